Background: an optimization exercise with open tools, aiming at small area. Do not read the settings as production practice.
Function was checked by simulation only, so behaviour that the tests miss may differ from the original.
Runs are listed by start time; runs that overlapped did not see each other's results, and the first one shown may already differ from the original design.
The series may have gaps, and a smaller design here may also do less where the tests do not look.
No driver is modelled on the clock port, so clock power and skew are understated where the tree is cut down; a real chip needs a root buffer or a tree.
No activity file was given, so power comes from the tool's default toggle rates.

## flow/design.v

```verilog
module clutchcamassy(clk, rst, clch_latch, power, cont_angle, clch_angle, rc1, rc2, rc3, rc4, rc5, rc6, rc7, rc8, rc9, rc12, rl1, rl2, rl3, rl10, sccb);
input logic clk;
input logic rst;
input logic clch_latch;
input logic power;
output int cont_angle;
output int clch_angle;
output logic rc1;
output logic rc2;
output logic rc3;
output logic rc4;
output logic rc5;
output logic rc6;
output logic rc7;
output logic rc8;
output logic rc9;
output logic rc12;
output logic rl1;
output logic rl2;
output logic rl3;
output logic rl10;
output logic sccb;
logic latched;
always @(posedge clk) begin
   if (rst) begin
      cont_angle <= 0;
      clch_angle <= 315;  
      latched = 0;
   end else begin
      if ((clch_angle == 315) && (
         cont_angle == 75 ||     
         cont_angle == 195 ||    
         cont_angle == 315)
      ) begin
            latched = clch_latch;
      end
      if (power) begin
         cont_angle <= (cont_angle + 1) % 360;
         if (latched)
            clch_angle <= (clch_angle + 1) % 360;
      end
   end
end
assign rc1 =
   (((cont_angle >= 8) && (cont_angle < 93))    ||
    ((cont_angle >= 128) && (cont_angle < 213)) ||
    ((cont_angle >= 248) && (cont_angle < 333)))
    ? 1'b1 : 1'b0;
assign rc2 =
    ((cont_angle >= 340) || (cont_angle < 65)   ||
    ((cont_angle >= 100) && (cont_angle < 195)) ||
    ((cont_angle >= 220) && (cont_angle < 306)))
    ? 1'b1 : 1'b0;
assign rc3 =
    ((cont_angle >= 342) || (cont_angle < 27)   ||
    ((cont_angle >= 102) && (cont_angle < 147)) ||
    ((cont_angle >= 222) && (cont_angle < 267)))
    ? 1'b1 : 1'b0;
assign rc4 =
   (((cont_angle >= 22) && (cont_angle < 107))  ||
    ((cont_angle >= 142) && (cont_angle < 227)) ||
    ((cont_angle >= 262) && (cont_angle < 347)))
    ? 1'b1 : 1'b0;
assign rc5 =
    ((cont_angle >= 272) && (cont_angle < 342))
    ? 1'b1 : 1'b0;
assign rc6 =
   (((cont_angle >= 32) && (cont_angle < 102))  ||
    ((cont_angle >= 152) && (cont_angle < 222)) ||
    ((cont_angle >= 272) && (cont_angle < 342)))
    ? 1'b1 : 1'b0;
assign rc7 =
    ((cont_angle >= 347) || (cont_angle < 22)   ||
    ((cont_angle >= 107) && (cont_angle < 142)) ||
    ((cont_angle >= 227) && (cont_angle < 262)))
    ? 1'b1 : 1'b0;
assign rc8 =
   (((cont_angle >= 32) && (cont_angle < 117))  ||
    ((cont_angle >= 152) && (cont_angle < 237)) ||
    ((cont_angle >= 272) && (cont_angle < 357)))
    ? 1'b1 : 1'b0;
assign rc9 =
    ((cont_angle >= 305) || (cont_angle < 15)   ||
    ((cont_angle >= 65) && (cont_angle < 135))  ||
    ((cont_angle >= 185) && (cont_angle < 265)))
    ? 1'b1 : 1'b0;
assign rc12 =
    ((cont_angle >= 331) || (cont_angle < 6)    ||
    ((cont_angle >= 91) && (cont_angle < 126))  ||
    ((cont_angle >= 211) && (cont_angle < 246)))
    ? 1'b1 : 1'b0;
assign rl1 =
   (((clch_angle >= 155) && (clch_angle < 185)) ||
    ((clch_angle >= 242) && (clch_angle < 307)))
    ? 1'b1 : 1'b0;
assign rl2 =
     (clch_angle >= 325) || (clch_angle < 155)
    ? 1'b1 : 1'b0;
assign rl3 =
    ((clch_angle >= 155) && (clch_angle < 277))
    ? 1'b1 : 1'b0;
assign rl10 =
    ((clch_angle >= 272) && (clch_angle < 342))
    ? 1'b1 : 1'b0;
assign sccb =
   (((clch_angle >= 12) && (clch_angle < 14)  ) ||
    ((clch_angle >= 30) && (clch_angle < 32))   ||
    ((clch_angle >= 48) && (clch_angle < 50))   ||
    ((clch_angle >= 66) && (clch_angle < 68))   ||
    ((clch_angle >= 84) && (clch_angle < 86))   ||
    ((clch_angle >= 102) && (clch_angle < 104)) ||
    ((clch_angle >= 120) && (clch_angle < 122)) ||
    ((clch_angle >= 138) && (clch_angle < 140)) ||
    ((clch_angle >= 156) && (clch_angle < 158)) ||
    ((clch_angle >= 174) && (clch_angle < 176)) ||
    ((clch_angle >= 192) && (clch_angle < 194)) ||
    ((clch_angle >= 210) && (clch_angle < 212)))
    ? 1'b1 : 1'b0;
endmodule
```

## flow/run.sh

```bash
#!/bin/bash
# synth_recipe.tcl (not shown) runs the flow's synth.tcl, then flattens the netlist and writes it again
# the make line also repeats each setting of config.mk as NAME=value (left out here)
make -C /OpenROAD-flow-scripts/flow DESIGN_CONFIG=/design/flow/config.mk WORK_HOME=/design/flow/orfs CLKGATE_MAP_FILE= SYNTH_SCRIPT=/design/flow/synth_recipe.tcl finish
```

## flow/config.mk

```make
export PLATFORM = sky130hd
export DESIGN_NAME = clutchcamassy
export DESIGN_NICKNAME = clutchcamassy
export VERILOG_FILES = /design/flow/design.v
export SDC_FILE = /design/flow/constraint.sdc
export NUM_CORES = 4
export LEC_CHECK = 0
export CAP_MARGIN = 20
export CORE_MARGIN = 2
export CORE_UTILIZATION = 40
export SLEW_MARGIN = 20
```

## flow/constraint.sdc

```tcl
create_clock -name core_clock -period 35.0 [get_ports {clk}]
set_input_delay 7.0000 -clock core_clock [delete_from_list [all_inputs] [get_ports {clk}]]
set_output_delay 7.0000 -clock core_clock [all_outputs]
set_load 0.01 [all_outputs]
```

==> results by group, run 1 <==
STA
  • Slew @ Worst Pin: about 1100 ps
  • Worst rel slew slack: 0.291
  • RSZ-0062 raised after global routing: no
  • Endpoints failing setup: 0
  • Period Utilization, post-route: 0.767
  • Hold Vio Cnt, Final: 0
  • Clock skew: 22.4 ps
  • Fmax: between 30 and 40 MHz
  • Final Max Tran Viols: 0
  • Fin Setup TNS: 0 ps
  • Period minus WS final: around 27000 ps

Worst setup path
  • CP arrival: approximately 27000 ps
  • Startpoint Class: flop
  • Largest delay share family, worst path: compound AO/OA/AOI/OAI gates
  • Data required time of the worst path: roughly 35000 ps
  • Worst Path Buf+Inv: 0
  • Critical Path Most Common Cell: a21oi_2
  • CP Max Fanout: 22
  • Max incr delay on CP: 890 ps
  • Kind of end point of the critical path: flop
  • Crit Path Category: flop to flop
  • Slowest stage cell, crit path: o2111ai_1

Synthesis
  • Synthesized cell area: roughly 0.024 mm²
  • Post-synth EDFFs: 0
  • Seq/Total Area, Yosys: 0.0534
  • Syn nets: approximately 3400
  • Cells after synthesis: ~3400
  • Ys flop type: dfxtp_1
  • Synth unique cells: roughly 180
  • Post-synth ARST share: 0
  • Yosys reg bits: 65
  • Warnings from Yosys: 1
  • Synth Area per Inst: between 7 and 8 µm²

Final layout
  • Layout cells sized above 1: 0.141
  • Most frequent cells in the layout: nor2_1 (364), nand2_1 (327), xnor2_1 (222)
  • Most common cell after layout, fill and taps aside: nor2_1
  • Net count, final: roughly 3400
  • # diodes: 0
  • Synth-to-layout area growth: 3.78%

Placement
  • Placer Congestion: around 0.94
  • Final HPWL DP: approximately 60 mm
  • Port buffer count: about 80

Job
  • Max Cap Viol: 0

Detailed routing
  • DRC errors left: 0
  • WL final: 78.6 mm
  • Routed len/inst: approximately 19 µm
  • Routed vias: between 20000 and 30000
  • TritonRoute pass-1 iters: 6
  • Via/cell ratio: 6.39
  • ANT nets after route: 0
  • Iteration-0 DRC Markers: around 2500

Clock tree
  • CTS Root Cell: clkbuf_16
  • CTS tree: done
  • Clock Sinks: 65
  • H-tree depth: 3
  • Worst skew pair latency: 380 ps
  • Setup Fix Bufs, Post-CTS: 0
  • Hold-fix buffers, CTS: 0
  • PostCTS Resize Cnt: 0
  • Longest Clk Path Bufs: 2
  • Clock transition at path regs: roughly 80 ps
  • TritonCTS buffer count: 9

Global routing
  • Initial antenna violation count: 0
  • First-pass GRT wire length: ~130 mm
  • Vias in the first global route: 23400
  • GRT Util Overall: 0.237
  • GR Overflow Total: 0
  • Largest net degree at the start of global routing: 40

Min path
  • Worst min path class: flop to flop

Floorplan
  • Ports: 83
  • Core area: 0.0602 mm²
  • # rows: 90
  • Initial core utilization: 0.404
  • Area of the die: 0.0629 mm²
  • Die height: ~250 µm
  • Die W: 251 µm

Status
  • Status: no timing/DRC/antenna violations
final timing paths:
kind                 start  cells after the start             end  slack (ps)
max reg2reg  clch_angle[1]                     72  clch_angle[20]        8170
max          clch_angle[1]                     72  clch_angle[20]        8170
min reg2reg        latched                      2         latched         550
min                latched                      2         latched         550
logic make-up after synthesis:
family / count (synthesis) / share of synthesized area
AO/OA/AOI/OAI: 1112 / 0.349
AND/OR/NAND/NOR: 1482 / 0.318
buffers and inverters: 262 / 0.0772
XOR/XNOR: 327 / 0.125
flip-flops: 65 / 0.0534
multiplexers: 140 / 0.0653
adder cells (fa/ha/maj): 28 / 0.0127
cells in the mapped netlist (all sizes together) (13+ instances only):
cell	n	area [µm²]
a2111oi	26	385
a211o	23	208
a211oi	56	495
a21boi	16	120
a21o	44	363
a21oi	218	1170
a221oi	13	150
a22oi	24	190
a31o	15	131
a31oi	56	393
and2	56	380
and3	52	352
and4	26	250
buf	82	676
clkbuf	125	981
dfxtp	65	1300
inv	51	191
maj3	18	184
mux2	38	462
mux2i	98	1030
nand2	351	1380
nand2b	25	164
nand3	145	763
nand4	68	465
nor2	374	1460
nor2b	18	113
nor3	148	807
nor4	64	449
o2111ai	20	181
o211ai	56	439
o21a	44	340
o21ai	201	1100
o221ai	21	208
o22ai	44	315
o31a	13	114
o31ai	43	379
o32ai	13	129
or2	33	209
or3	56	368
or4	18	155
xnor2	238	2190
xor2	89	840
metal layers:
layer,vias to the layer above,wire [µm],share of wire,GRT usage
met4,0,1550,0.020,0.0558
met2,927,34900,0.44,0.376
met5,-,0,0,0
met1,12500,37400,0.48,0.344
li1,12900,-,-,-
met3,95,4760,0.061,0.0213
worst register-to-register path, delay by kind of cell (launching register included):
family	cells	cell delay (ps)
xor+xnor	7	2630
flops	1	770
compound gates	46	17590
simple gates	15	4120
mux	3	1050
fa+ha+maj	1	550
per-stage QoR:
stage | hold slack, ps | util | instance area, µm² | instances | setup WS, ps
2_1_floorplan | 460 | - | 24400 | 3416 | 14900
3_3_place_gp | 534 | 0.414 | 25000 | 4131 | 8870
3_5_place_dp | 538 | 0.414 | 25000 | 4131 | 8240
4_1_cts | 552 | 0.419 | 25300 | 4147 | 8180
5_1_grt | 572 | 0.419 | 25300 | 4147 | 5950
6_report | 554 | 0.419 | 25300 | 4147 | 8170
area by class of cell:
| type | instances | area (µm²) |
|---|---|---|
| multi-input cells | 3089 | 21200 |
| clock buffers | 10 | 239 |
| inverters | 52 | 195 |
| fillers | 6260 | 35000 |
| flip-flops and latches | 65 | 1300 |
| well taps | 782 | 978 |
| repair buffers | 143 | 1280 |
| clock inverters | 6 | 65.1 |
Power of run 1 is not shown: the default activity estimate is doubtful for this run.
==> run 2, diff against run 1 <==
==> flow/design.v (replaced) <==
module clutchcamassy(clk, rst, clch_latch, power, cont_angle, clch_angle, rc1, rc2, rc3, rc4, rc5, rc6, rc7, rc8, rc9, rc12, rl1, rl2, rl3, rl10, sccb);
input wire clk;
input wire rst;
input wire clch_latch;
input wire power;
output wire signed [31:0] cont_angle;
output wire signed [31:0] clch_angle;
output wire rc1, rc2, rc3, rc4, rc5, rc6, rc7, rc8, rc9, rc12;
output wire rl1, rl2, rl3, rl10, sccb;
  wire _0000_;
  wire _0001_;
  wire _0002_;
  wire _0003_;
  wire _0004_;
  wire _0005_;
  wire _0006_;
  wire _0007_;
  wire _0008_;
  wire _0009_;
  wire _0010_;
  wire _0011_;
  wire _0012_;
  wire _0013_;
  wire _0014_;
  wire _0015_;
  wire _0016_;
  wire _0017_;
  wire _0018_;
  wire _0019_;
  wire _0020_;
  wire _0021_;
  wire _0022_;
  wire _0023_;
  wire _0024_;
  wire _0025_;
  wire _0026_;
  wire _0027_;
  wire _0028_;
  wire _0029_;
  wire _0030_;
  wire _0031_;
  wire _0032_;
  wire _0033_;
  wire _0034_;
  wire _0035_;
  wire _0036_;
  wire _0037_;
  wire _0038_;
  wire _0039_;
  wire _0040_;
  wire _0041_;
  wire _0042_;
  wire _0043_;
  wire _0044_;
  wire _0045_;
  wire _0046_;
  wire _0047_;
  wire _0048_;
  wire _0049_;
  wire _0050_;
  wire _0051_;
  wire _0052_;
  wire _0053_;
  wire _0054_;
  wire _0055_;
  wire _0056_;
  wire _0057_;
  wire _0058_;
  wire _0059_;
  wire _0060_;
  wire _0061_;
  wire _0062_;
  wire _0063_;
  wire _0064_;
  wire _0065_;
  wire _0066_;
  wire _0067_;
  wire _0068_;
  wire _0069_;
  wire _0070_;
  wire _0071_;
  wire _0072_;
  wire _0073_;
  wire _0074_;
  wire _0075_;
  wire _0076_;
  wire _0077_;
  wire _0078_;
  wire _0079_;
  wire _0080_;
  wire _0081_;
  wire _0082_;
  wire _0083_;
  wire _0084_;
  wire _0085_;
  wire _0086_;
  wire _0087_;
  wire _0088_;
  wire _0089_;
  wire _0090_;
  wire _0091_;
  wire _0092_;
  wire _0093_;
  wire _0094_;
  wire _0095_;
  wire _0096_;
  wire _0097_;
  wire _0098_;
  wire _0099_;
  wire _0100_;
  wire _0101_;
  wire _0102_;
  wire _0103_;
  wire _0104_;
  wire _0105_;
  wire _0106_;
  wire _0107_;
  wire _0108_;
  wire _0109_;
  wire _0110_;
  wire _0111_;
  wire _0112_;
  wire _0113_;
  wire _0114_;
  wire _0115_;
  wire _0116_;
  wire _0117_;
  wire _0118_;
  wire _0119_;
  wire _0120_;
  wire _0121_;
  wire _0122_;
  wire _0123_;
  wire _0124_;
  wire _0125_;
  wire _0126_;
  wire _0127_;
  wire _0128_;
  wire _0129_;
  wire _0130_;
  wire _0131_;
  wire _0132_;
  wire _0133_;
  wire _0134_;
  wire _0135_;
  wire _0136_;
  wire _0137_;
  wire _0138_;
  wire _0139_;
  wire _0140_;
  wire _0141_;
  wire _0142_;
  wire _0143_;
  wire _0144_;
  wire _0145_;
  wire _0146_;
  wire _0147_;
  wire _0148_;
  wire _0149_;
  wire _0150_;
  wire _0151_;
  wire _0152_;
  wire _0153_;
  wire _0154_;
  wire _0155_;
  wire _0156_;
  wire _0157_;
  wire _0158_;
  wire _0159_;
  wire _0160_;
  wire _0161_;
  wire _0162_;
  wire _0163_;
  wire _0164_;
  wire _0165_;
  wire _0166_;
  wire _0167_;
  wire _0168_;
  wire _0169_;
  wire _0170_;
  wire _0171_;
  wire _0172_;
  wire _0173_;
  wire _0174_;
  wire _0175_;
  wire _0176_;
  wire _0177_;
  wire _0178_;
  wire _0179_;
  wire _0180_;
  wire _0181_;
  wire _0182_;
  wire _0183_;
  wire _0184_;
  wire _0185_;
  wire _0186_;
  wire _0187_;
  wire _0188_;
  wire _0189_;
  wire _0190_;
  wire _0191_;
  wire _0192_;
  wire _0193_;
  wire _0194_;
  wire _0195_;
  wire _0196_;
  wire _0197_;
  wire _0198_;
  wire _0199_;
  wire _0200_;
  wire _0201_;
  wire _0202_;
  wire _0203_;
  wire _0204_;
  wire _0205_;
  wire _0206_;
  wire _0207_;
  wire _0208_;
  wire _0209_;
  wire _0210_;
  wire _0211_;
  wire _0212_;
  wire _0213_;
  wire _0214_;
  wire _0215_;
  wire _0216_;
  wire _0217_;
  wire _0218_;
  wire _0219_;
  wire _0220_;
  wire _0221_;
  wire _0222_;
  wire _0223_;
  wire _0224_;
  wire _0225_;
  wire _0226_;
  wire _0227_;
  wire _0228_;
  wire _0229_;
  wire _0230_;
  wire _0231_;
  wire _0232_;
  wire _0233_;
  wire _0234_;
  wire _0235_;
  wire _0236_;
  wire _0237_;
  wire _0238_;
  wire _0239_;
  wire _0240_;
  wire _0241_;
  wire _0242_;
  wire _0243_;
  wire _0244_;
  wire _0245_;
  wire _0246_;
  wire _0247_;
  wire _0248_;
  wire _0249_;
  wire _0250_;
  wire _0251_;
  wire _0252_;
  wire _0253_;
  wire _0254_;
  wire _0255_;
  wire _0256_;
  wire _0257_;
  wire _0258_;
  wire _0259_;
  wire _0260_;
  wire _0261_;
  wire _0262_;
  wire _0263_;
  wire _0264_;
  wire _0265_;
  wire _0266_;
  wire _0267_;
  wire _0268_;
  wire _0269_;
  wire _0270_;
  wire _0271_;
  wire _0272_;
  wire _0273_;
  wire _0274_;
  wire _0275_;
  wire _0276_;
  wire _0277_;
  wire _0278_;
  wire _0279_;
  wire _0280_;
  wire _0281_;
  wire _0282_;
  wire _0283_;
  wire _0284_;
  wire _0285_;
  wire _0286_;
  wire _0287_;
  wire _0288_;
  wire _0289_;
  wire _0290_;
  wire _0291_;
  wire _0292_;
  wire _0293_;
  wire _0294_;
  wire _0295_;
  wire _0296_;
  wire _0297_;
  wire _0298_;
  wire _0299_;
  wire _0300_;
  wire _0301_;
  wire _0302_;
  wire _0303_;
  wire _0304_;
  wire _0305_;
  wire _0306_;
  wire _0307_;
  wire _0308_;
  wire _0309_;
  wire _0310_;
  wire _0311_;
  wire _0312_;
  wire _0313_;
  wire _0314_;
  wire _0315_;
  wire _0316_;
  wire _0317_;
  wire _0318_;
  wire _0319_;
  wire _0320_;
  wire _0321_;
  wire _0322_;
  wire _0323_;
  wire _0324_;
  wire _0325_;
  wire _0326_;
  wire _0327_;
  wire _0328_;
  wire _0329_;
  wire _0330_;
  wire _0331_;
  wire _0332_;
  wire _0333_;
  wire _0334_;
  wire _0335_;
  wire _0336_;
  wire _0337_;
  wire _0338_;
  wire _0339_;
  wire _0340_;
  wire _0341_;
  wire _0342_;
  wire _0343_;
  wire _0344_;
  wire _0345_;
  wire _0346_;
  wire _0347_;
  wire _0348_;
  wire _0349_;
  wire _0350_;
  wire _0351_;
  wire _0352_;
  wire _0353_;
  wire _0354_;
  wire _0355_;
  wire _0356_;
  wire _0357_;
  wire _0358_;
  wire _0359_;
  wire _0360_;
  wire _0361_;
  wire _0362_;
  wire _0363_;
  wire _0364_;
  wire _0365_;
  wire _0366_;
  wire _0367_;
  wire _0368_;
  wire _0369_;
  wire _0370_;
  wire _0371_;
  wire _0372_;
  wire _0373_;
  wire _0374_;
  wire _0375_;
  wire _0376_;
  wire _0377_;
  wire _0378_;
  wire _0379_;
  wire _0380_;
  wire _0381_;
  wire _0382_;
  wire _0383_;
  wire _0384_;
  wire _0385_;
  wire _0386_;
  wire _0387_;
  wire _0388_;
  wire _0389_;
  wire _0390_;
  wire _0391_;
  wire _0392_;
  wire _0393_;
  wire _0394_;
  wire _0395_;
  wire _0396_;
  wire _0397_;
  wire _0398_;
  wire _0399_;
  wire _0400_;
  wire _0401_;
  wire _0402_;
  wire _0403_;
  wire _0404_;
  wire _0405_;
  wire _0406_;
  wire _0407_;
  wire _0408_;
  wire _0409_;
  wire _0410_;
  wire _0411_;
  wire _0412_;
  wire _0413_;
  wire _0414_;
  wire _0415_;
  wire _0416_;
  wire _0417_;
  wire _0418_;
  wire _0419_;
  wire _0420_;
  wire _0421_;
  wire _0422_;
  wire _0423_;
  wire _0424_;
  wire _0425_;
  wire _0426_;
  wire _0427_;
  wire _0428_;
  wire _0429_;
  wire _0430_;
  wire _0431_;
  wire _0432_;
  wire _0433_;
  wire _0434_;
  wire _0435_;
  wire _0436_;
  wire _0437_;
  wire _0438_;
  wire _0439_;
  wire _0440_;
  wire _0441_;
  wire _0442_;
  wire _0443_;
  wire _0444_;
  wire _0445_;
  wire _0446_;
  wire _0447_;
  wire _0448_;
  wire _0449_;
  wire _0450_;
  wire _0451_;
  wire _0452_;
  wire _0453_;
  wire _0454_;
  wire _0455_;
  wire _0456_;
  wire _0457_;
  wire _0458_;
  wire _0459_;
  wire _0460_;
  wire _0461_;
  wire _0462_;
  wire _0463_;
  wire _0464_;
  wire _0465_;
  wire _0466_;
  wire _0467_;
  wire _0468_;
  wire _0469_;
  wire _0470_;
  wire _0471_;
  wire _0472_;
  wire _0473_;
  wire _0474_;
  wire _0475_;
  wire _0476_;
  wire _0477_;
  wire _0478_;
  wire _0479_;
  wire _0480_;
  wire _0481_;
  wire _0482_;
  wire _0483_;
  wire _0484_;
  wire _0485_;
  wire _0486_;
  wire _0487_;
  wire _0488_;
  wire _0489_;
  wire _0490_;
  wire _0491_;
  wire _0492_;
  wire _0493_;
  wire _0494_;
  wire _0495_;
  wire _0496_;
  wire _0497_;
  wire _0498_;
  wire _0499_;
  wire _0500_;
  wire _0501_;
  wire _0502_;
  wire _0503_;
  wire _0504_;
  wire _0505_;
  wire _0506_;
  wire _0507_;
  wire _0508_;
  wire _0509_;
  wire _0510_;
  wire _0511_;
  wire _0512_;
  wire _0513_;
  wire _0514_;
  wire _0515_;
  wire _0516_;
  wire _0517_;
  wire _0518_;
  wire _0519_;
  wire _0520_;
  wire _0521_;
  wire _0522_;
  wire _0523_;
  wire _0524_;
  wire _0525_;
  wire _0526_;
  wire _0527_;
  wire _0528_;
  wire _0529_;
  wire _0530_;
  wire _0531_;
  wire _0532_;
  wire _0533_;
  wire _0534_;
  wire _0535_;
  wire _0536_;
  wire _0537_;
  wire _0538_;
  wire _0539_;
  wire _0540_;
  wire _0541_;
  wire _0542_;
  wire _0543_;
  wire _0544_;
  wire _0545_;
  wire _0546_;
  wire _0547_;
  wire _0548_;
  wire _0549_;
  wire _0550_;
  wire _0551_;
  wire _0552_;
  wire _0553_;
  wire _0554_;
  wire _0555_;
  wire _0556_;
  wire _0557_;
  wire _0558_;
  wire _0559_;
  wire _0560_;
  wire _0561_;
  wire _0562_;
  wire _0563_;
  wire _0564_;
  wire _0565_;
  wire _0566_;
  wire _0567_;
  wire _0568_;
  wire _0569_;
  wire _0570_;
  wire _0571_;
  wire _0572_;
  wire _0573_;
  wire _0574_;
  wire _0575_;
  wire _0576_;
  wire _0577_;
  wire _0578_;
  wire _0579_;
  wire _0580_;
  wire _0581_;
  wire _0582_;
  wire _0583_;
  wire _0584_;
  wire _0585_;
  wire _0586_;
  wire _0587_;
  wire _0588_;
  wire _0589_;
  wire _0590_;
  wire _0591_;
  wire _0592_;
  wire _0593_;
  wire _0594_;
  wire _0595_;
  wire _0596_;
  wire _0597_;
  wire _0598_;
  wire _0599_;
  wire _0600_;
  wire _0601_;
  wire _0602_;
  wire _0603_;
  wire _0604_;
  wire _0605_;
  wire _0606_;
  wire _0607_;
  wire _0608_;
  wire _0609_;
  wire _0610_;
  wire _0611_;
  wire _0612_;
  wire _0613_;
  wire _0614_;
  wire _0615_;
  wire _0616_;
  wire _0617_;
  wire _0618_;
  wire _0619_;
  wire _0620_;
  wire _0621_;
  wire _0622_;
  wire _0623_;
  wire _0624_;
  wire _0625_;
  wire _0626_;
  wire _0627_;
  wire _0628_;
  wire _0629_;
  wire _0630_;
  wire _0631_;
  wire _0632_;
  wire _0633_;
  wire _0634_;
  wire _0635_;
  wire _0636_;
  wire _0637_;
  wire _0638_;
  wire _0639_;
  wire _0640_;
  wire _0641_;
  wire _0642_;
  wire _0643_;
  wire _0644_;
  wire _0645_;
  wire _0646_;
  wire _0647_;
  wire _0648_;
  wire _0649_;
  wire _0650_;
  wire _0651_;
  wire _0652_;
  wire _0653_;
  wire _0654_;
  wire _0655_;
  wire _0656_;
  wire _0657_;
  wire _0658_;
  wire _0659_;
  wire _0660_;
  wire _0661_;
  wire _0662_;
  wire _0663_;
  wire _0664_;
  wire _0665_;
  wire _0666_;
  wire _0667_;
  wire _0668_;
  wire _0669_;
  wire _0670_;
  wire _0671_;
  wire _0672_;
  wire _0673_;
  wire _0674_;
  wire _0675_;
  wire _0676_;
  wire _0677_;
  wire _0678_;
  wire _0679_;
  wire _0680_;
  wire _0681_;
  wire _0682_;
  wire _0683_;
  wire _0684_;
  wire _0685_;
  wire _0686_;
  wire _0687_;
  wire _0688_;
  wire _0689_;
  wire _0690_;
  wire _0691_;
  wire _0692_;
  wire _0693_;
  wire [8:0] cx;
  reg [1:0] mode;
  reg \cx_reg[7] ;
  always @(posedge clk)
    \cx_reg[7]  <= _0108_;
  assign cx[7] = \cx_reg[7] ;
  reg \cx_reg[8] ;
  always @(posedge clk)
    \cx_reg[8]  <= _0120_;
  assign cx[8] = \cx_reg[8] ;
  reg \cx_reg[3] ;
  always @(posedge clk)
    \cx_reg[3]  <= _0105_;
  assign cx[3] = \cx_reg[3] ;
  reg \cx_reg[4] ;
  always @(posedge clk)
    \cx_reg[4]  <= _0103_;
  assign cx[4] = \cx_reg[4] ;
  reg \cx_reg[5] ;
  always @(posedge clk)
    \cx_reg[5]  <= _0101_;
  assign cx[5] = \cx_reg[5] ;
  reg \cx_reg[6] ;
  always @(posedge clk)
    \cx_reg[6]  <= _0122_;
  assign cx[6] = \cx_reg[6] ;
  reg \cont_angle_reg[0] ;
  always @(posedge clk)
    \cont_angle_reg[0]  <= _0118_;
  assign cont_angle[0] = \cont_angle_reg[0] ;
  reg \cont_angle_reg[1] ;
  always @(posedge clk)
    \cont_angle_reg[1]  <= _0116_;
  assign cont_angle[1] = \cont_angle_reg[1] ;
  reg \cont_angle_reg[2] ;
  always @(posedge clk)
    \cont_angle_reg[2]  <= _0094_;
  assign cont_angle[2] = \cont_angle_reg[2] ;
  always @(posedge clk)
    mode[0] <= _0113_;
  always @(posedge clk)
    mode[1] <= _0115_;
  assign _0001_ = ~cont_angle[1];
  assign _0000_ = _0123_ & _0124_;
  assign _0123_ = ~mode[1];
  assign _0124_ = ~mode[0];
  assign _0002_ = ~_0000_;
  assign clch_angle[1] = _0125_ | _0126_;
  assign _0125_ = ~_0001_;
  assign _0126_ = ~_0002_;
  assign _0003_ = ~cont_angle[0];
  assign clch_angle[0] = _0127_ | _0128_;
  assign _0127_ = ~_0003_;
  assign _0128_ = ~_0002_;
  assign _0004_ = ~cx[3];
  assign _0133_ = _0129_ & _0130_;
  assign _0134_ = _0131_ & _0132_;
  assign _0005_ = _0133_ | _0134_;
  assign _0129_ = ~cont_angle[0];
  assign _0130_ = ~cont_angle[2];
  assign _0131_ = ~cont_angle[1];
  assign _0132_ = ~cont_angle[2];
  assign _0006_ = _0135_ & _0136_;
  assign _0135_ = ~_0004_;
  assign _0136_ = ~_0005_;
  assign _0015_ = _0137_ & _0138_;
  assign _0137_ = ~cx[4];
  assign _0138_ = ~_0006_;
  assign _0007_ = ~cx[6];
  assign _0008_ = ~cx[5];
  assign _0009_ = _0139_ & _0140_;
  assign _0139_ = ~_0007_;
  assign _0140_ = ~_0008_;
  assign _0016_ = ~_0009_;
  assign _0010_ = _0141_ & _0142_;
  assign _0141_ = ~cx[6];
  assign _0142_ = ~cx[5];
  assign _0017_ = ~_0010_;
  assign _0013_ = ~cx[4];
  assign _0011_ = ~cont_angle[2];
  assign _0012_ = _0143_ & _0144_;
  assign _0143_ = ~_0001_;
  assign _0144_ = ~_0011_;
  assign _0014_ = _0145_ & _0146_;
  assign _0145_ = ~cx[3];
  assign _0146_ = ~_0012_;
  assign _0018_ = _0147_ & _0148_;
  assign _0147_ = ~_0013_;
  assign _0148_ = ~_0014_;
  assign _0153_ = _0149_ & _0150_;
  assign _0154_ = _0151_ & _0152_;
  assign rc7 = _0153_ | _0154_;
  assign _0149_ = ~_0017_;
  assign _0150_ = ~_0018_;
  assign _0151_ = ~_0015_;
  assign _0152_ = ~_0016_;
  assign clch_angle[2] = _0155_ & _0156_;
  assign _0155_ = ~_0011_;
  assign _0156_ = ~_0000_;
  assign _0160_ = _0157_ | _0158_;
  assign _0020_ = _0160_ | _0159_;
  assign _0157_ = ~_0004_;
  assign _0158_ = ~_0013_;
  assign _0159_ = ~cx[6];
  assign _0019_ = _0161_ & _0162_;
  assign _0161_ = ~_0009_;
  assign _0162_ = ~_0010_;
  assign _0021_ = ~_0019_;
  assign _0166_ = _0163_ & _0164_;
  assign rc6 = _0166_ | _0165_;
  assign _0163_ = ~_0012_;
  assign _0164_ = ~_0020_;
  assign _0165_ = ~_0021_;
  assign _0028_ = ~rc6;
  assign _0022_ = ~mode[0];
  assign _0025_ = ~cx[7];
  assign _0023_ = ~mode[1];
  assign _0170_ = _0167_ & _0168_;
  assign _0026_ = _0170_ & _0169_;
  assign _0167_ = ~cx[8];
  assign _0168_ = ~_0022_;
  assign _0169_ = ~_0023_;
  assign _0024_ = ~cx[8];
  assign _0175_ = _0171_ & _0172_;
  assign _0176_ = _0173_ & _0174_;
  assign _0027_ = _0175_ | _0176_;
  assign _0171_ = ~_0024_;
  assign _0172_ = ~mode[1];
  assign _0173_ = ~mode[0];
  assign _0174_ = ~mode[1];
  assign _0189_ = _0177_ & _0178_;
  assign _0190_ = _0189_ & _0179_;
  assign _0191_ = _0180_ & _0181_;
  assign _0192_ = _0191_ & _0182_;
  assign _0193_ = _0183_ & _0184_;
  assign _0194_ = _0193_ & _0185_;
  assign _0195_ = _0186_ & _0187_;
  assign _0196_ = _0195_ & _0188_;
  assign _0197_ = _0190_ | _0192_;
  assign _0198_ = _0197_ | _0194_;
  assign _0029_ = _0198_ | _0196_;
  assign _0177_ = ~_0022_;
  assign _0178_ = ~_0025_;
  assign _0179_ = ~_0027_;
  assign _0180_ = ~_0022_;
  assign _0181_ = ~_0026_;
  assign _0182_ = ~_0027_;
  assign _0183_ = ~cx[7];
  assign _0184_ = ~_0025_;
  assign _0185_ = ~_0027_;
  assign _0186_ = ~cx[7];
  assign _0187_ = ~_0026_;
  assign _0188_ = ~_0027_;
  assign _0203_ = _0199_ & _0200_;
  assign _0204_ = _0201_ & _0202_;
  assign rl10 = _0203_ | _0204_;
  assign _0199_ = ~_0002_;
  assign _0200_ = ~_0029_;
  assign _0201_ = ~_0028_;
  assign _0202_ = ~_0029_;
  assign rc5 = _0205_ & _0206_;
  assign _0205_ = ~_0024_;
  assign _0206_ = ~_0028_;
  assign _0030_ = ~_0029_;
  assign _0037_ = _0207_ | _0208_;
  assign _0207_ = ~_0002_;
  assign _0208_ = ~_0030_;
  assign _0031_ = _0209_ & _0210_;
  assign _0209_ = ~cont_angle[0];
  assign _0210_ = ~cont_angle[1];
  assign _0032_ = _0211_ & _0212_;
  assign _0211_ = ~_0011_;
  assign _0212_ = ~_0031_;
  assign _0216_ = _0213_ & _0214_;
  assign _0033_ = _0216_ & _0215_;
  assign _0213_ = ~cx[3];
  assign _0214_ = ~cx[4];
  assign _0215_ = ~_0032_;
  assign _0220_ = _0217_ & _0218_;
  assign _0038_ = _0220_ | _0219_;
  assign _0217_ = ~_0008_;
  assign _0218_ = ~_0033_;
  assign _0219_ = ~_0007_;
  assign _0224_ = _0221_ | _0222_;
  assign _0035_ = _0224_ | _0223_;
  assign _0221_ = ~_0004_;
  assign _0222_ = ~_0013_;
  assign _0223_ = ~_0005_;
  assign _0034_ = _0225_ | _0226_;
  assign _0225_ = ~_0024_;
  assign _0226_ = ~_0025_;
  assign _0239_ = _0227_ & _0228_;
  assign _0240_ = _0239_ & _0229_;
  assign _0241_ = _0230_ & _0231_;
  assign _0242_ = _0241_ & _0232_;
  assign _0243_ = _0233_ & _0234_;
  assign _0244_ = _0243_ & _0235_;
  assign _0245_ = _0236_ & _0237_;
  assign _0246_ = _0245_ & _0238_;
  assign _0247_ = _0240_ | _0242_;
  assign _0248_ = _0247_ | _0244_;
  assign _0036_ = _0248_ | _0246_;
  assign _0227_ = ~_0022_;
  assign _0228_ = ~_0023_;
  assign _0229_ = ~_0026_;
  assign _0230_ = ~_0022_;
  assign _0231_ = ~_0025_;
  assign _0232_ = ~_0026_;
  assign _0233_ = ~_0034_;
  assign _0234_ = ~_0023_;
  assign _0235_ = ~_0026_;
  assign _0236_ = ~_0034_;
  assign _0237_ = ~_0025_;
  assign _0238_ = ~_0026_;
  assign _0253_ = _0249_ & _0250_;
  assign _0254_ = _0253_ | _0251_;
  assign _0039_ = _0254_ | _0252_;
  assign _0249_ = ~cx[6];
  assign _0250_ = ~_0035_;
  assign _0251_ = ~_0036_;
  assign _0252_ = ~_0017_;
  assign _0258_ = _0255_ & _0256_;
  assign rl3 = _0258_ | _0257_;
  assign _0255_ = ~_0037_;
  assign _0256_ = ~_0038_;
  assign _0257_ = ~_0039_;
  assign _0040_ = _0259_ | _0260_;
  assign _0259_ = ~cx[3];
  assign _0260_ = ~cx[4];
  assign rc4 = _0261_ | _0262_;
  assign _0261_ = ~_0040_;
  assign _0262_ = ~rc7;
  assign _0042_ = _0263_ | _0264_;
  assign _0263_ = ~cx[4];
  assign _0264_ = ~_0006_;
  assign _0041_ = _0265_ & _0266_;
  assign _0265_ = ~cx[4];
  assign _0266_ = ~_0017_;
  assign _0043_ = _0267_ | _0268_;
  assign _0267_ = ~_0014_;
  assign _0268_ = ~_0041_;
  assign _0273_ = _0269_ & _0270_;
  assign _0274_ = _0273_ | _0271_;
  assign rc12 = _0274_ | _0272_;
  assign _0269_ = ~_0007_;
  assign _0270_ = ~_0042_;
  assign _0271_ = ~_0016_;
  assign _0272_ = ~_0043_;
  assign _0278_ = _0275_ & _0276_;
  assign _0044_ = _0278_ | _0277_;
  assign _0275_ = ~cx[5];
  assign _0276_ = ~_0042_;
  assign _0277_ = ~_0028_;
  assign rc3 = ~_0044_;
  assign _0283_ = _0279_ | _0280_;
  assign _0284_ = _0283_ | _0281_;
  assign _0045_ = _0284_ | _0282_;
  assign _0279_ = ~_0001_;
  assign _0280_ = ~_0013_;
  assign _0281_ = ~_0004_;
  assign _0282_ = ~_0011_;
  assign _0289_ = _0285_ & _0286_;
  assign _0290_ = _0287_ & _0288_;
  assign _0046_ = _0289_ | _0290_;
  assign _0285_ = ~_0024_;
  assign _0286_ = ~_0045_;
  assign _0287_ = ~cont_angle[0];
  assign _0288_ = ~_0045_;
  assign _0047_ = _0291_ | _0292_;
  assign _0291_ = ~cx[6];
  assign _0292_ = ~_0008_;
  assign _0296_ = _0293_ & _0294_;
  assign _0048_ = _0296_ & _0295_;
  assign _0293_ = ~cx[4];
  assign _0294_ = ~_0006_;
  assign _0295_ = ~_0025_;
  assign _0049_ = _0297_ | _0298_;
  assign _0297_ = ~cx[5];
  assign _0298_ = ~_0011_;
  assign _0299_ = _0046_ & _0020_;
  assign _0300_ = _0046_ & _0049_;
  assign _0301_ = _0047_ & _0020_;
  assign _0302_ = _0048_ & _0020_;
  assign _0303_ = _0047_ & _0049_;
  assign _0304_ = _0048_ & _0049_;
  assign _0305_ = _0299_ | _0300_;
  assign _0306_ = _0305_ | _0301_;
  assign _0307_ = _0306_ | _0302_;
  assign _0308_ = _0307_ | _0303_;
  assign rc2 = _0308_ | _0304_;
  assign _0050_ = ~_0036_;
  assign _0051_ = _0309_ & _0310_;
  assign _0309_ = ~_0004_;
  assign _0310_ = ~_0050_;
  assign _0315_ = _0311_ & _0312_;
  assign _0316_ = _0313_ & _0314_;
  assign _0052_ = _0315_ | _0316_;
  assign _0311_ = ~_0050_;
  assign _0312_ = ~_0051_;
  assign _0313_ = ~_0037_;
  assign _0314_ = ~_0051_;
  assign _0320_ = _0317_ & _0318_;
  assign _0053_ = _0320_ | _0319_;
  assign _0317_ = ~_0027_;
  assign _0318_ = ~_0052_;
  assign _0319_ = ~_0013_;
  assign _0055_ = _0321_ & _0322_;
  assign _0321_ = ~cx[5];
  assign _0322_ = ~_0053_;
  assign _0054_ = _0323_ & _0324_;
  assign _0323_ = ~_0051_;
  assign _0324_ = ~_0053_;
  assign _0328_ = _0325_ | _0326_;
  assign _0056_ = _0328_ | _0327_;
  assign _0325_ = ~cx[6];
  assign _0326_ = ~_0008_;
  assign _0327_ = ~_0054_;
  assign _0333_ = _0329_ & _0330_;
  assign _0334_ = _0333_ | _0331_;
  assign _0059_ = _0334_ | _0332_;
  assign _0329_ = ~cx[6];
  assign _0330_ = ~_0055_;
  assign _0331_ = ~_0002_;
  assign _0332_ = ~_0056_;
  assign _0338_ = _0335_ & _0336_;
  assign _0057_ = _0338_ | _0337_;
  assign _0335_ = ~cx[5];
  assign _0336_ = ~_0018_;
  assign _0337_ = ~_0050_;
  assign _0339_ = _0003_ & _0057_;
  assign _0340_ = _0013_ & _0057_;
  assign _0341_ = _0011_ & _0057_;
  assign _0342_ = _0029_ & _0057_;
  assign _0343_ = _0339_ | _0340_;
  assign _0344_ = _0343_ | _0341_;
  assign _0060_ = _0344_ | _0342_;
  assign _0349_ = _0345_ & _0346_;
  assign _0350_ = _0347_ & _0348_;
  assign _0058_ = _0349_ | _0350_;
  assign _0345_ = ~cont_angle[0];
  assign _0346_ = ~_0050_;
  assign _0347_ = ~cx[5];
  assign _0348_ = ~_0050_;
  assign _0354_ = _0351_ & _0352_;
  assign _0061_ = _0354_ | _0353_;
  assign _0351_ = ~_0029_;
  assign _0352_ = ~_0058_;
  assign _0353_ = ~_0039_;
  assign _0358_ = _0355_ & _0356_;
  assign rl2 = _0358_ | _0357_;
  assign _0355_ = ~_0059_;
  assign _0356_ = ~_0060_;
  assign _0357_ = ~_0061_;
  assign _0062_ = ~_0041_;
  assign _0064_ = _0359_ & _0360_;
  assign _0359_ = ~cx[3];
  assign _0360_ = ~_0062_;
  assign _0365_ = _0361_ & _0362_;
  assign _0366_ = _0363_ & _0364_;
  assign _0063_ = _0365_ | _0366_;
  assign _0361_ = ~_0017_;
  assign _0362_ = ~cont_angle[2];
  assign _0363_ = ~_0040_;
  assign _0364_ = ~cont_angle[2];
  assign _0065_ = _0367_ & _0368_;
  assign _0367_ = ~_0016_;
  assign _0368_ = ~_0063_;
  assign _0375_ = _0369_ & _0370_;
  assign _0376_ = _0375_ & _0371_;
  assign _0377_ = _0372_ & _0373_;
  assign _0378_ = _0377_ & _0374_;
  assign rc1 = _0376_ | _0378_;
  assign _0369_ = ~_0032_;
  assign _0370_ = ~_0064_;
  assign _0371_ = ~_0065_;
  assign _0372_ = ~rc12;
  assign _0373_ = ~_0064_;
  assign _0374_ = ~_0065_;
  assign _0385_ = _0379_ & _0380_;
  assign _0386_ = _0381_ & _0382_;
  assign _0387_ = _0383_ & _0384_;
  assign _0388_ = _0385_ | _0386_;
  assign clch_angle[8] = _0388_ | _0387_;
  assign _0379_ = ~_0002_;
  assign _0380_ = ~_0029_;
  assign _0381_ = ~_0030_;
  assign _0382_ = ~_0029_;
  assign _0383_ = ~_0041_;
  assign _0384_ = ~_0029_;
  assign _0393_ = _0389_ & _0390_;
  assign _0394_ = _0391_ & _0392_;
  assign clch_angle[7] = _0393_ | _0394_;
  assign _0389_ = ~_0050_;
  assign _0390_ = ~_0064_;
  assign _0391_ = ~_0037_;
  assign _0392_ = ~_0062_;
  assign clch_angle[6] = ~_0059_;
  assign _0401_ = _0395_ & _0396_;
  assign _0402_ = _0397_ & _0398_;
  assign _0403_ = _0399_ & _0400_;
  assign _0404_ = _0401_ | _0402_;
  assign rc8 = _0404_ | _0403_;
  assign _0395_ = ~cx[4];
  assign _0396_ = ~_0010_;
  assign _0397_ = ~_0009_;
  assign _0398_ = ~_0010_;
  assign _0399_ = ~_0032_;
  assign _0400_ = ~_0010_;
  assign _0066_ = _0405_ & _0406_;
  assign _0405_ = ~_0000_;
  assign _0406_ = ~_0055_;
  assign _0410_ = _0407_ & _0408_;
  assign clch_angle[5] = _0410_ | _0409_;
  assign _0407_ = ~_0008_;
  assign _0408_ = ~_0054_;
  assign _0409_ = ~_0066_;
  assign _0415_ = _0411_ & _0412_;
  assign _0416_ = _0413_ & _0414_;
  assign _0069_ = _0415_ | _0416_;
  assign _0411_ = ~cont_angle[1];
  assign _0412_ = ~cx[4];
  assign _0413_ = ~_0001_;
  assign _0414_ = ~_0013_;
  assign _0420_ = _0417_ & _0418_;
  assign _0067_ = _0420_ | _0419_;
  assign _0417_ = ~cx[5];
  assign _0418_ = ~_0011_;
  assign _0419_ = ~_0049_;
  assign _0068_ = ~_0067_;
  assign _0425_ = _0421_ & _0422_;
  assign _0426_ = _0425_ & _0423_;
  assign _0070_ = _0426_ & _0424_;
  assign _0421_ = ~cx[3];
  assign _0422_ = ~_0013_;
  assign _0423_ = ~_0021_;
  assign _0424_ = ~_0068_;
  assign _0071_ = _0427_ & _0428_;
  assign _0427_ = ~_0020_;
  assign _0428_ = ~_0067_;
  assign _0432_ = _0429_ & _0430_;
  assign _0077_ = _0432_ & _0431_;
  assign _0429_ = ~_0069_;
  assign _0430_ = ~_0070_;
  assign _0431_ = ~_0071_;
  assign _0072_ = _0433_ | _0434_;
  assign _0433_ = ~_0004_;
  assign _0434_ = ~_0011_;
  assign _0435_ = _0016_ & _0072_;
  assign _0436_ = _0435_ & _0068_;
  assign _0075_ = _0436_ | _0063_;
  assign _0073_ = _0437_ | _0438_;
  assign _0437_ = ~cx[3];
  assign _0438_ = ~cont_angle[2];
  assign _0439_ = _0017_ & _0069_;
  assign _0440_ = _0073_ & _0069_;
  assign _0074_ = _0439_ | _0440_;
  assign _0444_ = _0441_ & _0442_;
  assign _0076_ = _0444_ & _0443_;
  assign _0441_ = ~_0030_;
  assign _0442_ = ~_0074_;
  assign _0443_ = ~_0036_;
  assign _0449_ = _0445_ & _0446_;
  assign _0450_ = _0447_ & _0448_;
  assign _0078_ = _0449_ | _0450_;
  assign _0445_ = ~_0036_;
  assign _0446_ = ~_0076_;
  assign _0447_ = ~_0075_;
  assign _0448_ = ~_0076_;
  assign _0457_ = _0451_ & _0452_;
  assign _0458_ = _0457_ & _0453_;
  assign _0459_ = _0454_ & _0455_;
  assign _0460_ = _0459_ & _0456_;
  assign sccb = _0458_ | _0460_;
  assign _0451_ = ~_0007_;
  assign _0452_ = ~_0077_;
  assign _0453_ = ~_0078_;
  assign _0454_ = ~_0051_;
  assign _0455_ = ~_0077_;
  assign _0456_ = ~_0078_;
  assign _0464_ = _0461_ & _0462_;
  assign clch_angle[4] = _0464_ | _0463_;
  assign _0461_ = ~_0013_;
  assign _0462_ = ~_0052_;
  assign _0463_ = ~_0053_;
  assign _0468_ = _0465_ & _0466_;
  assign _0079_ = _0468_ | _0467_;
  assign _0465_ = ~cx[5];
  assign _0466_ = ~_0035_;
  assign _0467_ = ~cx[6];
  assign _0472_ = _0469_ & _0470_;
  assign _0080_ = _0472_ | _0471_;
  assign _0469_ = ~_0017_;
  assign _0470_ = ~_0045_;
  assign _0471_ = ~_0079_;
  assign _0081_ = _0473_ & _0474_;
  assign _0473_ = ~_0007_;
  assign _0474_ = ~_0031_;
  assign _0480_ = _0475_ & _0476_;
  assign _0481_ = _0480_ & _0477_;
  assign _0482_ = _0478_ & _0479_;
  assign rl1 = _0481_ | _0482_;
  assign _0475_ = ~_0080_;
  assign _0476_ = ~_0081_;
  assign _0477_ = ~_0039_;
  assign _0478_ = ~_0037_;
  assign _0479_ = ~_0080_;
  assign _0486_ = _0483_ & _0484_;
  assign _0082_ = _0486_ & _0485_;
  assign _0483_ = ~_0003_;
  assign _0484_ = ~_0001_;
  assign _0485_ = ~_0073_;
  assign _0490_ = _0487_ & _0488_;
  assign _0083_ = _0490_ | _0489_;
  assign _0487_ = ~cx[4];
  assign _0488_ = ~_0082_;
  assign _0489_ = ~_0024_;
  assign _0494_ = _0491_ & _0492_;
  assign _0084_ = _0494_ | _0493_;
  assign _0491_ = ~_0040_;
  assign _0492_ = ~_0031_;
  assign _0493_ = ~_0083_;
  assign _0085_ = _0495_ & _0496_;
  assign _0495_ = ~_0080_;
  assign _0496_ = ~_0081_;
  assign _0500_ = _0497_ & _0498_;
  assign rc9 = _0500_ | _0499_;
  assign _0497_ = ~_0044_;
  assign _0498_ = ~_0084_;
  assign _0499_ = ~_0085_;
  assign _0507_ = _0501_ & _0502_;
  assign _0508_ = _0503_ & _0504_;
  assign _0509_ = _0505_ & _0506_;
  assign _0510_ = _0507_ | _0508_;
  assign clch_angle[3] = _0510_ | _0509_;
  assign _0501_ = ~_0004_;
  assign _0502_ = ~_0051_;
  assign _0503_ = ~_0002_;
  assign _0504_ = ~_0051_;
  assign _0505_ = ~_0050_;
  assign _0506_ = ~_0051_;
  assign cont_angle[8] = _0511_ & _0512_;
  assign _0511_ = ~_0024_;
  assign _0512_ = ~_0041_;
  assign _0517_ = _0513_ & _0514_;
  assign _0518_ = _0515_ & _0516_;
  assign cont_angle[7] = _0517_ | _0518_;
  assign _0513_ = ~_0024_;
  assign _0514_ = ~_0062_;
  assign _0515_ = ~_0025_;
  assign _0516_ = ~_0064_;
  assign _0522_ = _0519_ & _0520_;
  assign _0086_ = _0522_ | _0521_;
  assign _0519_ = ~_0025_;
  assign _0520_ = ~_0004_;
  assign _0521_ = ~_0034_;
  assign _0087_ = ~_0086_;
  assign _0526_ = _0523_ & _0524_;
  assign _0088_ = _0526_ | _0525_;
  assign _0523_ = ~cx[8];
  assign _0524_ = ~_0087_;
  assign _0525_ = ~_0013_;
  assign _0089_ = _0527_ & _0528_;
  assign _0527_ = ~cx[4];
  assign _0528_ = ~_0086_;
  assign _0533_ = _0529_ & _0530_;
  assign _0534_ = _0531_ & _0532_;
  assign cont_angle[6] = _0533_ | _0534_;
  assign _0529_ = ~_0007_;
  assign _0530_ = ~_0089_;
  assign _0531_ = ~_0019_;
  assign _0532_ = ~_0088_;
  assign _0539_ = _0535_ & _0536_;
  assign _0540_ = _0537_ & _0538_;
  assign cont_angle[5] = _0539_ | _0540_;
  assign _0535_ = ~cx[5];
  assign _0536_ = ~_0088_;
  assign _0537_ = ~_0008_;
  assign _0538_ = ~_0089_;
  assign _0544_ = _0541_ & _0542_;
  assign cont_angle[4] = _0544_ | _0543_;
  assign _0541_ = ~_0013_;
  assign _0542_ = ~_0087_;
  assign _0543_ = ~_0088_;
  assign _0553_ = _0545_ & _0546_;
  assign _0554_ = _0547_ & _0548_;
  assign _0555_ = _0549_ & _0550_;
  assign _0556_ = _0551_ & _0552_;
  assign _0557_ = _0553_ | _0554_;
  assign _0558_ = _0557_ | _0555_;
  assign cont_angle[3] = _0558_ | _0556_;
  assign _0545_ = ~cx[7];
  assign _0546_ = ~_0025_;
  assign _0547_ = ~cx[7];
  assign _0548_ = ~_0004_;
  assign _0549_ = ~cx[3];
  assign _0550_ = ~_0025_;
  assign _0551_ = ~cx[3];
  assign _0552_ = ~_0004_;
  assign _0090_ = _0559_ | _0560_;
  assign _0559_ = ~cont_angle[0];
  assign _0560_ = ~power;
  assign _0091_ = _0561_ & _0562_;
  assign _0561_ = ~_0001_;
  assign _0562_ = ~_0090_;
  assign _0092_ = ~_0091_;
  assign _0093_ = _0563_ & _0564_;
  assign _0563_ = ~_0011_;
  assign _0564_ = ~_0092_;
  assign _0571_ = _0565_ & _0566_;
  assign _0572_ = _0571_ & _0567_;
  assign _0573_ = _0568_ & _0569_;
  assign _0574_ = _0573_ & _0570_;
  assign _0094_ = _0572_ | _0574_;
  assign _0565_ = ~_0011_;
  assign _0566_ = ~rst;
  assign _0567_ = ~_0093_;
  assign _0568_ = ~_0092_;
  assign _0569_ = ~rst;
  assign _0570_ = ~_0093_;
  assign _0095_ = _0575_ & _0576_;
  assign _0575_ = ~_0073_;
  assign _0576_ = ~_0092_;
  assign _0096_ = _0577_ | _0578_;
  assign _0577_ = ~cx[4];
  assign _0578_ = ~_0095_;
  assign _0099_ = _0579_ & _0580_;
  assign _0579_ = ~_0008_;
  assign _0580_ = ~_0096_;
  assign _0097_ = ~rst;
  assign _0584_ = _0581_ | _0582_;
  assign _0098_ = _0584_ | _0583_;
  assign _0581_ = ~cx[4];
  assign _0582_ = ~_0009_;
  assign _0583_ = ~_0093_;
  assign _0100_ = _0585_ | _0586_;
  assign _0585_ = ~_0097_;
  assign _0586_ = ~_0098_;
  assign _0593_ = _0587_ & _0588_;
  assign _0594_ = _0593_ & _0589_;
  assign _0595_ = _0590_ & _0591_;
  assign _0596_ = _0595_ & _0592_;
  assign _0101_ = _0594_ | _0596_;
  assign _0587_ = ~_0008_;
  assign _0588_ = ~_0099_;
  assign _0589_ = ~_0100_;
  assign _0590_ = ~_0096_;
  assign _0591_ = ~_0099_;
  assign _0592_ = ~_0100_;
  assign _0600_ = _0597_ & _0598_;
  assign _0102_ = _0600_ | _0599_;
  assign _0597_ = ~cx[4];
  assign _0598_ = ~_0095_;
  assign _0599_ = ~_0096_;
  assign _0103_ = _0601_ & _0602_;
  assign _0601_ = ~_0100_;
  assign _0602_ = ~_0102_;
  assign _0104_ = _0603_ & _0604_;
  assign _0603_ = ~cx[3];
  assign _0604_ = ~_0093_;
  assign _0608_ = _0605_ & _0606_;
  assign _0105_ = _0608_ & _0607_;
  assign _0605_ = ~_0100_;
  assign _0606_ = ~_0104_;
  assign _0607_ = ~_0095_;
  assign _0106_ = _0609_ & _0610_;
  assign _0609_ = ~cx[3];
  assign _0610_ = ~_0098_;
  assign _0107_ = ~_0106_;
  assign _0623_ = _0611_ & _0612_;
  assign _0624_ = _0623_ & _0613_;
  assign _0625_ = _0614_ & _0615_;
  assign _0626_ = _0625_ & _0616_;
  assign _0627_ = _0617_ & _0618_;
  assign _0628_ = _0627_ & _0619_;
  assign _0629_ = _0620_ & _0621_;
  assign _0630_ = _0629_ & _0622_;
  assign _0631_ = _0624_ | _0626_;
  assign _0632_ = _0631_ | _0628_;
  assign _0108_ = _0632_ | _0630_;
  assign _0611_ = ~_0025_;
  assign _0612_ = ~_0034_;
  assign _0613_ = ~rst;
  assign _0614_ = ~_0025_;
  assign _0615_ = ~_0106_;
  assign _0616_ = ~rst;
  assign _0617_ = ~_0107_;
  assign _0618_ = ~_0034_;
  assign _0619_ = ~rst;
  assign _0620_ = ~_0107_;
  assign _0621_ = ~_0106_;
  assign _0622_ = ~rst;
  assign _0110_ = _0633_ & _0634_;
  assign _0633_ = ~cx[8];
  assign _0634_ = ~_0025_;
  assign _0639_ = _0635_ & _0636_;
  assign _0640_ = _0639_ & _0637_;
  assign _0109_ = _0640_ & _0638_;
  assign _0635_ = ~_0004_;
  assign _0636_ = ~_0005_;
  assign _0637_ = ~cont_angle[2];
  assign _0638_ = ~_0056_;
  assign _0644_ = _0641_ | _0642_;
  assign _0111_ = _0644_ | _0643_;
  assign _0641_ = ~clch_latch;
  assign _0642_ = ~_0097_;
  assign _0643_ = ~_0109_;
  assign _0112_ = _0109_ | _0645_;
  assign _0645_ = ~_0097_;
  assign _0650_ = _0646_ & _0647_;
  assign _0651_ = _0648_ & _0649_;
  assign _0113_ = _0650_ | _0651_;
  assign _0646_ = ~_0022_;
  assign _0647_ = ~_0112_;
  assign _0648_ = ~_0110_;
  assign _0649_ = ~_0111_;
  assign _0114_ = ~cont_angle[6];
  assign _0656_ = _0652_ & _0653_;
  assign _0657_ = _0654_ & _0655_;
  assign _0115_ = _0656_ | _0657_;
  assign _0652_ = ~_0023_;
  assign _0653_ = ~_0112_;
  assign _0654_ = ~_0114_;
  assign _0655_ = ~_0111_;
  assign _0664_ = _0658_ & _0659_;
  assign _0665_ = _0664_ & _0660_;
  assign _0666_ = _0661_ & _0662_;
  assign _0667_ = _0666_ & _0663_;
  assign _0116_ = _0665_ | _0667_;
  assign _0658_ = ~_0001_;
  assign _0659_ = ~rst;
  assign _0660_ = ~_0091_;
  assign _0661_ = ~_0090_;
  assign _0662_ = ~rst;
  assign _0663_ = ~_0091_;
  assign _0671_ = _0668_ & _0669_;
  assign _0117_ = _0671_ | _0670_;
  assign _0668_ = ~cont_angle[0];
  assign _0669_ = ~power;
  assign _0670_ = ~_0097_;
  assign _0676_ = _0672_ & _0673_;
  assign _0677_ = _0674_ & _0675_;
  assign _0118_ = _0676_ | _0677_;
  assign _0672_ = ~cont_angle[0];
  assign _0673_ = ~_0117_;
  assign _0674_ = ~power;
  assign _0675_ = ~_0117_;
  assign _0119_ = _0678_ & _0679_;
  assign _0678_ = ~_0107_;
  assign _0679_ = ~_0110_;
  assign _0686_ = _0680_ & _0681_;
  assign _0687_ = _0686_ & _0682_;
  assign _0688_ = _0683_ & _0684_;
  assign _0689_ = _0688_ & _0685_;
  assign _0120_ = _0687_ | _0689_;
  assign _0680_ = ~_0024_;
  assign _0681_ = ~rst;
  assign _0682_ = ~_0119_;
  assign _0683_ = ~_0107_;
  assign _0684_ = ~rst;
  assign _0685_ = ~_0119_;
  assign _0121_ = _0690_ & _0691_;
  assign _0690_ = ~cx[6];
  assign _0691_ = ~_0099_;
  assign _0122_ = _0692_ & _0693_;
  assign _0692_ = ~_0100_;
  assign _0693_ = ~_0121_;
  assign cx[2:0] = cont_angle[2:0];
  assign clch_angle[31:9] = 23'h000000;
  assign cont_angle[31:9] = 23'h000000;
endmodule
==> flow/flow/run.sh (new file) <==
#!/bin/bash
# Own layout flow: the standard flow, with three changes that cut cell area.
#  1. After the standard synthesis, the combinational cells between the flip-flops are re-mapped
#     by Yosys/ABC for area (flow/reopt.tcl with flow/remap.abc). Every flip-flop keeps its cell
#     and its name.
#  2. Port buffers are buf_1 (BUFFER_PORTS_ARGS), not the larger cell buffer_ports picks itself.
#  3. The constant-0 outputs share one tie cell (SKIP_REPAIR_TIE_FANOUT) instead of one each.
# Each tool's full output goes to a log file in this folder.
set -euo pipefail
here=$(pwd)
res=$here/orfs/results/$FLOW_PLATFORM/clutchcamassy/base
YOSYS=${YOSYS_EXE:-$FLOW_HOME/../tools/install/yosys/bin/yosys}
[[ -x $YOSYS ]] || YOSYS=yosys

bash standard.sh synth > log_1_synth.txt 2>&1

cp $res/1_2_yosys.v $here/standard_synth.v
REOPT_IN=$here/standard_synth.v REOPT_OUT=$here/reopt.v REOPT_SCRIPT=$here/flow/remap.abc \
  $YOSYS -c $here/flow/reopt.tcl > log_2_reopt.txt 2>&1
cp $here/reopt.v $res/1_2_yosys.v
touch $res/1_2_yosys.v
rm -f $res/1_synth.odb $res/1_synth.sdc

export SKIP_REPAIR_TIE_FANOUT=1
export BUFFER_PORTS_ARGS="-buffer_cell sky130_fd_sc_hd__buf_1"
bash standard.sh > log_3_layout.txt 2>&1
==> flow/flow/remap.abc (new file) <==
strash
dch -f
amap
topo
==> flow/flow/reopt.tcl (new file) <==
# Re-map the combinational cells of the standard synthesis netlist for area. Every flip-flop
# instance is kept as it is (same cell, same name); only the logic between them is re-mapped.
yosys -import
set lib $::env(FLOW_HOME)/platforms/sky130hd/lib/sky130_fd_sc_hd__tt_025C_1v80.lib
set in $::env(REOPT_IN)
set out $::env(REOPT_OUT)
set script $::env(REOPT_SCRIPT)
read_liberty -ignore_miss_func $lib
read_verilog $in
hierarchy -top $::env(FLOW_TOP)
setattr -mod -set keep_hierarchy 1 sky130_fd_sc_hd__df* sky130_fd_sc_hd__edf* sky130_fd_sc_hd__sdf*
flatten
opt_clean -purge
# keep the nets into the flip-flops' pins, so ABC treats them as outputs of the logic
yosys cd $::env(FLOW_TOP)
setattr -set keep 1 t:sky130_fd_sc_hd__df* %x:+\[D\] t:sky130_fd_sc_hd__df* %d
yosys cd
tee -o reopt_pre_stat.txt stat -liberty $lib
abc -liberty $lib -script $script $::env(FLOW_TOP)
opt_clean -purge
hilomap -singleton -hicell sky130_fd_sc_hd__conb_1 HI -locell sky130_fd_sc_hd__conb_1 LO
splitnets
opt_clean -purge
insbuf -buf sky130_fd_sc_hd__buf_4 A X
yosys rename -hide w:*.*
opt_clean -purge
tee -o reopt_stat.txt stat -liberty $lib
read_liberty -lib -overwrite $lib
check -assert
select $::env(FLOW_TOP)
write_verilog -noattr -nohex -nodec -selected $out
==> flow/standard.sh (new file) <==
#!/bin/bash
# synth_recipe.tcl (not shown) runs the flow's synth.tcl, then flattens the netlist and writes it again
# the make line also repeats each setting of config.mk as NAME=value (left out here)
make -C /OpenROAD-flow-scripts/flow DESIGN_CONFIG=/design/flow/config.mk WORK_HOME=/design/flow/orfs CLKGATE_MAP_FILE= SYNTH_SCRIPT=/design/flow/synth_recipe.tcl "${@:-finish}"
--- a/flow/config.mk
+++ b/flow/config.mk
@@ -5,7 +5,9 @@
 export SDC_FILE = /design/flow/constraint.sdc
 export NUM_CORES = 4
 export LEC_CHECK = 0
+export ABC_AREA = 1
 export CAP_MARGIN = 20
 export CORE_MARGIN = 2
 export CORE_UTILIZATION = 40
+export CTS_BUF_LIST = sky130_fd_sc_hd__clkbuf_2 sky130_fd_sc_hd__clkbuf_4
 export SLEW_MARGIN = 20
removed: flow/run.sh
==> results by group, run 2 <==
Power
  • Net Sw Power: between 0.008 and 0.009 mW
  • Pint: 0.0186 mW
  • Gate power share: 0.159
  • Maximum ir drop on the vdd rail: roughly 0.015 mV
  • Pwr dens: 22.3 mW/mm²
  • Total power: roughly 0.027 mW
  • Leak Pwr: around 0.37 nW
  • Sw frac: 0.307
  • Register share of total power: 0.487
  • Clock share of power: 0.354

STA
  • Endpoints failing setup: 0
  • RSZ-0062 raised after global routing: no
  • Hold Vio Cnt, Final: 0
  • Fmax: between 100 and 150 MHz
  • Final Max Tran Viols: 0
  • Clock skew: a little under 5 ps
  • Period Utilization, post-route: 0.282
  • Hold slack final: 532 ps
  • Slew @ Worst Pin: around 660 ps
  • Fin Setup TNS: 0 ps
  • Period minus WS final: approximately 9900 ps
  • Worst rel slew slack: 0.553

Worst setup path
  • Max incr delay on CP: ~630 ps
  • Data required time of the worst path: between 20000 and 30000 ps
  • CP arrival: around 2900 ps
  • Crit path cell chain: clkinv_1 > a221oi_1 > clkinv_1 > nor2_1 > o21ai_0 > nor2_1 > nand3_1 > o211ai_1 > o21ai_0 > buf_1
  • Largest delay share family, worst path: compound AO/OA/AOI/OAI gates
  • Startpoint Class: flop
  • Crit Path Category: flop to primary output
  • CP Max Fanout: 9
  • Slowest stage cell, crit path: a221oi_1
  • Kind of end point of the critical path: primary output
  • Crit Reg-Reg Startpoint: cx_reg[7]
  • Worst Path Buf+Inv: 3
  • Crit path launch: cx_reg[7]
  • Reg2Reg Setup Slack: 32230 ps

Clock tree
  • TritonCTS buffer count: 3
  • Worst skew pair latency: around 270 ps
  • PostCTS Resize Cnt: 0
  • Hold-fix buffers, CTS: 0
  • Setup Fix Bufs, Post-CTS: 0
  • Clock Sinks: 11
  • Longest Clk Path Bufs: 2
  • H-tree depth: 1
  • Clock transition at path regs: about 60 ps
  • CTS tree: done
  • CTS Root Cell: clkbuf_4

Synthesis
  • Warnings from Yosys: 1
  • Syn nets: approximately 220
  • Cells after synthesis: between 200 and 250
  • Synthesized cell area: about 0.0013 mm²
  • Synth Area per Inst: 6.27 µm²

Final layout
  • Max reg flops: 6
  • Most frequent cells in the layout: nor2_1 (42), buf_1 (36), clkinv_1 (26)
  • Layout cells sized above 1: 0.0194
  • # diodes: 0
  • Synth-to-layout area growth: -10.3%
  • Most common cell after layout, fill and taps aside: nor2_1
  • Net count, final: 211

Global routing
  • Met1 Usage GRT: 0.251
  • First-pass GRT wire length: about 5.4 mm
  • Largest net degree at the start of global routing: between 40 and 50
  • GRT busiest layer: met2
  • Met3 usage: 0.0373
  • GR Overflow Total: 0
  • Vias in the first global route: 1226
  • Grt met2 use: 0.286
  • Initial antenna violation count: 0
  • GRT Util Overall: 0.188

Min path
  • Worst min path class: flop to flop
  • Hold Crit Start: mode[0]

Detailed routing
  • Routed vias: 1400
  • ANT nets after route: 0
  • Iteration-0 DRC Markers: between 100 and 150
  • TritonRoute pass-1 iters: 5
  • WL final: between 3 and 4 mm
  • Via/cell ratio: between 5 and 6
  • DRC errors left: 0
  • Routed len/inst: approximately 14 µm

Status
  • Status: no timing/DRC/antenna violations

Floorplan
  • Initial core utilization: 0.408
  • Die height: slightly above 60 µm
  • Core area: ~0.0033 mm²
  • Die W: just over 60 µm
  • Ports: 83
  • # rows: 21
  • Area of the die: around 0.0038 mm²

Job
  • Max Cap Viol: 0

Placement
  • Port buffer count: 36
  • Final HPWL DP: 2.71 mm
  • Placer Congestion: 0.921
[run 2: path summary, 6_finish.rpt]
| path | endpoint | depth (start not counted) |
|---|---|---|
| max | rl2 | 10 |
| min | mode[0] | 2 |
| max reg2reg | mode[0] | 10 |
| min reg2reg | mode[0] | 2 |
[run 2: cell type report]
class | count | area, µm²
Fill cell | 379 | 2080
Multi-Input combinational cell | 129 | 663
Sequential cell | 11 | 220
Timing Repair Buffer | 36 | 135
Inverter | 26 | 97.6
Tap cell | 46 | 57.6
Clock buffer | 4 | 30.0
[run 2: worst reg2reg max path: stages, from the launching register on]
cell	delay (ps)
dfxtp_1	400
clkinv_1	230
a221oi_1	630
clkinv_1	340
nor2_1	180
o21ai_0	140
nor2_1	160
nand3_1	110
nor2_1	240
nand3_1	130
o32ai_1	130
[run 2: layer usage]
metal,vias to the layer above,share of wire
li1,682,-
met3,11,0.099
met2,104,0.43
met4,0,0.017
met5,-,0
met1,603,0.45
[run 2: power by group through the flow]
stage          Sequential (mW)  Clock (mW)  Combinational [mW]
2_1_floorplan           0.0132           0             0.00752
4_1_cts                 0.0130     0.00973             0.00419
3_5_place_dp            0.0133           0             0.00418
5_1_grt                 0.0131      0.0104             0.00507
3_3_place_gp            0.0134           0             0.00423
6_report                0.0130     0.00951             0.00426
[run 2: stage by stage]
stage	std cells	instance area (µm²)	setup slack (ps)	utilization
after floorplan	214	1340	25920	-
after CTS	252	1200	25150	0.366
after detailed placement	248	1170	25450	0.357
final	252	1200	25120	0.366
after global routing	252	1200	24830	0.366
after global placement	248	1170	25440	0.357
==> run 3, diff against run 2 <==
--- a/flow/config.mk
+++ b/flow/config.mk
@@ -9,5 +9,5 @@
 export CAP_MARGIN = 20
 export CORE_MARGIN = 2
 export CORE_UTILIZATION = 40
-export CTS_BUF_LIST = sky130_fd_sc_hd__clkbuf_2 sky130_fd_sc_hd__clkbuf_4
+export CTS_BUF_LIST = sky130_fd_sc_hd__clkbuf_2
 export SLEW_MARGIN = 20
==> results by group, run 3 <==
Global routing
  • GRT Util Overall: 0.187
  • Vias in the first global route: roughly 1200
  • Initial antenna violation count: 0
  • Largest net degree at the start of global routing: 47
  • First-pass GRT wire length: 5.34 mm
  • GR Overflow Total: 0

Worst setup path
  • Startpoint Class: flop
  • Kind of end point of the critical path: primary output
  • Slowest stage cell, crit path: a221oi_1
  • Number of cells on the worst reg-to-reg path: 10
  • CP Max Fanout: 9
  • Max incr delay on CP: roughly 620 ps
  • Crit path cell chain: clkinv_1 > a221oi_1 > clkinv_1 > nor2_1 > o21ai_0 > nor2_1 > nand3_1 > o211ai_1 > o21ai_0 > buf_1
  • Data required time of the worst path: 28000 ps
  • Crit Path Category: flop to primary output
  • CP arrival: between 2000 and 3000 ps

Power
  • Pwr dens: 20.8 mW/mm²
  • Maximum ir drop on the vdd rail: between 0.01 and 0.015 mV
  • Leak Pwr: ~0.37 nW
  • Register share of total power: 0.527
  • Net Sw Power: 0.00833 mW
  • Sw frac: 0.336
  • Clock share of power: 0.301
  • Gate power share: 0.172
  • Pint: 0.0164 mW

Synthesis
  • Synthesized cell area: between 0.001 and 0.0015 mm²
  • Synth Area per Inst: around 6.3 µm²
  • Cells after synthesis: between 200 and 250
  • Syn nets: 218
  • Warnings from Yosys: 1

STA
  • Slew @ Worst Pin: 606 ps
  • Final Max Tran Viols: 0
  • Fmax: just over 100 MHz
  • RSZ-0062 raised after global routing: no
  • Endpoints failing setup: 0
  • Hold Vio Cnt, Final: 0
  • Clock skew: 5.72 ps
  • Fin Setup TNS: 0 ps
  • Period minus WS final: just under 10000 ps
  • Worst rel slew slack: 0.592
  • Period Utilization, post-route: 0.282

Final layout
  • Max reg flops: 6
  • Final cell count without fillers: between 200 and 300
  • Most common cell after layout, fill and taps aside: nor2_1
  • Fin area: ~0.0012 mm²
  • # diodes: 0
  • Fillers: roughly 380
  • Most frequent cells in the layout: nor2_1 (42), buf_1 (36), clkinv_1 (26)
  • Post-layout util: 0.363
  • Net count, final: about 210
  • Area of the multi-input gates: 663 µm²
  • Layout cells sized above 1: 0.0194
  • Reg area: 220 µm²
  • Synth-to-layout area growth: -11.0%

Placement
  • Cells after DPL: between 200 and 250
  • Placer Congestion: 0.921
  • Port buffer count: 36
  • Final HPWL DP: between 2 and 3 mm
  • Post-DP Area: 0.00117 mm²

Detailed routing
  • Via/cell ratio: roughly 5.5
  • Routed vias: 1387
  • Routed len/inst: 13.6 µm
  • TritonRoute pass-1 iters: 4
  • Iteration-0 DRC Markers: about 120
  • WL final: between 3 and 4 mm
  • DRC errors left: 0
  • ANT nets after route: 0

Clock tree
  • Clock transition at path regs: about 100 ps
  • PostCTS Resize Cnt: 0
  • Clock Sinks: 11
  • Longest Clk Path Bufs: 2
  • H-tree depth: 1
  • CTS tree: done
  • TritonCTS buffer count: 3
  • Hold-fix buffers, CTS: 0
  • CTS Root Cell: clkbuf_2
  • Setup Fix Bufs, Post-CTS: 0
  • Worst skew pair latency: ~270 ps

Floorplan
  • Initial core utilization: 0.408
  • # rows: 21
  • Die W: around 62 µm
  • Ports: 83
  • Core area: approximately 0.0033 mm²
  • Die height: roughly 62 µm
  • Area of the die: roughly 0.0038 mm²

Min path
  • Worst min path class: flop to flop
  • Hold path depth: 2

Status
  • Status: no timing/DRC/antenna violations

Job
  • Max Cap Viol: 0
-- run 3: cell count changes in the layout (fill, tap and decap cells not counted) --
cell,previous run,this run
clkbuf_2,0,4
clkbuf_4,4,0
-- run 3: final cells by class --
cell class              instances  area share
well taps                      46      0.0482
flip-flops and latches         11       0.184
repair buffers                 36       0.113
clock buffers                   4      0.0168
inverters                      26      0.0818
multi-input cells             129       0.556
-- run 3: final timing paths --
kind | start | endpoint | slack, ps
hold / removal | mode[1] | mode[1] | 530
setup / recovery | cx_reg[7] | rl2 | 25130
setup reg to reg | cx_reg[7] | mode[0] | 32240
hold reg to reg | mode[1] | mode[1] | 530
-- run 3: power groups by stage --
stage          Combinational, mW  Sequential, mW  Clock [mW]
3_5_place_dp             0.00418          0.0133           0
6_report                 0.00426          0.0131     0.00746
4_1_cts                  0.00419          0.0131     0.00757
5_1_grt                  0.00507          0.0131     0.00823
2_1_floorplan            0.00752          0.0132           0
3_3_place_gp             0.00423          0.0134           0
-- run 3: stage by stage --
step                setup WS, ps  power (mW)  hold slack, ps
floorplan                  25920      0.0208             483
detailed placement         25450      0.0175             526
CTS                        25140      0.0248             542
global placement           25440      0.0176             518
global route               24810      0.0264             563
finish                     25130      0.0248             535
-- run 3: worst max-delay path, delay by kind of cell (launching register included) --
family,cells,cell delay (ps)
and+or+nand+nor,3,450
AOI/OAI and AO/OA,4,1030
DFF,1,410
buffers and inverters,3,700
-- run 3: layer usage --
layer  track usage  vias to the layer above  wire length [µm]
met5             0                        -                 0
met4        0.0973                        0                70
met3        0.0373                       10               314
met2         0.286                       97              1490
met1         0.249                      594              1550
li1              -                      686                 -
==> run 4, diff against run 3 <==
--- a/flow/config.mk
+++ b/flow/config.mk
@@ -9,5 +9,7 @@
 export CAP_MARGIN = 20
 export CORE_MARGIN = 2
 export CORE_UTILIZATION = 40
-export CTS_BUF_LIST = sky130_fd_sc_hd__clkbuf_2
+export CTS_BUF_LIST = sky130_fd_sc_hd__clkbuf_4
+export CTS_CLUSTER_DIAMETER = 200
+export CTS_CLUSTER_SIZE = 20
 export SLEW_MARGIN = 20
==> results by group, run 4 <==
STA
  • Fin Setup TNS: 0 ps
  • Hold Vio Cnt, Final: 0
  • Period Utilization, post-route: 0.282
  • Clock skew: between 4 and 5 ps
  • Worst rel slew slack: 0.553
  • Final Max Tran Viols: 0
  • Fmax: about 100 MHz
  • RSZ-0062 raised after global routing: no
  • Endpoints failing setup: 0
  • Slew @ Worst Pin: about 660 ps
  • Period minus WS final: 9880 ps

Final layout
  • Layout cells sized above 1: 0.0194
  • Max reg flops: 6
  • Most frequent cells in the layout: nor2_1 (42), buf_1 (36), clkinv_1 (26)
  • Most common cell after layout, fill and taps aside: nor2_1
  • Synth-to-layout area growth: -10.3%
  • # diodes: 0
  • Net count, final: 211

Power
  • Leak Pwr: 0.373 nW
  • Total power: 0.0268 mW
  • Maximum ir drop on the vdd rail: ~0.015 mV
  • Pwr dens: 22.3 mW/mm²

Synthesis
  • Synth Area per Inst: 6.27 µm²
  • Cells after synthesis: between 200 and 250
  • Warnings from Yosys: 1
  • Syn nets: between 200 and 250
  • Synthesized cell area: between 0.001 and 0.0015 mm²

Worst setup path
  • CP arrival: 2880 ps
  • Kind of end point of the critical path: primary output
  • CP Max Fanout: 9
  • Slowest stage cell, crit path: a221oi_1
  • Max incr delay on CP: approximately 630 ps
  • Number of cells on the worst reg-to-reg path: 10
  • Crit Path Category: flop to primary output
  • Crit path cell chain: clkinv_1 > a221oi_1 > clkinv_1 > nor2_1 > o21ai_0 > nor2_1 > nand3_1 > o211ai_1 > o21ai_0 > buf_1
  • Data required time of the worst path: ~28000 ps
  • Startpoint Class: flop

Floorplan
  • Area of the die: approximately 0.0038 mm²
  • Core area: between 0.003 and 0.004 mm²
  • Ports: 83
  • Die W: 61.9 µm
  • Initial core utilization: 0.408
  • # rows: 21
  • Die height: 61.9 µm

Global routing
  • Largest net degree at the start of global routing: 47
  • First-pass GRT wire length: 5.35 mm
  • GR Overflow Total: 0
  • GRT Util Overall: 0.188
  • Initial antenna violation count: 0
  • Vias in the first global route: 1226

Min path
  • Hold path depth: 2
  • Worst min path class: flop to flop

Placement
  • Placer Congestion: roughly 0.92
  • Port buffer count: 36
  • Final HPWL DP: 2.71 mm

Job
  • Max Cap Viol: 0

Detailed routing
  • Iteration-0 DRC Markers: 106
  • WL final: around 3.4 mm
  • TritonRoute pass-1 iters: 5
  • Routed vias: between 1000 and 1500
  • Via/cell ratio: approximately 5.6
  • DRC errors left: 0
  • ANT nets after route: 0
  • Routed len/inst: 13.6 µm

Clock tree
  • Hold-fix buffers, CTS: 0
  • Setup Fix Bufs, Post-CTS: 0
  • Clock Sinks: 11
  • CTS Root Cell: clkbuf_4
  • CTS tree: done
  • Longest Clk Path Bufs: 2
  • TritonCTS buffer count: 3
  • PostCTS Resize Cnt: 0
  • Clock transition at path regs: about 60 ps
  • Worst skew pair latency: about 270 ps
  • H-tree depth: 1

Status
  • Status: no timing/DRC/antenna violations
[run 4: final cells by class]
type,count,area [µm²]
timing repair buffer,36,135
inverter,26,97.6
sequential,11,220
clock buffer,4,30.0
multi-input combinational,129,663
fill,379,2080
tap,46,57.6
[run 4: final timing paths]
check                                from       to  slack, ps
worst max-delay path            cx_reg[7]      rl2      25120
worst min-delay path              mode[0]  mode[0]        530
worst min register to register    mode[0]  mode[0]        530
worst max register to register  cx_reg[7]  mode[0]      32230
[run 4: per-layer routing]
layer	GRT usage	routed length, µm
met5	0	0
met4	0.0973	59
met3	0.0373	341
met2	0.286	1490
met1	0.251	1550
[run 4: per-stage QoR]
stage          utilization  hold slack (ps)  worst slack, ps  area, µm²  instances
3_3_place_gp         0.357              518            25440       1170        248
5_1_grt              0.366              557            24830       1200        252
6_report             0.366              532            25120       1200        252
3_5_place_dp         0.357              526            25450       1170        248
4_1_cts              0.366              536            25150       1200        252
2_1_floorplan            -              483            25920       1340        214
[run 4: report_power, final]
group          leakage, nW  internal [mW]  total [mW]  switching (mW)
combinational        0.265       0.000696     0.00426         0.00357
sequential          0.0890         0.0127      0.0130        0.000347
clock               0.0184        0.00519     0.00951         0.00431
[run 4: critical path: cells and delay by family, from the launching register on]
family                 cells  cell delay, ps
buffers and inverters      3             710
AND/OR/NAND/NOR            3             450
AO/OA/AOI/OAI              4            1050
flip-flops                 1             400
==> run 5, diff against run 4 <==
--- a/flow/config.mk
+++ b/flow/config.mk
@@ -9,7 +9,7 @@
 export CAP_MARGIN = 20
 export CORE_MARGIN = 2
 export CORE_UTILIZATION = 40
-export CTS_BUF_LIST = sky130_fd_sc_hd__clkbuf_4
+export CTS_BUF_LIST = sky130_fd_sc_hd__clkbuf_2
 export CTS_CLUSTER_DIAMETER = 200
 export CTS_CLUSTER_SIZE = 20
 export SLEW_MARGIN = 20
==> results by group, run 5 <==
Status
  • Status: no timing/DRC/antenna violations

Placement
  • Final HPWL DP: roughly 2.7 mm
  • Post-DP Area: between 0.001 and 0.0015 mm²
  • Placer Congestion: between 0.9 and 1
  • Port buffer count: 36

Floorplan
  • Ports: 83
  • Initial core utilization: 0.408
  • # rows: 21
  • Die W: 61.9 µm
  • Core area: roughly 0.0033 mm²
  • Area of the die: roughly 0.0038 mm²
  • Die height: 61.9 µm

Final layout
  • Max reg flops: 6
  • Synth-to-layout area growth: -11.0%
  • Most frequent cells in the layout: nor2_1 (42), buf_1 (36), clkinv_1 (26)
  • Layout cells sized above 1: 0.0194
  • Net count, final: 211
  • Most common cell after layout, fill and taps aside: nor2_1
  • Fin area: between 0.001 and 0.0015 mm²
  • # diodes: 0

Worst setup path
  • Worst Path Buf+Inv: 3
  • Number of cells on the worst reg-to-reg path: 10
  • Crit path cell chain: clkinv_1 > a221oi_1 > clkinv_1 > nor2_1 > o21ai_0 > nor2_1 > nand3_1 > o211ai_1 > o21ai_0 > buf_1
  • Data required time of the worst path: around 28000 ps
  • Startpoint Class: flop
  • Kind of end point of the critical path: primary output
  • CP Max Fanout: 9
  • Crit Path Category: flop to primary output
  • CP Depth: 10
  • Crit Reg-Reg Startpoint: cx_reg[7]
  • Largest delay share family, worst path: compound AO/OA/AOI/OAI gates
  • Slowest stage cell, crit path: a221oi_1
  • Max incr delay on CP: 620 ps
  • CP arrival: 2870 ps
  • Crit path launch: cx_reg[7]

STA
  • Hold Vio Cnt, Final: 0
  • RSZ-0062 raised after global routing: no
  • Worst rel slew slack: 0.592
  • Slew @ Worst Pin: around 610 ps
  • Hold slack final: around 530 ps
  • Period Utilization, post-route: 0.282
  • Endpoints failing setup: 0
  • Period minus WS final: between 9000 and 10000 ps
  • Clock skew: 5.72 ps
  • Fin Setup TNS: 0 ps
  • Fmax: between 100 and 150 MHz
  • Final Max Tran Viols: 0

Detailed routing
  • TritonRoute pass-1 iters: 4
  • Routed len/inst: 13.6 µm
  • Via/cell ratio: about 5.5
  • Routed vias: between 1000 and 1500
  • DRC errors left: 0
  • ANT nets after route: 0
  • Iteration-0 DRC Markers: approximately 120
  • WL final: ~3.4 mm

Clock tree
  • Worst skew pair latency: 270 ps
  • CTS Root Cell: clkbuf_2
  • Hold-fix buffers, CTS: 0
  • CTS tree: done
  • Clock transition at path regs: 100 ps
  • Setup Fix Bufs, Post-CTS: 0
  • PostCTS Resize Cnt: 0
  • H-tree depth: 1
  • Clock Sinks: 11
  • TritonCTS buffer count: 3
  • Longest Clk Path Bufs: 2

Synthesis
  • Syn nets: 218
  • Warnings from Yosys: 1
  • Cells after synthesis: approximately 210
  • Synthesized cell area: 0.00134 mm²
  • Synth Area per Inst: around 6.3 µm²

Global routing
  • Vias in the first global route: between 1000 and 1500
  • GR Overflow Total: 0
  • Initial antenna violation count: 0
  • GRT Util Overall: 0.187
  • First-pass GRT wire length: 5.34 mm
  • Largest net degree at the start of global routing: 47

Power
  • Register share of total power: 0.527
  • Leak Pwr: 0.371 nW
  • Gate power share: 0.172
  • Maximum ir drop on the vdd rail: 0.0128 mV
  • Total power: around 0.025 mW
  • Pint: ~0.016 mW
  • Pwr dens: a little over 20 mW/mm²
  • Net Sw Power: roughly 0.0083 mW
  • Sw frac: 0.336
  • Clock share of power: 0.301

Min path
  • Hold path depth: 2
  • Hold Crit Start: mode[1]
  • Worst min path class: flop to flop

Job
  • Max Cap Viol: 0
[run 5: final cells by class]
class / count / area [µm²]
well taps: 46 / 57.6
flip-flops and latches: 11 / 220
multi-input cells: 129 / 663
repair buffers: 36 / 135
clock buffers: 4 / 20.0
inverters: 26 / 97.6
fillers: 378 / 2090
[run 5: metal layers]
| metal | wire, µm | part of all wire | up-vias | track usage |
|---|---|---|---|---|
| met5 | 0 | 0 | - | 0 |
| met4 | 70 | 0.020 | 0 | 0.0973 |
| met3 | 314 | 0.092 | 10 | 0.0373 |
| met2 | 1490 | 0.43 | 97 | 0.286 |
| met1 | 1550 | 0.45 | 594 | 0.249 |
| li1 | - | - | 686 | - |
[run 5: final timing paths]
path                                 to  slack, ps
worst min-delay path            mode[1]        530
worst min register to register  mode[1]        530
worst max-delay path                rl2      25130
worst max register to register  mode[0]      32240
[run 5: worst min-delay path: cells and delay by family, from the launching register on]
family / cells / cell delay [ps]
DFF: 1 / 340
AOI/OAI and AO/OA: 1 / 80
buffers and inverters: 1 / 70
[run 5: power by group through the flow]
stage	registers [mW]	logic (mW)	clock network (mW)
2_1_floorplan	0.0132	0.00752	0
3_3_place_gp	0.0134	0.00423	0
3_5_place_dp	0.0133	0.00418	0
4_1_cts	0.0131	0.00419	0.00757
5_1_grt	0.0131	0.00507	0.00823
6_report	0.0131	0.00426	0.00746
[run 5: through the flow]
stage          utilization  instances  setup WS (ps)
2_1_floorplan            -        214          25920
3_3_place_gp         0.357        248          25440
3_5_place_dp         0.357        248          25450
4_1_cts              0.363        252          25140
5_1_grt              0.363        252          24810
6_report             0.363        252          25130
==> run 6, diff against run 5 <==
--- a/flow/flow/run.sh
+++ b/flow/flow/run.sh
@@ -23,4 +23,5 @@
 
 export SKIP_REPAIR_TIE_FANOUT=1
 export BUFFER_PORTS_ARGS="-buffer_cell sky130_fd_sc_hd__buf_1"
+export CTS_ARGS="-repair_clock_nets -buf_list sky130_fd_sc_hd__clkbuf_2 -dont_use_dummy_load"
 bash standard.sh > log_3_layout.txt 2>&1
--- a/flow/config.mk
+++ b/flow/config.mk
@@ -9,7 +9,5 @@
 export CAP_MARGIN = 20
 export CORE_MARGIN = 2
 export CORE_UTILIZATION = 40
-export CTS_BUF_LIST = sky130_fd_sc_hd__clkbuf_2
-export CTS_CLUSTER_DIAMETER = 200
-export CTS_CLUSTER_SIZE = 20
+export CTS_BUF_LIST = sky130_fd_sc_hd__clkbuf_2 sky130_fd_sc_hd__clkbuf_4
 export SLEW_MARGIN = 20
==> results by group, run 6 <==
Status
  • Status: no timing/DRC/antenna violations

Floorplan
  • Die height: 61.9 µm
  • Initial core utilization: 0.408
  • Ports: 83
  • Core area: around 0.0033 mm²
  • Die W: 61.9 µm
  • # rows: 21
  • Area of the die: 0.00383 mm²

Final layout
  • # diodes: 0
  • Max reg flops: 6
  • Synth-to-layout area growth: -11.4%
  • Most common cell after layout, fill and taps aside: nor2_1
  • Layout cells sized above 1: 0.0146
  • Most frequent cells in the layout: nor2_1 (42), buf_1 (36), clkinv_1 (26)
  • Final cell count without fillers: 251
  • Net count, final: 211

STA
  • Final Max Tran Viols: 0
  • Hold Vio Cnt, Final: 0
  • Period minus WS final: just under 10000 ps
  • Period Utilization, post-route: 0.283
  • RSZ-0062 raised after global routing: no
  • Fmax: approximately 100 MHz
  • Worst rel slew slack: 0.576
  • Clock skew: about 13 ps
  • Slew @ Worst Pin: between 600 and 700 ps
  • Fin Setup TNS: 0 ps
  • Endpoints failing setup: 0

Global routing
  • First-pass GRT wire length: 5.35 mm
  • Met1 Usage GRT: 0.252
  • Initial antenna violation count: 0
  • GRT busiest layer: met2
  • GR Overflow Total: 0
  • Grt met2 use: 0.286
  • GRT Util Overall: 0.187
  • Largest net degree at the start of global routing: 47
  • Vias in the first global route: 1210
  • Met3 usage: 0.0352

Worst setup path
  • Crit Path Category: flop to primary output
  • CP arrival: a little under 3000 ps
  • Startpoint Class: flop
  • Kind of end point of the critical path: primary output
  • Data required time of the worst path: 28000 ps
  • CP Max Fanout: 9

Placement
  • Port buffer count: 36
  • Final HPWL DP: ~2.7 mm
  • Cells after DPL: approximately 250
  • Placer Congestion: 0.921

Clock tree
  • Clock Sinks: 11
  • Worst skew pair latency: between 200 and 300 ps
  • Longest Clk Path Bufs: 2
  • CTS tree: done
  • Hold-fix buffers, CTS: 0
  • H-tree depth: 1
  • Clock transition at path regs: roughly 90 ps
  • TritonCTS buffer count: 3
  • Setup Fix Bufs, Post-CTS: 0
  • PostCTS Resize Cnt: 0
  • CTS Root Cell: clkbuf_2

Detailed routing
  • Via/cell ratio: ~5.6
  • Routed len/inst: ~14 µm
  • Iteration-0 DRC Markers: roughly 110
  • Routed vias: around 1400
  • DRC errors left: 0
  • WL final: 3.42 mm
  • TritonRoute pass-1 iters: 4
  • ANT nets after route: 0

Power
  • Clock share of power: 0.273
  • Net Sw Power: 0.00808 mW
  • Pint: 0.0157 mW
  • Pwr dens: between 20 and 25 mW/mm²
  • Leak Pwr: 0.367 nW
  • Gate power share: 0.179
  • Sw frac: 0.339
  • Register share of total power: 0.548
  • Maximum ir drop on the vdd rail: around 0.012 mV

Synthesis
  • Synthesized cell area: between 0.001 and 0.0015 mm²
  • Syn nets: approximately 220
  • Cells after synthesis: between 200 and 250
  • Synth Area per Inst: 6.27 µm²
  • Warnings from Yosys: 1

Job
  • Max Cap Viol: 0

Min path
  • Worst min path class: flop to flop
[run 6: routing by layer]
layer	wire (µm)	vias to the layer above	part of all wire
met1	1480	604	0.43
li1	-	681	-
met2	1530	104	0.45
met4	42	0	0.012
met3	373	6	0.11
met5	0	-	0
[run 6: worst max-delay path, stage by stage, from the launching register on]
cell and delay (ps):
dfxtp_1 410, clkinv_1 240, a221oi_1 640, clkinv_1 340, nor2_1 180, o21ai_0 140, nor2_1 160, nand3_1 110
o211ai_1 150, o21ai_0 120, buf_1 140
[run 6: cell type report]
cell class / count / area, µm²
tap: 46 / 57.6
multi-input combinational: 129 / 663
clock buffer: 3 / 15.0
fill: 380 / 2100
inverter: 26 / 97.6
sequential: 11 / 220
timing repair buffer: 36 / 135
[run 6: power by group through the flow]
stage | Clock, mW | Combinational [mW] | Sequential (mW)
2_1_floorplan | 0 | 0.00752 | 0.0132
3_3_place_gp | 0 | 0.00423 | 0.0134
3_5_place_dp | 0 | 0.00418 | 0.0133
4_1_cts | 0.00661 | 0.00419 | 0.0131
5_1_grt | 0.00728 | 0.00507 | 0.0131
6_report | 0.00651 | 0.00426 | 0.0131
[run 6: through the flow]
step | setup slack [ps] | cell area, µm² | hold WS (ps) | util | power [mW]
after floorplan | 25920 | 1340 | 483 | - | 0.0208
after global placement | 25440 | 1170 | 518 | 0.357 | 0.0176
after detailed placement | 25450 | 1170 | 526 | 0.357 | 0.0175
after CTS | 25140 | 1190 | 540 | 0.362 | 0.0238
after global routing | 24820 | 1190 | 561 | 0.362 | 0.0255
final | 25110 | 1190 | 535 | 0.362 | 0.0238
[run 6: worst paths after layout]
kind / cells after the start / endpoint / from / slack (ps)
worst max-delay path: 10 / rl2 / cx_reg[7] / 25110
worst min-delay path: 2 / mode[0] / mode[0] / 530
worst min register to register: 2 / mode[0] / mode[0] / 530
worst max register to register: 10 / mode[0] / cx_reg[7] / 32210
==> run 7, diff against run 6 <==
--- a/flow/flow/run.sh
+++ b/flow/flow/run.sh
@@ -23,5 +23,5 @@
 
 export SKIP_REPAIR_TIE_FANOUT=1
 export BUFFER_PORTS_ARGS="-buffer_cell sky130_fd_sc_hd__buf_1"
-export CTS_ARGS="-repair_clock_nets -buf_list sky130_fd_sc_hd__clkbuf_2 -dont_use_dummy_load"
+export CTS_ARGS="-repair_clock_nets -buf_list sky130_fd_sc_hd__clkbuf_4 -dont_use_dummy_load"
 bash standard.sh > log_3_layout.txt 2>&1
==> results by group, run 7 <==
Status
  • Status: no timing/DRC/antenna violations

Worst setup path
  • Worst Path Buf+Inv: 3
  • Largest delay share family, worst path: compound AO/OA/AOI/OAI gates
  • Startpoint Class: flop
  • CP arrival: approximately 2900 ps
  • Crit Reg-Reg Startpoint: cx_reg[7]
  • Data required time of the worst path: approximately 28000 ps
  • Max incr delay on CP: between 600 and 700 ps
  • Crit Path Category: flop to primary output
  • Crit path cell chain: clkinv_1 > a221oi_1 > clkinv_1 > nor2_1 > o21ai_0 > nor2_1 > nand3_1 > o211ai_1 > o21ai_0 > buf_1
  • Crit path launch: cx_reg[7]
  • Reg2Reg Setup Slack: 32250 ps
  • Slowest stage cell, crit path: a221oi_1
  • CP Max Fanout: 9
  • Kind of end point of the critical path: primary output

STA
  • Worst rel slew slack: 0.586
  • Endpoints failing setup: 0
  • Clock skew: 11.6 ps
  • Period minus WS final: between 9000 and 10000 ps
  • Final Max Tran Viols: 0
  • RSZ-0062 raised after global routing: no
  • Fmax: 102 MHz
  • Slew @ Worst Pin: ~600 ps
  • Period Utilization, post-route: 0.281
  • Hold Vio Cnt, Final: 0
  • Fin Setup TNS: 0 ps

Detailed routing
  • Routed len/inst: about 13 µm
  • Via/cell ratio: 5.54
  • Iteration-0 DRC Markers: between 80 and 90
  • Routed vias: around 1400
  • DRC errors left: 0
  • ANT nets after route: 0
  • TritonRoute pass-1 iters: 4
  • WL final: around 3.4 mm

Clock tree
  • Longest Clk Path Bufs: 2
  • H-tree depth: 1
  • Worst skew pair latency: ~270 ps
  • PostCTS Resize Cnt: 0
  • Setup Fix Bufs, Post-CTS: 0
  • Hold-fix buffers, CTS: 0
  • CTS Root Cell: clkbuf_4
  • TritonCTS buffer count: 3
  • CTS tree: done
  • Clock transition at path regs: around 60 ps
  • Clock Sinks: 11

Power
  • Maximum ir drop on the vdd rail: 0.0124 mV
  • Pwr dens: 21.2 mW/mm²
  • Pint: 0.0174 mW
  • Sw frac: 0.316
  • Net Sw Power: around 0.0080 mW
  • Clock share of power: 0.319
  • Leak Pwr: around 0.37 nW
  • Gate power share: 0.168
  • Register share of total power: 0.514

Final layout
  • Max reg flops: 6
  • Fillers: around 380
  • # diodes: 0
  • Reg area: around 220 µm²
  • Final cell count without fillers: between 200 and 300
  • Most common cell after layout, fill and taps aside: nor2_1
  • Synth-to-layout area growth: -10.8%
  • Area of the multi-input gates: about 660 µm²
  • Net count, final: roughly 210
  • Most frequent cells in the layout: nor2_1 (42), buf_1 (36), clkinv_1 (26)
  • Layout cells sized above 1: 0.0146

Global routing
  • GR Overflow Total: 0
  • Initial antenna violation count: 0
  • GRT Util Overall: 0.189
  • Vias in the first global route: ~1200
  • First-pass GRT wire length: roughly 5.4 mm
  • Largest net degree at the start of global routing: 47

Placement
  • Cells after DPL: about 250
  • Port buffer count: 36
  • Placer Congestion: just over 0.9
  • Final HPWL DP: 2.71 mm

Min path
  • Hold Crit Start: mode[1]
  • Worst min path class: flop to flop

Synthesis
  • Synth Area per Inst: approximately 6.3 µm²
  • Synthesized cell area: roughly 0.0013 mm²
  • Syn nets: between 200 and 250
  • Warnings from Yosys: 1
  • Cells after synthesis: ~210

Job
  • Max Cap Viol: 0

Floorplan
  • Ports: a little over 80
  • Core area: approximately 0.0033 mm²
  • Initial core utilization: 0.408
  • Area of the die: ~0.0038 mm²
  • Die W: approximately 62 µm
  • # rows: 21
  • Die height: slightly above 60 µm
-- run 7: area by class of cell --
cell class,count,area share
Sequential cell,11,0.184
Timing Repair Buffer,36,0.113
Tap cell,46,0.0481
Clock buffer,3,0.0188
Multi-Input combinational cell,129,0.554
Inverter,26,0.0816
-- run 7: power by group through the flow --
stage	Clock [mW]	Combinational (mW)	Sequential (mW)
after floorplan	0	0.00752	0.0132
after global placement	0	0.00423	0.0134
after detailed placement	0	0.00418	0.0133
after CTS	0.00836	0.00419	0.0130
after global routing	0.00911	0.00507	0.0131
final	0.00809	0.00426	0.0130
-- run 7: stage by stage --
stage	setup WS (ps)	total power, mW	util	instance area, µm²	hold slack [ps]
2_1_floorplan	25920	0.0208	-	1340	483
4_1_cts	25150	0.0256	0.364	1200	535
3_3_place_gp	25440	0.0176	0.357	1170	518
3_5_place_dp	25450	0.0175	0.357	1170	526
6_report	25150	0.0254	0.364	1200	529
5_1_grt	24830	0.0273	0.364	1200	556
-- run 7: path summary, 6_finish.rpt --
path,endpoint,cells past startpoint
setup reg to reg,mode[0],10
hold reg to reg,mode[1],2
setup / recovery,rl2,10
hold / removal,mode[1],2
-- run 7: worst reg2reg max path, delay by kind of cell (launching register included) --
family                 cells  cell delay (ps)
AND/OR/NAND/NOR            5              820
buffers and inverters      2              560
AO/OA/AOI/OAI              3              890
flip-flops                 1              390
-- run 7: layer usage --
metal | vias to the layer above | part of all wire | wire length, µm | GRT usage
met5 | - | 0 | 0 | 0
met4 | 0 | 0.021 | 71 | 0.100
met3 | 10 | 0.076 | 258 | 0.0352
met2 | 92 | 0.44 | 1490 | 0.287
met1 | 604 | 0.46 | 1550 | 0.253
li1 | 684 | - | - | -
==> run 8, diff against run 7 <==
--- a/flow/flow/run.sh
+++ b/flow/flow/run.sh
@@ -23,5 +23,5 @@
 
 export SKIP_REPAIR_TIE_FANOUT=1
 export BUFFER_PORTS_ARGS="-buffer_cell sky130_fd_sc_hd__buf_1"
-export CTS_ARGS="-repair_clock_nets -buf_list sky130_fd_sc_hd__clkbuf_4 -dont_use_dummy_load"
+export CTS_ARGS="-sink_clustering_enable -sink_clustering_size 12 -sink_clustering_max_diameter 500 -sink_buffer_max_cap_derate 1.0 -repair_clock_nets -buf_list sky130_fd_sc_hd__clkbuf_2 -dont_use_dummy_load"
 bash standard.sh > log_3_layout.txt 2>&1
==> results by group, run 8 <==
Status
  • Status: no timing/DRC/antenna violations

Clock tree
  • Longest Clk Path Bufs: 2
  • TritonCTS buffer count: 3
  • Setup Fix Bufs, Post-CTS: 0
  • CTS tree: done
  • PostCTS Resize Cnt: 0
  • Clock transition at path regs: roughly 90 ps
  • Clock Sinks: 11
  • Worst skew pair latency: about 270 ps
  • Hold-fix buffers, CTS: 0
  • CTS Root Cell: clkbuf_2
  • H-tree depth: 1

Worst setup path
  • CP Max Fanout: 9
  • Crit Path Category: flop to primary output
  • Crit path launch: cx_reg[7]
  • Worst r2r dst: mode[0]
  • Data required time of the worst path: between 20000 and 30000 ps
  • Reg2Reg Setup Slack: ~32000 ps
  • Kind of end point of the critical path: primary output
  • CP endpoint: rl2
  • Number of cells on the worst reg-to-reg path: 10
  • Startpoint Class: flop
  • CP arrival: between 2000 and 3000 ps
  • Crit Reg-Reg Startpoint: cx_reg[7]

STA
  • Clock skew: about 13 ps
  • Worst rel slew slack: 0.576
  • Slew @ Worst Pin: roughly 640 ps
  • Hold Vio Cnt, Final: 0
  • Fmax: about 100 MHz
  • RSZ-0062 raised after global routing: no
  • Hold slack final: between 500 and 600 ps
  • PnR worst setup slack: between 20000 and 30000 ps
  • Endpoints failing setup: 0
  • Fin Setup TNS: 0 ps
  • Period Utilization, post-route: 0.283
  • Period minus WS final: about 9900 ps
  • Final Max Tran Viols: 0

Floorplan
  • Core area: between 0.003 and 0.004 mm²
  • # rows: 21
  • Die height: around 62 µm
  • Area of the die: roughly 0.0038 mm²
  • Initial core utilization: 0.408
  • Ports: 83
  • Die W: 61.9 µm

Final layout
  • Fillers: 380
  • Most common cell after layout, fill and taps aside: nor2_1
  • Final cell count without fillers: roughly 250
  • Net count, final: 211
  • # diodes: 0
  • Area of the multi-input gates: 663 µm²
  • Fin area: 0.00119 mm²
  • Post-layout util: 0.362
  • Synth-to-layout area growth: -11.4%
  • Max reg flops: 6
  • Most frequent cells in the layout: nor2_1 (42), buf_1 (36), clkinv_1 (26)
  • Layout cells sized above 1: 0.0146
  • Reg area: roughly 220 µm²

Min path
  • Hold path depth: 2
  • Worst min path class: flop to flop

Global routing
  • GRT Util Overall: 0.187
  • GR Overflow Total: 0
  • Vias in the first global route: 1210
  • Initial antenna violation count: 0
  • First-pass GRT wire length: between 5 and 6 mm
  • Largest net degree at the start of global routing: 47

Detailed routing
  • Routed len/inst: between 10 and 15 µm
  • Iteration-0 DRC Markers: 114
  • TritonRoute pass-1 iters: 4
  • Via/cell ratio: between 5 and 6
  • ANT nets after route: 0
  • DRC errors left: 0
  • Routed vias: 1395
  • WL final: 3.42 mm

Placement
  • Post-DP Area: about 0.0012 mm²
  • Post-place setup slack: ~25000 ps
  • Final HPWL DP: 2.71 mm
  • Placer Congestion: 0.921
  • Cells after DPL: between 200 and 250
  • Port buffer count: 36

Synthesis
  • Synthesized cell area: between 0.001 and 0.0015 mm²
  • Syn nets: between 200 and 250
  • Synth Area per Inst: approximately 6.3 µm²
  • Warnings from Yosys: 1
  • Cells after synthesis: 214

Power
  • Pwr dens: 20.0 mW/mm²
  • Total power: 0.0238 mW
  • Maximum ir drop on the vdd rail: 0.0123 mV
  • Leak Pwr: about 0.37 nW

Job
  • Max Cap Viol: 0
run 8: cell count changes in the layout (fill, tap and decap cells not counted):
cell / previous run / this run
clkbuf_2: 0 / 3
clkbuf_4: 3 / 0
run 8: power breakdown:
group,switching [mW],total [mW],internal [mW],leakage [nW]
Combinational,0.00356,0.00426,0.000696,0.265
Clock,0.00417,0.00651,0.00234,0.0125
Sequential,0.000351,0.0131,0.0127,0.0890
Total,0.00808,0.0238,0.0157,0.367
run 8: cell type report:
cell class / count / area share
inverters: 26 / 0.0821
multi-input cells: 129 / 0.558
clock buffers: 3 / 0.0126
flip-flops and latches: 11 / 0.185
repair buffers: 36 / 0.114
well taps: 46 / 0.0484
run 8: worst max-delay path: stages, from the launching register on:
cell and delay (ps):
dfxtp_1 410, clkinv_1 240, a221oi_1 640, clkinv_1 340, nor2_1 180, o21ai_0 140, nor2_1 160, nand3_1 110
o211ai_1 150, o21ai_0 120, buf_1 140
run 8: how the worst min path moves through the flow:
| stage | to | slack (ps) | from |
|---|---|---|---|
| finish | mode[0] | 530 | mode[0] |
| global route | mode[1] | 560 | mode[1] |
| CTS | mode[1] | 540 | mode[1] |
| detailed placement | mode[1] | 530 | mode[1] |
| global placement | mode[1] | 520 | mode[1] |
| floorplan | cx_reg[8] | 480 | cx_reg[7] |
run 8: routing by layer:
metal,vias up,track usage,share of wire
li1,681,-,-
met1,604,0.252,0.43
met2,104,0.286,0.45
met5,-,0,0
met3,6,0.0352,0.11
met4,0,0.0942,0.012
==> run 9, diff against run 8 <==
--- a/flow/flow/run.sh
+++ b/flow/flow/run.sh
@@ -23,5 +23,5 @@
 
 export SKIP_REPAIR_TIE_FANOUT=1
 export BUFFER_PORTS_ARGS="-buffer_cell sky130_fd_sc_hd__buf_1"
-export CTS_ARGS="-sink_clustering_enable -sink_clustering_size 12 -sink_clustering_max_diameter 500 -sink_buffer_max_cap_derate 1.0 -repair_clock_nets -buf_list sky130_fd_sc_hd__clkbuf_2 -dont_use_dummy_load"
+export CTS_ARGS="-sink_clustering_enable -sink_clustering_size 12 -sink_clustering_max_diameter 500 -sink_buffer_max_cap_derate 1.0 -repair_clock_nets -buf_list sky130_fd_sc_hd__clkbuf_4 -dont_use_dummy_load"
 bash standard.sh > log_3_layout.txt 2>&1
==> results by group, run 9 <==
Final layout
  • Post-layout util: 0.364
  • Synth-to-layout area growth: -10.8%
  • Layout cells sized above 1: 0.0146
  • Final cell count without fillers: ~250
  • Max reg flops: 6
  • Net count, final: ~210
  • # diodes: 0
  • Most frequent cells in the layout: nor2_1 (42), buf_1 (36), clkinv_1 (26)
  • Most common cell after layout, fill and taps aside: nor2_1

Clock tree
  • Clock Sinks: 11
  • Longest Clk Path Bufs: 2
  • Worst skew pair latency: 270 ps
  • Setup Fix Bufs, Post-CTS: 0
  • Clock transition at path regs: 60 ps
  • CTS tree: done
  • H-tree depth: 1
  • TritonCTS buffer count: 3
  • Hold-fix buffers, CTS: 0
  • PostCTS Resize Cnt: 0
  • CTS Root Cell: clkbuf_4

Global routing
  • First-pass GRT wire length: approximately 5.4 mm
  • Initial antenna violation count: 0
  • Largest net degree at the start of global routing: 47
  • GRT Util Overall: 0.189
  • GR Overflow Total: 0
  • Vias in the first global route: 1216

Detailed routing
  • Metal-1 WL: around 1.6 mm
  • DRC errors left: 0
  • Uppermost routed layer: met4
  • Via/cell ratio: ~5.5
  • Met3 wire len: about 260 µm
  • WL final: between 3 and 4 mm
  • Routed vias: between 1000 and 1500
  • Iteration-0 DRC Markers: 85
  • WL met2: roughly 1.5 mm
  • ANT nets after route: 0
  • TritonRoute pass-1 iters: 4
  • Routed len/inst: about 13 µm

Power
  • Gate power share: 0.168
  • Leak Pwr: 0.368 nW
  • Pwr dens: 21.2 mW/mm²
  • Clock share of power: 0.319
  • Sw frac: 0.316
  • Net Sw Power: 0.00802 mW
  • Register share of total power: 0.514
  • Maximum ir drop on the vdd rail: approximately 0.012 mV
  • Pint: around 0.017 mW

Worst setup path
  • Crit Reg-Reg Startpoint: cx_reg[7]
  • CP arrival: approximately 2900 ps
  • Worst r2r dst: mode[0]
  • Kind of end point of the critical path: primary output
  • CP endpoint: rl2
  • Data required time of the worst path: roughly 28000 ps
  • Crit Path Category: flop to primary output
  • Startpoint Class: flop
  • Crit path launch: cx_reg[7]
  • CP Max Fanout: 9
  • Number of cells on the worst reg-to-reg path: 10
  • Reg2Reg Setup Slack: about 32000 ps

STA
  • Endpoints failing setup: 0
  • Final Max Tran Viols: 0
  • Slew @ Worst Pin: 614 ps
  • Hold slack final: approximately 530 ps
  • RSZ-0062 raised after global routing: no
  • Clock skew: about 12 ps
  • Period minus WS final: 9850 ps
  • Fin Setup TNS: 0 ps
  • Hold Vio Cnt, Final: 0
  • Worst rel slew slack: 0.586
  • Period Utilization, post-route: 0.281
  • Fmax: roughly 100 MHz

Synthesis
  • Synthesized cell area: 0.00134 mm²
  • Warnings from Yosys: 1
  • Syn nets: ~220
  • Cells after synthesis: about 210
  • Synth Area per Inst: ~6.3 µm²

Placement
  • Final HPWL DP: around 2.7 mm
  • Port buffer count: 36
  • Cells after DPL: 248
  • Placer Congestion: roughly 0.9

Job
  • Max Cap Viol: 0

Floorplan
  • Core area: between 0.003 and 0.004 mm²
  • Initial core utilization: 0.408
  • Die height: 61.9 µm
  • Area of the die: about 0.0038 mm²
  • # rows: 21
  • Die W: 61.9 µm
  • Ports: 83

Status
  • Status: no timing/DRC/antenna violations

Min path
  • Worst min path class: flop to flop
[run 9: worst min-delay path by stage]
| stage | startpoint | endpoint | slack, ps | depth (start not counted) |
|---|---|---|---|---|
| 2_1_floorplan | cx_reg[7] | cx_reg[8] | 480 | 2 |
| 5_1_grt | mode[1] | mode[1] | 560 | 2 |
| 3_3_place_gp | mode[1] | mode[1] | 520 | 2 |
| 3_5_place_dp | mode[1] | mode[1] | 530 | 2 |
| 4_1_cts | mode[1] | mode[1] | 540 | 2 |
| 6_report | mode[1] | mode[1] | 530 | 2 |
[run 9: critical path: stages (launching register included)]
cell and delay, ps:
dfxtp_1 390, clkinv_1 230, a221oi_1 620, clkinv_1 330
nor2_1 180, o21ai_0 140, nor2_1 160, nand3_1 110
o211ai_1 150, o21ai_0 120, buf_1 140
[run 9: power by group through the flow]
stage / combinational [mW] / clock [mW] / sequential (mW)
CTS: 0.00419 / 0.00836 / 0.0130
floorplan: 0.00752 / 0 / 0.0132
detailed placement: 0.00418 / 0 / 0.0133
global placement: 0.00423 / 0 / 0.0134
finish: 0.00426 / 0.00809 / 0.0130
global route: 0.00507 / 0.00911 / 0.0131
[run 9: layout make-up]
class	instances	area [µm²]
fillers	379	2090
inverters	26	97.6
flip-flops and latches	11	220
clock buffers	3	22.5
repair buffers	36	135
multi-input cells	129	663
well taps	46	57.6
[run 9: metal layers]
layer	vias up	GRT usage
met4	0	0.100
met1	604	0.253
li1	684	-
met5	-	0
met2	92	0.287
met3	10	0.0352
[run 9: stage by stage]
stage / power, mW / worst slack (ps) / area [µm²]
after global placement: 0.0176 / 25440 / 1170
after global routing: 0.0273 / 24830 / 1200
final: 0.0254 / 25150 / 1200
after CTS: 0.0256 / 25150 / 1200
after floorplan: 0.0208 / 25920 / 1340
after detailed placement: 0.0175 / 25450 / 1170
==> run 10, diff against run 9 <==
==> flow/design.v (replaced) <==
module clutchcamassy(clk, rst, clch_latch, power, cont_angle, clch_angle, rc1, rc2, rc3, rc4, rc5, rc6, rc7, rc8, rc9, rc12, rl1, rl2, rl3, rl10, sccb);
input wire clk;
input wire rst;
input wire clch_latch;
input wire power;
output wire signed [31:0] cont_angle;
output wire signed [31:0] clch_angle;
output wire rc1, rc2, rc3, rc4, rc5, rc6, rc7, rc8, rc9, rc12;
output wire rl1, rl2, rl3, rl10, sccb;
  wire _0113_;
  wire _0114_;
  wire _0115_;
  wire _0116_;
  wire _0117_;
  wire _0118_;
  wire _0119_;
  wire _0120_;
  wire _0121_;
  wire _0122_;
  wire _0123_;
  wire _0124_;
  wire _0125_;
  wire _0126_;
  wire _0127_;
  wire _0128_;
  wire _0129_;
  wire _0130_;
  wire _0131_;
  wire _0132_;
  wire _0133_;
  wire _0134_;
  wire _0135_;
  wire _0136_;
  wire _0137_;
  wire _0138_;
  wire _0139_;
  wire _0140_;
  wire _0141_;
  wire _0142_;
  wire _0143_;
  wire _0144_;
  wire _0145_;
  wire _0146_;
  wire _0147_;
  wire _0148_;
  wire _0149_;
  wire _0150_;
  wire _0151_;
  wire _0152_;
  wire _0153_;
  wire _0154_;
  wire _0155_;
  wire _0156_;
  wire _0157_;
  wire _0158_;
  wire _0159_;
  wire _0160_;
  wire _0161_;
  wire _0162_;
  wire _0163_;
  wire _0164_;
  wire _0165_;
  wire _0166_;
  wire _0167_;
  wire _0168_;
  wire _0169_;
  wire _0170_;
  wire _0171_;
  wire _0172_;
  wire _0173_;
  wire _0174_;
  wire _0175_;
  wire _0176_;
  wire _0177_;
  wire _0178_;
  wire _0179_;
  wire _0180_;
  wire _0181_;
  wire _0182_;
  wire _0183_;
  wire _0184_;
  wire _0185_;
  wire _0186_;
  wire _0187_;
  wire _0188_;
  wire _0189_;
  wire _0190_;
  wire _0191_;
  wire _0192_;
  wire _0193_;
  wire _0194_;
  wire _0195_;
  wire _0196_;
  wire _0197_;
  wire _0198_;
  wire _0199_;
  wire _0200_;
  wire _0201_;
  wire _0202_;
  wire _0203_;
  wire _0204_;
  wire _0205_;
  wire _0206_;
  wire _0207_;
  wire _0208_;
  wire _0209_;
  wire _0210_;
  wire _0211_;
  wire _0212_;
  wire _0213_;
  wire _0214_;
  wire _0215_;
  wire _0216_;
  wire _0217_;
  wire _0218_;
  wire _0219_;
  wire _0220_;
  wire _0221_;
  wire _0222_;
  wire _0223_;
  wire _0224_;
  wire _0225_;
  wire _0226_;
  wire _0227_;
  wire _0228_;
  wire _0229_;
  wire _0230_;
  wire _0231_;
  wire _0232_;
  wire _0233_;
  wire _0234_;
  wire _0235_;
  wire _0236_;
  wire _0237_;
  wire _0238_;
  wire _0239_;
  wire _0240_;
  wire _0241_;
  wire _0242_;
  wire _0243_;
  wire _0244_;
  wire _0245_;
  wire _0246_;
  wire _0247_;
  wire _0248_;
  wire _0249_;
  wire _0250_;
  wire _0251_;
  wire _0252_;
  wire _0253_;
  wire _0254_;
  wire _0255_;
  wire _0256_;
  wire _0257_;
  wire _0258_;
  wire _0259_;
  wire _0260_;
  wire _0261_;
  wire _0262_;
  wire _0263_;
  wire _0264_;
  wire _0265_;
  wire _0266_;
  wire _0267_;
  wire _0268_;
  wire _0269_;
  wire _0270_;
  wire _0271_;
  wire _0272_;
  wire _0273_;
  wire _0274_;
  wire _0275_;
  wire _0276_;
  wire _0277_;
  wire _0278_;
  wire _0279_;
  wire _0280_;
  wire _0281_;
  wire _0282_;
  wire _0283_;
  wire _0284_;
  wire _0285_;
  wire _0286_;
  wire _0287_;
  wire _0288_;
  wire _0289_;
  wire _0290_;
  wire _0291_;
  wire _0292_;
  wire _0293_;
  wire _0294_;
  wire _0295_;
  wire _0296_;
  wire _0297_;
  wire _0298_;
  wire _0299_;
  wire _0300_;
  wire _0301_;
  wire _0302_;
  wire _0303_;
  wire _0304_;
  wire _0305_;
  wire _0306_;
  wire _0307_;
  wire _0308_;
  wire _0309_;
  wire _0310_;
  wire _0311_;
  wire _0312_;
  wire _0313_;
  wire _0314_;
  wire _0315_;
  wire _0316_;
  wire _0317_;
  wire _0318_;
  wire _0319_;
  wire _0320_;
  wire _0321_;
  wire _0322_;
  wire _0323_;
  wire _0324_;
  wire _0325_;
  wire _0326_;
  wire _0327_;
  wire _0328_;
  wire _0329_;
  wire _0330_;
  wire _0331_;
  wire _0332_;
  wire _0333_;
  wire _0334_;
  wire _0335_;
  wire _0336_;
  wire _0337_;
  wire _0338_;
  wire _0339_;
  wire _0340_;
  wire _0341_;
  wire _0342_;
  wire _0343_;
  wire _0344_;
  wire _0345_;
  wire _0346_;
  wire _0347_;
  wire _0348_;
  wire _0349_;
  wire _0350_;
  wire _0351_;
  wire _0352_;
  wire _0353_;
  wire _0354_;
  wire _0355_;
  wire _0356_;
  wire _0357_;
  wire _0358_;
  wire _0359_;
  wire _0360_;
  wire _0361_;
  wire _0362_;
  wire _0363_;
  wire _0364_;
  wire _0365_;
  wire _0366_;
  wire _0367_;
  wire _0368_;
  wire _0369_;
  wire _0370_;
  wire _0371_;
  wire _0372_;
  wire _0373_;
  wire _0374_;
  wire _0375_;
  wire _0376_;
  wire _0377_;
  wire _0378_;
  wire _0379_;
  wire _0380_;
  wire _0381_;
  wire _0382_;
  wire _0383_;
  wire _0384_;
  wire _0385_;
  wire _0386_;
  wire _0387_;
  wire _0388_;
  wire _0389_;
  wire _0390_;
  wire _0391_;
  wire _0392_;
  wire _0393_;
  wire _0394_;
  wire _0395_;
  wire _0396_;
  wire _0397_;
  wire _0398_;
  wire _0399_;
  wire _0400_;
  wire _0401_;
  wire _0402_;
  wire _0403_;
  wire _0404_;
  wire _0405_;
  wire _0406_;
  wire _0407_;
  wire _0408_;
  wire _0409_;
  wire _0410_;
  wire _0411_;
  wire _0412_;
  wire _0413_;
  wire _0414_;
  wire _0415_;
  wire _0416_;
  wire _0417_;
  wire _0418_;
  wire _0419_;
  wire _0420_;
  wire _0421_;
  wire _0422_;
  wire _0423_;
  wire _0424_;
  wire _0425_;
  wire _0426_;
  wire _0427_;
  wire _0428_;
  wire _0429_;
  wire _0430_;
  wire _0431_;
  wire _0432_;
  wire _0433_;
  wire _0434_;
  wire _0435_;
  wire _0436_;
  wire _0437_;
  wire _0438_;
  wire _0439_;
  wire _0440_;
  wire _0441_;
  wire _0442_;
  wire _0443_;
  wire _0444_;
  wire _0445_;
  wire _0446_;
  wire _0447_;
  wire _0448_;
  wire _0449_;
  wire _0450_;
  wire _0451_;
  wire _0452_;
  wire _0453_;
  wire _0454_;
  wire _0455_;
  wire _0456_;
  wire _0457_;
  wire _0458_;
  wire _0459_;
  wire _0460_;
  wire _0461_;
  wire _0462_;
  wire _0463_;
  wire _0464_;
  wire _0465_;
  wire _0466_;
  wire _0467_;
  wire _0468_;
  wire _0469_;
  wire _0470_;
  wire _0471_;
  wire _0472_;
  wire _0473_;
  wire _0474_;
  wire _0475_;
  wire _0476_;
  wire _0477_;
  wire _0478_;
  wire _0479_;
  wire _0480_;
  wire _0481_;
  wire _0482_;
  wire _0483_;
  wire _0484_;
  wire _0485_;
  wire _0486_;
  wire _0487_;
  wire _0488_;
  wire _0489_;
  wire _0490_;
  wire _0491_;
  wire _0492_;
  wire _0493_;
  wire _0494_;
  wire _0495_;
  wire _0496_;
  wire _0497_;
  wire _0498_;
  wire _0499_;
  wire _0500_;
  wire _0501_;
  wire _0502_;
  wire _0503_;
  wire _0504_;
  wire _0505_;
  wire _0506_;
  wire _0507_;
  wire _0508_;
  wire _0509_;
  wire _0510_;
  wire _0511_;
  wire _0512_;
  wire _0513_;
  wire _0514_;
  wire _0515_;
  wire _0516_;
  wire _0517_;
  wire _0518_;
  wire _0519_;
  wire _0520_;
  wire _0521_;
  wire _0522_;
  wire _0523_;
  wire _0524_;
  wire _0525_;
  wire _0526_;
  wire _0527_;
  wire _0528_;
  wire _0529_;
  wire _0530_;
  wire _0531_;
  wire _0532_;
  wire _0533_;
  wire _0534_;
  wire _0535_;
  wire _0536_;
  wire _0537_;
  wire _0538_;
  wire _0539_;
  wire _0540_;
  wire _0541_;
  wire _0542_;
  wire _0543_;
  wire _0544_;
  wire _0545_;
  wire _0546_;
  wire _0547_;
  wire _0548_;
  wire _0549_;
  wire _0550_;
  wire _0551_;
  wire _0552_;
  wire _0553_;
  wire _0554_;
  wire _0555_;
  wire _0556_;
  wire _0557_;
  wire _0558_;
  wire _0559_;
  wire _0560_;
  wire _0561_;
  wire _0562_;
  wire _0563_;
  wire _0564_;
  wire _0565_;
  wire _0566_;
  wire _0567_;
  wire _0568_;
  wire _0569_;
  wire _0570_;
  wire _0571_;
  wire _0572_;
  wire _0573_;
  wire _0574_;
  wire _0575_;
  wire _0576_;
  wire _0577_;
  wire _0578_;
  wire _0579_;
  wire _0580_;
  wire _0581_;
  wire _0582_;
  wire _0583_;
  wire _0584_;
  wire _0585_;
  wire _0586_;
  wire _0587_;
  wire _0588_;
  wire _0589_;
  wire _0590_;
  wire _0591_;
  wire _0592_;
  wire _0593_;
  wire _0594_;
  wire _0595_;
  wire _0596_;
  wire _0597_;
  wire _0598_;
  wire _0599_;
  wire _0600_;
  wire _0601_;
  wire _0602_;
  wire _0603_;
  wire _0604_;
  wire _0605_;
  wire _0606_;
  wire _0607_;
  wire _0608_;
  wire _0609_;
  wire _0610_;
  wire _0611_;
  wire _0612_;
  wire _0613_;
  wire _0614_;
  wire _0615_;
  wire _0616_;
  wire _0617_;
  wire _0618_;
  wire _0619_;
  wire _0620_;
  wire _0621_;
  wire _0622_;
  wire _0623_;
  wire _0624_;
  wire _0625_;
  wire _0626_;
  wire _0627_;
  wire _0628_;
  wire _0629_;
  wire _0630_;
  wire _0631_;
  wire _0632_;
  wire _0633_;
  wire _0634_;
  wire _0635_;
  wire _0636_;
  wire _0637_;
  wire _0638_;
  wire _0639_;
  wire _0640_;
  wire _0641_;
  wire _0642_;
  wire _0643_;
  wire _0644_;
  wire _0645_;
  wire _0646_;
  wire _0647_;
  wire _0648_;
  wire _0649_;
  wire _0650_;
  wire _0651_;
  wire _0652_;
  wire _0653_;
  wire _0654_;
  wire _0655_;
  wire _0656_;
  wire _0657_;
  wire _0658_;
  wire _0659_;
  wire _0660_;
  wire _0661_;
  wire _0662_;
  wire _0663_;
  wire _0664_;
  wire _0665_;
  wire _0666_;
  wire _0667_;
  wire _0668_;
  wire _0669_;
  wire _0670_;
  wire _0671_;
  wire _0672_;
  wire _0673_;
  wire _0674_;
  wire _0675_;
  wire _0676_;
  wire _0677_;
  wire _0678_;
  wire _0679_;
  wire _0680_;
  wire _0681_;
  wire _0682_;
  wire _0683_;
  wire _0684_;
  wire _0685_;
  wire _0686_;
  wire _0687_;
  wire _0688_;
  wire _0689_;
  wire _0690_;
  wire _0691_;
  wire _0692_;
  wire _0693_;
  wire _0694_;
  wire _0695_;
  wire _0696_;
  wire _0697_;
  wire _0698_;
  wire _0699_;
  wire _0700_;
  wire _0701_;
  wire _0702_;
  wire _0703_;
  wire _0704_;
  wire _0705_;
  wire _0706_;
  wire _0707_;
  wire _0708_;
  wire _0709_;
  wire _0710_;
  wire _0711_;
  wire _0712_;
  wire _0713_;
  wire _0714_;
  wire _0715_;
  wire _0716_;
  wire _0717_;
  wire _0718_;
  wire _0719_;
  wire _0720_;
  wire _0721_;
  wire _0722_;
  wire _0723_;
  wire _0724_;
  wire _0725_;
  wire _0726_;
  wire _0727_;
  wire _0728_;
  wire _0729_;
  wire _0730_;
  wire _0731_;
  wire _0732_;
  wire _0733_;
  wire _0734_;
  wire _0735_;
  wire _0736_;
  wire _0737_;
  wire _0738_;
  wire _0739_;
  wire _0740_;
  wire _0741_;
  wire _0742_;
  wire _0743_;
  wire _0744_;
  wire _0745_;
  wire _0746_;
  wire _0747_;
  wire _0748_;
  wire _0749_;
  wire _0750_;
  wire _0751_;
  wire _0752_;
  wire _0753_;
  wire _0754_;
  wire _0755_;
  wire _0756_;
  wire _0757_;
  wire _0758_;
  wire _0759_;
  wire _0760_;
  wire _0761_;
  wire _0762_;
  wire _0763_;
  wire _0086_;
  wire _0089_;
  wire _0094_;
  wire _0097_;
  wire _0101_;
  wire _0105_;
  wire _0106_;
  wire _0107_;
  wire _0109_;
  wire _0110_;
  wire _0112_;
  reg cont_angle_reg_0 ;
  reg cont_angle_reg_1 ;
  reg cont_angle_reg_2 ;
  reg cx_reg_3 ;
  reg cx_reg_4 ;
  reg cx_reg_5 ;
  reg cx_reg_6 ;
  reg cx_reg_7 ;
  reg cx_reg_8 ;
  reg [1:0] mode;
  always @(posedge clk)
    mode[1] <= _0107_;
  always @(posedge clk)
    mode[0] <= _0094_;
  always @(posedge clk)
    cx_reg_8  <= _0106_;
  always @(posedge clk)
    cx_reg_7  <= _0101_;
  always @(posedge clk)
    cx_reg_6  <= _0105_;
  always @(posedge clk)
    cx_reg_5  <= _0109_;
  always @(posedge clk)
    cx_reg_4  <= _0110_;
  always @(posedge clk)
    cx_reg_3  <= _0112_;
  always @(posedge clk)
    cont_angle_reg_2  <= _0097_;
  always @(posedge clk)
    cont_angle_reg_1  <= _0086_;
  always @(posedge clk)
    cont_angle_reg_0  <= _0089_;
  assign _0138_ = ~mode[1];
  assign _0116_ = ~cont_angle_reg_2 ;
  assign _0113_ = ~cont_angle_reg_0 ;
  assign _0114_ = ~cont_angle_reg_1 ;
  assign _0115_ = _0216_ & _0217_;
  assign _0216_ = ~_0113_;
  assign _0217_ = ~_0114_;
  assign _0117_ = ~_0115_;
  assign _0118_ = ~cx_reg_3 ;
  assign _0222_ = _0218_ & _0219_;
  assign _0223_ = _0220_ & _0221_;
  assign _0135_ = _0222_ | _0223_;
  assign _0218_ = ~_0116_;
  assign _0219_ = ~_0118_;
  assign _0220_ = ~_0117_;
  assign _0221_ = ~_0118_;
  assign _0120_ = ~mode[0];
  assign _0121_ = _0224_ | _0225_;
  assign _0224_ = ~mode[1];
  assign _0225_ = ~cx_reg_7 ;
  assign _0119_ = ~cx_reg_7 ;
  assign _0229_ = _0226_ & _0227_;
  assign _0122_ = _0229_ | _0228_;
  assign _0226_ = ~cx_reg_8 ;
  assign _0227_ = ~_0119_;
  assign _0228_ = ~_0120_;
  assign _0235_ = _0230_ & _0231_;
  assign _0236_ = _0232_ & _0233_;
  assign _0237_ = _0235_ | _0236_;
  assign _0129_ = _0237_ | _0234_;
  assign _0230_ = ~mode[1];
  assign _0231_ = ~cx_reg_8 ;
  assign _0232_ = ~_0120_;
  assign _0233_ = ~_0121_;
  assign _0234_ = ~_0122_;
  assign _0123_ = _0238_ & _0239_;
  assign _0238_ = ~mode[1];
  assign _0239_ = ~mode[0];
  assign _0128_ = ~_0123_;
  assign _0124_ = ~cx_reg_8 ;
  assign _0243_ = _0240_ & _0241_;
  assign _0125_ = _0243_ | _0242_;
  assign _0240_ = ~mode[1];
  assign _0241_ = ~cx_reg_7 ;
  assign _0242_ = ~_0121_;
  assign _0247_ = _0244_ | _0245_;
  assign _0126_ = _0247_ | _0246_;
  assign _0244_ = ~mode[0];
  assign _0245_ = ~_0124_;
  assign _0246_ = ~_0125_;
  assign _0251_ = _0248_ & _0249_;
  assign _0127_ = _0251_ | _0250_;
  assign _0248_ = ~_0121_;
  assign _0249_ = ~_0122_;
  assign _0250_ = ~_0126_;
  assign _0130_ = ~_0127_;
  assign _0255_ = _0252_ | _0253_;
  assign _0131_ = _0255_ | _0254_;
  assign _0252_ = ~_0128_;
  assign _0253_ = ~_0129_;
  assign _0254_ = ~_0130_;
  assign _0259_ = _0256_ & _0257_;
  assign _0132_ = _0259_ | _0258_;
  assign _0256_ = ~_0118_;
  assign _0257_ = ~_0129_;
  assign _0258_ = ~_0131_;
  assign _0133_ = _0260_ & _0261_;
  assign _0260_ = ~cx_reg_4 ;
  assign _0261_ = ~_0132_;
  assign _0134_ = ~_0133_;
  assign _0136_ = _0262_ & _0263_;
  assign _0262_ = ~cx_reg_5 ;
  assign _0263_ = ~_0134_;
  assign _0268_ = _0264_ | _0265_;
  assign _0269_ = _0268_ | _0266_;
  assign _0137_ = _0269_ | _0267_;
  assign _0264_ = ~_0116_;
  assign _0265_ = ~cx_reg_6 ;
  assign _0266_ = ~_0135_;
  assign _0267_ = ~_0136_;
  assign _0139_ = rst | _0270_;
  assign _0270_ = ~_0137_;
  assign _0272_ = rst | _0137_;
  assign _0140_ = _0272_ | _0271_;
  assign _0271_ = ~clch_latch;
  assign _0277_ = _0273_ & _0274_;
  assign _0278_ = _0275_ & _0276_;
  assign _0107_ = _0277_ | _0278_;
  assign _0273_ = ~_0119_;
  assign _0274_ = ~_0140_;
  assign _0275_ = ~_0138_;
  assign _0276_ = ~_0139_;
  assign _0145_ = ~cx_reg_5 ;
  assign _0141_ = ~cx_reg_4 ;
  assign _0282_ = _0279_ & _0280_;
  assign _0142_ = _0282_ | _0281_;
  assign _0279_ = ~cx_reg_3 ;
  assign _0280_ = ~_0124_;
  assign _0281_ = ~cx_reg_7 ;
  assign _0143_ = _0283_ | _0284_;
  assign _0283_ = ~_0141_;
  assign _0284_ = ~_0142_;
  assign _0144_ = _0285_ & _0286_;
  assign _0285_ = ~_0118_;
  assign _0286_ = ~_0124_;
  assign _0146_ = _0287_ & _0288_;
  assign _0287_ = ~_0143_;
  assign _0288_ = ~_0144_;
  assign _0147_ = ~cx_reg_6 ;
  assign _0292_ = _0289_ | _0290_;
  assign _0148_ = _0292_ | _0291_;
  assign _0289_ = ~_0141_;
  assign _0290_ = ~_0142_;
  assign _0291_ = ~_0145_;
  assign _0305_ = _0293_ & _0294_;
  assign _0306_ = _0295_ & _0296_;
  assign _0307_ = _0297_ & _0298_;
  assign _0308_ = _0299_ & _0300_;
  assign _0309_ = _0301_ & _0302_;
  assign _0310_ = _0303_ & _0304_;
  assign _0311_ = _0305_ | _0306_;
  assign _0312_ = _0311_ | _0307_;
  assign _0313_ = _0312_ | _0308_;
  assign _0314_ = _0313_ | _0309_;
  assign cont_angle[6] = _0314_ | _0310_;
  assign _0293_ = ~_0145_;
  assign _0294_ = ~_0147_;
  assign _0295_ = ~_0145_;
  assign _0296_ = ~_0148_;
  assign _0297_ = ~cx_reg_6 ;
  assign _0298_ = ~_0147_;
  assign _0299_ = ~_0146_;
  assign _0300_ = ~_0147_;
  assign _0301_ = ~cx_reg_6 ;
  assign _0302_ = ~_0148_;
  assign _0303_ = ~_0146_;
  assign _0304_ = ~_0148_;
  assign _0319_ = _0315_ & _0316_;
  assign _0320_ = _0317_ & _0318_;
  assign _0152_ = _0319_ | _0320_;
  assign _0315_ = ~cont_angle_reg_2 ;
  assign _0316_ = ~cx_reg_3 ;
  assign _0317_ = ~cont_angle_reg_1 ;
  assign _0318_ = ~cx_reg_3 ;
  assign _0149_ = _0321_ & _0322_;
  assign _0321_ = ~cx_reg_5 ;
  assign _0322_ = ~cx_reg_6 ;
  assign _0150_ = ~_0149_;
  assign _0326_ = _0323_ & _0324_;
  assign _0151_ = _0326_ | _0325_;
  assign _0323_ = ~_0145_;
  assign _0324_ = ~_0147_;
  assign _0325_ = ~_0150_;
  assign _0153_ = ~_0151_;
  assign _0333_ = _0327_ & _0328_;
  assign _0334_ = _0329_ & _0330_;
  assign _0335_ = _0331_ & _0332_;
  assign _0336_ = _0333_ | _0334_;
  assign _0154_ = _0336_ | _0335_;
  assign _0327_ = ~_0141_;
  assign _0328_ = ~_0153_;
  assign _0329_ = ~cx_reg_6 ;
  assign _0330_ = ~_0153_;
  assign _0331_ = ~_0152_;
  assign _0332_ = ~_0153_;
  assign rc6 = ~_0154_;
  assign _0340_ = _0337_ & _0338_;
  assign _0155_ = _0340_ & _0339_;
  assign _0337_ = ~_0118_;
  assign _0338_ = ~_0116_;
  assign _0339_ = ~_0117_;
  assign _0156_ = _0341_ | _0342_;
  assign _0341_ = ~power;
  assign _0342_ = ~_0155_;
  assign _0157_ = _0343_ & _0344_;
  assign _0343_ = ~_0141_;
  assign _0344_ = ~_0156_;
  assign _0166_ = _0345_ | _0346_;
  assign _0345_ = ~cx_reg_5 ;
  assign _0346_ = ~_0157_;
  assign _0158_ = ~power;
  assign _0159_ = _0347_ & _0348_;
  assign _0347_ = ~_0113_;
  assign _0348_ = ~_0158_;
  assign _0160_ = _0349_ | _0350_;
  assign _0349_ = ~cont_angle_reg_1 ;
  assign _0350_ = ~_0159_;
  assign _0163_ = ~_0160_;
  assign _0161_ = _0351_ | _0352_;
  assign _0351_ = ~_0113_;
  assign _0352_ = ~_0114_;
  assign _0356_ = _0353_ | _0354_;
  assign _0162_ = _0356_ | _0355_;
  assign _0353_ = ~cont_angle_reg_2 ;
  assign _0354_ = ~_0161_;
  assign _0355_ = ~cx_reg_4 ;
  assign _0360_ = _0357_ & _0358_;
  assign _0164_ = _0360_ & _0359_;
  assign _0357_ = ~_0145_;
  assign _0358_ = ~_0147_;
  assign _0359_ = ~_0162_;
  assign _0165_ = _0361_ | _0362_;
  assign _0361_ = ~_0163_;
  assign _0362_ = ~_0164_;
  assign _0167_ = rst | _0363_;
  assign _0363_ = ~_0165_;
  assign _0368_ = _0364_ & _0365_;
  assign _0369_ = _0366_ & _0367_;
  assign _0105_ = _0368_ | _0369_;
  assign _0364_ = ~_0147_;
  assign _0365_ = ~_0167_;
  assign _0366_ = ~rst;
  assign _0367_ = ~_0166_;
  assign _0168_ = _0370_ & _0371_;
  assign _0370_ = ~_0116_;
  assign _0371_ = ~_0160_;
  assign _0378_ = _0372_ & _0373_;
  assign _0379_ = _0378_ & _0374_;
  assign _0380_ = _0375_ & _0376_;
  assign _0381_ = _0380_ & _0377_;
  assign _0097_ = _0379_ | _0381_;
  assign _0372_ = ~_0116_;
  assign _0373_ = ~rst;
  assign _0374_ = ~_0168_;
  assign _0375_ = ~_0160_;
  assign _0376_ = ~rst;
  assign _0377_ = ~_0168_;
  assign _0386_ = _0382_ & _0383_;
  assign _0387_ = _0384_ & _0385_;
  assign _0171_ = _0386_ | _0387_;
  assign _0382_ = ~_0116_;
  assign _0383_ = ~_0145_;
  assign _0384_ = ~_0117_;
  assign _0385_ = ~_0145_;
  assign _0169_ = _0388_ & _0389_;
  assign _0388_ = ~cx_reg_3 ;
  assign _0389_ = ~cx_reg_4 ;
  assign _0170_ = _0390_ | _0391_;
  assign _0390_ = ~cont_angle_reg_2 ;
  assign _0391_ = ~_0161_;
  assign _0398_ = _0392_ & _0393_;
  assign _0399_ = _0394_ & _0395_;
  assign _0400_ = _0396_ & _0397_;
  assign _0401_ = _0398_ | _0399_;
  assign _0172_ = _0401_ | _0400_;
  assign _0392_ = ~_0147_;
  assign _0393_ = ~_0149_;
  assign _0394_ = ~_0169_;
  assign _0395_ = ~_0149_;
  assign _0396_ = ~_0170_;
  assign _0397_ = ~_0149_;
  assign _0173_ = _0402_ & _0403_;
  assign _0402_ = ~_0171_;
  assign _0403_ = ~_0172_;
  assign _0408_ = _0404_ & _0405_;
  assign _0409_ = _0406_ & _0407_;
  assign rl3 = _0408_ | _0409_;
  assign _0404_ = ~_0130_;
  assign _0405_ = ~_0172_;
  assign _0406_ = ~_0129_;
  assign _0407_ = ~_0173_;
  assign _0174_ = _0410_ & _0411_;
  assign _0410_ = ~_0118_;
  assign _0411_ = ~_0141_;
  assign _0175_ = ~_0174_;
  assign _0415_ = _0412_ | _0413_;
  assign _0176_ = _0415_ | _0414_;
  assign _0412_ = ~_0145_;
  assign _0413_ = ~_0175_;
  assign _0414_ = ~_0162_;
  assign _0177_ = _0416_ | _0417_;
  assign _0416_ = ~cx_reg_6 ;
  assign _0417_ = ~_0176_;
  assign _0178_ = _0418_ & _0419_;
  assign _0418_ = ~_0129_;
  assign _0419_ = ~_0173_;
  assign _0426_ = _0420_ & _0421_;
  assign _0427_ = _0426_ & _0422_;
  assign _0428_ = _0423_ & _0424_;
  assign _0429_ = _0428_ & _0425_;
  assign rl2 = _0427_ | _0429_;
  assign _0420_ = ~_0127_;
  assign _0421_ = ~_0123_;
  assign _0422_ = ~_0178_;
  assign _0423_ = ~_0177_;
  assign _0424_ = ~_0123_;
  assign _0425_ = ~_0178_;
  assign _0433_ = _0430_ | _0431_;
  assign _0179_ = _0433_ | _0432_;
  assign _0430_ = ~_0145_;
  assign _0431_ = ~_0116_;
  assign _0432_ = ~_0169_;
  assign _0180_ = _0434_ & _0435_;
  assign _0434_ = ~cont_angle_reg_1 ;
  assign _0435_ = ~_0179_;
  assign _0181_ = _0436_ & _0437_;
  assign _0436_ = ~_0145_;
  assign _0437_ = ~_0116_;
  assign _0441_ = _0438_ & _0439_;
  assign _0182_ = _0441_ | _0440_;
  assign _0438_ = ~_0161_;
  assign _0439_ = ~_0179_;
  assign _0440_ = ~cx_reg_6 ;
  assign _0448_ = _0442_ & _0443_;
  assign _0449_ = _0448_ & _0444_;
  assign _0450_ = _0445_ & _0446_;
  assign _0451_ = _0450_ & _0447_;
  assign _0184_ = _0449_ | _0451_;
  assign _0442_ = ~_0119_;
  assign _0443_ = ~_0181_;
  assign _0444_ = ~_0182_;
  assign _0445_ = ~_0180_;
  assign _0446_ = ~_0181_;
  assign _0447_ = ~_0182_;
  assign _0183_ = _0452_ & _0453_;
  assign _0452_ = ~cx_reg_5 ;
  assign _0453_ = ~_0135_;
  assign _0460_ = _0454_ & _0455_;
  assign _0461_ = _0456_ & _0457_;
  assign _0462_ = _0458_ & _0459_;
  assign _0463_ = _0460_ | _0461_;
  assign rc3 = _0463_ | _0462_;
  assign _0454_ = ~cx_reg_4 ;
  assign _0455_ = ~rc6;
  assign _0456_ = ~_0147_;
  assign _0457_ = ~rc6;
  assign _0458_ = ~_0135_;
  assign _0459_ = ~rc6;
  assign _0470_ = _0464_ & _0465_;
  assign _0471_ = _0466_ & _0467_;
  assign _0472_ = _0468_ & _0469_;
  assign _0473_ = _0470_ | _0471_;
  assign _0185_ = _0473_ | _0472_;
  assign _0464_ = ~cx_reg_8 ;
  assign _0465_ = ~rc3;
  assign _0466_ = ~_0141_;
  assign _0467_ = ~rc3;
  assign _0468_ = ~_0183_;
  assign _0469_ = ~rc3;
  assign rc2 = _0474_ | _0475_;
  assign _0474_ = ~_0184_;
  assign _0475_ = ~_0185_;
  assign _0186_ = _0476_ & _0477_;
  assign _0476_ = ~cont_angle_reg_1 ;
  assign _0477_ = ~_0159_;
  assign _0481_ = _0478_ & _0479_;
  assign _0086_ = _0481_ & _0480_;
  assign _0478_ = ~rst;
  assign _0479_ = ~_0186_;
  assign _0480_ = ~_0163_;
  assign _0187_ = _0482_ | _0483_;
  assign _0482_ = ~_0178_;
  assign _0483_ = ~_0182_;
  assign _0484_ = _0147_ & cx_reg_6 ;
  assign _0485_ = _0147_ & _0180_;
  assign _0486_ = _0179_ & cx_reg_6 ;
  assign _0487_ = _0115_ & cx_reg_6 ;
  assign _0488_ = _0179_ & _0180_;
  assign _0489_ = _0115_ & _0180_;
  assign _0490_ = _0484_ | _0485_;
  assign _0491_ = _0490_ | _0486_;
  assign _0492_ = _0491_ | _0487_;
  assign _0493_ = _0492_ | _0488_;
  assign _0188_ = _0493_ | _0489_;
  assign _0498_ = _0494_ & _0495_;
  assign _0499_ = _0496_ & _0497_;
  assign rl1 = _0498_ | _0499_;
  assign _0494_ = ~_0130_;
  assign _0495_ = ~_0188_;
  assign _0496_ = ~_0187_;
  assign _0497_ = ~_0188_;
  assign _0504_ = _0500_ & _0501_;
  assign _0505_ = _0502_ & _0503_;
  assign cont_angle[3] = _0504_ | _0505_;
  assign _0500_ = ~_0118_;
  assign _0501_ = ~_0144_;
  assign _0502_ = ~_0124_;
  assign _0503_ = ~_0144_;
  assign _0509_ = _0506_ & _0507_;
  assign cont_angle[4] = _0509_ | _0508_;
  assign _0506_ = ~_0141_;
  assign _0507_ = ~_0142_;
  assign _0508_ = ~_0143_;
  assign _0514_ = _0510_ & _0511_;
  assign _0515_ = _0512_ & _0513_;
  assign _0189_ = _0514_ | _0515_;
  assign _0510_ = ~_0145_;
  assign _0511_ = ~_0181_;
  assign _0512_ = ~_0116_;
  assign _0513_ = ~_0181_;
  assign _0190_ = _0516_ & _0517_;
  assign _0516_ = ~_0131_;
  assign _0517_ = ~_0151_;
  assign _0521_ = _0518_ | _0519_;
  assign _0199_ = _0521_ | _0520_;
  assign _0518_ = ~cx_reg_4 ;
  assign _0519_ = ~_0189_;
  assign _0520_ = ~_0190_;
  assign _0191_ = _0522_ | _0523_;
  assign _0522_ = ~_0141_;
  assign _0523_ = ~cx_reg_6 ;
  assign _0192_ = _0524_ | _0525_;
  assign _0524_ = ~cx_reg_4 ;
  assign _0525_ = ~_0147_;
  assign _0526_ = _0131_ & _0129_;
  assign _0527_ = _0191_ & _0129_;
  assign _0528_ = _0131_ & _0192_;
  assign _0529_ = _0191_ & _0192_;
  assign _0530_ = _0526_ | _0527_;
  assign _0531_ = _0530_ | _0528_;
  assign _0193_ = _0531_ | _0529_;
  assign _0535_ = _0532_ & _0533_;
  assign _0195_ = _0535_ | _0534_;
  assign _0532_ = ~_0193_;
  assign _0533_ = ~_0189_;
  assign _0534_ = ~_0175_;
  assign _0539_ = _0536_ & _0537_;
  assign _0194_ = _0539_ & _0538_;
  assign _0536_ = ~cx_reg_6 ;
  assign _0537_ = ~_0189_;
  assign _0538_ = ~_0129_;
  assign _0544_ = _0540_ & _0541_;
  assign _0545_ = _0542_ & _0543_;
  assign _0196_ = _0544_ | _0545_;
  assign _0540_ = ~_0145_;
  assign _0541_ = ~_0194_;
  assign _0542_ = ~cx_reg_3 ;
  assign _0543_ = ~_0194_;
  assign _0200_ = _0195_ | _0196_;
  assign _0549_ = _0546_ & _0547_;
  assign _0197_ = _0549_ & _0548_;
  assign _0546_ = ~cont_angle_reg_2 ;
  assign _0547_ = ~_0147_;
  assign _0548_ = ~_0129_;
  assign _0553_ = _0550_ & _0551_;
  assign _0198_ = _0553_ & _0552_;
  assign _0550_ = ~_0116_;
  assign _0551_ = ~_0150_;
  assign _0552_ = ~_0131_;
  assign _0559_ = _0554_ & _0555_;
  assign _0560_ = _0559_ & _0556_;
  assign _0561_ = _0557_ & _0558_;
  assign _0201_ = _0560_ | _0561_;
  assign _0554_ = ~_0118_;
  assign _0555_ = ~_0197_;
  assign _0556_ = ~_0198_;
  assign _0557_ = ~_0114_;
  assign _0558_ = ~_0195_;
  assign _0568_ = _0562_ & _0563_;
  assign _0569_ = _0564_ & _0565_;
  assign _0570_ = _0566_ & _0567_;
  assign _0571_ = _0568_ | _0569_;
  assign sccb = _0571_ | _0570_;
  assign _0562_ = ~_0114_;
  assign _0563_ = ~_0201_;
  assign _0564_ = ~_0199_;
  assign _0565_ = ~_0201_;
  assign _0566_ = ~_0200_;
  assign _0567_ = ~_0201_;
  assign _0202_ = _0572_ & _0573_;
  assign _0572_ = ~cx_reg_4 ;
  assign _0573_ = ~_0150_;
  assign _0203_ = ~_0202_;
  assign _0204_ = _0574_ & _0575_;
  assign _0574_ = ~cx_reg_3 ;
  assign _0575_ = ~_0203_;
  assign _0580_ = _0576_ & _0577_;
  assign _0581_ = _0578_ & _0579_;
  assign cont_angle[7] = _0580_ | _0581_;
  assign _0576_ = ~cx_reg_7 ;
  assign _0577_ = ~_0203_;
  assign _0578_ = ~_0124_;
  assign _0579_ = ~_0204_;
  assign _0585_ = _0582_ & _0583_;
  assign clch_angle[8] = _0585_ | _0584_;
  assign _0582_ = ~_0130_;
  assign _0583_ = ~_0202_;
  assign _0584_ = ~_0128_;
  assign clch_angle[0] = _0586_ | _0587_;
  assign _0586_ = ~_0113_;
  assign _0587_ = ~_0128_;
  assign _0588_ = _0135_ & _0152_;
  assign _0589_ = _0588_ & _0151_;
  assign _0590_ = _0191_ & _0152_;
  assign _0591_ = _0590_ & _0151_;
  assign _0592_ = _0135_ & _0192_;
  assign _0593_ = _0592_ & _0151_;
  assign _0594_ = _0191_ & _0192_;
  assign _0595_ = _0594_ & _0151_;
  assign _0596_ = _0589_ | _0591_;
  assign _0597_ = _0596_ | _0593_;
  assign rc7 = _0597_ | _0595_;
  assign _0604_ = _0598_ & _0599_;
  assign _0605_ = _0604_ & _0600_;
  assign _0606_ = _0601_ & _0602_;
  assign _0607_ = _0606_ & _0603_;
  assign _0089_ = _0605_ | _0607_;
  assign _0598_ = ~_0113_;
  assign _0599_ = ~rst;
  assign _0600_ = ~_0159_;
  assign _0601_ = ~_0158_;
  assign _0602_ = ~rst;
  assign _0603_ = ~_0159_;
  assign clch_angle[1] = _0608_ | _0609_;
  assign _0608_ = ~_0114_;
  assign _0609_ = ~_0128_;
  assign _0205_ = _0610_ | _0611_;
  assign _0610_ = ~_0202_;
  assign _0611_ = ~_0152_;
  assign _0615_ = _0612_ & _0613_;
  assign rc12 = _0615_ | _0614_;
  assign _0612_ = ~_0177_;
  assign _0613_ = ~_0183_;
  assign _0614_ = ~_0205_;
  assign rc4 = _0616_ | _0617_;
  assign _0616_ = ~_0175_;
  assign _0617_ = ~rc7;
  assign rc5 = _0618_ & _0619_;
  assign _0618_ = ~cx_reg_7 ;
  assign _0619_ = ~_0154_;
  assign _0626_ = _0620_ & _0621_;
  assign _0627_ = _0626_ & _0622_;
  assign _0628_ = _0623_ & _0624_;
  assign _0629_ = _0628_ & _0625_;
  assign _0110_ = _0627_ | _0629_;
  assign _0620_ = ~_0141_;
  assign _0621_ = ~_0167_;
  assign _0622_ = ~_0157_;
  assign _0623_ = ~_0156_;
  assign _0624_ = ~_0167_;
  assign _0625_ = ~_0157_;
  assign _0633_ = _0630_ & _0631_;
  assign cont_angle[5] = _0633_ | _0632_;
  assign _0630_ = ~_0145_;
  assign _0631_ = ~_0146_;
  assign _0632_ = ~_0148_;
  assign _0206_ = rst | _0165_;
  assign _0634_ = cx_reg_7  & _0124_;
  assign _0635_ = _0167_ & _0124_;
  assign _0636_ = cx_reg_7  & _0206_;
  assign _0637_ = _0167_ & _0206_;
  assign _0638_ = _0634_ | _0635_;
  assign _0639_ = _0638_ | _0636_;
  assign _0101_ = _0639_ | _0637_;
  assign _0207_ = _0640_ & _0641_;
  assign _0640_ = ~_0118_;
  assign _0641_ = ~_0129_;
  assign _0648_ = _0642_ & _0643_;
  assign _0649_ = _0644_ & _0645_;
  assign _0650_ = _0646_ & _0647_;
  assign _0651_ = _0648_ | _0649_;
  assign clch_angle[3] = _0651_ | _0650_;
  assign _0642_ = ~_0128_;
  assign _0643_ = ~_0207_;
  assign _0644_ = ~_0129_;
  assign _0645_ = ~_0207_;
  assign _0646_ = ~_0118_;
  assign _0647_ = ~_0207_;
  assign _0208_ = _0652_ & _0653_;
  assign _0652_ = ~_0123_;
  assign _0653_ = ~_0132_;
  assign _0657_ = _0654_ & _0655_;
  assign clch_angle[4] = _0657_ | _0656_;
  assign _0654_ = ~_0141_;
  assign _0655_ = ~_0208_;
  assign _0656_ = ~_0134_;
  assign _0663_ = _0658_ & _0659_;
  assign _0664_ = _0663_ & _0660_;
  assign _0665_ = _0661_ & _0662_;
  assign _0106_ = _0664_ | _0665_;
  assign _0658_ = ~cx_reg_8 ;
  assign _0659_ = ~_0119_;
  assign _0660_ = ~_0206_;
  assign _0661_ = ~_0124_;
  assign _0662_ = ~_0167_;
  assign _0669_ = _0666_ & _0667_;
  assign _0209_ = _0669_ | _0668_;
  assign _0666_ = ~cx_reg_3 ;
  assign _0667_ = ~_0168_;
  assign _0668_ = ~_0156_;
  assign _0112_ = _0670_ & _0671_;
  assign _0670_ = ~_0167_;
  assign _0671_ = ~_0209_;
  assign _0210_ = _0672_ | _0673_;
  assign _0672_ = ~_0174_;
  assign _0673_ = ~_0161_;
  assign _0686_ = _0674_ & _0675_;
  assign _0687_ = _0686_ & _0676_;
  assign _0688_ = _0677_ & _0678_;
  assign _0689_ = _0688_ & _0679_;
  assign _0690_ = _0680_ & _0681_;
  assign _0691_ = _0690_ & _0682_;
  assign _0692_ = _0683_ & _0684_;
  assign _0693_ = _0692_ & _0685_;
  assign _0694_ = _0687_ | _0689_;
  assign _0695_ = _0694_ | _0691_;
  assign _0211_ = _0695_ | _0693_;
  assign _0674_ = ~_0116_;
  assign _0675_ = ~_0145_;
  assign _0676_ = ~_0147_;
  assign _0677_ = ~_0116_;
  assign _0678_ = ~_0210_;
  assign _0679_ = ~_0147_;
  assign _0680_ = ~_0174_;
  assign _0681_ = ~_0145_;
  assign _0682_ = ~_0147_;
  assign _0683_ = ~_0174_;
  assign _0684_ = ~_0210_;
  assign _0685_ = ~_0147_;
  assign rc1 = _0696_ & _0697_;
  assign _0696_ = ~_0204_;
  assign _0697_ = ~_0211_;
  assign _0701_ = _0698_ & _0699_;
  assign _0212_ = _0701_ | _0700_;
  assign _0698_ = ~cx_reg_5 ;
  assign _0699_ = ~_0157_;
  assign _0700_ = ~_0166_;
  assign _0109_ = _0702_ & _0703_;
  assign _0702_ = ~_0167_;
  assign _0703_ = ~_0212_;
  assign clch_angle[2] = _0704_ & _0705_;
  assign _0704_ = ~_0116_;
  assign _0705_ = ~_0123_;
  assign _0709_ = _0706_ & _0707_;
  assign rl10 = _0709_ | _0708_;
  assign _0706_ = ~_0130_;
  assign _0707_ = ~_0154_;
  assign _0708_ = ~_0128_;
  assign cont_angle[8] = _0710_ & _0711_;
  assign _0710_ = ~cx_reg_7 ;
  assign _0711_ = ~_0202_;
  assign rc8 = _0712_ & _0713_;
  assign _0712_ = ~_0149_;
  assign _0713_ = ~_0164_;
  assign _0718_ = _0714_ & _0715_;
  assign _0719_ = _0716_ & _0717_;
  assign _0094_ = _0718_ | _0719_;
  assign _0714_ = ~cx_reg_8 ;
  assign _0715_ = ~_0140_;
  assign _0716_ = ~_0120_;
  assign _0717_ = ~_0139_;
  assign _0732_ = _0720_ & _0721_;
  assign _0733_ = _0732_ & _0722_;
  assign _0734_ = _0723_ & _0724_;
  assign _0735_ = _0734_ & _0725_;
  assign _0736_ = _0726_ & _0727_;
  assign _0737_ = _0736_ & _0728_;
  assign _0738_ = _0729_ & _0730_;
  assign _0739_ = _0738_ & _0731_;
  assign _0740_ = _0733_ | _0735_;
  assign _0741_ = _0740_ | _0737_;
  assign clch_angle[6] = _0741_ | _0739_;
  assign _0720_ = ~_0133_;
  assign _0721_ = ~_0147_;
  assign _0722_ = ~_0123_;
  assign _0723_ = ~_0133_;
  assign _0724_ = ~_0134_;
  assign _0725_ = ~_0123_;
  assign _0726_ = ~_0153_;
  assign _0727_ = ~_0147_;
  assign _0728_ = ~_0123_;
  assign _0729_ = ~_0153_;
  assign _0730_ = ~_0134_;
  assign _0731_ = ~_0123_;
  assign _0213_ = _0742_ & _0743_;
  assign _0742_ = ~_0123_;
  assign _0743_ = ~_0136_;
  assign _0747_ = _0744_ & _0745_;
  assign clch_angle[5] = _0747_ | _0746_;
  assign _0744_ = ~_0145_;
  assign _0745_ = ~_0133_;
  assign _0746_ = ~_0213_;
  assign _0751_ = _0748_ & _0749_;
  assign _0214_ = _0751_ | _0750_;
  assign _0748_ = ~cx_reg_4 ;
  assign _0749_ = ~_0155_;
  assign _0750_ = ~cx_reg_7 ;
  assign _0755_ = _0752_ | _0753_;
  assign _0215_ = _0755_ | _0754_;
  assign _0752_ = ~rc3;
  assign _0753_ = ~_0210_;
  assign _0754_ = ~_0214_;
  assign rc9 = _0756_ | _0757_;
  assign _0756_ = ~_0182_;
  assign _0757_ = ~_0215_;
  assign _0762_ = _0758_ & _0759_;
  assign _0763_ = _0760_ & _0761_;
  assign clch_angle[7] = _0762_ | _0763_;
  assign _0758_ = ~_0130_;
  assign _0759_ = ~_0203_;
  assign _0760_ = ~_0129_;
  assign _0761_ = ~_0204_;
  assign clch_angle[31:9] = 23'h000000;
  assign { cont_angle[31:9], cont_angle[2:0] } = { 23'h000000, cont_angle_reg_2 , cont_angle_reg_1 , cont_angle_reg_0  };
endmodule
==> flow/flow/run.sh (replaced) <==
#!/bin/bash
# Own layout flow: the standard flow, with four changes that cut cell area.
#  1. After the standard synthesis, the combinational cells between the flip-flops are re-mapped
#     by Yosys/ABC for area (flow/reopt.tcl tries flow/remap_*.abc and keeps the smallest).
#     Every flip-flop keeps its cell and its name.
#  2. Port buffers are buf_1 (BUFFER_PORTS_ARGS), not the larger cell buffer_ports picks itself.
#  3. The constant-0 outputs share one tie cell (SKIP_REPAIR_TIE_FANOUT) instead of one each.
#  4. Clock tree: clkbuf_2 buffers only, without sink clustering or dummy loads (CTS_ARGS).
# Each tool's full output goes to a log file in this folder.
set -euo pipefail
here=$(pwd)
res=$here/orfs/results/$FLOW_PLATFORM/clutchcamassy/base
YOSYS=${YOSYS_EXE:-$FLOW_HOME/../tools/install/yosys/bin/yosys}
[[ -x $YOSYS ]] || YOSYS=yosys

bash standard.sh synth > log_1_synth.txt 2>&1

cp $res/1_2_yosys.v $here/standard_synth.v
REOPT_IN=$here/standard_synth.v REOPT_OUT=$here/reopt.v REOPT_DIR=$here/flow \
  $YOSYS -c $here/flow/reopt.tcl > log_2_reopt.txt 2>&1
cp $here/reopt.v $res/1_2_yosys.v
touch $res/1_2_yosys.v
rm -f $res/1_synth.odb $res/1_synth.sdc

export SKIP_REPAIR_TIE_FANOUT=1
export BUFFER_PORTS_ARGS="-buffer_cell sky130_fd_sc_hd__buf_1"
export CTS_ARGS="-repair_clock_nets -buf_list sky130_fd_sc_hd__clkbuf_2 -dont_use_dummy_load"
bash standard.sh > log_3_layout.txt 2>&1
==> flow/flow/remap_1.abc (new file) <==
strash
dch -f
amap
topo
==> flow/flow/remap_2.abc (new file) <==
strash
dch -f
amap
strash
dch -f
amap
topo
==> flow/flow/remap_3.abc (new file) <==
strash
dch -f
amap
strash
dch -f
amap
strash
dch -f
amap
topo
==> flow/flow/remap_4.abc (new file) <==
strash
dch -f
amap
strash
dch -f
amap
strash
dch -f
amap
strash
dch -f
amap
topo
==> flow/flow/remap_5.abc (new file) <==
strash
dch -f
amap
strash
dch -f
amap
strash
dch -f
amap
strash
dch -f
amap
strash
dch -f
amap
topo
==> flow/flow/remap_6.abc (new file) <==
strash
dch -f
amap
strash
dch -f
amap
strash
dch -f
amap
strash
dch -f
amap
strash
dch -f
amap
strash
dch -f
amap
topo
==> flow/flow/reopt.tcl (replaced) <==
# Re-map the combinational cells of the standard synthesis netlist for area. Every flip-flop
# instance is kept as it is (same cell, same name); only the logic between them is re-mapped.
# Several ABC scripts (flow/remap_*.abc) are tried and the smallest result is kept.
yosys -import
set lib $::env(FLOW_HOME)/platforms/sky130hd/lib/sky130_fd_sc_hd__tt_025C_1v80.lib
set in $::env(REOPT_IN)
set out $::env(REOPT_OUT)
set top $::env(FLOW_TOP)
read_liberty -ignore_miss_func $lib
read_verilog $in
hierarchy -top $top
setattr -mod -set keep_hierarchy 1 sky130_fd_sc_hd__df* sky130_fd_sc_hd__edf* sky130_fd_sc_hd__sdf*
flatten
opt_clean -purge
# keep the nets into the flip-flops' pins, so ABC treats them as outputs of the logic
yosys cd $top
setattr -set keep 1 t:sky130_fd_sc_hd__df* %x:+\[D\] t:sky130_fd_sc_hd__df* %d
yosys cd
design -save base

# the platform's don't-use cells (DONT_USE_CELLS in its config.mk) must not be mapped to
set dont_use {}
set f [open $::env(FLOW_HOME)/platforms/sky130hd/config.mk r]
set cfg [read $f]
close $f
if {[regexp {DONT_USE_CELLS \+= \\(.*?)\n\s*\n} $cfg -> block]} {
  foreach c [regexp -all -inline {sky130_fd_sc_hd__\w+} $block] { lappend dont_use -dont_use $c }
}
if {[llength $dont_use] < 20} { error "could not read the platform's don't-use cells" }
puts "REOPT dont_use: [expr {[llength $dont_use] / 2}] cells"

proc area_of {lib top} {
  set s [tee -q -s result.string stat -liberty $lib $top]
  if {[regexp {Chip area for module '\\[^']+': ([0-9.]+)} $s -> a]} { return $a }
  return 1e9
}

set best 1e9
set best_script ""
foreach script [lsort [glob $::env(REOPT_DIR)/remap_*.abc]] {
  design -load base
  abc -liberty $lib {*}$dont_use -script $script $top
  opt_clean -purge
  set a [area_of $lib $top]
  puts "REOPT [file tail $script]: $a"
  if {$a < $best} {
    set best $a
    set best_script $script
    design -save best
  }
}
puts "REOPT best: [file tail $best_script] $best"
design -load best
hilomap -singleton -hicell sky130_fd_sc_hd__conb_1 HI -locell sky130_fd_sc_hd__conb_1 LO
splitnets
opt_clean -purge
insbuf -buf sky130_fd_sc_hd__buf_4 A X
yosys rename -hide w:*.*
opt_clean -purge
tee -o reopt_stat.txt stat -liberty $lib
read_liberty -lib -overwrite $lib
check -assert
select $top
write_verilog -noattr -nohex -nodec -selected $out
--- a/flow/config.mk
+++ b/flow/config.mk
@@ -9,5 +9,4 @@
 export CAP_MARGIN = 20
 export CORE_MARGIN = 2
 export CORE_UTILIZATION = 40
-export CTS_BUF_LIST = sky130_fd_sc_hd__clkbuf_2 sky130_fd_sc_hd__clkbuf_4
 export SLEW_MARGIN = 20
removed: flow/flow/remap.abc
==> results by group, run 10 <==
Floorplan
  • Die W: slightly above 60 µm
  • Die height: about 61 µm
  • # rows: 20
  • Area of the die: between 0.003 and 0.004 mm²
  • Core area: approximately 0.0031 mm²
  • Ports: 83
  • Initial core utilization: 0.422

Global routing
  • Largest net degree at the start of global routing: 47
  • GRT Util Overall: 0.181
  • GR Overflow Total: 0
  • First-pass GRT wire length: 5.08 mm
  • Initial antenna violation count: 0
  • Vias in the first global route: around 1100

Placement
  • Placer Congestion: ~0.97
  • Post-place setup slack: 25530 ps
  • Final HPWL DP: 2.51 mm
  • Post-DP Area: 0.00112 mm²
  • Port buffer count: 36
  • Cells after DPL: 230

Min path
  • Hold path depth: 2
  • Hold Path End: mode[0]
  • Worst min path class: flop to flop
  • Hold Crit Start: mode[0]

Clock tree
  • Clock Sinks: 11
  • TritonCTS buffer count: 3
  • Clock transition at path regs: 100 ps
  • Longest Clk Path Bufs: 2
  • PostCTS Resize Cnt: 0
  • Setup Fix Bufs, Post-CTS: 0
  • H-tree depth: 1
  • Worst skew pair latency: about 260 ps
  • CTS tree: done
  • CTS Root Cell: clkbuf_2
  • Hold-fix buffers, CTS: 0

STA
  • Hold Vio Cnt, Final: 0
  • PnR worst setup slack: roughly 25000 ps
  • RSZ-0062 raised after global routing: no
  • Worst rel slew slack: 0.606
  • Fmax: roughly 100 MHz
  • Endpoints failing setup: 0
  • Period Utilization, post-route: 0.281
  • Clock skew: 9.64 ps
  • Final Max Tran Viols: 0
  • Fin Setup TNS: 0 ps
  • Period minus WS final: about 9800 ps
  • Slew @ Worst Pin: 591 ps
  • Hold slack final: about 530 ps

Detailed routing
  • DRC errors left: 0
  • Iteration-0 DRC Markers: about 180
  • ANT nets after route: 0
  • Via/cell ratio: about 5.7
  • TritonRoute pass-1 iters: 4
  • Routed len/inst: 14.4 µm
  • WL final: around 3.4 mm
  • Routed vias: between 1000 and 1500

Final layout
  • Synth-to-layout area growth: -12.0%
  • Most common cell after layout, fill and taps aside: buf_1
  • Post-layout util: 0.371
  • Final cell count without fillers: 233
  • Net count, final: 195
  • Max reg flops: 2
  • Fin area: about 0.0011 mm²
  • Most frequent cells in the layout: buf_1 (36), nor2_1 (27), clkinv_1 (22)
  • Fillers: 354
  • # diodes: 0
  • Layout cells sized above 1: 0.0159

Power
  • Total power: roughly 0.023 mW
  • Pwr dens: between 20 and 25 mW/mm²
  • Leak Pwr: between 0.3 and 0.4 nW
  • Maximum ir drop on the vdd rail: roughly 0.012 mV

Status
  • Status: no timing/DRC/antenna violations

Synthesis
  • Warnings from Yosys: 1
  • Cells after synthesis: ~200
  • Synth Area per Inst: between 6 and 7 µm²
  • Syn nets: about 200
  • Synthesized cell area: around 0.0013 mm²

Job
  • Max Cap Viol: 0

Worst setup path
  • Startpoint Class: flop
  • Data required time of the worst path: between 20000 and 30000 ps
  • CP arrival: 2830 ps
  • Crit Path Category: flop to primary output
  • Reg2Reg Setup Slack: around 32000 ps
  • Kind of end point of the critical path: primary output
  • Worst r2r dst: mode[0]
  • CP Max Fanout: 9
  • Number of cells on the worst reg-to-reg path: 9
  • Crit Reg-Reg Startpoint: cx_reg_8
[run 10: area by class of cell]
cell class / count / area (µm²) / share of cell area
well taps: 44 / 55.1 / 0.0486
flip-flops and latches: 11 / 220 / 0.194
multi-input cells: 117 / 626 / 0.552
repair buffers: 36 / 135 / 0.119
clock buffers: 3 / 15.0 / 0.0132
inverters: 22 / 82.6 / 0.0728
[run 10: worst max-delay path by stage]
stage                               end      from  slack [ps]
final                     clch_angle[6]  cx_reg_8       25170
after global routing      clch_angle[6]  cx_reg_8       24970
after CTS                 clch_angle[6]  cx_reg_8       25240
after detailed placement  clch_angle[6]  cx_reg_8       25530
after global placement    clch_angle[6]  cx_reg_8       25490
after floorplan                    sccb  cx_reg_8       25960
[run 10: metal layers]
metal,vias up,global-route usage,share of wire
li1,636,-,-
met1,574,0.282,0.44
met2,108,0.241,0.41
met3,7,0.0341,0.14
met4,0,0.0683,0.011
met5,-,0,0
[run 10: power by group]
part | switching [mW] | internal (mW)
Clock | 0.00421 | 0.00234
Combinational | 0.00334 | 0.000587
Sequential | 0.000284 | 0.0127
Total | 0.00783 | 0.0156
[run 10: critical path, cell delays in order, from the launching register on]
cell and delay [ps]:
dfxtp_1 410, clkinv_1 250, a221oi_1 610, clkinv_1 340
o21ai_0 350, nor2_1 90, nand2_1 150, o21ai_0 100
a21oi_1 120, buf_1 160
==> run 11, diff against run 10 <==
==> flow/design.v (replaced) <==
module clutchcamassy(clk, rst, clch_latch, power, cont_angle, clch_angle, rc1, rc2, rc3, rc4, rc5, rc6, rc7, rc8, rc9, rc12, rl1, rl2, rl3, rl10, sccb);
input wire clk;
input wire rst;
input wire clch_latch;
input wire power;
output wire signed [31:0] cont_angle;
output wire signed [31:0] clch_angle;
output wire rc1, rc2, rc3, rc4, rc5, rc6, rc7, rc8, rc9, rc12;
output wire rl1, rl2, rl3, rl10, sccb;
  wire _0189_;
  wire _0190_;
  wire _0191_;
  wire _0192_;
  wire _0193_;
  wire _0194_;
  wire _0195_;
  wire _0196_;
  wire _0197_;
  wire _0198_;
  wire _0199_;
  wire _0200_;
  wire _0201_;
  wire _0202_;
  wire _0203_;
  wire _0204_;
  wire _0205_;
  wire _0206_;
  wire _0207_;
  wire _0208_;
  wire _0209_;
  wire _0210_;
  wire _0211_;
  wire _0212_;
  wire _0213_;
  wire _0214_;
  wire _0215_;
  wire _0216_;
  wire _0217_;
  wire _0218_;
  wire _0219_;
  wire _0220_;
  wire _0221_;
  wire _0222_;
  wire _0223_;
  wire _0224_;
  wire _0225_;
  wire _0226_;
  wire _0227_;
  wire _0228_;
  wire _0229_;
  wire _0230_;
  wire _0231_;
  wire _0232_;
  wire _0233_;
  wire _0234_;
  wire _0235_;
  wire _0236_;
  wire _0237_;
  wire _0238_;
  wire _0239_;
  wire _0240_;
  wire _0241_;
  wire _0242_;
  wire _0243_;
  wire _0244_;
  wire _0245_;
  wire _0246_;
  wire _0247_;
  wire _0248_;
  wire _0249_;
  wire _0250_;
  wire _0251_;
  wire _0252_;
  wire _0253_;
  wire _0254_;
  wire _0255_;
  wire _0256_;
  wire _0257_;
  wire _0258_;
  wire _0259_;
  wire _0260_;
  wire _0261_;
  wire _0262_;
  wire _0263_;
  wire _0264_;
  wire _0265_;
  wire _0266_;
  wire _0267_;
  wire _0268_;
  wire _0269_;
  wire _0270_;
  wire _0271_;
  wire _0272_;
  wire _0273_;
  wire _0274_;
  wire _0275_;
  wire _0276_;
  wire _0277_;
  wire _0278_;
  wire _0279_;
  wire _0280_;
  wire _0281_;
  wire _0282_;
  wire _0283_;
  wire _0284_;
  wire _0285_;
  wire _0286_;
  wire _0287_;
  wire _0288_;
  wire _0289_;
  wire _0290_;
  wire _0291_;
  wire _0292_;
  wire _0293_;
  wire _0294_;
  wire _0295_;
  wire _0296_;
  wire _0297_;
  wire _0298_;
  wire _0299_;
  wire _0300_;
  wire _0301_;
  wire _0302_;
  wire _0303_;
  wire _0304_;
  wire _0305_;
  wire _0306_;
  wire _0307_;
  wire _0308_;
  wire _0309_;
  wire _0310_;
  wire _0311_;
  wire _0312_;
  wire _0313_;
  wire _0314_;
  wire _0315_;
  wire _0316_;
  wire _0317_;
  wire _0318_;
  wire _0319_;
  wire _0320_;
  wire _0321_;
  wire _0322_;
  wire _0323_;
  wire _0324_;
  wire _0325_;
  wire _0326_;
  wire _0327_;
  wire _0328_;
  wire _0329_;
  wire _0330_;
  wire _0331_;
  wire _0332_;
  wire _0333_;
  wire _0334_;
  wire _0335_;
  wire _0336_;
  wire _0337_;
  wire _0338_;
  wire _0339_;
  wire _0340_;
  wire _0341_;
  wire _0342_;
  wire _0343_;
  wire _0344_;
  wire _0345_;
  wire _0346_;
  wire _0347_;
  wire _0348_;
  wire _0349_;
  wire _0350_;
  wire _0351_;
  wire _0352_;
  wire _0353_;
  wire _0354_;
  wire _0355_;
  wire _0356_;
  wire _0357_;
  wire _0358_;
  wire _0359_;
  wire _0360_;
  wire _0361_;
  wire _0362_;
  wire _0363_;
  wire _0364_;
  wire _0365_;
  wire _0366_;
  wire _0367_;
  wire _0368_;
  wire _0369_;
  wire _0370_;
  wire _0371_;
  wire _0372_;
  wire _0373_;
  wire _0374_;
  wire _0375_;
  wire _0376_;
  wire _0377_;
  wire _0378_;
  wire _0379_;
  wire _0380_;
  wire _0381_;
  wire _0382_;
  wire _0383_;
  wire _0384_;
  wire _0385_;
  wire _0386_;
  wire _0387_;
  wire _0388_;
  wire _0389_;
  wire _0390_;
  wire _0391_;
  wire _0392_;
  wire _0393_;
  wire _0394_;
  wire _0395_;
  wire _0396_;
  wire _0397_;
  wire _0398_;
  wire _0399_;
  wire _0400_;
  wire _0401_;
  wire _0402_;
  wire _0403_;
  wire _0404_;
  wire _0405_;
  wire _0406_;
  wire _0407_;
  wire _0408_;
  wire _0409_;
  wire _0410_;
  wire _0411_;
  wire _0412_;
  wire _0413_;
  wire _0414_;
  wire _0415_;
  wire _0416_;
  wire _0417_;
  wire _0418_;
  wire _0419_;
  wire _0420_;
  wire _0421_;
  wire _0422_;
  wire _0423_;
  wire _0424_;
  wire _0425_;
  wire _0426_;
  wire _0427_;
  wire _0428_;
  wire _0429_;
  wire _0430_;
  wire _0431_;
  wire _0432_;
  wire _0433_;
  wire _0434_;
  wire _0435_;
  wire _0436_;
  wire _0437_;
  wire _0438_;
  wire _0439_;
  wire _0440_;
  wire _0441_;
  wire _0442_;
  wire _0443_;
  wire _0444_;
  wire _0445_;
  wire _0446_;
  wire _0447_;
  wire _0448_;
  wire _0449_;
  wire _0450_;
  wire _0451_;
  wire _0452_;
  wire _0453_;
  wire _0454_;
  wire _0455_;
  wire _0456_;
  wire _0457_;
  wire _0458_;
  wire _0459_;
  wire _0460_;
  wire _0461_;
  wire _0462_;
  wire _0463_;
  wire _0464_;
  wire _0465_;
  wire _0466_;
  wire _0467_;
  wire _0468_;
  wire _0469_;
  wire _0470_;
  wire _0471_;
  wire _0472_;
  wire _0473_;
  wire _0474_;
  wire _0475_;
  wire _0476_;
  wire _0477_;
  wire _0478_;
  wire _0479_;
  wire _0480_;
  wire _0481_;
  wire _0482_;
  wire _0483_;
  wire _0484_;
  wire _0485_;
  wire _0486_;
  wire _0487_;
  wire _0488_;
  wire _0489_;
  wire _0490_;
  wire _0491_;
  wire _0492_;
  wire _0493_;
  wire _0494_;
  wire _0495_;
  wire _0496_;
  wire _0497_;
  wire _0498_;
  wire _0499_;
  wire _0500_;
  wire _0501_;
  wire _0502_;
  wire _0503_;
  wire _0504_;
  wire _0505_;
  wire _0506_;
  wire _0507_;
  wire _0508_;
  wire _0509_;
  wire _0510_;
  wire _0511_;
  wire _0512_;
  wire _0513_;
  wire _0514_;
  wire _0515_;
  wire _0516_;
  wire _0517_;
  wire _0518_;
  wire _0519_;
  wire _0520_;
  wire _0521_;
  wire _0522_;
  wire _0523_;
  wire _0524_;
  wire _0525_;
  wire _0526_;
  wire _0527_;
  wire _0528_;
  wire _0529_;
  wire _0530_;
  wire _0531_;
  wire _0532_;
  wire _0533_;
  wire _0534_;
  wire _0535_;
  wire _0536_;
  wire _0537_;
  wire _0538_;
  wire _0539_;
  wire _0540_;
  wire _0541_;
  wire _0542_;
  wire _0543_;
  wire _0544_;
  wire _0545_;
  wire _0546_;
  wire _0547_;
  wire _0548_;
  wire _0549_;
  wire _0550_;
  wire _0551_;
  wire _0552_;
  wire _0553_;
  wire _0554_;
  wire _0555_;
  wire _0556_;
  wire _0557_;
  wire _0558_;
  wire _0559_;
  wire _0560_;
  wire _0561_;
  wire _0562_;
  wire _0563_;
  wire _0564_;
  wire _0565_;
  wire _0566_;
  wire _0567_;
  wire _0568_;
  wire _0569_;
  wire _0570_;
  wire _0571_;
  wire _0572_;
  wire _0573_;
  wire _0574_;
  wire _0575_;
  wire _0576_;
  wire _0577_;
  wire _0578_;
  wire _0579_;
  wire _0580_;
  wire _0581_;
  wire _0582_;
  wire _0583_;
  wire _0584_;
  wire _0585_;
  wire _0586_;
  wire _0587_;
  wire _0588_;
  wire _0589_;
  wire _0590_;
  wire _0591_;
  wire _0592_;
  wire _0593_;
  wire _0594_;
  wire _0595_;
  wire _0596_;
  wire _0597_;
  wire _0598_;
  wire _0599_;
  wire _0600_;
  wire _0601_;
  wire _0602_;
  wire _0603_;
  wire _0604_;
  wire _0605_;
  wire _0606_;
  wire _0607_;
  wire _0608_;
  wire _0609_;
  wire _0610_;
  wire _0611_;
  wire _0612_;
  wire _0613_;
  wire _0614_;
  wire _0615_;
  wire _0616_;
  wire _0617_;
  wire _0618_;
  wire _0619_;
  wire _0620_;
  wire _0621_;
  wire _0622_;
  wire _0623_;
  wire _0624_;
  wire _0625_;
  wire _0626_;
  wire _0627_;
  wire _0628_;
  wire _0629_;
  wire _0630_;
  wire _0631_;
  wire _0632_;
  wire _0633_;
  wire _0634_;
  wire _0635_;
  wire _0636_;
  wire _0637_;
  wire _0638_;
  wire _0639_;
  wire _0640_;
  wire _0641_;
  wire _0642_;
  wire _0643_;
  wire _0644_;
  wire _0645_;
  wire _0646_;
  wire _0647_;
  wire _0648_;
  wire _0649_;
  wire _0650_;
  wire _0651_;
  wire _0652_;
  wire _0653_;
  wire _0654_;
  wire _0655_;
  wire _0656_;
  wire _0657_;
  wire _0658_;
  wire _0659_;
  wire _0660_;
  wire _0661_;
  wire _0662_;
  wire _0663_;
  wire _0664_;
  wire _0665_;
  wire _0666_;
  wire _0667_;
  wire _0668_;
  wire _0669_;
  wire _0670_;
  wire _0671_;
  wire _0672_;
  wire _0673_;
  wire _0674_;
  wire _0675_;
  wire _0676_;
  wire _0677_;
  wire _0678_;
  wire _0679_;
  wire _0680_;
  wire _0681_;
  wire _0682_;
  wire _0683_;
  wire _0684_;
  wire _0685_;
  wire _0686_;
  wire _0687_;
  wire _0688_;
  wire _0689_;
  wire _0690_;
  wire _0691_;
  wire _0692_;
  wire _0693_;
  wire _0694_;
  wire _0695_;
  wire _0696_;
  wire _0697_;
  wire _0698_;
  wire _0699_;
  wire _0700_;
  wire _0701_;
  wire _0702_;
  wire _0703_;
  wire _0704_;
  wire _0705_;
  wire _0706_;
  wire _0707_;
  wire _0708_;
  wire _0709_;
  wire _0710_;
  wire _0711_;
  wire _0712_;
  wire _0713_;
  wire _0714_;
  wire _0715_;
  wire _0716_;
  wire _0717_;
  wire _0718_;
  wire _0719_;
  wire _0720_;
  wire _0721_;
  wire _0722_;
  wire _0723_;
  wire _0724_;
  wire _0725_;
  wire _0726_;
  wire _0727_;
  wire _0728_;
  wire _0729_;
  wire _0730_;
  wire _0731_;
  wire _0732_;
  wire _0733_;
  wire _0734_;
  wire _0735_;
  wire _0736_;
  wire _0737_;
  wire _0738_;
  wire _0739_;
  wire _0740_;
  wire _0741_;
  wire _0742_;
  wire _0743_;
  wire _0744_;
  wire _0745_;
  wire _0746_;
  wire _0747_;
  wire _0748_;
  wire _0749_;
  wire _0750_;
  wire _0751_;
  wire _0752_;
  wire _0753_;
  wire _0754_;
  wire _0755_;
  wire _0756_;
  wire _0757_;
  wire _0758_;
  wire _0759_;
  wire _0760_;
  wire _0761_;
  wire _0762_;
  wire _0763_;
  wire _0764_;
  wire _0765_;
  wire _0766_;
  wire _0767_;
  wire _0768_;
  wire _0769_;
  wire _0770_;
  wire _0771_;
  wire _0772_;
  wire _0773_;
  wire _0774_;
  wire _0145_;
  wire _0146_;
  wire _0164_;
  wire _0168_;
  wire _0170_;
  wire _0172_;
  wire _0175_;
  wire _0180_;
  wire _0184_;
  wire _0186_;
  wire _0188_;
  reg cont_angle_reg_0;
  reg cont_angle_reg_1;
  reg cont_angle_reg_2;
  reg cx_reg_3;
  reg cx_reg_4;
  reg cx_reg_5;
  reg cx_reg_6;
  reg cx_reg_7;
  reg cx_reg_8;
  reg [1:0] kq;
  always @(posedge clk)
    cont_angle_reg_0 <= _0146_;
  always @(posedge clk)
    cont_angle_reg_1 <= _0145_;
  always @(posedge clk)
    cont_angle_reg_2 <= _0170_;
  always @(posedge clk)
    cx_reg_3 <= _0186_;
  always @(posedge clk)
    cx_reg_4 <= _0184_;
  always @(posedge clk)
    cx_reg_5 <= _0175_;
  always @(posedge clk)
    cx_reg_6 <= _0172_;
  always @(posedge clk)
    cx_reg_7 <= _0168_;
  always @(posedge clk)
    cx_reg_8 <= _0188_;
  always @(posedge clk)
    kq[0] <= _0164_;
  always @(posedge clk)
    kq[1] <= _0180_;
  assign _0189_ = ~cont_angle_reg_1;
  assign _0190_ = ~cont_angle_reg_0;
  assign _0194_ = _0292_ & _0293_;
  assign _0292_ = ~_0189_;
  assign _0293_ = ~_0190_;
  assign _0191_ = ~cx_reg_3;
  assign _0192_ = ~cx_reg_6;
  assign _0193_ = ~cx_reg_4;
  assign _0297_ = _0294_ | _0295_;
  assign _0195_ = _0297_ | _0296_;
  assign _0294_ = ~_0191_;
  assign _0295_ = ~_0192_;
  assign _0296_ = ~_0193_;
  assign _0301_ = _0298_ & _0299_;
  assign _0196_ = _0301_ & _0300_;
  assign _0298_ = ~cont_angle_reg_2;
  assign _0299_ = ~_0194_;
  assign _0300_ = ~_0195_;
  assign _0197_ = _0302_ & _0303_;
  assign _0302_ = ~cx_reg_6;
  assign _0303_ = ~cx_reg_5;
  assign _0307_ = _0304_ & _0305_;
  assign _0205_ = _0307_ & _0306_;
  assign _0304_ = ~kq[1];
  assign _0305_ = ~_0196_;
  assign _0306_ = ~_0197_;
  assign _0201_ = ~cx_reg_5;
  assign _0202_ = _0308_ | _0309_;
  assign _0308_ = ~cx_reg_3;
  assign _0309_ = ~cx_reg_4;
  assign _0198_ = ~cont_angle_reg_2;
  assign _0199_ = _0310_ & _0311_;
  assign _0310_ = ~cont_angle_reg_1;
  assign _0311_ = ~cont_angle_reg_0;
  assign _0200_ = _0312_ & _0313_;
  assign _0312_ = ~_0198_;
  assign _0313_ = ~_0199_;
  assign _0203_ = _0314_ | _0315_;
  assign _0314_ = ~cx_reg_4;
  assign _0315_ = ~_0200_;
  assign _0316_ = _0201_ & _0202_;
  assign _0204_ = _0316_ & _0203_;
  assign _0320_ = _0317_ & _0318_;
  assign _0206_ = _0320_ | _0319_;
  assign _0317_ = ~_0192_;
  assign _0318_ = ~_0204_;
  assign _0319_ = ~kq[0];
  assign rl2 = _0321_ & _0206_;
  assign _0321_ = ~_0205_;
  assign _0207_ = ~power;
  assign _0208_ = _0322_ & _0323_;
  assign _0322_ = ~_0190_;
  assign _0323_ = ~_0207_;
  assign _0330_ = _0324_ & _0325_;
  assign _0331_ = _0330_ & _0326_;
  assign _0332_ = _0327_ & _0328_;
  assign _0333_ = _0332_ & _0329_;
  assign _0146_ = _0331_ | _0333_;
  assign _0324_ = ~_0190_;
  assign _0325_ = ~rst;
  assign _0326_ = ~_0208_;
  assign _0327_ = ~_0207_;
  assign _0328_ = ~rst;
  assign _0329_ = ~_0208_;
  assign _0212_ = ~_0197_;
  assign _0338_ = _0334_ & _0335_;
  assign _0339_ = _0336_ & _0337_;
  assign _0209_ = _0338_ | _0339_;
  assign _0334_ = ~cont_angle_reg_2;
  assign _0335_ = ~cx_reg_3;
  assign _0336_ = ~cont_angle_reg_1;
  assign _0337_ = ~cx_reg_3;
  assign _0210_ = ~_0209_;
  assign _0211_ = _0340_ & _0341_;
  assign _0340_ = ~_0192_;
  assign _0341_ = ~_0201_;
  assign _0345_ = _0342_ & _0343_;
  assign _0213_ = _0345_ | _0344_;
  assign _0342_ = ~cx_reg_4;
  assign _0343_ = ~_0210_;
  assign _0344_ = ~_0211_;
  assign _0214_ = _0346_ | _0347_;
  assign _0346_ = ~_0212_;
  assign _0347_ = ~_0213_;
  assign rc6 = ~_0214_;
  assign _0215_ = ~_0194_;
  assign _0352_ = _0348_ & _0349_;
  assign _0353_ = _0350_ & _0351_;
  assign _0216_ = _0352_ | _0353_;
  assign _0348_ = ~_0198_;
  assign _0349_ = ~_0191_;
  assign _0350_ = ~_0215_;
  assign _0351_ = ~_0191_;
  assign _0360_ = _0354_ & _0355_;
  assign _0361_ = _0356_ & _0357_;
  assign _0362_ = _0358_ & _0359_;
  assign _0363_ = _0360_ | _0361_;
  assign rc3 = _0363_ | _0362_;
  assign _0354_ = ~cx_reg_4;
  assign _0355_ = ~rc6;
  assign _0356_ = ~_0216_;
  assign _0357_ = ~rc6;
  assign _0358_ = ~_0213_;
  assign _0359_ = ~rc6;
  assign _0367_ = _0364_ & _0365_;
  assign _0217_ = _0367_ & _0366_;
  assign _0364_ = ~cont_angle_reg_2;
  assign _0365_ = ~cx_reg_3;
  assign _0366_ = ~cx_reg_4;
  assign _0218_ = _0368_ | _0369_;
  assign _0368_ = ~_0201_;
  assign _0369_ = ~_0217_;
  assign _0374_ = _0370_ & _0371_;
  assign _0375_ = _0374_ & _0372_;
  assign _0223_ = _0375_ | _0373_;
  assign _0370_ = ~cont_angle_reg_1;
  assign _0371_ = ~cont_angle_reg_0;
  assign _0372_ = ~_0218_;
  assign _0373_ = ~cx_reg_6;
  assign _0376_ = _0191_ | _0193_;
  assign _0221_ = _0376_ | _0199_;
  assign _0219_ = _0377_ | _0378_;
  assign _0377_ = ~cont_angle_reg_2;
  assign _0378_ = ~cx_reg_3;
  assign _0220_ = _0379_ & _0380_;
  assign _0379_ = ~_0215_;
  assign _0380_ = ~_0219_;
  assign _0384_ = _0381_ & _0382_;
  assign _0222_ = _0384_ | _0383_;
  assign _0381_ = ~cx_reg_4;
  assign _0382_ = ~_0220_;
  assign _0383_ = ~cx_reg_8;
  assign _0388_ = _0385_ | _0386_;
  assign _0224_ = _0388_ | _0387_;
  assign _0385_ = ~_0221_;
  assign _0386_ = ~_0222_;
  assign _0387_ = ~rc3;
  assign rc9 = _0389_ | _0390_;
  assign _0389_ = ~_0223_;
  assign _0390_ = ~_0224_;
  assign _0225_ = _0391_ & _0392_;
  assign _0391_ = ~cx_reg_3;
  assign _0392_ = ~kq[1];
  assign _0226_ = _0393_ & _0394_;
  assign _0393_ = ~kq[0];
  assign _0394_ = ~_0225_;
  assign _0227_ = _0395_ & _0396_;
  assign _0395_ = ~cx_reg_4;
  assign _0396_ = ~_0226_;
  assign _0230_ = _0397_ | _0398_;
  assign _0397_ = ~_0201_;
  assign _0398_ = ~_0227_;
  assign _0228_ = ~kq[0];
  assign _0229_ = _0399_ & _0400_;
  assign _0399_ = ~kq[1];
  assign _0400_ = ~_0228_;
  assign _0231_ = ~_0229_;
  assign _0404_ = _0401_ & _0402_;
  assign _0232_ = _0404_ | _0403_;
  assign _0401_ = ~_0192_;
  assign _0402_ = ~_0230_;
  assign _0403_ = ~_0231_;
  assign _0409_ = _0405_ & _0406_;
  assign _0410_ = _0407_ & _0408_;
  assign clch_angle[6] = _0409_ | _0410_;
  assign _0405_ = ~_0192_;
  assign _0406_ = ~_0232_;
  assign _0407_ = ~_0230_;
  assign _0408_ = ~_0232_;
  assign _0233_ = _0411_ | _0412_;
  assign _0411_ = ~cont_angle_reg_1;
  assign _0412_ = ~_0208_;
  assign _0235_ = ~_0233_;
  assign _0234_ = ~_0211_;
  assign _0236_ = _0413_ & _0414_;
  assign _0413_ = ~_0203_;
  assign _0414_ = ~_0234_;
  assign _0237_ = _0415_ | _0416_;
  assign _0415_ = ~_0235_;
  assign _0416_ = ~_0236_;
  assign _0240_ = _0417_ & _0418_;
  assign _0417_ = ~cx_reg_3;
  assign _0418_ = ~_0237_;
  assign _0238_ = ~rst;
  assign _0239_ = _0419_ | _0420_;
  assign _0419_ = ~_0238_;
  assign _0420_ = ~_0237_;
  assign _0424_ = _0421_ & _0422_;
  assign _0241_ = _0424_ | _0423_;
  assign _0421_ = ~rst;
  assign _0422_ = ~_0225_;
  assign _0423_ = ~_0239_;
  assign _0428_ = _0425_ & _0426_;
  assign _0164_ = _0428_ | _0427_;
  assign _0425_ = ~_0228_;
  assign _0426_ = ~_0240_;
  assign _0427_ = ~_0241_;
  assign _0242_ = ~cx_reg_7;
  assign _0432_ = _0429_ & _0430_;
  assign _0243_ = _0432_ | _0431_;
  assign _0429_ = ~cx_reg_3;
  assign _0430_ = ~_0242_;
  assign _0431_ = ~cx_reg_8;
  assign _0244_ = _0433_ | _0434_;
  assign _0433_ = ~_0193_;
  assign _0434_ = ~_0243_;
  assign _0245_ = _0435_ & _0436_;
  assign _0435_ = ~cx_reg_5;
  assign _0436_ = ~_0244_;
  assign _0246_ = ~_0245_;
  assign _0441_ = _0437_ & _0438_;
  assign _0442_ = _0439_ & _0440_;
  assign cont_angle[6] = _0441_ | _0442_;
  assign _0437_ = ~cx_reg_6;
  assign _0438_ = ~_0246_;
  assign _0439_ = ~_0192_;
  assign _0440_ = ~_0245_;
  assign _0247_ = _0443_ & _0444_;
  assign _0443_ = ~cx_reg_4;
  assign _0444_ = ~_0212_;
  assign _0248_ = ~_0247_;
  assign _0249_ = _0445_ & _0446_;
  assign _0445_ = ~cx_reg_3;
  assign _0446_ = ~_0248_;
  assign _0451_ = _0447_ & _0448_;
  assign _0452_ = _0449_ & _0450_;
  assign cont_angle[7] = _0451_ | _0452_;
  assign _0447_ = ~_0242_;
  assign _0448_ = ~_0249_;
  assign _0449_ = ~cx_reg_8;
  assign _0450_ = ~_0248_;
  assign _0250_ = _0453_ & _0454_;
  assign _0453_ = ~_0198_;
  assign _0454_ = ~_0233_;
  assign _0251_ = _0455_ & _0456_;
  assign _0455_ = ~cx_reg_3;
  assign _0456_ = ~_0250_;
  assign _0252_ = _0457_ & _0458_;
  assign _0457_ = ~_0219_;
  assign _0458_ = ~_0233_;
  assign _0462_ = _0459_ & _0460_;
  assign _0186_ = _0462_ & _0461_;
  assign _0459_ = ~_0239_;
  assign _0460_ = ~_0251_;
  assign _0461_ = ~_0252_;
  assign _0253_ = _0463_ & _0464_;
  assign _0463_ = ~cx_reg_4;
  assign _0464_ = ~_0216_;
  assign _0468_ = _0465_ & _0466_;
  assign _0254_ = _0468_ | _0467_;
  assign _0465_ = ~_0193_;
  assign _0466_ = ~_0209_;
  assign _0467_ = ~_0197_;
  assign _0472_ = _0469_ & _0470_;
  assign rc7 = _0472_ | _0471_;
  assign _0469_ = ~_0234_;
  assign _0470_ = ~_0253_;
  assign _0471_ = ~_0254_;
  assign rc4 = _0473_ | _0474_;
  assign _0473_ = ~_0202_;
  assign _0474_ = ~rc7;
  assign _0255_ = _0475_ | _0476_;
  assign _0475_ = ~cx_reg_4;
  assign _0476_ = ~_0252_;
  assign _0480_ = _0477_ & _0478_;
  assign _0256_ = _0480_ | _0479_;
  assign _0477_ = ~cx_reg_4;
  assign _0478_ = ~_0252_;
  assign _0479_ = ~_0255_;
  assign _0184_ = _0481_ & _0482_;
  assign _0481_ = ~_0239_;
  assign _0482_ = ~_0256_;
  assign _0486_ = _0483_ & _0484_;
  assign cont_angle[4] = _0486_ | _0485_;
  assign _0483_ = ~_0193_;
  assign _0484_ = ~_0243_;
  assign _0485_ = ~_0244_;
  assign _0490_ = _0487_ | _0488_;
  assign _0257_ = _0490_ | _0489_;
  assign _0487_ = ~_0201_;
  assign _0488_ = ~_0217_;
  assign _0489_ = ~_0189_;
  assign _0497_ = _0491_ & _0492_;
  assign _0498_ = _0493_ & _0494_;
  assign _0499_ = _0495_ & _0496_;
  assign _0500_ = _0497_ | _0498_;
  assign _0258_ = _0500_ | _0499_;
  assign _0491_ = ~_0201_;
  assign _0492_ = ~_0223_;
  assign _0493_ = ~cx_reg_7;
  assign _0494_ = ~_0223_;
  assign _0495_ = ~_0253_;
  assign _0496_ = ~_0223_;
  assign _0506_ = _0501_ & _0502_;
  assign _0507_ = _0503_ & _0504_;
  assign _0508_ = _0506_ | _0507_;
  assign rc2 = _0508_ | _0505_;
  assign _0501_ = ~cx_reg_8;
  assign _0502_ = ~_0257_;
  assign _0503_ = ~_0201_;
  assign _0504_ = ~_0217_;
  assign _0505_ = ~_0258_;
  assign _0513_ = _0509_ & _0510_;
  assign _0514_ = _0511_ & _0512_;
  assign _0259_ = _0513_ | _0514_;
  assign _0509_ = ~cx_reg_4;
  assign _0510_ = ~_0227_;
  assign _0511_ = ~_0226_;
  assign _0512_ = ~_0227_;
  assign clch_angle[4] = _0515_ | _0516_;
  assign _0515_ = ~_0231_;
  assign _0516_ = ~_0259_;
  assign _0523_ = _0517_ & _0518_;
  assign _0524_ = _0523_ & _0519_;
  assign _0525_ = _0520_ & _0521_;
  assign _0526_ = _0525_ & _0522_;
  assign _0170_ = _0524_ | _0526_;
  assign _0517_ = ~_0198_;
  assign _0518_ = ~rst;
  assign _0519_ = ~_0250_;
  assign _0520_ = ~_0233_;
  assign _0521_ = ~rst;
  assign _0522_ = ~_0250_;
  assign _0531_ = _0527_ & _0528_;
  assign _0532_ = _0529_ & _0530_;
  assign _0260_ = _0531_ | _0532_;
  assign _0527_ = ~cont_angle_reg_2;
  assign _0528_ = ~_0201_;
  assign _0529_ = ~_0198_;
  assign _0530_ = ~cx_reg_5;
  assign _0261_ = ~kq[1];
  assign _0536_ = _0533_ | _0534_;
  assign _0262_ = _0536_ | _0535_;
  assign _0533_ = ~cx_reg_3;
  assign _0534_ = ~cx_reg_6;
  assign _0535_ = ~_0198_;
  assign _0537_ = cx_reg_3 & _0261_;
  assign _0538_ = _0537_ & _0262_;
  assign _0539_ = cx_reg_6 & _0261_;
  assign _0540_ = _0539_ & _0262_;
  assign _0541_ = _0260_ & _0261_;
  assign _0542_ = _0541_ & _0262_;
  assign _0543_ = _0538_ | _0540_;
  assign _0268_ = _0543_ | _0542_;
  assign _0547_ = _0544_ & _0545_;
  assign _0264_ = _0547_ | _0546_;
  assign _0544_ = ~_0212_;
  assign _0545_ = ~_0219_;
  assign _0546_ = ~kq[1];
  assign _0263_ = _0548_ | _0549_;
  assign _0548_ = ~_0212_;
  assign _0549_ = ~_0260_;
  assign _0554_ = _0550_ & _0551_;
  assign _0555_ = _0554_ & _0552_;
  assign _0265_ = _0555_ & _0553_;
  assign _0550_ = ~cont_angle_reg_1;
  assign _0551_ = ~cx_reg_3;
  assign _0552_ = ~_0211_;
  assign _0553_ = ~_0263_;
  assign _0562_ = _0556_ & _0557_;
  assign _0563_ = _0562_ & _0558_;
  assign _0564_ = _0559_ & _0560_;
  assign _0565_ = _0564_ & _0561_;
  assign _0269_ = _0563_ | _0565_;
  assign _0556_ = ~cont_angle_reg_1;
  assign _0557_ = ~_0193_;
  assign _0558_ = ~_0265_;
  assign _0559_ = ~_0264_;
  assign _0560_ = ~_0193_;
  assign _0561_ = ~_0265_;
  assign _0266_ = _0264_ | _0566_;
  assign _0566_ = ~_0189_;
  assign _0570_ = _0567_ & _0568_;
  assign _0267_ = _0570_ | _0569_;
  assign _0567_ = ~cx_reg_3;
  assign _0568_ = ~_0192_;
  assign _0569_ = ~cont_angle_reg_1;
  assign _0577_ = _0571_ & _0572_;
  assign _0578_ = _0573_ & _0574_;
  assign _0579_ = _0575_ & _0576_;
  assign _0580_ = _0577_ | _0578_;
  assign _0270_ = _0580_ | _0579_;
  assign _0571_ = ~_0266_;
  assign _0572_ = ~cx_reg_4;
  assign _0573_ = ~_0267_;
  assign _0574_ = ~cx_reg_4;
  assign _0575_ = ~_0263_;
  assign _0576_ = ~cx_reg_4;
  assign _0585_ = _0581_ & _0582_;
  assign _0586_ = _0585_ & _0583_;
  assign sccb = _0586_ & _0584_;
  assign _0581_ = ~kq[0];
  assign _0582_ = ~_0268_;
  assign _0583_ = ~_0269_;
  assign _0584_ = ~_0270_;
  assign clch_angle[1] = _0587_ | _0588_;
  assign _0587_ = ~_0189_;
  assign _0588_ = ~_0231_;
  assign _0592_ = _0589_ & _0590_;
  assign _0271_ = _0592_ | _0591_;
  assign _0589_ = ~cx_reg_8;
  assign _0590_ = ~_0242_;
  assign _0591_ = ~_0194_;
  assign _0597_ = _0593_ & _0594_;
  assign _0598_ = _0597_ & _0595_;
  assign _0273_ = _0598_ & _0596_;
  assign _0593_ = ~_0262_;
  assign _0594_ = ~_0271_;
  assign _0595_ = ~_0206_;
  assign _0596_ = ~clch_latch;
  assign _0602_ = _0599_ & _0600_;
  assign _0272_ = _0602_ & _0601_;
  assign _0599_ = ~_0262_;
  assign _0600_ = ~_0271_;
  assign _0601_ = ~_0206_;
  assign _0606_ = _0603_ & _0604_;
  assign _0274_ = _0606_ & _0605_;
  assign _0603_ = ~kq[1];
  assign _0604_ = ~_0240_;
  assign _0605_ = ~_0272_;
  assign _0615_ = _0607_ & _0608_;
  assign _0616_ = _0615_ & _0609_;
  assign _0617_ = _0616_ & _0610_;
  assign _0618_ = _0611_ & _0612_;
  assign _0619_ = _0618_ & _0613_;
  assign _0620_ = _0619_ & _0614_;
  assign _0180_ = _0617_ | _0620_;
  assign _0607_ = ~_0240_;
  assign _0608_ = ~rst;
  assign _0609_ = ~_0273_;
  assign _0610_ = ~_0274_;
  assign _0611_ = ~clch_angle[4];
  assign _0612_ = ~rst;
  assign _0613_ = ~_0273_;
  assign _0614_ = ~_0274_;
  assign clch_angle[2] = _0621_ & _0622_;
  assign _0621_ = ~_0198_;
  assign _0622_ = ~_0229_;
  assign _0627_ = _0623_ & _0624_;
  assign _0628_ = _0625_ & _0626_;
  assign rl10 = _0627_ | _0628_;
  assign _0623_ = ~kq[1];
  assign _0624_ = ~_0228_;
  assign _0625_ = ~_0214_;
  assign _0626_ = ~_0228_;
  assign _0632_ = _0629_ & _0630_;
  assign _0276_ = _0632_ | _0631_;
  assign _0629_ = ~kq[0];
  assign _0630_ = ~_0205_;
  assign _0631_ = ~_0231_;
  assign _0277_ = _0633_ & _0634_;
  assign _0633_ = ~cx_reg_6;
  assign _0634_ = ~_0257_;
  assign _0275_ = _0635_ & _0636_;
  assign _0635_ = ~_0194_;
  assign _0636_ = ~_0218_;
  assign _0641_ = _0637_ & _0638_;
  assign _0642_ = _0639_ & _0640_;
  assign _0278_ = _0641_ | _0642_;
  assign _0637_ = ~kq[0];
  assign _0638_ = ~_0223_;
  assign _0639_ = ~_0275_;
  assign _0640_ = ~_0223_;
  assign _0646_ = _0643_ & _0644_;
  assign rl1 = _0646_ & _0645_;
  assign _0643_ = ~_0276_;
  assign _0644_ = ~_0277_;
  assign _0645_ = ~_0278_;
  assign _0279_ = _0647_ & _0648_;
  assign _0647_ = ~_0201_;
  assign _0648_ = ~_0255_;
  assign _0280_ = _0649_ | _0650_;
  assign _0649_ = ~_0238_;
  assign _0650_ = ~_0279_;
  assign _0654_ = _0651_ & _0652_;
  assign _0172_ = _0654_ | _0653_;
  assign _0651_ = ~_0192_;
  assign _0652_ = ~_0239_;
  assign _0653_ = ~_0280_;
  assign clch_angle[0] = _0655_ | _0656_;
  assign _0655_ = ~_0190_;
  assign _0656_ = ~_0231_;
  assign _0281_ = _0657_ & _0658_;
  assign _0657_ = ~cont_angle_reg_1;
  assign _0658_ = ~_0208_;
  assign _0662_ = _0659_ & _0660_;
  assign _0145_ = _0662_ & _0661_;
  assign _0659_ = ~rst;
  assign _0660_ = ~_0281_;
  assign _0661_ = ~_0235_;
  assign _0667_ = _0663_ & _0664_;
  assign _0668_ = _0667_ | _0665_;
  assign clch_angle[5] = _0668_ | _0666_;
  assign _0663_ = ~_0201_;
  assign _0664_ = ~_0227_;
  assign _0665_ = ~_0230_;
  assign _0666_ = ~_0231_;
  assign _0282_ = _0669_ & _0670_;
  assign _0669_ = ~kq[1];
  assign _0670_ = ~_0249_;
  assign _0283_ = _0671_ & _0672_;
  assign _0671_ = ~kq[0];
  assign _0672_ = ~_0282_;
  assign _0677_ = _0673_ & _0674_;
  assign _0678_ = _0675_ & _0676_;
  assign clch_angle[8] = _0677_ | _0678_;
  assign _0673_ = ~kq[1];
  assign _0674_ = ~_0228_;
  assign _0675_ = ~_0247_;
  assign _0676_ = ~_0228_;
  assign clch_angle[7] = _0679_ & _0680_;
  assign _0679_ = ~_0283_;
  assign _0680_ = ~clch_angle[8];
  assign _0685_ = _0681_ & _0682_;
  assign _0686_ = _0683_ & _0684_;
  assign cont_angle[3] = _0685_ | _0686_;
  assign _0681_ = ~_0191_;
  assign _0682_ = ~cx_reg_7;
  assign _0683_ = ~cx_reg_3;
  assign _0684_ = ~_0242_;
  assign _0691_ = _0687_ & _0688_;
  assign _0692_ = _0689_ & _0690_;
  assign _0284_ = _0691_ | _0692_;
  assign _0687_ = ~_0201_;
  assign _0688_ = ~_0192_;
  assign _0689_ = ~_0221_;
  assign _0690_ = ~_0192_;
  assign _0697_ = _0693_ & _0694_;
  assign _0698_ = _0695_ & _0696_;
  assign rc1 = _0697_ | _0698_;
  assign _0693_ = ~cont_angle_reg_2;
  assign _0694_ = ~_0202_;
  assign _0695_ = ~_0249_;
  assign _0696_ = ~_0284_;
  assign cont_angle[8] = _0699_ & _0700_;
  assign _0699_ = ~cx_reg_8;
  assign _0700_ = ~_0247_;
  assign _0705_ = _0701_ & _0702_;
  assign _0706_ = _0703_ & _0704_;
  assign _0285_ = _0705_ | _0706_;
  assign _0701_ = ~cx_reg_3;
  assign _0702_ = ~_0244_;
  assign _0703_ = ~cx_reg_7;
  assign _0704_ = ~_0244_;
  assign _0710_ = _0707_ & _0708_;
  assign cont_angle[5] = _0710_ | _0709_;
  assign _0707_ = ~_0201_;
  assign _0708_ = ~_0285_;
  assign _0709_ = ~_0246_;
  assign _0286_ = _0711_ & _0712_;
  assign _0711_ = ~_0242_;
  assign _0712_ = ~_0237_;
  assign _0287_ = _0713_ & _0714_;
  assign _0713_ = ~cx_reg_8;
  assign _0714_ = ~_0239_;
  assign _0719_ = _0715_ & _0716_;
  assign _0720_ = _0717_ & _0718_;
  assign _0188_ = _0719_ | _0720_;
  assign _0715_ = ~_0238_;
  assign _0716_ = ~_0287_;
  assign _0717_ = ~_0286_;
  assign _0718_ = ~_0287_;
  assign _0288_ = _0721_ | _0722_;
  assign _0721_ = ~cx_reg_4;
  assign _0722_ = ~_0216_;
  assign _0728_ = _0723_ & _0724_;
  assign _0729_ = _0725_ & _0726_;
  assign _0730_ = _0728_ | _0729_;
  assign rc12 = _0730_ | _0727_;
  assign _0723_ = ~_0210_;
  assign _0724_ = ~_0248_;
  assign _0725_ = ~_0192_;
  assign _0726_ = ~_0288_;
  assign _0727_ = ~_0234_;
  assign _0737_ = _0731_ & _0732_;
  assign _0738_ = _0733_ & _0734_;
  assign _0739_ = _0735_ & _0736_;
  assign _0740_ = _0737_ | _0738_;
  assign _0289_ = _0740_ | _0739_;
  assign _0731_ = ~_0235_;
  assign _0732_ = ~cx_reg_7;
  assign _0733_ = ~_0236_;
  assign _0734_ = ~cx_reg_7;
  assign _0735_ = ~cx_reg_8;
  assign _0736_ = ~cx_reg_7;
  assign _0744_ = _0741_ & _0742_;
  assign _0168_ = _0744_ & _0743_;
  assign _0741_ = ~rst;
  assign _0742_ = ~_0289_;
  assign _0743_ = ~_0286_;
  assign rc8 = _0745_ & _0746_;
  assign _0745_ = ~_0197_;
  assign _0746_ = ~_0236_;
  assign _0753_ = _0747_ & _0748_;
  assign _0754_ = _0753_ & _0749_;
  assign _0755_ = _0750_ & _0751_;
  assign _0756_ = _0755_ & _0752_;
  assign _0175_ = _0754_ | _0756_;
  assign _0747_ = ~_0201_;
  assign _0748_ = ~_0239_;
  assign _0749_ = ~_0279_;
  assign _0750_ = ~_0255_;
  assign _0751_ = ~_0239_;
  assign _0752_ = ~_0279_;
  assign _0290_ = _0757_ & _0758_;
  assign _0757_ = ~_0225_;
  assign _0758_ = ~_0229_;
  assign _0762_ = _0759_ & _0760_;
  assign clch_angle[3] = _0762_ | _0761_;
  assign _0759_ = ~_0191_;
  assign _0760_ = ~_0261_;
  assign _0761_ = ~_0290_;
  assign _0291_ = _0195_ | _0200_;
  assign _0769_ = _0763_ & _0764_;
  assign _0770_ = _0765_ & _0766_;
  assign _0771_ = _0767_ & _0768_;
  assign _0772_ = _0769_ | _0770_;
  assign rl3 = _0772_ | _0771_;
  assign _0763_ = ~kq[1];
  assign _0764_ = ~_0276_;
  assign _0765_ = ~_0212_;
  assign _0766_ = ~_0276_;
  assign _0767_ = ~_0291_;
  assign _0768_ = ~_0276_;
  assign rc5 = _0773_ & _0774_;
  assign _0773_ = ~cx_reg_8;
  assign _0774_ = ~_0214_;
  assign clch_angle[31:9] = 23'h000000;
  assign { cont_angle[31:9], cont_angle[2:0] } = { 23'h000000, cont_angle_reg_2, cont_angle_reg_1, cont_angle_reg_0 };
endmodule
==> results by group, run 11 <==
Final layout
  • Synth-to-layout area growth: -13.5%
  • Post-layout util: 0.361
  • # diodes: 0
  • Final cell count without fillers: roughly 220
  • Net count, final: slightly below 200
  • Most frequent cells in the layout: nor2_1 (37), buf_1 (36), nand2_1 (19)
  • Max reg flops: 2
  • Most common cell after layout, fill and taps aside: nor2_1
  • Layout cells sized above 1: 0.0157
  • Fin area: 0.00108 mm²

STA
  • RSZ-0062 raised after global routing: no
  • Hold slack final: roughly 530 ps
  • Fin Setup TNS: 0 ps
  • Hold Vio Cnt, Final: 0
  • Fmax: around 110 MHz
  • Period minus WS final: ~9200 ps
  • PnR worst setup slack: about 26000 ps
  • Period Utilization, post-route: 0.264
  • Endpoints failing setup: 0
  • Final Max Tran Viols: 0
  • Clock skew: 18.5 ps

Detailed routing
  • Routed len/inst: ~14 µm
  • DRC errors left: 0
  • ANT nets after route: 0
  • TritonRoute pass-1 iters: 5
  • WL final: 3.21 mm
  • Iteration-0 DRC Markers: 190
  • Routed vias: roughly 1200
  • Via/cell ratio: 5.56

Worst setup path
  • Reg2Reg Setup Slack: ~33000 ps
  • CP arrival: between 2000 and 2500 ps
  • CP Max Fanout: 10
  • Kind of end point of the critical path: primary output
  • Crit Path Category: flop to primary output
  • Startpoint Class: flop
  • Crit path cell chain: clkinv_1 > o32ai_1 > a21oi_1 > a2111oi_0 > buf_1
  • Worst Path Buf+Inv: 2
  • Max incr delay on CP: between 500 and 600 ps
  • Data required time of the worst path: 28000 ps
  • Slowest stage cell, crit path: dfxtp_1
  • Largest delay share family, worst path: compound AO/OA/AOI/OAI gates

Global routing
  • Vias in the first global route: 1073
  • First-pass GRT wire length: around 5 mm
  • Largest net degree at the start of global routing: 47
  • Initial antenna violation count: 0
  • GRT Util Overall: 0.184
  • GR Overflow Total: 0

Clock tree
  • Clock transition at path regs: ~120 ps
  • Hold-fix buffers, CTS: 0
  • CTS tree: done
  • Worst skew pair latency: ~280 ps
  • TritonCTS buffer count: 3
  • CTS Root Cell: clkbuf_2
  • Clock Sinks: 11
  • Longest Clk Path Bufs: 2
  • PostCTS Resize Cnt: 0
  • H-tree depth: 1
  • Setup Fix Bufs, Post-CTS: 0

Power
  • Maximum ir drop on the vdd rail: between 0.01 and 0.015 mV
  • Pwr dens: around 22 mW/mm²
  • Sw frac: 0.347
  • Pint: around 0.016 mW
  • Clock share of power: 0.286
  • Register share of total power: 0.542
  • Total power: between 0.02 and 0.025 mW
  • Net Sw Power: about 0.0083 mW
  • Leak Pwr: around 0.36 nW
  • Gate power share: 0.171

Status
  • Status: no timing/DRC/antenna violations

Synthesis
  • Syn nets: ~200
  • Synthesized cell area: 0.00125 mm²
  • Warnings from Yosys: 1
  • Cells after synthesis: 200
  • Synth Area per Inst: 6.26 µm²

Min path
  • Worst min path class: flop to flop

Floorplan
  • Die height: 60.0 µm
  • Core area: between 0.003 and 0.004 mm²
  • Ports: between 80 and 90
  • Initial core utilization: 0.417
  • # rows: 20
  • Area of the die: approximately 0.0036 mm²
  • Die W: ~60 µm

Placement
  • Post-place setup slack: roughly 26000 ps
  • Cells after DPL: between 200 and 250
  • Final HPWL DP: between 2 and 2.5 mm
  • Post-DP Area: 0.00107 mm²
  • Port buffer count: 36
  • Placer Congestion: slightly below 1

Job
  • Max Cap Viol: 0
run 11: worst min-delay path, cell delays in order (launching register included):
cell      delay, ps
dfxtp_1         340
clkinv_1         80
a211oi_1         70
run 11: path summary, 6_finish.rpt:
| path | start | endpoint | cells after the start |
|---|---|---|---|
| max | cx_reg_6 | sccb | 5 |
| min | cont_angle_reg_0 | cont_angle_reg_0 | 2 |
| max reg2reg | cont_angle_reg_2 | kq[1] | 9 |
| min reg2reg | cont_angle_reg_0 | cont_angle_reg_0 | 2 |
run 11: power by group through the flow:
stage,Combinational (mW),Sequential [mW],Clock [mW]
final,0.00411,0.0130,0.00687
after detailed placement,0.00402,0.0133,0
after CTS,0.00404,0.0130,0.00673
after global placement,0.00408,0.0133,0
after floorplan,0.00740,0.0132,0
after global routing,0.00463,0.0130,0.00724
run 11: routing by layer:
| metal | global-route usage | wire length [µm] |
|---|---|---|
| met1 | 0.226 | 1240 |
| met4 | 0.0857 | 111 |
| met2 | 0.318 | 1500 |
| met3 | 0.0195 | 355 |
| met5 | 0 | 0 |
run 11: area by class of cell:
cell class	instances	area [µm²]
Clock buffer	3	15.0
Fill cell	338	1920
Inverter	18	67.6
Multi-Input combinational cell	123	604
Sequential cell	11	220
Tap cell	33	41.3
Timing Repair Buffer	36	135
==> run 12, diff against run 11 <==
--- a/flow/flow/run.sh
+++ b/flow/flow/run.sh
@@ -24,5 +24,5 @@
 
 export SKIP_REPAIR_TIE_FANOUT=1
 export BUFFER_PORTS_ARGS="-buffer_cell sky130_fd_sc_hd__buf_1"
-export CTS_ARGS="-repair_clock_nets -buf_list sky130_fd_sc_hd__clkbuf_2 -dont_use_dummy_load"
+export CTS_ARGS="-repair_clock_nets -root_buf sky130_fd_sc_hd__clkbuf_2 -buf_list sky130_fd_sc_hd__clkbuf_4 -dont_use_dummy_load"
 bash standard.sh > log_3_layout.txt 2>&1
==> results by group, run 12 <==
Floorplan
  • Die height: 60.0 µm
  • Ports: 83
  • Area of the die: 0.00359 mm²
  • Initial core utilization: 0.417
  • Die W: between 50 and 60 µm
  • Core area: 0.00300 mm²
  • # rows: 20

Global routing
  • GRT Util Overall: 0.184
  • Largest net degree at the start of global routing: 47
  • Initial antenna violation count: 0
  • First-pass GRT wire length: between 4 and 5 mm
  • Vias in the first global route: approximately 1100
  • GR Overflow Total: 0

Worst setup path
  • Kind of end point of the critical path: primary output
  • Crit path launch: cx_reg_6
  • CP arrival: 2250 ps
  • Crit Reg-Reg Startpoint: cont_angle_reg_2
  • Number of cells on the worst reg-to-reg path: 9
  • CP Max Fanout: 10
  • Data required time of the worst path: between 20000 and 30000 ps
  • Startpoint Class: flop
  • Reg2Reg Setup Slack: ~33000 ps
  • Crit Path Category: flop to primary output
  • Worst r2r dst: kq[1]
  • CP endpoint: sccb

Detailed routing
  • Iteration-0 DRC Markers: 190
  • DRC errors left: 0
  • ANT nets after route: 0
  • Met3 wire len: ~360 µm
  • Metal-1 WL: 1.24 mm
  • TritonRoute pass-1 iters: 5
  • Routed vias: between 1000 and 1500
  • Via/cell ratio: roughly 5.6
  • Routed len/inst: 14.3 µm
  • WL met2: approximately 1.5 mm
  • Uppermost routed layer: met4
  • WL final: between 3 and 4 mm

Clock tree
  • Clock Sinks: 11
  • H-tree depth: 1
  • TritonCTS buffer count: 3
  • Longest Clk Path Bufs: 2
  • CTS tree: done
  • CTS Root Cell: clkbuf_2
  • Worst skew pair latency: approximately 280 ps
  • Clock transition at path regs: 120 ps
  • Setup Fix Bufs, Post-CTS: 0
  • Hold-fix buffers, CTS: 0
  • PostCTS Resize Cnt: 0

Synthesis
  • Synth Area per Inst: around 6.3 µm²
  • Cells after synthesis: 200
  • Warnings from Yosys: 1
  • Synthesized cell area: roughly 0.0013 mm²
  • Syn nets: just over 200

STA
  • Period Utilization, post-route: 0.264
  • Clock skew: between 15 and 20 ps
  • Fmax: 108 MHz
  • Final Max Tran Viols: 0
  • Hold Vio Cnt, Final: 0
  • Period minus WS final: around 9000 ps
  • PnR worst setup slack: about 26000 ps
  • Endpoints failing setup: 0
  • Fin Setup TNS: 0 ps
  • RSZ-0062 raised after global routing: no

Power
  • Pwr dens: 22.2 mW/mm²
  • Leak Pwr: roughly 0.36 nW
  • Maximum ir drop on the vdd rail: 0.0116 mV

Final layout
  • Layout cells sized above 1: 0.0157
  • Fillers: between 300 and 400
  • # diodes: 0
  • Final cell count without fillers: 224
  • Net count, final: between 150 and 200
  • Max reg flops: 2
  • Most frequent cells in the layout: nor2_1 (37), buf_1 (36), nand2_1 (19)
  • Synth-to-layout area growth: -13.5%
  • Most common cell after layout, fill and taps aside: nor2_1

Placement
  • Post-place setup slack: 26130 ps
  • Cells after DPL: 221
  • Port buffer count: 36
  • Final HPWL DP: approximately 2.4 mm
  • Placer Congestion: roughly 0.97

Job
  • Max Cap Viol: 0

Status
  • Status: no timing/DRC/antenna violations

Min path
  • Worst min path class: flop to flop
run 12: report_power, final:
part	internal, mW	switching, mW
Clock	0.00234	0.00454
Sequential	0.0127	0.000310
Combinational	0.000629	0.00348
Total	0.0157	0.00833
run 12: how the worst min path moves through the flow:
stage,start,endpoint,slack (ps),cells past startpoint
finish,cont_angle_reg_0,cont_angle_reg_0,530,2
global route,cont_angle_reg_0,cont_angle_reg_0,570,2
CTS,cont_angle_reg_0,cont_angle_reg_0,530,2
detailed placement,cont_angle_reg_0,cont_angle_reg_0,510,2
global placement,cont_angle_reg_0,cont_angle_reg_0,510,2
floorplan,cont_angle_reg_0,cont_angle_reg_0,480,2
run 12: area by class of cell:
type / instances / area [µm²] / area share
flip-flops and latches: 11 / 220 / 0.203
inverters: 18 / 67.6 / 0.0624
repair buffers: 36 / 135 / 0.125
clock buffers: 3 / 15.0 / 0.0139
well taps: 33 / 41.3 / 0.0381
multi-input cells: 123 / 604 / 0.558
run 12: layer usage:
metal	global-route usage	vias up
met5	0	-
met4	0.0857	0
met3	0.0195	13
met2	0.318	89
met1	0.226	521
li1	-	623
run 12: critical path, cell delays in order, from the launching register on:
cell and delay, ps:
dfxtp_1 560, clkinv_1 340, o32ai_1 340, a21oi_1 100, a2111oi_0 430, buf_1 200
run 12: metrics by stage:
stage          power (mW)  utilization  hold slack [ps]  cell area, µm²
6_report           0.0240        0.361              532            1080
3_3_place_gp       0.0174        0.356              512            1070
3_5_place_dp       0.0173        0.356              514            1070
4_1_cts            0.0238        0.361              530            1080
5_1_grt            0.0249        0.361              569            1080
2_1_floorplan      0.0206            -              479            1250
==> run 13, diff against run 12 <==
--- a/flow/flow/run.sh
+++ b/flow/flow/run.sh
@@ -24,5 +24,5 @@
 
 export SKIP_REPAIR_TIE_FANOUT=1
 export BUFFER_PORTS_ARGS="-buffer_cell sky130_fd_sc_hd__buf_1"
-export CTS_ARGS="-repair_clock_nets -root_buf sky130_fd_sc_hd__clkbuf_2 -buf_list sky130_fd_sc_hd__clkbuf_4 -dont_use_dummy_load"
+export CTS_ARGS="-sink_clustering_enable -sink_clustering_size 12 -sink_clustering_max_diameter 1000 -sink_clustering_levels 1 -repair_clock_nets -buf_list sky130_fd_sc_hd__clkbuf_4 -dont_use_dummy_load"
 bash standard.sh > log_3_layout.txt 2>&1
==> results by group, run 13 <==
Worst setup path
  • Number of cells on the worst reg-to-reg path: 9
  • Data required time of the worst path: 28000 ps
  • Crit path cell chain: clkinv_1 > o32ai_1 > a21oi_1 > a2111oi_0 > buf_1
  • Max incr delay on CP: 540 ps
  • Kind of end point of the critical path: primary output
  • CP Max Fanout: 10
  • Startpoint Class: flop
  • Slowest stage cell, crit path: dfxtp_1
  • Crit Path Category: flop to primary output
  • CP arrival: 2230 ps

Placement
  • Final HPWL DP: 2.43 mm
  • Post-DP Area: 0.00107 mm²
  • Placer Congestion: 0.968
  • Port buffer count: 36
  • Post-place setup slack: approximately 26000 ps
  • Cells after DPL: roughly 220

Min path
  • Worst min path class: flop to flop
  • Hold path depth: 2

Clock tree
  • H-tree depth: 1
  • CTS Root Cell: clkbuf_4
  • CTS tree: done
  • Hold-fix buffers, CTS: 0
  • PostCTS Resize Cnt: 0
  • Setup Fix Bufs, Post-CTS: 0
  • TritonCTS buffer count: 3
  • Clock Sinks: 11
  • Clock transition at path regs: 80 ps
  • Longest Clk Path Bufs: 2
  • Worst skew pair latency: 280 ps

Detailed routing
  • Iteration-0 DRC Markers: 200
  • TritonRoute pass-1 iters: 5
  • WL final: around 3.2 mm
  • Via/cell ratio: between 5 and 6
  • Routed len/inst: 14.3 µm
  • Routed vias: 1239
  • DRC errors left: 0
  • ANT nets after route: 0

Final layout
  • Layout cells sized above 1: 0.0157
  • Fin area: 0.00109 mm²
  • Net count, final: between 150 and 200
  • # diodes: 0
  • Synth-to-layout area growth: -12.9%
  • Final cell count without fillers: around 220
  • Fillers: around 340
  • Max reg flops: 2
  • Most common cell after layout, fill and taps aside: nor2_1
  • Most frequent cells in the layout: nor2_1 (37), buf_1 (36), nand2_1 (19)

STA
  • Period Utilization, post-route: 0.264
  • Fin Setup TNS: 0 ps
  • PnR worst setup slack: about 26000 ps
  • Final Max Tran Viols: 0
  • Hold Vio Cnt, Final: 0
  • RSZ-0062 raised after global routing: no
  • Period minus WS final: around 9200 ps
  • Hold slack final: between 500 and 600 ps
  • Endpoints failing setup: 0
  • Fmax: 108 MHz
  • Clock skew: approximately 14 ps

Floorplan
  • Die W: between 50 and 60 µm
  • Initial core utilization: 0.417
  • Die height: approximately 60 µm
  • # rows: 20
  • Area of the die: 0.00359 mm²
  • Ports: 83
  • Core area: approximately 0.003 mm²

Job
  • Max Cap Viol: 0

Synthesis
  • Warnings from Yosys: 1
  • Cells after synthesis: 200
  • Synthesized cell area: roughly 0.0013 mm²
  • Synth Area per Inst: between 6 and 7 µm²
  • Syn nets: slightly above 200

Global routing
  • GR Overflow Total: 0
  • Vias in the first global route: between 1000 and 1500
  • GRT Util Overall: 0.184
  • First-pass GRT wire length: ~5.0 mm
  • Initial antenna violation count: 0
  • Largest net degree at the start of global routing: 47

Power
  • Maximum ir drop on the vdd rail: ~0.014 mV
  • Leak Pwr: 0.359 nW
  • Pwr dens: approximately 23 mW/mm²

Status
  • Status: no timing/DRC/antenna violations
run 13: worst max-delay path, delay by kind of cell (launching register included):
family                 cells  cell delay, ps
AOI/OAI and AO/OA          3             870
DFF                        1             540
buffers and inverters      2             540
run 13: final timing paths:
kind	start	end	slack, ps
min	cont_angle_reg_0	cont_angle_reg_0	530
min reg2reg	cont_angle_reg_0	cont_angle_reg_0	530
max reg2reg	cont_angle_reg_2	kq[1]	32860
max	cx_reg_6	sccb	25770
run 13: cell type report:
class / count / area (µm²) / share of cell area
Multi-Input combinational cell: 123 / 604 / 0.554
Timing Repair Buffer: 36 / 135 / 0.124
Tap cell: 33 / 41.3 / 0.0378
Inverter: 18 / 67.6 / 0.0619
Clock buffer: 3 / 22.5 / 0.0206
Sequential cell: 11 / 220 / 0.202
run 13: metal layers:
layer	GRT usage	vias up	part of all wire
li1	-	623	-
met1	0.226	522	0.40
met2	0.318	80	0.46
met3	0.0195	14	0.11
met4	0.0857	0	0.034
met5	0	-	0
run 13: per-stage QoR:
stage                     total power, mW   util
after floorplan                    0.0206      -
after global placement             0.0174  0.356
after detailed placement           0.0173  0.356
after CTS                          0.0255  0.363
after global routing               0.0266  0.363
final                              0.0255  0.363
run 13: power breakdown:
part           internal [mW]  switching [mW]  leakage, nW
registers             0.0127        0.000311       0.0891
clock network        0.00398         0.00442       0.0138
logic               0.000629         0.00349        0.256
==> run 14, diff against run 13 <==
==> flow/design.v (replaced) <==
module clutchcamassy(clk, rst, clch_latch, power, cont_angle, clch_angle, rc1, rc2, rc3, rc4, rc5, rc6, rc7, rc8, rc9, rc12, rl1, rl2, rl3, rl10, sccb);
input wire clk;
input wire rst;
input wire clch_latch;
input wire power;
output wire signed [31:0] cont_angle;
output wire signed [31:0] clch_angle;
output wire rc1, rc2, rc3, rc4, rc5, rc6, rc7, rc8, rc9, rc12;
output wire rl1, rl2, rl3, rl10, sccb;
  wire _0189_;
  wire _0190_;
  wire _0191_;
  wire _0192_;
  wire _0193_;
  wire _0194_;
  wire _0195_;
  wire _0196_;
  wire _0197_;
  wire _0198_;
  wire _0199_;
  wire _0200_;
  wire _0201_;
  wire _0202_;
  wire _0203_;
  wire _0204_;
  wire _0205_;
  wire _0206_;
  wire _0207_;
  wire _0208_;
  wire _0209_;
  wire _0210_;
  wire _0211_;
  wire _0212_;
  wire _0213_;
  wire _0214_;
  wire _0215_;
  wire _0216_;
  wire _0217_;
  wire _0218_;
  wire _0219_;
  wire _0220_;
  wire _0221_;
  wire _0222_;
  wire _0223_;
  wire _0224_;
  wire _0225_;
  wire _0226_;
  wire _0227_;
  wire _0228_;
  wire _0229_;
  wire _0230_;
  wire _0231_;
  wire _0232_;
  wire _0233_;
  wire _0234_;
  wire _0235_;
  wire _0236_;
  wire _0237_;
  wire _0238_;
  wire _0239_;
  wire _0240_;
  wire _0241_;
  wire _0242_;
  wire _0243_;
  wire _0244_;
  wire _0245_;
  wire _0246_;
  wire _0247_;
  wire _0248_;
  wire _0249_;
  wire _0250_;
  wire _0251_;
  wire _0252_;
  wire _0253_;
  wire _0254_;
  wire _0255_;
  wire _0256_;
  wire _0257_;
  wire _0258_;
  wire _0259_;
  wire _0260_;
  wire _0261_;
  wire _0262_;
  wire _0263_;
  wire _0264_;
  wire _0265_;
  wire _0266_;
  wire _0267_;
  wire _0268_;
  wire _0269_;
  wire _0270_;
  wire _0271_;
  wire _0272_;
  wire _0273_;
  wire _0274_;
  wire _0275_;
  wire _0276_;
  wire _0277_;
  wire _0278_;
  wire _0279_;
  wire _0280_;
  wire _0281_;
  wire _0282_;
  wire _0283_;
  wire _0284_;
  wire _0285_;
  wire _0286_;
  wire _0287_;
  wire _0288_;
  wire _0289_;
  wire _0290_;
  wire _0291_;
  wire _0292_;
  wire _0293_;
  wire _0294_;
  wire _0295_;
  wire _0296_;
  wire _0297_;
  wire _0298_;
  wire _0299_;
  wire _0300_;
  wire _0301_;
  wire _0302_;
  wire _0303_;
  wire _0304_;
  wire _0305_;
  wire _0306_;
  wire _0307_;
  wire _0308_;
  wire _0309_;
  wire _0310_;
  wire _0311_;
  wire _0312_;
  wire _0313_;
  wire _0314_;
  wire _0315_;
  wire _0316_;
  wire _0317_;
  wire _0318_;
  wire _0319_;
  wire _0320_;
  wire _0321_;
  wire _0322_;
  wire _0323_;
  wire _0324_;
  wire _0325_;
  wire _0326_;
  wire _0327_;
  wire _0328_;
  wire _0329_;
  wire _0330_;
  wire _0331_;
  wire _0332_;
  wire _0333_;
  wire _0334_;
  wire _0335_;
  wire _0336_;
  wire _0337_;
  wire _0338_;
  wire _0339_;
  wire _0340_;
  wire _0341_;
  wire _0342_;
  wire _0343_;
  wire _0344_;
  wire _0345_;
  wire _0346_;
  wire _0347_;
  wire _0348_;
  wire _0349_;
  wire _0350_;
  wire _0351_;
  wire _0352_;
  wire _0353_;
  wire _0354_;
  wire _0355_;
  wire _0356_;
  wire _0357_;
  wire _0358_;
  wire _0359_;
  wire _0360_;
  wire _0361_;
  wire _0362_;
  wire _0363_;
  wire _0364_;
  wire _0365_;
  wire _0366_;
  wire _0367_;
  wire _0368_;
  wire _0369_;
  wire _0370_;
  wire _0371_;
  wire _0372_;
  wire _0373_;
  wire _0374_;
  wire _0375_;
  wire _0376_;
  wire _0377_;
  wire _0378_;
  wire _0379_;
  wire _0380_;
  wire _0381_;
  wire _0382_;
  wire _0383_;
  wire _0384_;
  wire _0385_;
  wire _0386_;
  wire _0387_;
  wire _0388_;
  wire _0389_;
  wire _0390_;
  wire _0391_;
  wire _0392_;
  wire _0393_;
  wire _0394_;
  wire _0395_;
  wire _0396_;
  wire _0397_;
  wire _0398_;
  wire _0399_;
  wire _0400_;
  wire _0401_;
  wire _0402_;
  wire _0403_;
  wire _0404_;
  wire _0405_;
  wire _0406_;
  wire _0407_;
  wire _0408_;
  wire _0409_;
  wire _0410_;
  wire _0411_;
  wire _0412_;
  wire _0413_;
  wire _0414_;
  wire _0415_;
  wire _0416_;
  wire _0417_;
  wire _0418_;
  wire _0419_;
  wire _0420_;
  wire _0421_;
  wire _0422_;
  wire _0423_;
  wire _0424_;
  wire _0425_;
  wire _0426_;
  wire _0427_;
  wire _0428_;
  wire _0429_;
  wire _0430_;
  wire _0431_;
  wire _0432_;
  wire _0433_;
  wire _0434_;
  wire _0435_;
  wire _0436_;
  wire _0437_;
  wire _0438_;
  wire _0439_;
  wire _0440_;
  wire _0441_;
  wire _0442_;
  wire _0443_;
  wire _0444_;
  wire _0445_;
  wire _0446_;
  wire _0447_;
  wire _0448_;
  wire _0449_;
  wire _0450_;
  wire _0451_;
  wire _0452_;
  wire _0453_;
  wire _0454_;
  wire _0455_;
  wire _0456_;
  wire _0457_;
  wire _0458_;
  wire _0459_;
  wire _0460_;
  wire _0461_;
  wire _0462_;
  wire _0463_;
  wire _0464_;
  wire _0465_;
  wire _0466_;
  wire _0467_;
  wire _0468_;
  wire _0469_;
  wire _0470_;
  wire _0471_;
  wire _0472_;
  wire _0473_;
  wire _0474_;
  wire _0475_;
  wire _0476_;
  wire _0477_;
  wire _0478_;
  wire _0479_;
  wire _0480_;
  wire _0481_;
  wire _0482_;
  wire _0483_;
  wire _0484_;
  wire _0485_;
  wire _0486_;
  wire _0487_;
  wire _0488_;
  wire _0489_;
  wire _0490_;
  wire _0491_;
  wire _0492_;
  wire _0493_;
  wire _0494_;
  wire _0495_;
  wire _0496_;
  wire _0497_;
  wire _0498_;
  wire _0499_;
  wire _0500_;
  wire _0501_;
  wire _0502_;
  wire _0503_;
  wire _0504_;
  wire _0505_;
  wire _0506_;
  wire _0507_;
  wire _0508_;
  wire _0509_;
  wire _0510_;
  wire _0511_;
  wire _0512_;
  wire _0513_;
  wire _0514_;
  wire _0515_;
  wire _0516_;
  wire _0517_;
  wire _0518_;
  wire _0519_;
  wire _0520_;
  wire _0521_;
  wire _0522_;
  wire _0523_;
  wire _0524_;
  wire _0525_;
  wire _0526_;
  wire _0527_;
  wire _0528_;
  wire _0529_;
  wire _0530_;
  wire _0531_;
  wire _0532_;
  wire _0533_;
  wire _0534_;
  wire _0535_;
  wire _0536_;
  wire _0537_;
  wire _0538_;
  wire _0539_;
  wire _0540_;
  wire _0541_;
  wire _0542_;
  wire _0543_;
  wire _0544_;
  wire _0545_;
  wire _0546_;
  wire _0547_;
  wire _0548_;
  wire _0549_;
  wire _0550_;
  wire _0551_;
  wire _0552_;
  wire _0553_;
  wire _0554_;
  wire _0555_;
  wire _0556_;
  wire _0557_;
  wire _0558_;
  wire _0559_;
  wire _0560_;
  wire _0561_;
  wire _0562_;
  wire _0563_;
  wire _0564_;
  wire _0565_;
  wire _0566_;
  wire _0567_;
  wire _0568_;
  wire _0569_;
  wire _0570_;
  wire _0571_;
  wire _0572_;
  wire _0573_;
  wire _0574_;
  wire _0575_;
  wire _0576_;
  wire _0577_;
  wire _0578_;
  wire _0579_;
  wire _0580_;
  wire _0581_;
  wire _0582_;
  wire _0583_;
  wire _0584_;
  wire _0585_;
  wire _0586_;
  wire _0587_;
  wire _0588_;
  wire _0589_;
  wire _0590_;
  wire _0591_;
  wire _0592_;
  wire _0593_;
  wire _0594_;
  wire _0595_;
  wire _0596_;
  wire _0597_;
  wire _0598_;
  wire _0599_;
  wire _0600_;
  wire _0601_;
  wire _0602_;
  wire _0603_;
  wire _0604_;
  wire _0605_;
  wire _0606_;
  wire _0607_;
  wire _0608_;
  wire _0609_;
  wire _0610_;
  wire _0611_;
  wire _0612_;
  wire _0613_;
  wire _0614_;
  wire _0615_;
  wire _0616_;
  wire _0617_;
  wire _0618_;
  wire _0619_;
  wire _0620_;
  wire _0621_;
  wire _0622_;
  wire _0623_;
  wire _0624_;
  wire _0625_;
  wire _0626_;
  wire _0627_;
  wire _0628_;
  wire _0629_;
  wire _0630_;
  wire _0631_;
  wire _0632_;
  wire _0633_;
  wire _0634_;
  wire _0635_;
  wire _0636_;
  wire _0637_;
  wire _0638_;
  wire _0639_;
  wire _0640_;
  wire _0641_;
  wire _0642_;
  wire _0643_;
  wire _0644_;
  wire _0645_;
  wire _0646_;
  wire _0647_;
  wire _0648_;
  wire _0649_;
  wire _0650_;
  wire _0651_;
  wire _0652_;
  wire _0653_;
  wire _0654_;
  wire _0655_;
  wire _0656_;
  wire _0657_;
  wire _0658_;
  wire _0659_;
  wire _0660_;
  wire _0661_;
  wire _0662_;
  wire _0663_;
  wire _0664_;
  wire _0665_;
  wire _0666_;
  wire _0667_;
  wire _0668_;
  wire _0669_;
  wire _0670_;
  wire _0671_;
  wire _0672_;
  wire _0673_;
  wire _0674_;
  wire _0675_;
  wire _0676_;
  wire _0677_;
  wire _0678_;
  wire _0679_;
  wire _0680_;
  wire _0681_;
  wire _0682_;
  wire _0683_;
  wire _0684_;
  wire _0685_;
  wire _0686_;
  wire _0687_;
  wire _0688_;
  wire _0689_;
  wire _0690_;
  wire _0691_;
  wire _0692_;
  wire _0693_;
  wire _0694_;
  wire _0695_;
  wire _0696_;
  wire _0697_;
  wire _0698_;
  wire _0699_;
  wire _0700_;
  wire _0701_;
  wire _0702_;
  wire _0703_;
  wire _0704_;
  wire _0705_;
  wire _0706_;
  wire _0707_;
  wire _0708_;
  wire _0709_;
  wire _0710_;
  wire _0711_;
  wire _0712_;
  wire _0713_;
  wire _0714_;
  wire _0715_;
  wire _0716_;
  wire _0717_;
  wire _0718_;
  wire _0719_;
  wire _0720_;
  wire _0721_;
  wire _0722_;
  wire _0723_;
  wire _0724_;
  wire _0725_;
  wire _0726_;
  wire _0727_;
  wire _0728_;
  wire _0729_;
  wire _0730_;
  wire _0731_;
  wire _0732_;
  wire _0733_;
  wire _0734_;
  wire _0735_;
  wire _0736_;
  wire _0737_;
  wire _0738_;
  wire _0739_;
  wire _0740_;
  wire _0741_;
  wire _0742_;
  wire _0743_;
  wire _0744_;
  wire _0745_;
  wire _0746_;
  wire _0747_;
  wire _0748_;
  wire _0749_;
  wire _0750_;
  wire _0751_;
  wire _0752_;
  wire _0753_;
  wire _0754_;
  wire _0755_;
  wire _0756_;
  wire _0757_;
  wire _0758_;
  wire _0759_;
  wire _0760_;
  wire _0761_;
  wire _0762_;
  wire _0763_;
  wire _0764_;
  wire _0765_;
  wire _0766_;
  wire _0767_;
  wire _0768_;
  wire _0769_;
  wire _0770_;
  wire _0771_;
  wire _0772_;
  wire _0773_;
  wire _0774_;
  wire _0775_;
  wire _0776_;
  wire _0777_;
  wire _0778_;
  wire _0779_;
  wire _0780_;
  wire _0781_;
  wire _0782_;
  wire _0783_;
  wire _0784_;
  wire _0785_;
  wire _0786_;
  wire _0787_;
  wire _0788_;
  wire _0789_;
  wire _0790_;
  wire _0791_;
  wire _0792_;
  wire _0793_;
  wire _0794_;
  wire _0795_;
  wire _0796_;
  wire _0797_;
  wire _0798_;
  wire _0145_;
  wire _0146_;
  wire _0164_;
  wire _0168_;
  wire _0170_;
  wire _0172_;
  wire _0175_;
  wire _0180_;
  wire _0184_;
  wire _0186_;
  wire _0188_;
  reg cont_angle_reg_0;
  reg cont_angle_reg_1;
  reg cont_angle_reg_2;
  reg cx_reg_3;
  reg cx_reg_4;
  reg cx_reg_5;
  reg cx_reg_6;
  reg cx_reg_7;
  reg cx_reg_8;
  reg [1:0] kq;
  always @(posedge clk)
    kq[1] <= _0180_;
  always @(posedge clk)
    kq[0] <= _0164_;
  always @(posedge clk)
    cx_reg_8 <= _0188_;
  always @(posedge clk)
    cx_reg_7 <= _0168_;
  always @(posedge clk)
    cx_reg_6 <= _0172_;
  always @(posedge clk)
    cx_reg_5 <= _0175_;
  always @(posedge clk)
    cx_reg_4 <= _0184_;
  always @(posedge clk)
    cx_reg_3 <= _0186_;
  always @(posedge clk)
    cont_angle_reg_2 <= _0170_;
  always @(posedge clk)
    cont_angle_reg_1 <= _0145_;
  always @(posedge clk)
    cont_angle_reg_0 <= _0146_;
  assign _0194_ = ~cx_reg_5;
  assign _0189_ = ~kq[0];
  assign _0294_ = _0291_ & _0292_;
  assign _0190_ = _0294_ | _0293_;
  assign _0291_ = ~kq[1];
  assign _0292_ = ~cx_reg_3;
  assign _0293_ = ~_0189_;
  assign _0191_ = ~_0190_;
  assign _0195_ = _0295_ & _0296_;
  assign _0295_ = ~cx_reg_4;
  assign _0296_ = ~_0191_;
  assign _0192_ = _0297_ & _0298_;
  assign _0297_ = ~_0189_;
  assign _0298_ = ~kq[1];
  assign _0302_ = _0299_ & _0300_;
  assign _0193_ = _0302_ & _0301_;
  assign _0299_ = ~cx_reg_4;
  assign _0300_ = ~_0191_;
  assign _0301_ = ~cx_reg_5;
  assign _0196_ = _0303_ & _0304_;
  assign _0303_ = ~_0192_;
  assign _0304_ = ~_0193_;
  assign _0308_ = _0305_ & _0306_;
  assign clch_angle[5] = _0308_ | _0307_;
  assign _0305_ = ~_0194_;
  assign _0306_ = ~_0195_;
  assign _0307_ = ~_0196_;
  assign _0213_ = ~cx_reg_7;
  assign _0210_ = ~rst;
  assign _0197_ = ~cx_reg_6;
  assign _0198_ = _0309_ & _0310_;
  assign _0309_ = ~_0194_;
  assign _0310_ = ~_0197_;
  assign _0202_ = ~_0198_;
  assign _0199_ = ~cont_angle_reg_2;
  assign _0200_ = _0311_ & _0312_;
  assign _0311_ = ~cont_angle_reg_0;
  assign _0312_ = ~cont_angle_reg_1;
  assign _0201_ = _0313_ & _0314_;
  assign _0313_ = ~_0199_;
  assign _0314_ = ~_0200_;
  assign _0203_ = _0315_ | _0316_;
  assign _0315_ = ~cx_reg_4;
  assign _0316_ = ~_0201_;
  assign _0208_ = _0317_ & _0318_;
  assign _0317_ = ~_0202_;
  assign _0318_ = ~_0203_;
  assign _0204_ = ~power;
  assign _0205_ = ~cont_angle_reg_0;
  assign _0206_ = _0319_ & _0320_;
  assign _0319_ = ~_0204_;
  assign _0320_ = ~_0205_;
  assign _0207_ = _0321_ | _0322_;
  assign _0321_ = ~cont_angle_reg_1;
  assign _0322_ = ~_0206_;
  assign _0209_ = ~_0207_;
  assign _0211_ = _0323_ | _0324_;
  assign _0323_ = ~_0208_;
  assign _0324_ = ~_0209_;
  assign _0214_ = _0325_ | _0326_;
  assign _0325_ = ~_0210_;
  assign _0326_ = ~_0211_;
  assign _0212_ = _0327_ & _0328_;
  assign _0327_ = ~cx_reg_7;
  assign _0328_ = ~_0211_;
  assign _0332_ = _0329_ | _0330_;
  assign _0215_ = _0332_ | _0331_;
  assign _0329_ = ~cx_reg_8;
  assign _0330_ = ~_0212_;
  assign _0331_ = ~_0210_;
  assign _0336_ = _0333_ & _0334_;
  assign _0168_ = _0336_ | _0335_;
  assign _0333_ = ~_0213_;
  assign _0334_ = ~_0214_;
  assign _0335_ = ~_0215_;
  assign _0216_ = _0337_ & _0338_;
  assign _0337_ = ~cont_angle_reg_1;
  assign _0338_ = ~_0206_;
  assign _0342_ = _0339_ & _0340_;
  assign _0145_ = _0342_ & _0341_;
  assign _0339_ = ~rst;
  assign _0340_ = ~_0216_;
  assign _0341_ = ~_0209_;
  assign _0355_ = _0343_ & _0344_;
  assign _0356_ = _0355_ & _0345_;
  assign _0357_ = _0346_ & _0347_;
  assign _0358_ = _0357_ & _0348_;
  assign _0359_ = _0349_ & _0350_;
  assign _0360_ = _0359_ & _0351_;
  assign _0361_ = _0352_ & _0353_;
  assign _0362_ = _0361_ & _0354_;
  assign _0363_ = _0356_ | _0358_;
  assign _0364_ = _0363_ | _0360_;
  assign _0170_ = _0364_ | _0362_;
  assign _0343_ = ~_0199_;
  assign _0344_ = ~cont_angle_reg_2;
  assign _0345_ = ~rst;
  assign _0346_ = ~_0199_;
  assign _0347_ = ~_0209_;
  assign _0348_ = ~rst;
  assign _0349_ = ~_0207_;
  assign _0350_ = ~cont_angle_reg_2;
  assign _0351_ = ~rst;
  assign _0352_ = ~_0207_;
  assign _0353_ = ~_0209_;
  assign _0354_ = ~rst;
  assign _0217_ = ~cx_reg_4;
  assign _0218_ = _0365_ & _0366_;
  assign _0365_ = ~_0195_;
  assign _0366_ = ~_0192_;
  assign _0370_ = _0367_ & _0368_;
  assign clch_angle[4] = _0370_ | _0369_;
  assign _0367_ = ~_0217_;
  assign _0368_ = ~_0190_;
  assign _0369_ = ~_0218_;
  assign _0374_ = _0371_ & _0372_;
  assign _0227_ = _0374_ & _0373_;
  assign _0371_ = ~cx_reg_3;
  assign _0372_ = ~cont_angle_reg_2;
  assign _0373_ = ~cx_reg_4;
  assign _0219_ = ~cont_angle_reg_1;
  assign _0379_ = _0375_ & _0376_;
  assign _0380_ = _0379_ & _0377_;
  assign _0220_ = _0380_ & _0378_;
  assign _0375_ = ~cx_reg_3;
  assign _0376_ = ~cont_angle_reg_2;
  assign _0377_ = ~cx_reg_4;
  assign _0378_ = ~cx_reg_5;
  assign _0228_ = _0381_ | _0382_;
  assign _0381_ = ~_0219_;
  assign _0382_ = ~_0220_;
  assign _0221_ = _0383_ & _0384_;
  assign _0383_ = ~_0205_;
  assign _0384_ = ~_0219_;
  assign _0222_ = _0385_ & _0386_;
  assign _0385_ = ~cont_angle_reg_2;
  assign _0386_ = ~_0221_;
  assign _0223_ = ~_0222_;
  assign _0391_ = _0387_ & _0388_;
  assign _0392_ = _0389_ & _0390_;
  assign _0225_ = _0391_ | _0392_;
  assign _0387_ = ~cx_reg_3;
  assign _0388_ = ~cx_reg_4;
  assign _0389_ = ~_0223_;
  assign _0390_ = ~cx_reg_4;
  assign _0224_ = _0393_ | _0394_;
  assign _0393_ = ~_0200_;
  assign _0394_ = ~_0220_;
  assign _0226_ = _0395_ | _0396_;
  assign _0395_ = ~cx_reg_6;
  assign _0396_ = ~_0224_;
  assign _0403_ = _0397_ & _0398_;
  assign _0404_ = _0399_ & _0400_;
  assign _0405_ = _0401_ & _0402_;
  assign _0406_ = _0403_ | _0404_;
  assign _0229_ = _0406_ | _0405_;
  assign _0397_ = ~_0194_;
  assign _0398_ = ~_0226_;
  assign _0399_ = ~cx_reg_7;
  assign _0400_ = ~_0226_;
  assign _0401_ = ~_0225_;
  assign _0402_ = ~_0226_;
  assign _0412_ = _0407_ & _0408_;
  assign _0413_ = _0409_ & _0410_;
  assign _0414_ = _0412_ | _0413_;
  assign rc2 = _0414_ | _0411_;
  assign _0407_ = ~cx_reg_8;
  assign _0408_ = ~_0228_;
  assign _0409_ = ~_0194_;
  assign _0410_ = ~_0227_;
  assign _0411_ = ~_0229_;
  assign _0230_ = ~_0192_;
  assign clch_angle[0] = _0415_ | _0416_;
  assign _0415_ = ~_0205_;
  assign _0416_ = ~_0230_;
  assign _0231_ = ~cx_reg_3;
  assign _0232_ = _0417_ & _0418_;
  assign _0417_ = ~_0231_;
  assign _0418_ = ~_0217_;
  assign _0238_ = ~_0232_;
  assign _0233_ = _0419_ & _0420_;
  assign _0419_ = ~cx_reg_5;
  assign _0420_ = ~cx_reg_6;
  assign _0234_ = ~_0233_;
  assign _0235_ = _0421_ & _0422_;
  assign _0421_ = ~cx_reg_4;
  assign _0422_ = ~_0234_;
  assign _0236_ = ~_0235_;
  assign _0237_ = _0423_ & _0424_;
  assign _0423_ = ~cx_reg_3;
  assign _0424_ = ~_0236_;
  assign _0428_ = _0425_ & _0426_;
  assign _0239_ = _0428_ | _0427_;
  assign _0425_ = ~_0219_;
  assign _0426_ = ~_0199_;
  assign _0427_ = ~_0237_;
  assign _0434_ = _0429_ & _0430_;
  assign _0435_ = _0434_ & _0431_;
  assign _0436_ = _0435_ | _0432_;
  assign rc12 = _0436_ | _0433_;
  assign _0429_ = ~_0222_;
  assign _0430_ = ~_0238_;
  assign _0431_ = ~_0197_;
  assign _0432_ = ~_0202_;
  assign _0433_ = ~_0239_;
  assign rc8 = _0437_ & _0438_;
  assign _0437_ = ~_0208_;
  assign _0438_ = ~_0233_;
  assign _0240_ = _0439_ | _0440_;
  assign _0439_ = ~cx_reg_3;
  assign _0440_ = ~cont_angle_reg_2;
  assign _0241_ = _0441_ & _0442_;
  assign _0441_ = ~_0207_;
  assign _0442_ = ~_0240_;
  assign _0242_ = _0443_ | _0444_;
  assign _0443_ = ~cx_reg_4;
  assign _0444_ = ~_0241_;
  assign _0450_ = _0445_ & _0446_;
  assign _0451_ = _0450_ & _0447_;
  assign _0452_ = _0448_ & _0449_;
  assign _0172_ = _0451_ | _0452_;
  assign _0445_ = ~_0194_;
  assign _0446_ = ~_0242_;
  assign _0447_ = ~rst;
  assign _0448_ = ~_0197_;
  assign _0449_ = ~_0214_;
  assign _0456_ = _0453_ & _0454_;
  assign _0243_ = _0456_ | _0455_;
  assign _0453_ = ~cx_reg_3;
  assign _0454_ = ~_0213_;
  assign _0455_ = ~cx_reg_8;
  assign _0244_ = _0457_ | _0458_;
  assign _0457_ = ~_0217_;
  assign _0458_ = ~_0243_;
  assign _0462_ = _0459_ & _0460_;
  assign cont_angle[4] = _0462_ | _0461_;
  assign _0459_ = ~_0217_;
  assign _0460_ = ~_0243_;
  assign _0461_ = ~_0244_;
  assign _0245_ = _0463_ & _0464_;
  assign _0463_ = ~cx_reg_4;
  assign _0464_ = ~_0241_;
  assign _0246_ = ~_0242_;
  assign _0468_ = _0465_ & _0466_;
  assign _0184_ = _0468_ & _0467_;
  assign _0465_ = ~_0214_;
  assign _0466_ = ~_0245_;
  assign _0467_ = ~_0246_;
  assign _0472_ = _0469_ & _0470_;
  assign _0247_ = _0472_ | _0471_;
  assign _0469_ = ~_0219_;
  assign _0470_ = ~_0199_;
  assign _0471_ = ~_0231_;
  assign _0478_ = _0473_ & _0474_;
  assign _0479_ = _0475_ & _0476_;
  assign _0480_ = _0478_ | _0479_;
  assign rc7 = _0480_ | _0477_;
  assign _0473_ = ~_0202_;
  assign _0474_ = ~_0225_;
  assign _0475_ = ~_0234_;
  assign _0476_ = ~_0247_;
  assign _0477_ = ~_0236_;
  assign rc4 = _0481_ | _0482_;
  assign _0481_ = ~_0238_;
  assign _0482_ = ~rc7;
  assign _0486_ = _0483_ | _0484_;
  assign _0248_ = _0486_ | _0485_;
  assign _0483_ = ~_0231_;
  assign _0484_ = ~_0197_;
  assign _0485_ = ~_0217_;
  assign _0249_ = _0487_ & _0488_;
  assign _0487_ = ~_0223_;
  assign _0488_ = ~_0248_;
  assign _0492_ = _0489_ & _0490_;
  assign _0250_ = _0492_ & _0491_;
  assign _0489_ = ~kq[1];
  assign _0490_ = ~_0249_;
  assign _0491_ = ~_0233_;
  assign _0496_ = _0493_ & _0494_;
  assign _0252_ = _0496_ | _0495_;
  assign _0493_ = ~kq[0];
  assign _0494_ = ~_0250_;
  assign _0495_ = ~_0230_;
  assign _0251_ = ~_0221_;
  assign _0503_ = _0497_ & _0498_;
  assign _0504_ = _0499_ & _0500_;
  assign _0505_ = _0501_ & _0502_;
  assign _0506_ = _0503_ | _0504_;
  assign _0253_ = _0506_ | _0505_;
  assign _0497_ = ~kq[0];
  assign _0498_ = ~_0226_;
  assign _0499_ = ~_0251_;
  assign _0500_ = ~_0226_;
  assign _0501_ = ~_0220_;
  assign _0502_ = ~_0226_;
  assign _0254_ = _0507_ & _0508_;
  assign _0507_ = ~cx_reg_6;
  assign _0508_ = ~_0228_;
  assign _0512_ = _0509_ & _0510_;
  assign rl1 = _0512_ & _0511_;
  assign _0509_ = ~_0252_;
  assign _0510_ = ~_0253_;
  assign _0511_ = ~_0254_;
  assign _0517_ = _0513_ & _0514_;
  assign _0518_ = _0515_ & _0516_;
  assign _0255_ = _0517_ | _0518_;
  assign _0513_ = ~cont_angle_reg_2;
  assign _0514_ = ~cx_reg_3;
  assign _0515_ = ~_0209_;
  assign _0516_ = ~cx_reg_3;
  assign _0522_ = _0519_ & _0520_;
  assign _0186_ = _0522_ & _0521_;
  assign _0519_ = ~_0214_;
  assign _0520_ = ~_0255_;
  assign _0521_ = ~_0241_;
  assign _0523_ = cx_reg_8 & _0211_;
  assign _0524_ = _0523_ | rst;
  assign _0188_ = _0524_ | _0212_;
  assign _0537_ = _0525_ & _0526_;
  assign _0538_ = _0537_ & _0527_;
  assign _0539_ = _0528_ & _0529_;
  assign _0540_ = _0539_ & _0530_;
  assign _0541_ = _0531_ & _0532_;
  assign _0542_ = _0541_ & _0533_;
  assign _0543_ = _0534_ & _0535_;
  assign _0544_ = _0543_ & _0536_;
  assign _0545_ = _0538_ | _0540_;
  assign _0546_ = _0545_ | _0542_;
  assign _0175_ = _0546_ | _0544_;
  assign _0525_ = ~cx_reg_5;
  assign _0526_ = ~_0194_;
  assign _0527_ = ~_0214_;
  assign _0528_ = ~cx_reg_5;
  assign _0529_ = ~_0242_;
  assign _0530_ = ~_0214_;
  assign _0531_ = ~_0246_;
  assign _0532_ = ~_0194_;
  assign _0533_ = ~_0214_;
  assign _0534_ = ~_0246_;
  assign _0535_ = ~_0242_;
  assign _0536_ = ~_0214_;
  assign _0551_ = _0547_ & _0548_;
  assign _0552_ = _0549_ & _0550_;
  assign cont_angle[7] = _0551_ | _0552_;
  assign _0547_ = ~cx_reg_8;
  assign _0548_ = ~_0236_;
  assign _0549_ = ~_0213_;
  assign _0550_ = ~_0237_;
  assign _0256_ = _0553_ & _0554_;
  assign _0553_ = ~cx_reg_5;
  assign _0554_ = ~_0244_;
  assign _0257_ = _0555_ | _0556_;
  assign _0555_ = ~_0235_;
  assign _0556_ = ~_0243_;
  assign _0560_ = _0557_ & _0558_;
  assign cont_angle[6] = _0560_ | _0559_;
  assign _0557_ = ~_0197_;
  assign _0558_ = ~_0256_;
  assign _0559_ = ~_0257_;
  assign _0258_ = _0561_ & _0562_;
  assign _0561_ = ~cx_reg_4;
  assign _0562_ = ~_0247_;
  assign _0566_ = _0563_ & _0564_;
  assign _0259_ = _0566_ | _0565_;
  assign _0563_ = ~_0202_;
  assign _0564_ = ~_0258_;
  assign _0565_ = ~_0234_;
  assign rc6 = ~_0259_;
  assign _0570_ = _0567_ & _0568_;
  assign _0260_ = _0570_ | _0569_;
  assign _0567_ = ~cont_angle_reg_0;
  assign _0568_ = ~cont_angle_reg_1;
  assign _0569_ = ~_0232_;
  assign _0575_ = _0571_ & _0572_;
  assign _0576_ = _0573_ & _0574_;
  assign _0261_ = _0575_ | _0576_;
  assign _0571_ = ~_0194_;
  assign _0572_ = ~_0197_;
  assign _0573_ = ~_0260_;
  assign _0574_ = ~_0197_;
  assign _0581_ = _0577_ & _0578_;
  assign _0582_ = _0579_ & _0580_;
  assign rc1 = _0581_ | _0582_;
  assign _0577_ = ~_0237_;
  assign _0578_ = ~_0261_;
  assign _0579_ = ~cont_angle_reg_2;
  assign _0580_ = ~_0238_;
  assign _0262_ = _0583_ & _0584_;
  assign _0583_ = ~cx_reg_3;
  assign _0584_ = ~_0211_;
  assign _0264_ = _0585_ & _0586_;
  assign _0585_ = ~kq[0];
  assign _0586_ = ~_0262_;
  assign _0263_ = ~kq[1];
  assign _0590_ = _0587_ & _0588_;
  assign _0265_ = _0590_ & _0589_;
  assign _0587_ = ~_0263_;
  assign _0588_ = ~cx_reg_3;
  assign _0589_ = ~_0211_;
  assign _0594_ = _0591_ & _0592_;
  assign _0164_ = _0594_ | _0593_;
  assign _0591_ = ~_0264_;
  assign _0592_ = ~_0265_;
  assign _0593_ = ~_0210_;
  assign _0599_ = _0595_ & _0596_;
  assign _0600_ = _0597_ & _0598_;
  assign rl10 = _0599_ | _0600_;
  assign _0595_ = ~kq[1];
  assign _0596_ = ~_0189_;
  assign _0597_ = ~_0259_;
  assign _0598_ = ~_0189_;
  assign clch_angle[2] = _0601_ & _0602_;
  assign _0601_ = ~_0199_;
  assign _0602_ = ~_0192_;
  assign _0611_ = _0603_ & _0604_;
  assign _0612_ = _0605_ & _0606_;
  assign _0613_ = _0607_ & _0608_;
  assign _0614_ = _0609_ & _0610_;
  assign _0615_ = _0611_ | _0612_;
  assign _0616_ = _0615_ | _0613_;
  assign clch_angle[3] = _0616_ | _0614_;
  assign _0603_ = ~kq[1];
  assign _0604_ = ~_0263_;
  assign _0605_ = ~kq[1];
  assign _0606_ = ~_0191_;
  assign _0607_ = ~_0231_;
  assign _0608_ = ~_0263_;
  assign _0609_ = ~_0231_;
  assign _0610_ = ~_0191_;
  assign _0621_ = _0617_ & _0618_;
  assign _0622_ = _0619_ & _0620_;
  assign _0266_ = _0621_ | _0622_;
  assign _0617_ = ~cx_reg_3;
  assign _0618_ = ~_0244_;
  assign _0619_ = ~cx_reg_7;
  assign _0620_ = ~_0244_;
  assign _0627_ = _0623_ & _0624_;
  assign _0628_ = _0625_ & _0626_;
  assign cont_angle[5] = _0627_ | _0628_;
  assign _0623_ = ~_0194_;
  assign _0624_ = ~_0266_;
  assign _0625_ = ~cx_reg_5;
  assign _0626_ = ~_0244_;
  assign _0267_ = _0629_ & _0630_;
  assign _0629_ = ~_0197_;
  assign _0630_ = ~_0193_;
  assign _0635_ = _0631_ & _0632_;
  assign _0636_ = _0633_ & _0634_;
  assign _0268_ = _0635_ | _0636_;
  assign _0631_ = ~_0190_;
  assign _0632_ = ~_0267_;
  assign _0633_ = ~_0235_;
  assign _0634_ = ~_0267_;
  assign clch_angle[6] = _0637_ & _0638_;
  assign _0637_ = ~_0192_;
  assign _0638_ = ~_0268_;
  assign _0270_ = _0639_ & _0640_;
  assign _0639_ = ~_0213_;
  assign _0640_ = ~cx_reg_8;
  assign _0644_ = _0641_ | _0642_;
  assign _0271_ = _0644_ | _0643_;
  assign _0641_ = ~cx_reg_3;
  assign _0642_ = ~cx_reg_6;
  assign _0643_ = ~_0199_;
  assign _0645_ = _0194_ & _0238_;
  assign _0269_ = _0645_ & _0203_;
  assign _0649_ = _0646_ & _0647_;
  assign _0272_ = _0649_ | _0648_;
  assign _0646_ = ~_0197_;
  assign _0647_ = ~_0269_;
  assign _0648_ = ~kq[0];
  assign _0654_ = _0650_ & _0651_;
  assign _0655_ = _0654_ & _0652_;
  assign _0273_ = _0655_ & _0653_;
  assign _0650_ = ~_0251_;
  assign _0651_ = ~_0270_;
  assign _0652_ = ~_0271_;
  assign _0653_ = ~_0272_;
  assign _0274_ = _0656_ & _0273_;
  assign _0656_ = ~clch_latch;
  assign _0660_ = _0657_ & _0658_;
  assign _0275_ = _0660_ & _0659_;
  assign _0657_ = ~kq[1];
  assign _0658_ = ~_0262_;
  assign _0659_ = ~_0273_;
  assign _0669_ = _0661_ & _0662_;
  assign _0670_ = _0669_ & _0663_;
  assign _0671_ = _0670_ & _0664_;
  assign _0672_ = _0665_ & _0666_;
  assign _0673_ = _0672_ & _0667_;
  assign _0674_ = _0673_ & _0668_;
  assign _0180_ = _0671_ | _0674_;
  assign _0661_ = ~clch_angle[4];
  assign _0662_ = ~rst;
  assign _0663_ = ~_0274_;
  assign _0664_ = ~_0275_;
  assign _0665_ = ~_0262_;
  assign _0666_ = ~rst;
  assign _0667_ = ~_0274_;
  assign _0668_ = ~_0275_;
  assign cont_angle[8] = _0675_ & _0676_;
  assign _0675_ = ~cx_reg_8;
  assign _0676_ = ~_0235_;
  assign _0681_ = _0677_ & _0678_;
  assign _0682_ = _0679_ & _0680_;
  assign cont_angle[3] = _0681_ | _0682_;
  assign _0677_ = ~_0231_;
  assign _0678_ = ~cx_reg_7;
  assign _0679_ = ~cx_reg_3;
  assign _0680_ = ~_0213_;
  assign _0689_ = _0683_ & _0684_;
  assign _0690_ = _0685_ & _0686_;
  assign _0691_ = _0687_ & _0688_;
  assign _0692_ = _0689_ | _0690_;
  assign rc3 = _0692_ | _0691_;
  assign _0683_ = ~_0223_;
  assign _0684_ = ~rc6;
  assign _0685_ = ~_0232_;
  assign _0686_ = ~rc6;
  assign _0687_ = ~_0202_;
  assign _0688_ = ~rc6;
  assign _0276_ = _0693_ & _0694_;
  assign _0693_ = ~_0251_;
  assign _0694_ = ~_0240_;
  assign _0698_ = _0695_ & _0696_;
  assign _0277_ = _0698_ | _0697_;
  assign _0695_ = ~cx_reg_4;
  assign _0696_ = ~_0276_;
  assign _0697_ = ~cx_reg_8;
  assign _0702_ = _0699_ | _0700_;
  assign _0278_ = _0702_ | _0701_;
  assign _0699_ = ~_0260_;
  assign _0700_ = ~rc3;
  assign _0701_ = ~_0277_;
  assign rc9 = _0703_ | _0704_;
  assign _0703_ = ~_0226_;
  assign _0704_ = ~_0278_;
  assign _0709_ = _0705_ & _0706_;
  assign _0710_ = _0707_ & _0708_;
  assign clch_angle[8] = _0709_ | _0710_;
  assign _0705_ = ~kq[1];
  assign _0706_ = ~_0189_;
  assign _0707_ = ~_0235_;
  assign _0708_ = ~_0189_;
  assign _0279_ = _0201_ | _0248_;
  assign _0717_ = _0711_ & _0712_;
  assign _0718_ = _0713_ & _0714_;
  assign _0719_ = _0715_ & _0716_;
  assign _0720_ = _0717_ | _0718_;
  assign rl3 = _0720_ | _0719_;
  assign _0711_ = ~kq[1];
  assign _0712_ = ~_0252_;
  assign _0713_ = ~_0234_;
  assign _0714_ = ~_0252_;
  assign _0715_ = ~_0279_;
  assign _0716_ = ~_0252_;
  assign _0280_ = _0721_ & _0722_;
  assign _0721_ = ~kq[1];
  assign _0722_ = ~_0237_;
  assign _0281_ = _0723_ & _0724_;
  assign _0723_ = ~kq[0];
  assign _0724_ = ~_0280_;
  assign clch_angle[7] = _0725_ & _0726_;
  assign _0725_ = ~clch_angle[8];
  assign _0726_ = ~_0281_;
  assign clch_angle[1] = _0727_ | _0728_;
  assign _0727_ = ~_0219_;
  assign _0728_ = ~_0230_;
  assign rc5 = _0729_ & _0730_;
  assign _0729_ = ~cx_reg_8;
  assign _0730_ = ~_0259_;
  assign _0735_ = _0731_ & _0732_;
  assign _0736_ = _0733_ & _0734_;
  assign _0282_ = _0735_ | _0736_;
  assign _0731_ = ~cx_reg_5;
  assign _0732_ = ~_0199_;
  assign _0733_ = ~_0194_;
  assign _0734_ = ~cont_angle_reg_2;
  assign _0737_ = cx_reg_3 & _0263_;
  assign _0738_ = _0737_ & _0271_;
  assign _0739_ = cx_reg_6 & _0263_;
  assign _0740_ = _0739_ & _0271_;
  assign _0741_ = _0282_ & _0263_;
  assign _0742_ = _0741_ & _0271_;
  assign _0743_ = _0738_ | _0740_;
  assign _0288_ = _0743_ | _0742_;
  assign _0750_ = _0744_ & _0745_;
  assign _0751_ = _0746_ & _0747_;
  assign _0752_ = _0748_ & _0749_;
  assign _0753_ = _0750_ | _0751_;
  assign _0283_ = _0753_ | _0752_;
  assign _0744_ = ~cx_reg_3;
  assign _0745_ = ~_0263_;
  assign _0746_ = ~cont_angle_reg_2;
  assign _0747_ = ~_0263_;
  assign _0748_ = ~_0233_;
  assign _0749_ = ~_0263_;
  assign _0285_ = _0754_ & _0755_;
  assign _0754_ = ~_0219_;
  assign _0755_ = ~_0283_;
  assign _0284_ = _0756_ | _0757_;
  assign _0756_ = ~_0234_;
  assign _0757_ = ~_0282_;
  assign _0762_ = _0758_ & _0759_;
  assign _0763_ = _0762_ & _0760_;
  assign _0286_ = _0763_ & _0761_;
  assign _0758_ = ~cx_reg_3;
  assign _0759_ = ~cont_angle_reg_1;
  assign _0760_ = ~_0198_;
  assign _0761_ = ~_0284_;
  assign _0767_ = _0764_ & _0765_;
  assign _0289_ = _0767_ & _0766_;
  assign _0764_ = ~_0217_;
  assign _0765_ = ~_0285_;
  assign _0766_ = ~_0286_;
  assign _0773_ = _0768_ & _0769_;
  assign _0774_ = _0773_ & _0770_;
  assign _0775_ = _0771_ & _0772_;
  assign _0287_ = _0774_ | _0775_;
  assign _0768_ = ~cx_reg_3;
  assign _0769_ = ~_0219_;
  assign _0770_ = ~_0197_;
  assign _0771_ = ~cont_angle_reg_1;
  assign _0772_ = ~_0283_;
  assign _0780_ = _0776_ & _0777_;
  assign _0781_ = _0778_ & _0779_;
  assign _0290_ = _0780_ | _0781_;
  assign _0776_ = ~_0284_;
  assign _0777_ = ~cx_reg_4;
  assign _0778_ = ~_0287_;
  assign _0779_ = ~cx_reg_4;
  assign _0786_ = _0782_ & _0783_;
  assign _0787_ = _0786_ & _0784_;
  assign sccb = _0787_ & _0785_;
  assign _0782_ = ~kq[0];
  assign _0783_ = ~_0288_;
  assign _0784_ = ~_0289_;
  assign _0785_ = ~_0290_;
  assign _0794_ = _0788_ & _0789_;
  assign _0795_ = _0794_ & _0790_;
  assign _0796_ = _0791_ & _0792_;
  assign _0797_ = _0796_ & _0793_;
  assign _0146_ = _0795_ | _0797_;
  assign _0788_ = ~_0204_;
  assign _0789_ = ~rst;
  assign _0790_ = ~_0206_;
  assign _0791_ = ~_0205_;
  assign _0792_ = ~rst;
  assign _0793_ = ~_0206_;
  assign rl2 = _0798_ & _0272_;
  assign _0798_ = ~_0250_;
  assign clch_angle[31:9] = 23'h000000;
  assign { cont_angle[31:9], cont_angle[2:0] } = { 23'h000000, cont_angle_reg_2, cont_angle_reg_1, cont_angle_reg_0 };
endmodule
--- a/flow/flow/run.sh
+++ b/flow/flow/run.sh
@@ -24,5 +24,5 @@
 
 export SKIP_REPAIR_TIE_FANOUT=1
 export BUFFER_PORTS_ARGS="-buffer_cell sky130_fd_sc_hd__buf_1"
-export CTS_ARGS="-sink_clustering_enable -sink_clustering_size 12 -sink_clustering_max_diameter 1000 -sink_clustering_levels 1 -repair_clock_nets -buf_list sky130_fd_sc_hd__clkbuf_4 -dont_use_dummy_load"
+export CTS_ARGS="-repair_clock_nets -buf_list sky130_fd_sc_hd__clkbuf_2 -dont_use_dummy_load"
 bash standard.sh > log_3_layout.txt 2>&1
==> results by group, run 14 <==
Status
  • Status: no timing/DRC/antenna violations

STA
  • Hold Vio Cnt, Final: 0
  • Period minus WS final: around 9400 ps
  • Endpoints failing setup: 0
  • Fin Setup TNS: 0 ps
  • RSZ-0062 raised after global routing: no
  • Final Max Tran Viols: 0
  • Period Utilization, post-route: 0.270
  • Slew @ Worst Pin: about 520 ps
  • Clock skew: roughly 4.2 ps
  • Fmax: around 110 MHz
  • Hold slack final: 569 ps
  • Worst rel slew slack: 0.650

Worst setup path
  • Max incr delay on CP: around 550 ps
  • Reg2Reg Setup Slack: approximately 33000 ps
  • Crit path cell chain: clkinv_1 > nor2_1 > nor2_1 > a311oi_1 > o21ai_0 > a31oi_1 > buf_1
  • Crit Path Category: flop to primary output
  • CP Depth: 7
  • Critical Path Most Common Cell: nor2_1
  • Slowest stage cell, crit path: dfxtp_1
  • CP arrival: 2440 ps
  • Startpoint Class: flop
  • CP Max Fanout: 10
  • Worst Path Buf+Inv: 2
  • Number of cells on the worst reg-to-reg path: 7
  • Kind of end point of the critical path: primary output
  • Data required time of the worst path: about 28000 ps
  • Largest delay share family, worst path: compound AO/OA/AOI/OAI gates

Detailed routing
  • Routed len/inst: approximately 14 µm
  • TritonRoute pass-1 iters: 4
  • Iteration-0 DRC Markers: between 70 and 80
  • DRC errors left: 0
  • Via/cell ratio: about 5.6
  • ANT nets after route: 0
  • WL final: approximately 3.1 mm
  • Routed vias: around 1200

Power
  • Maximum ir drop on the vdd rail: 0.0116 mV
  • Pwr dens: 21.9 mW/mm²
  • Leak Pwr: 0.345 nW

Floorplan
  • Area of the die: approximately 0.0036 mm²
  • Ports: 83
  • Initial core utilization: 0.413
  • Die height: between 50 and 60 µm
  • # rows: 20
  • Die W: slightly below 60 µm
  • Core area: 0.00300 mm²

Global routing
  • Largest net degree at the start of global routing: 47
  • Initial antenna violation count: 0
  • First-pass GRT wire length: between 5 and 6 mm
  • GRT Util Overall: 0.183
  • Vias in the first global route: about 1100
  • GR Overflow Total: 0

Final layout
  • Final cell count without fillers: 221
  • Synth-to-layout area growth: -13.6%
  • Max reg flops: 2
  • Most common cell after layout, fill and taps aside: buf_1
  • Most frequent cells in the layout: buf_1 (36), nor2_1 (34), o21ai_0 (19)
  • Fin area: between 0.001 and 0.0015 mm²
  • Layout cells sized above 1: 0.0160
  • # diodes: 0
  • Net count, final: just under 200

Placement
  • Final HPWL DP: roughly 2.4 mm
  • Post-DP Area: around 0.0011 mm²
  • Port buffer count: 36
  • Placer Congestion: 0.999
  • Cells after DPL: around 220

Clock tree
  • Hold-fix buffers, CTS: 0
  • Setup Fix Bufs, Post-CTS: 0
  • TritonCTS buffer count: 3
  • PostCTS Resize Cnt: 0
  • CTS Root Cell: clkbuf_2
  • Worst skew pair latency: approximately 250 ps
  • CTS tree: done
  • Longest Clk Path Bufs: 2
  • Clock transition at path regs: approximately 100 ps
  • Clock Sinks: 11
  • H-tree depth: 1

Min path
  • Worst min path class: flop to flop
  • Hold path depth: 2

Synthesis
  • Warnings from Yosys: 1
  • Syn nets: between 200 and 250
  • Cells after synthesis: 197
  • Synthesized cell area: between 0.001 and 0.0015 mm²
  • Synth Area per Inst: around 6.3 µm²

Job
  • Max Cap Viol: 0
## run 14: metrics by stage
stage          total power, mW  setup slack [ps]   util
2_1_floorplan           0.0205             26380      -
6_report                0.0234             25560  0.357
3_3_place_gp            0.0173             25860  0.352
4_1_cts                 0.0235             25630  0.357
5_1_grt                 0.0247             25430  0.357
3_5_place_dp            0.0173             25940  0.352
## run 14: layout make-up
| class | count | area, µm² |
|---|---|---|
| Clock buffer | 3 | 15.0 |
| Fill cell | 368 | 1930 |
| Inverter | 18 | 67.6 |
| Multi-Input combinational cell | 120 | 592 |
| Sequential cell | 11 | 220 |
| Tap cell | 33 | 41.3 |
| Timing Repair Buffer | 36 | 135 |
## run 14: worst register-to-register path: stages, from the launching register on
cell and delay, ps:
dfxtp_1 550, clkinv_1 350, nor2_1 310, nand4_1 230
nor2_1 220, a21oi_1 90, o21ai_0 90, a21oi_1 50
## run 14: final timing paths
check | startpoint | end
worst min-delay path | cont_angle_reg_0 | cont_angle_reg_0
worst min register to register | cont_angle_reg_0 | cont_angle_reg_0
worst max-delay path | cont_angle_reg_1 | rl3
worst max register to register | cx_reg_4 | kq[1]
## run 14: power breakdown
| part | leakage, nW | switching (mW) | internal (mW) |
|---|---|---|---|
| Clock | 0.0125 | 0.00405 | 0.00234 |
| Combinational | 0.244 | 0.00339 | 0.000536 |
| Sequential | 0.0891 | 0.000410 | 0.0127 |
| Total | 0.345 | 0.00784 | 0.0156 |
## run 14: metal layers
layer,vias up,share of wire,track usage
met5,-,0,0
met1,561,0.46,0.269
met3,4,0.078,0.0195
met4,0,0.010,0.0730
met2,54,0.45,0.270
li1,617,-,-
==> run 15, diff against run 14 <==
--- a/flow/flow/run.sh
+++ b/flow/flow/run.sh
@@ -25,4 +25,6 @@
 export SKIP_REPAIR_TIE_FANOUT=1
 export BUFFER_PORTS_ARGS="-buffer_cell sky130_fd_sc_hd__buf_1"
 export CTS_ARGS="-repair_clock_nets -buf_list sky130_fd_sc_hd__clkbuf_2 -dont_use_dummy_load"
+export POST_CTS_TCL=$here/flow/post_cts.tcl
+export POST_CTS_ROOT_BUF=sky130_fd_sc_hd__clkbuf_4
 bash standard.sh > log_3_layout.txt 2>&1
==> flow/flow/post_cts.tcl (new file) <==
# After CTS: the tree for this small design is a root buffer feeding two leaf buffers. Replace it
# with one buffer that drives every flip-flop clock pin directly (all sinks see the same single
# buffer stage, so no register's clock is moved relative to another).
set block [ord::get_db_block]
set clk_port_net [[$block findBTerm clk] getNet]
set root ""
foreach it [$clk_port_net getITerms] {
  if {[$it isInputSignal]} { set root [$it getInst] }
}
if {$root eq ""} { error "no clock root buffer" }
set root_net [[$root findITerm X] getNet]
set leaves {}
foreach it [$root_net getITerms] {
  set inst [$it getInst]
  if {$inst == $root} { continue }
  if {[string match "sky130_fd_sc_hd__clkbuf*" [[$inst getMaster] getName]]} { lappend leaves $inst }
}
puts "POST_CTS: root [$root getName], [llength $leaves] leaf buffers"
foreach leaf $leaves {
  set leaf_net [[$leaf findITerm X] getNet]
  set sinks {}
  foreach it [$leaf_net getITerms] {
    if {[$it getInst] != $leaf} { lappend sinks $it }
  }
  foreach it $sinks {
    $it disconnect
    $it connect $root_net
  }
  [$leaf findITerm A] disconnect
  [$leaf findITerm X] disconnect
  odb::dbInst_destroy $leaf
  odb::dbNet_destroy $leaf_net
}
set m [[ord::get_db] findMaster $::env(POST_CTS_ROOT_BUF)]
$root swapMaster $m
puts "POST_CTS: root is now [[$root getMaster] getName], driving [llength [$root_net getITerms]] pins"
detailed_placement
check_placement -verbose
estimate_parasitics -placement
report_clock_skew
==> results by group, run 15 <==
Job
  • Max Cap Viol: 0

STA
  • PnR worst setup slack: 25720 ps
  • Final Max Tran Viols: 0
  • RSZ-0062 raised after global routing: no
  • Worst rel slew slack: 0.654
  • Slew @ Worst Pin: 518 ps
  • Endpoints failing setup: 0
  • Hold Vio Cnt, Final: 0
  • Fmax: 108 MHz
  • Fin Setup TNS: 0 ps
  • Clock skew: around 1.2 ps
  • Period minus WS final: roughly 9300 ps
  • Period Utilization, post-route: 0.265

Detailed routing
  • ANT nets after route: 0
  • WL final: between 3 and 4 mm
  • Iteration-0 DRC Markers: 100
  • TritonRoute pass-1 iters: 4
  • DRC errors left: 0
  • Uppermost routed layer: met4
  • Via/cell ratio: between 5 and 6
  • Routed len/inst: 14.1 µm
  • Metal-1 WL: approximately 1.4 mm
  • Routed vias: about 1200
  • Met3 wire len: around 230 µm
  • WL met2: roughly 1.4 mm

Power
  • Maximum ir drop on the vdd rail: between 0.015 and 0.02 mV
  • Pwr dens: 20.1 mW/mm²
  • Leak Pwr: around 0.34 nW

Global routing
  • Initial antenna violation count: 0
  • GRT Util Overall: 0.186
  • GR Overflow Total: 0
  • Largest net degree at the start of global routing: between 40 and 50
  • Vias in the first global route: approximately 1000
  • First-pass GRT wire length: roughly 5 mm

Min path
  • Hold Path End: cont_angle_reg_0
  • Hold Crit Start: cont_angle_reg_0
  • Hold path depth: 2
  • Worst min path class: flop to flop

Final layout
  • Reg area: ~220 µm²
  • Most common cell after layout, fill and taps aside: buf_1
  • # diodes: 0
  • Most frequent cells in the layout: buf_1 (36), nor2_1 (34), o21ai_0 (19)
  • Max reg flops: 2
  • Net count, final: roughly 190
  • Fillers: around 370
  • Layout cells sized above 1: 0.00538
  • Synth-to-layout area growth: -14.2%
  • Area of the multi-input gates: 592 µm²

Clock tree
  • Worst skew pair latency: about 170 ps
  • Clock Sinks: 11
  • Clock transition at path regs: around 110 ps

Placement
  • Post-place setup slack: 25940 ps
  • Port buffer count: 36
  • Final HPWL DP: between 2 and 2.5 mm
  • Placer Congestion: ~1.0

Synthesis
  • Synthesized cell area: 0.00124 mm²
  • Syn nets: 201
  • Synth Area per Inst: between 6 and 7 µm²
  • Warnings from Yosys: 1
  • Cells after synthesis: 197

Worst setup path
  • Worst r2r dst: kq[1]
  • Crit Reg-Reg Startpoint: cx_reg_4
  • Number of cells on the worst reg-to-reg path: 7
  • CP Max Fanout: 10
  • CP arrival: around 2300 ps
  • Kind of end point of the critical path: primary output
  • Data required time of the worst path: 28000 ps
  • Reg2Reg Setup Slack: around 33000 ps
  • Startpoint Class: flop
  • Crit Path Category: flop to primary output

Status
  • Status: no timing/DRC/antenna violations

Floorplan
  • Die height: 59.7 µm
  • Initial core utilization: 0.413
  • Ports: between 80 and 90
  • # rows: 20
  • Area of the die: 0.00356 mm²
  • Core area: about 0.003 mm²
  • Die W: 59.7 µm
## run 15: cell types whose count changed in the layout (fill, tap and decap cells not counted), sizes merged
cell	change
clkbuf	-2
## run 15: power by group
| part | switching, mW | total, mW | internal, mW |
|---|---|---|---|
| Combinational | 0.00339 | 0.00392 | 0.000536 |
| Clock | 0.00301 | 0.00438 | 0.00137 |
| Sequential | 0.000385 | 0.0131 | 0.0127 |
| Total | 0.00678 | 0.0214 | 0.0146 |
## run 15: through the flow
step | util | cells | area, µm² | hold WS [ps] | power, mW
floorplan | - | 197 | 1240 | 495 | 0.0205
global placement | 0.352 | 218 | 1060 | 571 | 0.0173
detailed placement | 0.352 | 218 | 1060 | 558 | 0.0173
global route | 0.354 | 219 | 1060 | 639 | 0.0225
finish | 0.354 | 219 | 1060 | 573 | 0.0214
## run 15: worst max-delay path by stage
stage                     startpoint  slack [ps]  cells after the start   end
finish              cont_angle_reg_1       25720                      7   rl3
global route        cont_angle_reg_1       25530                      7   rl3
detailed placement  cont_angle_reg_1       25940                      7   rl3
global placement    cont_angle_reg_1       25860                      7   rl3
floorplan           cont_angle_reg_2       26380                      6  sccb
## run 15: layout make-up
class / instances / share of cell area
repair buffers: 36 / 0.127
multi-input cells: 120 / 0.556
inverters: 18 / 0.0635
clock buffers: 1 / 0.00706
flip-flops and latches: 11 / 0.207
well taps: 33 / 0.0388
## run 15: per-layer routing
layer / global-route usage / vias to the layer above
li1: - / 608
met1: 0.281 / 550
met3: 0.0195 / 2
met4: 0.0349 / 0
met5: 0 / -
met2: 0.286 / 49
## run 15: worst max-delay path: stages (launching register included)
cell,delay (ps)
dfxtp_1,530
clkinv_1,260
nor2_1,260
nor2_1,120
a311oi_1,410
o21ai_0,180
a31oi_1,180
buf_1,170
==> run 16, diff against run 15 <==
--- a/flow/flow/run.sh
+++ b/flow/flow/run.sh
@@ -5,7 +5,8 @@
 #     Every flip-flop keeps its cell and its name.
 #  2. Port buffers are buf_1 (BUFFER_PORTS_ARGS), not the larger cell buffer_ports picks itself.
 #  3. The constant-0 outputs share one tie cell (SKIP_REPAIR_TIE_FANOUT) instead of one each.
-#  4. Clock tree: clkbuf_2 buffers only, without sink clustering or dummy loads (CTS_ARGS).
+#  4. Clock tree: CTS builds a root and two leaf buffers (CTS_ARGS); flow/post_cts.tcl
+#     (POST_CTS_TCL) then makes it one clkbuf_4 that drives all eleven flip-flops directly.
 # Each tool's full output goes to a log file in this folder.
 set -euo pipefail
 here=$(pwd)
==> results by group, run 16 <==
Final layout
  • Layout cells sized above 1: 0.00538
  • Synth-to-layout area growth: -14.2%
  • Final cell count without fillers: approximately 220
  • Post-layout util: 0.354
  • # diodes: 0
  • Most frequent cells in the layout: buf_1 (36), nor2_1 (34), o21ai_0 (19)
  • Net count, final: around 190
  • Max reg flops: 2
  • Fin area: roughly 0.0011 mm²
  • Most common cell after layout, fill and taps aside: buf_1

STA
  • RSZ-0062 raised after global routing: no
  • Fmax: 108 MHz
  • Period Utilization, post-route: 0.265
  • Period minus WS final: 9280 ps
  • PnR worst setup slack: ~26000 ps
  • Hold slack final: roughly 570 ps
  • Final Max Tran Viols: 0
  • Clock skew: 1.16 ps
  • Endpoints failing setup: 0
  • Fin Setup TNS: 0 ps
  • Hold Vio Cnt, Final: 0
  • Worst rel slew slack: 0.654
  • Slew @ Worst Pin: 518 ps

Detailed routing
  • DRC errors left: 0
  • TritonRoute pass-1 iters: 4
  • Metal-1 WL: around 1.4 mm
  • Iteration-0 DRC Markers: 100
  • Routed vias: between 1000 and 1500
  • WL final: around 3.1 mm
  • ANT nets after route: 0
  • WL met2: ~1.4 mm
  • Uppermost routed layer: met4
  • Via/cell ratio: about 5.5
  • Routed len/inst: 14.1 µm
  • Met3 wire len: about 230 µm

Worst setup path
  • Worst r2r dst: kq[1]
  • Kind of end point of the critical path: primary output
  • Crit path launch: cont_angle_reg_1
  • Reg2Reg Setup Slack: between 30000 and 40000 ps
  • CP arrival: between 2000 and 2500 ps
  • Crit Reg-Reg Startpoint: cx_reg_4
  • Number of cells on the worst reg-to-reg path: 7
  • CP endpoint: rl3
  • Data required time of the worst path: roughly 28000 ps
  • Startpoint Class: flop
  • CP Max Fanout: 10
  • Crit Path Category: flop to primary output

Placement
  • Final HPWL DP: 2.42 mm
  • Post-place setup slack: ~26000 ps
  • Cells after DPL: around 220
  • Port buffer count: 36
  • Placer Congestion: roughly 1
  • Post-DP Area: about 0.0011 mm²

Min path
  • Worst min path class: flop to flop

Clock tree
  • Worst skew pair latency: between 150 and 200 ps
  • Clock Sinks: 11
  • Clock transition at path regs: approximately 110 ps

Power
  • Pint: 0.0146 mW
  • Sw frac: 0.317
  • Net Sw Power: a little under 0.007 mW
  • Leak Pwr: ~0.34 nW
  • Gate power share: 0.183
  • Pwr dens: between 20 and 25 mW/mm²
  • Maximum ir drop on the vdd rail: between 0.015 and 0.02 mV
  • Register share of total power: 0.612
  • Total power: 0.0214 mW
  • Clock share of power: 0.205

Global routing
  • Initial antenna violation count: 0
  • GRT Util Overall: 0.186
  • GR Overflow Total: 0
  • Vias in the first global route: around 1000
  • Largest net degree at the start of global routing: 47
  • First-pass GRT wire length: between 4 and 5 mm

Status
  • Status: no timing/DRC/antenna violations

Floorplan
  • Die W: 59.7 µm
  • Area of the die: between 0.003 and 0.004 mm²
  • Initial core utilization: 0.413
  • Ports: a little over 80
  • Core area: between 0.003 and 0.004 mm²
  • # rows: 20
  • Die height: approximately 60 µm

Job
  • Max Cap Viol: 0

Synthesis
  • Syn nets: 201
  • Synthesized cell area: about 0.0012 mm²
  • Synth Area per Inst: ~6.3 µm²
  • Warnings from Yosys: 1
  • Cells after synthesis: between 150 and 200
-- run 16: power by group through the flow --
| stage | Sequential (mW) | Clock [mW] | Combinational (mW) |
|---|---|---|---|
| after floorplan | 0.0132 | 0 | 0.00727 |
| after global routing | 0.0132 | 0.00491 | 0.00438 |
| final | 0.0131 | 0.00438 | 0.00392 |
| after detailed placement | 0.0134 | 0 | 0.00389 |
| after global placement | 0.0134 | 0 | 0.00388 |
-- run 16: worst max-delay path, stage by stage, from the launching register on --
cell and delay (ps):
dfxtp_1 530, clkinv_1 260, nor2_1 260, nor2_1 120
a311oi_1 410, o21ai_0 180, a31oi_1 180, buf_1 170
-- run 16: per-layer routing --
layer | vias up | track usage
li1 | 608 | -
met1 | 550 | 0.281
met2 | 49 | 0.286
met3 | 2 | 0.0195
met4 | 0 | 0.0349
met5 | - | 0
-- run 16: worst min-delay path by stage --
stage	start	to	slack, ps	depth (start not counted)
2_1_floorplan	cont_angle_reg_0	cont_angle_reg_0	490	2
3_3_place_gp	cont_angle_reg_0	cont_angle_reg_0	570	2
3_5_place_dp	cont_angle_reg_0	cont_angle_reg_0	560	2
5_1_grt	cont_angle_reg_1	cont_angle_reg_1	640	1
6_report	cont_angle_reg_0	cont_angle_reg_0	570	2
-- run 16: area by class of cell --
class | instances | area (µm²)
inverter | 18 | 67.6
clock buffer | 1 | 7.51
sequential | 11 | 220
multi-input combinational | 120 | 592
timing repair buffer | 36 | 135
fill | 365 | 1940
tap | 33 | 41.3

separate check: timing with driven ports:
In the flow no input, the clock included, has a driving cell. The finished layouts below were timed again as built, in two steps.
Step 1: set_driving_cell puts a clkbuf_16 on clk and a buf_2 on each other input, an assumption about the parent block.
Step 2, shift: input delay + t, output delay - t, t = (earliest + latest rising clock arrival at the registers) / 2. This alone moves slack from input paths to output paths.
a / b / c = ideal ports / drivers / drivers and shift; a / b = the first two.
run	shift t [ns]	setup slack, ns	clock arrival spread, ns	worst register clock-pin slew, ns
run 1	0.410	8.165 / 8.165 / 8.165	0.022 / 0.022	0.08 / 0.08
run 2	0.288	25.121 / 25.101 / 25.390	0.005 / 0.005	0.07 / 0.07
run 3	0.285	25.135 / 25.115 / 25.400	0.005 / 0.006	0.11 / 0.11
run 4	0.288	25.121 / 25.101 / 25.390	0.005 / 0.005	0.07 / 0.07
run 5	0.285	25.135 / 25.115 / 25.400	0.005 / 0.006	0.11 / 0.11
run 6	0.279	25.111 / 25.092 / 25.371	0.013 / 0.012	0.11 / 0.11
run 7	0.288	25.151 / 25.131 / 25.419	0.011 / 0.012	0.07 / 0.07
run 8	0.279	25.111 / 25.092 / 25.371	0.013 / 0.012	0.11 / 0.11
run 9	0.288	25.151 / 25.131 / 25.419	0.011 / 0.012	0.07 / 0.07
run 10	0.279	25.174 / 25.154 / 25.433	0.009 / 0.010	0.11 / 0.11
run 11	0.290	25.751 / 25.730 / 26.020	0.018 / 0.019	0.12 / 0.12
run 12	0.290	25.751 / 25.730 / 26.020	0.018 / 0.019	0.12 / 0.12
run 13	0.294	25.774 / 25.752 / 26.046	0.014 / 0.014	0.08 / 0.08
run 14	0.271	25.555 / 25.537 / 25.808	0.004 / 0.004	0.10 / 0.10
run 15	0.182	25.719 / 25.702 / 25.885	0.001 / 0.001	0.11 / 0.11
run 16	0.182	25.719 / 25.702 / 25.885	0.001 / 0.001	0.11 / 0.11
After both steps setup and hold are still met in every run listed.
